What follows belongs to an exercise in optimizing a design on an open flow for small area; a production flow would make more cautious choices. RTL that was checked went through simulation tests only; none was proved equivalent to the original. Runs are listed by start time; runs that overlapped did not see each other's results, and the first one shown may already differ from the original design. Some runs may be left out. An edit can pass the tests and still lose a function that they never use. For runs 4, 6 and 16, only the layout was checked, not whether the RTL still works. The clock port is modelled as an ideal driver; clocking choices that lean on that would not hold on a real chip. No activity file was given, so power comes from the tool's default toggle rates.

`constraint.sdc`:
```
create_clock -name core_clock -period 20.0 [get_ports {CLK}]
set_input_delay 4.0000 -clock core_clock [delete_from_list [all_inputs] [get_ports {CLK}]]
set_output_delay 4.0000 -clock core_clock [all_outputs]
set_load 0.01 [all_outputs]
```
`design.v`:
```
`timescale 1ns / 1ps
module guanjie(
    input z,
    input bw,
    input lo,
    input lt,
    output pos,
    output neg
    );
assign pos = z & (bw | lo | lt);
assign neg = z & (bw | (lo & ~lt));
endmodule
`timescale 1ns / 1ps
module hexapod(
    input CLK,
    input rst,
    output zu11,
    output zu12,
    output zu13,
    output zu21,
    output zu22,
    output zu23,
    output zu31,
    output zu32,
    output zu33,
    output zu41,
    output zu42,
    output zu43,
    output zu51,
    output zu52,
    output zu53,
    output zu61,
    output zu62,
    output zu63,
    output [2:0] servo_en
    );
reg [7:0]  P;
reg [12:0] Y;
reg [3:0]  qh;
reg        nr;
reg        d;
reg        h;
wire p_end = P[7] & P[6] & P[2] & P[1] & P[0];                  
wire y_end = Y[12] & Y[9] & Y[8] & Y[7] & Y[6] & Y[4];           
wire g_adv = p_end & ~Y[12] & (&Y[11:0]);                        
always @ (posedge CLK or posedge rst)
begin
	if (rst)
	begin
		P  <= 8'd150;
		Y  <= 13'd5072;
		qh <= 4'd0;
		nr <= 1'b0;
		d  <= 1'b1;
		h  <= 1'b1;
	end
	else
	begin
		if (p_end)
		begin
			P <= 8'd0;
			if (y_end)
				Y <= 13'd73;
			else
				Y <= Y + 13'd1;
		end
		else
			P <= P + 8'd1;
		if (g_adv)
		begin
			if (!d)
			begin
				qh <= qh + 4'd1;
				if (qh[3] & qh[1] & qh[0])       
					d <= 1'b1;
			end
			else if (qh == 4'd0)                 
			begin
				d  <= 1'b0;
				h  <= ~h;
				nr <= 1'b1;
			end
			else
				qh <= qh - 4'd1;
		end
	end
end
wire       z  = ~|Y[12:9];                       
wire       bw = ~(Y[8] & Y[7]);                  
wire       lo = ~Y[6];                           
wire [5:0] e  = Y[5:0] ^ {6{~Y[6]}};             
wire [4:0] q = {qh, nr};
wire lt1  = e < {1'b0, q};
wire lt2  = e < {q, 1'b0};
wire lt25 = e < 6'd25;
wire sel  = ~(h ^ d);                            
wire cu = sel ? lt1 : lt25;
wire cv = sel ? lt25 : lt1;
wire a, b, c, dd, ee, f;
guanjie jb(.z(z), .bw(bw), .lo(lo), .lt(cu),  .pos(b),  .neg(c));
guanjie je(.z(z), .bw(bw), .lo(lo), .lt(cv),  .pos(ee), .neg(f));
guanjie ja(.z(z), .bw(bw), .lo(lo), .lt(lt2), .pos(a),  .neg(dd));
wire wa = h ? a : dd;
wire wd = h ? dd : a;
assign zu11 = wa;
assign zu41 = wa;
assign zu31 = wa;
assign zu61 = wa;
assign zu21 = wd;
assign zu51 = wd;
assign zu12 = b;
assign zu32 = b;
assign zu53 = b;
assign zu13 = c;
assign zu33 = c;
assign zu52 = c;
assign zu22 = ee;
assign zu43 = ee;
assign zu63 = ee;
assign zu23 = f;
assign zu42 = f;
assign zu62 = f;
assign servo_en = 3'b111;
endmodule
```
`config.mk`:
```
export PLATFORM = sky130hd
export DESIGN_NAME = hexapod
export DESIGN_NICKNAME = hexapod
export VERILOG_FILES = /design/flow/design.v
export SDC_FILE = /design/flow/constraint.sdc
export NUM_CORES = 4
export LEC_CHECK = 0
export CAP_MARGIN = 20
export CORE_MARGIN = 2
export CORE_UTILIZATION = 40
export SLEW_MARGIN = 20
```
`run.sh`:
```
#!/bin/bash
# synth_recipe.tcl (not shown) runs the flow's synth.tcl, then flattens the netlist and writes it again
# the make line also repeats each setting of config.mk as NAME=value (left out here)
make -C /OpenROAD-flow-scripts/flow DESIGN_CONFIG=/design/flow/config.mk WORK_HOME=/design/flow/orfs CLKGATE_MAP_FILE= SYNTH_SCRIPT=/design/flow/synth_recipe.tcl finish
```
==> impl_summary.log, run 1 <==
[metrics] outcome: complete, no violations
[metrics] largest fanout on the critical path: 16
[metrics] starting utilization of the core area: 41.30%
[metrics] clock tree from TritonCTS: built
[metrics] Synth Instances: 205
[metrics] number of buffers inserted to repair setup after CTS: 0
[metrics] final period utilization: 36.37%
[metrics] Post-synth EDFFs: 0
[metrics] start of the worst register-to-register path: P[2]$_DFF_PP1_
[metrics] Worst setup SP type: flop
[metrics] remaining design rule violation count: 0
[metrics] worst slew margin relative to its limit: 46.50%
[metrics] std cell rows: 25
[metrics] post-DR vias/cell: 5.135
[metrics] worst path required time: 16.00 ns
[metrics] clock-pin slew on the worst setup and hold paths: 0.10 ns
[metrics] adder-cell share of the synthesized area: 9.365%
[metrics] Num CTS Buffers: 3
[metrics] Yosys cell types: 52
[metrics] Tightest Pin Transition: 0.7996 ns
[metrics] vias in the first global route: 1397
[metrics] Layout Area Growth over Synthesis: 10.07%
[metrics] drt pass-1 iters: 4
[metrics] critical path launch point: Y[6]$_DFFE_PP1N_
[metrics] placed wire-length estimate: 2741 um
[metrics] antenna diode count: 0
[metrics] All-Layer GR Usage: 14.77%
[metrics] simple logic cell fraction of the synthesized area: 21.74%
[metrics] final hold slack: 0.4847 ns
[metrics] total standard cell area after synthesis: 1951 um^2
[metrics] CTS sink cnt: 28
[metrics] Die X: 73.83 um
[metrics] Post-layout nets: 224
[metrics] clock period minus worst slack: 7.274 ns
[metrics] # hold bufs at CTS: 0
[metrics] total via count after detailed routing: 1407
[metrics] proportion of synthesized chip area in sequential cells: 36.69%
[metrics] number of warnings printed during yosys synthesis: 1
[metrics] register-to-register path setup slack: 17.61 ns
[metrics] cell count after placement: 270
[metrics] ratio of cells with drive above 1 in the final layout: 14.01%
[metrics] clock latency on the worst-skew pair: 0.28 ns
[metrics] Critical Path AT: 3.27 ns
[metrics] clk_skew: 0.004055 ns
[metrics] cells resized by post-CTS repair: 0
[metrics] post-synthesis compound-gate area fraction: 11.35%
[metrics] crit path kind: reg -> out
[metrics] depth of the most critical reg-to-reg path: 5
[metrics] Chip Height: 73.83 um
[metrics] area taken by multi-input logic gates: 1041 um^2
[metrics] Iteration-0 DRC Markers: 50
[metrics] Finished Cell Area: 2147 um^2
[metrics] count of buffers inserted at the top-level ports: 19
[metrics] instance area at placement: 2076 um^2
[metrics] unrepaired setup endpoints after global routing: false
[metrics] end of the worst register-to-register path: Y[11]$_DFFE_PP0N_
[metrics] filler cell count in the final layout: 429
[metrics] Fmax: 137.5 MHz
[metrics] dominant register cell in the synthesized netlist: dfrtp_1
[metrics] global placement routability congestion: 0.8389
[metrics] FF/Latch Area: 715.7 um^2
[metrics] placeable core area: 4723 um^2
[metrics] maximum level of the CTS H-tree: 1
[metrics] Max Buffers Root-to-Sink: 2
[metrics] number of max-cap violations: 0
[metrics] classification of the worst-slack hold path: reg -> reg
[metrics] final setup fails: 0
[metrics] largest net degree at the start of global routing: 29
[metrics] DR WL/cell: 13.09 um
[metrics] area of the die: 5451 um^2
[metrics] initial antenna violation count: 0
[metrics] synthesized area divided by synthesized cell count: 9.515 um^2
[metrics] async set-reset flop share out of synthesis: 100.0%
[metrics] Ports: 23
[metrics] summed negative setup slack over all endpoints: 0 ns
[metrics] largest family of logic cells by synthesized area: simple AND/OR/NAND/NOR gates
[metrics] parity-gate share of the synthesized area counting xor and xnor cells: 7.633%
[metrics] capture point of the worst path: zu43
[metrics] overflow left after global routing: 0
[metrics] multiplexer share of the synthesized area: 2.694%
[metrics] cell at the root of the clock tree: clkbuf_8
[metrics] wire length of the first global-routing pass: 6313 um
[metrics] hold violation total from the final report: 0
[metrics] count of antenna-violating nets left after detailed routing: 0
[metrics] final-report max-slew violation count: 0
[metrics] total wirelength of the detailed-routed design: 3587 um
[metrics] Seq cells post-synth: 28
[metrics] final non-filler cell total: 274
[metrics] crit path capture type: output pin
## final cells by class
class,count,share of cell area (%)
Clock inverter,1,1.399
Multi-Input combinational cell,145,48.48
Timing Repair Buffer,20,9.207
Tap cell,67,3.904
Sequential cell,28,33.33
Clock buffer,3,1.923
Inverter,10,1.748
## synth_stat cells, types with 4 or more instances
| cell type | count | area share, % |
|---|---|---|
| nor2_1 | 15 | 2.9 |
| a31oi_1 | 5 | 1.6 |
| xnor2_1 | 9 | 4.0 |
| nand4_1 | 4 | 1.3 |
| a21oi_1 | 6 | 1.5 |
| o21ai_0 | 8 | 2.1 |
| nand2_1 | 14 | 2.7 |
| dfrtp_1 | 16 | 21 |
| nand3_1 | 8 | 2.1 |
| dfstp_2 | 12 | 16 |
| xor2_1 | 8 | 3.6 |
| buf_4 | 17 | 6.5 |
| clkbuf_1 | 4 | 0.77 |
| ha_1 | 13 | 8.3 |
| inv_1 | 10 | 1.9 |
| nor3_1 | 4 | 1.0 |
## sequential cells by signal (all words and copies together), names as in the netlist
register and cells:
nr 1, P 8, qh 4, d 1, h 1, Y 13
## logic make-up after synthesis
logic type | Yosys count
xor+xnor | 17
other cells | 1
buf+inv | 34
compound gates | 33
mux | 5
flops | 28
fa+ha+maj | 14
simple gates | 73
## worst max-delay path: stages (launching register included)
cell,delay (ns)
dfstp_2,0.75
xnor2_1,0.20
ha_1,0.27
nor2_1,0.11
a311oi_1,0.06
or4_1,0.48
mux2_2,0.29
a31oi_1,0.24
clkdlybuf4s50_1,0.59
## per-stage QoR
step | utilization [%] | setup slack, ns
floorplan | - | 13.17
global placement | 43.95 | 13.05
detailed placement | 43.95 | 13.02
CTS | 45.46 | 12.70
global route | 45.46 | 12.53
finish | 45.46 | 12.73
## layer usage
metal / GRT usage, % / share of wire, % / vias to the layer above
li1: - / - / 712
met1: 19.15 / 48 / 671
met2: 25.30 / 49 / 20
met3: 3.292 / 2.7 / 4
met4: 2.828 / 0.61 / 0
met5: 0 / 0 / -
## how the worst min path moves through the flow
stage,start,to,depth (start not counted)
after floorplan,P[0]$_DFF_PP0_,P[0]$_DFF_PP0_,1
after global placement,P[0]$_DFF_PP0_,P[0]$_DFF_PP0_,1
after detailed placement,P[0]$_DFF_PP0_,P[0]$_DFF_PP0_,1
after CTS,P[0]$_DFF_PP0_,P[0]$_DFF_PP0_,1
after global routing,P[0]$_DFF_PP0_,P[0]$_DFF_PP0_,1
final,P[0]$_DFF_PP0_,P[0]$_DFF_PP0_,1
## cells in the final DEF (no fill, tap or decap), drive strengths merged, types with 2 or more instances in the layout
cell type | Yosys | layout
o21ai | 8 | 8
clkbuf | 5 | 3
or3 | 3 | 3
or4 | 3 | 3
nor3 | 4 | 4
inv | 10 | 10
nand2 | 15 | 15
xnor2 | 9 | 9
ha | 13 | 13
dfstp | 12 | 12
a21o | 3 | 3
o2bb2ai | 2 | 2
conb | 1 | 3
dfrtp | 16 | 16
clkdlybuf4s50 | 0 | 19
xor2 | 8 | 8
nor4 | 2 | 2
and3 | 4 | 4
and2 | 2 | 2
mux2i | 3 | 3
mux2 | 2 | 2
nor2 | 16 | 16
nor2b | 3 | 3
a31oi | 5 | 5
nand4 | 4 | 4
a21oi | 6 | 6
nand3 | 10 | 10
Power of run 1 is not shown: the default activity estimate is doubtful for this run.
==> run 2, diff against run 1 <==
==> design.v (replaced) <==
`timescale 1ns / 1ps
module guanjie(
    input z,
    input bw,
    input lo,
    input lt,
    output pos,
    output neg
    );
assign pos = z & (bw | lo | lt);
assign neg = z & (bw | (lo & ~lt));
endmodule
`timescale 1ns / 1ps
module hexapod(
    input CLK,
    input rst,
    output zu11,
    output zu12,
    output zu13,
    output zu21,
    output zu22,
    output zu23,
    output zu31,
    output zu32,
    output zu33,
    output zu41,
    output zu42,
    output zu43,
    output zu51,
    output zu52,
    output zu53,
    output zu61,
    output zu62,
    output zu63,
    output [2:0] servo_en
    );
reg [7:0]  P;
reg [6:0]  L;
reg [5:0]  H;
reg [3:0]  c;
reg        nr;
reg        d;
reg        h;
wire p_end = ~P[6] & P[5] & P[4] & ~P[3] & ~P[2] & P[1] & P[0];
wire l_end = L[6] & L[5] & L[4] & L[3] & L[2];                   
wire h_end = H[5] & H[2] & H[1] & H[0];                          
wire b_end = p_end & l_end;
wire g_adv = b_end & h_end;
wire c_top = ~d & c[3] & c[1] & c[0];                             
always @ (posedge CLK or posedge rst)
begin
	if (rst)
	begin
		P  <= 8'd206;
		L  <= 7'd63;
		H  <= 6'd0;
		c  <= 4'd15;
		nr <= 1'b0;
		d  <= 1'b1;
		h  <= 1'b1;
	end
	else
	begin
		P <= {P[6:0], P[7] ^ P[2] ^ p_end};
		if (p_end)
		begin
			if (l_end)
				L <= 7'd0;
			else
				L <= L + 7'd1;
		end
		if (b_end)
		begin
			if (h_end)
				H <= 6'd0;
			else
				H <= H + 6'd1;
		end
		if (g_adv)
		begin
			if (c_top)
			begin
				c[3] <= 1'b0;                    
				d    <= 1'b1;
			end
			else
			begin
				c <= c + 4'd1;
				if (d & (&c))                    
				begin
					d  <= 1'b0;
					h  <= ~h;
					nr <= 1'b1;
				end
			end
		end
	end
end
wire       grp = ~|H[5:2];
wire       blk = H[1] & H[0];
wire       z  = grp & (blk | H[1] | H[0] | L[6]);
wire       bw = ~blk;
wire       lo = ~L[6];
wire [5:0] e  = L[5:0] ^ {6{~L[6]}};             
wire [3:0] qh = c ^ {4{d}};
wire [4:0] q = {qh, nr};
wire lt1  = e < {1'b0, q};
wire lt2  = e < {q, 1'b0};
wire lt25 = e < 6'd25;
wire sel  = ~(h ^ d);                            
wire cu = sel ? lt1 : lt25;
wire cv = sel ? lt25 : lt1;
wire pa, pd, wb, wc, we, wf;
guanjie jb(.z(z), .bw(bw), .lo(lo), .lt(cu),  .pos(wb), .neg(wc));
guanjie je(.z(z), .bw(bw), .lo(lo), .lt(cv),  .pos(we), .neg(wf));
guanjie ja(.z(z), .bw(bw), .lo(lo), .lt(lt2), .pos(pa), .neg(pd));
wire wa = h ? pa : pd;
wire wd = h ? pd : pa;
assign zu11 = wa;
assign zu41 = wa;
assign zu31 = wa;
assign zu61 = wa;
assign zu21 = wd;
assign zu51 = wd;
assign zu12 = wb;
assign zu32 = wb;
assign zu53 = wb;
assign zu13 = wc;
assign zu33 = wc;
assign zu52 = wc;
assign zu22 = we;
assign zu43 = we;
assign zu63 = we;
assign zu23 = wf;
assign zu42 = wf;
assign zu62 = wf;
assign servo_en = 3'b111;
endmodule
==> run 2 against run 1 <==
Effect of this change:
- count of clock-buffer cells in the layout stayed put
- critical path depth down 1
- sequential share of layout area rose by 3.1 points
- maximum frequency rose by 1.1%
- core utilization increased by 0.089 points
- non-clock buffer count shrank 1
==> impl_summary.log, run 2 <==
[metrics] end of the worst register-to-register path: h$_DFFE_PP1P_
[metrics] Critical Path AT: 3.19 ns
[metrics] most frequent cells in the layout: clkdlybuf4s50_1, dfstp_2, nand2_1, o21ai_0, xnor2_1
[metrics] final-report max-slew violation count: 0
[metrics] All-Layer GR Usage: 13.92%
[metrics] vias in the first global route: 1250
[metrics] final setup fails: 0
[metrics] initial antenna violation count: 0
[metrics] final period utilization: 35.96%
[metrics] clock-pin slew on the worst setup and hold paths: 0.09 ns
[metrics] Layout Area Growth over Synthesis: 9.461%
[metrics] remaining design rule violation count: 0
[metrics] final hold slack: 0.3703 ns
[metrics] met1 Use GR: 17.64%
[metrics] dominant register cell in the synthesized netlist: dfstp_2
[metrics] largest fanout on the critical path: 13
[metrics] Seq cells post-synth: 28
[metrics] overflow left after global routing: 0
[metrics] # hold bufs at CTS: 0
[metrics] number of buffers inserted to repair setup after CTS: 0
[metrics] Largest register FFs: 8
[metrics] number of warnings printed during yosys synthesis: 1
[metrics] Chip Height: 71.30 um
[metrics] post-DR vias/cell: 5.440
[metrics] wire length of the first global-routing pass: 5740 um
[metrics] Die X: 71.30 um
[metrics] Worst setup SP type: flop
[metrics] ratio of cells with drive above 1 in the final layout: 15.71%
[metrics] Fmax: 139.1 MHz
[metrics] crit path capture type: output pin
[metrics] busiest metal layer after global routing: met2
[metrics] summed negative setup slack over all endpoints: 0 ns
[metrics] classification of the worst-slack hold path: reg -> reg
[metrics] start of the worst register-to-register path: L[6]$_DFFE_PP0N_
[metrics] clock period minus worst slack: 7.192 ns
[metrics] final non-filler cell total: 243
[metrics] hold violation total from the final report: 0
[metrics] starting utilization of the core area: 41.61%
[metrics] largest registers ranked by flip-flop count: P x8, L x7, H x6
[metrics] depth of the most critical reg-to-reg path: 6
[metrics] Yosys cell types: 45
[metrics] cells taking the most area after synthesis: dfstp_2, dfrtp_1, ha_1
[metrics] Max Buffers Root-to-Sink: 2
[metrics] critical path launch point: L[6]$_DFFE_PP0N_
[metrics] std cell rows: 24
[metrics] most frequently used cell type in the post-synthesis netlist: dfstp_2
[metrics] unrepaired setup endpoints after global routing: false
[metrics] cell at the root of the clock tree: clkbuf_8
[metrics] clock latency on the worst-skew pair: 0.27 ns
[metrics] capture point of the worst path: zu41
[metrics] clock tree from TritonCTS: built
[metrics] M2 GR Usage: 24.38%
[metrics] filler cell count in the final layout: 379
[metrics] Iteration-0 DRC Markers: 97
[metrics] total via count after detailed routing: 1322
[metrics] Tightest Pin Transition: 0.9625 ns
[metrics] Post-layout nets: 204
[metrics] count of buffers inserted at the top-level ports: 19
[metrics] register-to-register path setup slack: 17.17 ns
[metrics] DR WL/cell: 13.63 um
[metrics] cell count after placement: 239
[metrics] clk_skew: 0.002958 ns
[metrics] number of max-cap violations: 0
[metrics] leading post-synthesis cells by instance count: dfstp_2, buf_4, nand2_1, o21ai_0, xnor2_1
[metrics] proportion of synthesized chip area in sequential cells: 39.85%
[metrics] area of the die: 5084 um^2
[metrics] count of antenna-violating nets left after detailed routing: 0
[metrics] critical hold path startpoint: P[1]$_DFF_PP1_
[metrics] met3 GRT Util: 2.532%
[metrics] synthesized area divided by synthesized cell count: 9.688 um^2
[metrics] cell accounting for the most synthesized area: dfstp_2
[metrics] maximum level of the CTS H-tree: 1
[metrics] placeable core area: 4354 um^2
[metrics] Synth Instances: 187
[metrics] Ports: 23
[metrics] cells resized by post-CTS repair: 0
[metrics] global placement routability congestion: 0.9314
[metrics] register with the most flip-flops: P
[metrics] drt pass-1 iters: 4
[metrics] async set-reset flop share out of synthesis: 100.0%
[metrics] CTS sink cnt: 28
[metrics] Post-synth EDFFs: 0
[metrics] placed wire-length estimate: 2459 um
[metrics] largest net degree at the start of global routing: 29
[metrics] leading cell type in the layout, fill and taps excluded: clkdlybuf4s50_1
[metrics] total standard cell area after synthesis: 1812 um^2
[metrics] Num CTS Buffers: 3
[metrics] outcome: complete, no violations
[metrics] crit path kind: reg -> out
[metrics] antenna diode count: 0
[metrics] worst slew margin relative to its limit: 35.44%
[metrics] total wirelength of the detailed-routed design: 3311 um
[metrics] worst path required time: 16.00 ns
[metrics] share of the synthesized area in the top cell type: 24.65%
[metrics] Post-Route Utilization: 45.55%
==> run 2: cell type report <==
type,instances,area [um^2],share of cell area [%]
Multi-Input combinational cell,131,900.9,45.43
Sequential cell,28,721.9,36.40
Tap cell,52,65.06,3.281
Timing Repair Buffer,19,190.2,9.590
Clock inverter,1,30.03,1.514
Clock buffer,3,41.29,2.082
Inverter,9,33.78,1.703
==> run 2: worst min path at each step <==
stage | depth (start not counted) | endpoint
2_1_floorplan | 0 | P[7]$_DFF_PP1_
3_3_place_gp | 0 | P[7]$_DFF_PP1_
3_5_place_dp | 0 | P[7]$_DFF_PP1_
4_1_cts | 0 | P[7]$_DFF_PP1_
5_1_grt | 0 | P[2]$_DFF_PP1_
6_report | 0 | P[2]$_DFF_PP1_
==> run 2: through the flow <==
stage	cell area (um^2)	setup slack (ns)
floorplan	1819	13.57
detailed placement	1912	13.17
global placement	1912	13.35
global route	1983	12.52
CTS	1983	12.86
finish	1983	12.81
==> run 2: cells by family (layout without fill, tap and decap cells) <==
group	after synthesis	after routing	synth area share (%)
xor gates and xnor gates	20	20	9.669
DFF	28	28	39.85
other	1	3	0.2070
and+or+nand+nor	61	61	19.34
AOI/OAI and AO/OA	35	35	12.02
buffers and inverters	30	32	10.84
adders and majority gates	10	10	6.906
muxes	2	2	1.174
==> run 2: per-layer routing <==
metal,vias up,part of all wire (%)
li1,646,-
met1,641,44
met3,2,4.1
met5,-,0
met2,33,51
met4,0,0.51
==> run 2: worst max-delay path, cell delays in order, from the launching register on <==
cell	delay, ns
dfrtp_1	0.63
xnor2_1	0.20
ha_1	0.25
a2111oi_0	0.41
o21ai_0	0.24
and3b_1	0.24
nor3_1	0.34
clkdlybuf4s50_1	0.61
Power of run 2 is not shown: the default activity estimate is doubtful for this run.
==> run 3, diff against run 2 <==
==> flow/run.sh (new file) <==
#!/bin/bash
# The standard layout (standard.sh, ORFS) with three changes aimed at
# cell area: 1x port buffers, a clock tree without dummy loads built from one
# buffer type, and a pass before CTS that moves logic cells to their smallest
# drive strength. Each tool's output is in flow.log and orfs/logs/.
export BUFFER_PORTS_ARGS="-buffer_cell sky130_fd_sc_hd__buf_1"
export CTS_ARGS="-sink_clustering_enable -repair_clock_nets -dont_use_dummy_load -root_buf sky130_fd_sc_hd__clkbuf_8 -buf_list sky130_fd_sc_hd__clkbuf_8 -sink_clustering_size 40 -sink_clustering_max_diameter 300"
export PRE_CTS_TCL=$PWD/flow/pre_cts.tcl
bash standard.sh > flow.log 2>&1
==> flow/downsize.tcl (new file) <==
# Swap every logic cell to the smallest-area cell of the same family
# (same function and pins, other drive strength), then repair slew/cap.
proc area_downsize {} {
  set db [ord::get_db]
  set block [ord::get_db_block]
  set n 0
  foreach inst [$block getInsts] {
    set m [$inst getMaster]
    set name [$m getName]
    if {![regexp {^(sky130_fd_sc_hd__[a-z0-9]+)_([0-9]+)$} $name -> base drv]} { continue }
    if {[regexp {tap|fill|decap|conb|clkbuf|clkdly|dly|df|dl|sdf|edf|lpflow|probe} $base]} { continue }
    set best $m
    set barea [expr {[$m getWidth] * [$m getHeight]}]
    foreach d {0 1 2 4 6 8 12 16} {
      set c [$db findMaster ${base}_$d]
      if {$c == "NULL" || $c == ""} { continue }
      set a [expr {[$c getWidth] * [$c getHeight]}]
      if {$a < $barea} { set best $c; set barea $a }
    }
    if {$best != $m} {
      replace_cell [$inst getName] [$best getName]
      incr n
    }
  }
  puts "area_downsize: swapped $n cells"
}
area_downsize
==> flow/pre_cts.tcl (new file) <==
source [file join [file dirname [info script]] downsize.tcl]
estimate_parasitics -placement
repair_design
==> standard.sh (new file) <==
#!/bin/bash
# synth_recipe.tcl (not shown) runs the flow's synth.tcl, then flattens the netlist and writes it again
# the make line also repeats each setting of config.mk as NAME=value (left out here)
make -C /OpenROAD-flow-scripts/flow DESIGN_CONFIG=/design/flow/config.mk WORK_HOME=/design/flow/orfs CLKGATE_MAP_FILE= SYNTH_SCRIPT=/design/flow/synth_recipe.tcl "${@:-finish}"
removed: run.sh
==> run 3 against run 2 <==
Effect of this change:
- still clean
- non-clock buffer count is 2 higher
- global-route usage is 0.72 points lower
- register-to-register slack worse by 0.40 ns
- worst setup slack better by 0.49 ns
- die area stayed put
- critical path type unchanged
==> impl_summary.log, run 3 <==
[metrics] Fmax: 149.2 MHz
[metrics] Num CTS Buffers: 3
[metrics] remaining design rule violation count: 0
[metrics] clock tree from TritonCTS: built
[metrics] Critical Path AT: 2.70 ns
[metrics] worst hold stages: 0
[metrics] Worst path max stage delay: 0.64 ns
[metrics] Synth Instances: 187
[metrics] crit path capture type: output pin
[metrics] Chip Height: 71.30 um
[metrics] global placement routability congestion: 0.8434
[metrics] CTS sink cnt: 28
[metrics] starting utilization of the core area: 41.61%
[metrics] async set-reset flop share out of synthesis: 100.0%
[metrics] cells taking the most area after synthesis: dfstp_2, dfrtp_1, ha_1
[metrics] post-DR vias/cell: 5.291
[metrics] number of max-cap violations: 0
[metrics] number of warnings printed during yosys synthesis: 1
[metrics] Setup Slack @ Placement: 13.64 ns
[metrics] final setup fails: 0
[metrics] proportion of synthesized chip area in sequential cells: 39.85%
[metrics] Worst setup SP type: flop
[metrics] ratio of cells with drive above 1 in the final layout: 12.50%
[metrics] cell accounting for the most synthesized area: dfstp_2
[metrics] std cell rows: 24
[metrics] total wirelength of the detailed-routed design: 3083 um
[metrics] Critical-path top delay cell: dfrtp_1
[metrics] clk_skew: 0.01574 ns
[metrics] total via count after detailed routing: 1291
[metrics] Iteration-0 DRC Markers: 65
[metrics] largest fanout on the critical path: 13
[metrics] clock latency on the worst-skew pair: 0.27 ns
[metrics] count of antenna-violating nets left after detailed routing: 0
[metrics] Layout Area Growth over Synthesis: -0.5524%
[metrics] All-Layer GR Usage: 13.20%
[metrics] register with the most flip-flops: P
[metrics] synthesized area divided by synthesized cell count: 9.688 um^2
[metrics] initial antenna violation count: 0
[metrics] DR WL/cell: 12.64 um
[metrics] post-layout worst setup margin: 13.30 ns
[metrics] overflow left after global routing: 0
[metrics] total standard cell area after synthesis: 1812 um^2
[metrics] crit path kind: reg -> out
[metrics] area of the die: 5084 um^2
[metrics] Seq cells post-synth: 28
[metrics] Yosys cell types: 45
[metrics] classification of the worst-slack hold path: reg -> reg
[metrics] final-report max-slew violation count: 0
[metrics] antenna diode count: 0
[metrics] dominant register cell in the synthesized netlist: dfstp_2
[metrics] unrepaired setup endpoints after global routing: false
[metrics] Tightest Pin Transition: 0.9485 ns
[metrics] wire length of the first global-routing pass: 5485 um
[metrics] share of the synthesized area in the top cell type: 24.65%
[metrics] depth of the most critical reg-to-reg path: 7
[metrics] clock period minus worst slack: 6.701 ns
[metrics] hold violation total from the final report: 0
[metrics] worst slew margin relative to its limit: 36.28%
[metrics] # hold bufs at CTS: 0
[metrics] cells resized by post-CTS repair: 0
[metrics] count of buffers inserted at the top-level ports: 19
[metrics] outcome: complete, no violations
[metrics] Post-layout nets: 206
[metrics] final period utilization: 33.51%
[metrics] placed wire-length estimate: 2330 um
[metrics] Ports: 23
[metrics] number of buffers inserted to repair setup after CTS: 0
[metrics] most frequent cells in the layout: buf_1, dfstp_2, nand2_1, o21ai_0, xnor2_1
[metrics] series of cell instances along the critical path: xnor2_1 -> ha_1 -> a2111oi_0 -> o21ai_0 -> and3b_1 -> nor3_1 -> buf_1
[metrics] Die X: 71.30 um
[metrics] leading post-synthesis cells by instance count: dfstp_2, buf_4, nand2_1, o21ai_0, xnor2_1
[metrics] Largest register FFs: 8
[metrics] placeable core area: 4354 um^2
[metrics] largest registers ranked by flip-flop count: P x8, L x7, H x6
[metrics] drt pass-1 iters: 4
[metrics] clock-pin slew on the worst setup and hold paths: 0.09 ns
[metrics] Post-synth EDFFs: 0
[metrics] summed negative setup slack over all endpoints: 0 ns
[metrics] most frequently used cell type in the post-synthesis netlist: dfstp_2
[metrics] worst path required time: 16.00 ns
[metrics] vias in the first global route: 1197
[metrics] largest net degree at the start of global routing: 29
[metrics] leading cell type in the layout, fill and taps excluded: buf_1
run 3: cell counts after synthesis:
No cell type changed its count.
run 3: cells by family after synthesis:
family | after synthesis | share of synthesized area [%]
DFF | 28 | 39.85
AOI/OAI and AO/OA | 35 | 12.02
muxes | 2 | 1.174
buffers and inverters | 30 | 10.84
and+or+nand+nor | 61 | 19.34
adders and majority gates | 10 | 6.906
xor gates and xnor gates | 20 | 9.669
other | 1 | 0.2070
run 3: final cells by class:
| class | count | area (um^2) |
|---|---|---|
| Clock buffer | 3 | 41.29 |
| Sequential cell | 28 | 721.9 |
| Timing Repair Buffer | 21 | 81.33 |
| Tap cell | 52 | 65.06 |
| Multi-Input combinational cell | 131 | 858.3 |
| Inverter | 9 | 33.78 |
| Fill cell | 456 | 2552 |
run 3: per-layer routing:
layer,up-vias,share of wire [%],track usage [%]
met3,2,3.7,1.688
met4,0,0.62,3.774
li1,652,-,-
met5,-,0,0
met1,609,52,19.38
met2,28,44,20.47
run 3: final timing paths:
kind | slack [ns] | end | start
setup / recovery | 13.30 | zu41 | L[6]$_DFFE_PP0N_
hold / removal | 0.37 | P[7]$_DFF_PP1_ | P[6]$_DFF_PP1_
setup reg to reg | 16.77 | h$_DFFE_PP1P_ | L[6]$_DFFE_PP0N_
hold reg to reg | 0.37 | P[7]$_DFF_PP1_ | P[6]$_DFF_PP1_
max in group asynchronous | 15.72 | nr$_DFFE_PP0P_ | rst
min in group asynchronous | 3.85 | P[5]$_DFF_PP0_ | rst
run 3: through the flow:
step / util, % / hold WS, ns / instance area, um^2 / cells
3_5_place_dp: 41.35 / 0.3565 / 1800 / 240
6_report: 41.38 / 0.3677 / 1802 / 244
2_1_floorplan: - / 0.3506 / 1819 / 189
3_3_place_gp: 41.35 / 0.3549 / 1800 / 240
5_1_grt: 41.38 / 0.3731 / 1802 / 244
4_1_cts: 41.38 / 0.3691 / 1802 / 244
run 3: critical path: cells and delay by family, from the launching register on:
family / cells / cell delay, ns
fa+ha+maj: 1 / 0.25
flops: 1 / 0.64
simple gates: 2 / 0.56
xor+xnor: 1 / 0.21
compound gates: 2 / 0.57
buf+inv: 1 / 0.19
Power of run 3 is not shown: the default activity estimate is doubtful for this run.
==> run 4, diff against run 3 <==
--- a/design.v
+++ b/design.v
@@ -38,15 +38,15 @@
 reg [6:0]  L;
 reg [5:0]  H;
 reg [3:0]  c;
-reg        nr;
 reg        d;
 reg        h;
+wire       nr = d | ~(c[3] & c[2]);
 wire p_end = ~P[6] & P[5] & P[4] & ~P[3] & ~P[2] & P[1] & P[0];
 wire l_end = L[6] & L[5] & L[4] & L[3] & L[2];                   
 wire h_end = H[5] & H[2] & H[1] & H[0];                          
 wire b_end = p_end & l_end;
 wire g_adv = b_end & h_end;
-wire c_top = ~d & c[3] & c[1] & c[0];                             
+wire c_top = ~d & c[3] & ~c[2] & c[1] & c[0];                    
 always @ (posedge CLK or posedge rst)
 begin
 	if (rst)
@@ -55,9 +55,8 @@
 		L  <= 7'd63;
 		H  <= 6'd0;
 		c  <= 4'd15;
-		nr <= 1'b0;
-		d  <= 1'b1;
-		h  <= 1'b1;
+		d  <= 1'b0;
+		h  <= 1'b0;
 	end
 	else
 	begin
@@ -90,7 +89,6 @@
 				begin
 					d  <= 1'b0;
 					h  <= ~h;
-					nr <= 1'b1;
 				end
 			end
 		end
@@ -104,8 +102,8 @@
 wire [5:0] e  = L[5:0] ^ {6{~L[6]}};             
 wire [3:0] qh = c ^ {4{d}};
 wire [4:0] q = {qh, nr};
-wire lt1  = e < {1'b0, q};
-wire lt2  = e < {q, 1'b0};
+wire lt1  = nr & (e < {1'b0, q});
+wire lt2  = nr & (e < {q, 1'b0});
 wire lt25 = e < 6'd25;
 wire sel  = ~(h ^ d);                            
 wire cu = sel ? lt1 : lt25;
==> flow/run.sh (replaced) <==
#!/bin/bash
# The standard layout (standard.sh, ORFS) with changes aimed at cell
# area: 1x port buffers; before CTS, logic cells moved to their smallest
# drive strength and the clock sinks split over three buffers fed by the
# clock port (TritonCTS then skips those nets). Each tool's output is in
# flow.log and orfs/logs/.
export BUFFER_PORTS_ARGS="-buffer_cell sky130_fd_sc_hd__buf_1"
export CTS_ARGS="-sink_clustering_enable -dont_use_dummy_load"
export PRE_CTS_TCL=$PWD/flow/pre_cts.tcl
bash standard.sh > flow.log 2>&1
==> flow/clkbuf.tcl (new file) <==
# Drive the clock sinks from k clock buffers fed directly by the clock port,
# each buffer placed at the centroid of its group of sinks (groups are
# contiguous in x).
proc split_clock_buffers {cell k} {
  set db [ord::get_db]
  set block [ord::get_db_block]
  set clk [$block findNet CLK]
  set master [$db findMaster $cell]
  set sinks {}
  foreach it [$clk getITerms] {
    set loc [[$it getInst] getLocation]
    lappend sinks [list [lindex $loc 0] [lindex $loc 1] $it]
  }
  set sinks [lsort -integer -index 0 $sinks]
  set n [llength $sinks]
  for {set g 0} {$g < $k} {incr g} {
    set lo [expr {$g * $n / $k}]
    set hi [expr {($g + 1) * $n / $k - 1}]
    set inst [odb::dbInst_create $block $master clkbuf_root_$g]
    set net [odb::dbNet_create $block clknet_root_$g]
    $net setSigType CLOCK
    set sx 0; set sy 0; set m 0
    foreach s [lrange $sinks $lo $hi] {
      set it [lindex $s 2]
      set sx [expr {$sx + [lindex $s 0]}]; set sy [expr {$sy + [lindex $s 1]}]; incr m
      $it disconnect
      $it connect $net
    }
    [$inst findITerm A] connect $clk
    [$inst findITerm X] connect $net
    $inst setLocation [expr {$sx / $m}] [expr {$sy / $m}]
    $inst setPlacementStatus PLACED
    set_cts_config -skip_nets [get_nets clknet_root_$g]
    puts "split_clock_buffers: $cell $g drives $m sinks"
  }
}
==> flow/pre_cts.tcl (replaced) <==
set dir [file dirname [info script]]
source [file join $dir downsize.tcl]
source [file join $dir clkbuf.tcl]
split_clock_buffers sky130_fd_sc_hd__buf_4 3
estimate_parasitics -placement
repair_design
--- a/config.mk
+++ b/config.mk
@@ -7,5 +7,5 @@
 export LEC_CHECK = 0
 export CAP_MARGIN = 20
 export CORE_MARGIN = 2
-export CORE_UTILIZATION = 40
+export CORE_UTILIZATION = 65
 export SLEW_MARGIN = 20
==> run 4 against run 3 <==
Effect of this change:
- routed wire length grew 4.2%
- synthesized area grew 4.0%
- core utilization grew 24 points
- via count rose by 1.2%
- flip-flop and latch count is 1 lower
- synthesized cell count increased by 3.2%
- sequential share of layout area fell by 1.5 points
- clock skew grew 0.0029 ns
- global-route usage grew 9.8 points
- worst setup slack lost 0.19 ns
- critical path type unchanged
- largest cell class unchanged
==> impl_summary.log, run 4 <==
[metrics] Fmax: 145.0 MHz
[metrics] Yosys cell types: 54
[metrics] proportion of synthesized chip area in sequential cells: 36.85%
[metrics] async set-reset flop share out of synthesis: 100.0%
[metrics] total standard cell area after synthesis: 1884 um^2
[metrics] Ports: 23
[metrics] total via count after detailed routing: 1306
[metrics] number of buffers inserted to repair setup after CTS: 0
[metrics] largest fanout on the critical path: 11
[metrics] ratio of cells with drive above 1 in the final layout: 13.40%
[metrics] global placement routability congestion: 0.8950
[metrics] worst path required time: 16.00 ns
[metrics] antenna diode count: 0
[metrics] simple logic cell fraction of the synthesized area: 19.26%
[metrics] clock-pin slew on the worst setup and hold paths: 0.10 ns
[metrics] initial antenna violation count: 0
[metrics] placed wire-length estimate: 2391 um
[metrics] synthesized area divided by synthesized cell count: 9.763 um^2
[metrics] share of the synthesized area in the top cell type: 20.92%
[metrics] summed negative setup slack over all endpoints: 0 ns
[metrics] number of max-cap violations: 0
[metrics] Iteration-0 DRC Markers: 67
[metrics] clock tree from TritonCTS: built
[metrics] Die X: 57.84 um
[metrics] wire length of the first global-routing pass: 5968 um
[metrics] final period utilization: 34.48%
[metrics] # hold bufs at CTS: 0
[metrics] most frequently used cell type in the post-synthesis netlist: nor2_1
[metrics] count of antenna-violating nets left after detailed routing: 0
[metrics] multiplexer share of the synthesized area: 2.523%
[metrics] worst slew margin relative to its limit: 37.10%
[metrics] cells taking the most area after synthesis: dfstp_2, dfrtp_1, ha_1
[metrics] Post-layout nets: 208
[metrics] unrepaired setup endpoints after global routing: false
[metrics] clock latency on the worst-skew pair: 0.40 ns
[metrics] area of the die: 3345 um^2
[metrics] filler cell count in the final layout: 237
[metrics] cell accounting for the most synthesized area: dfstp_2
[metrics] final-report max-slew violation count: 0
[metrics] drt pass-1 iters: 6
[metrics] register with the most flip-flops: P
[metrics] Seq cells post-synth: 27
[metrics] crit path capture type: output pin
[metrics] Largest register FFs: 8
[metrics] busiest metal layer after global routing: met2
[metrics] largest registers ranked by flip-flop count: P x8, L x7, H x6
[metrics] starting utilization of the core area: 68.33%
[metrics] placeable core area: 2758 um^2
[metrics] vias in the first global route: 1311
[metrics] number of warnings printed during yosys synthesis: 1
[metrics] largest net degree at the start of global routing: 28
[metrics] clk_skew: 0.01861 ns
[metrics] most frequent cells in the layout: nor2_1, buf_1, dfstp_2
[metrics] Tightest Pin Transition: 0.9357 ns
[metrics] DR WL/cell: 14.28 um
[metrics] FF/Latch Area: 694.4 um^2
[metrics] All-Layer GR Usage: 22.99%
[metrics] area taken by multi-input logic gates: 914.6 um^2
[metrics] count of buffers inserted at the top-level ports: 19
[metrics] dominant register cell in the synthesized netlist: dfstp_2
[metrics] largest family of logic cells by synthesized area: simple AND/OR/NAND/NOR gates
[metrics] met1 Use GR: 30.76%
[metrics] Chip Height: 57.84 um
[metrics] overflow left after global routing: 0
[metrics] parity-gate share of the synthesized area counting xor and xnor cells: 10.23%
[metrics] Layout Area Growth over Synthesis: -4.382%
[metrics] final setup fails: 0
[metrics] hold violation total from the final report: 0
[metrics] met3 GRT Util: 5.134%
[metrics] post-DR vias/cell: 5.804
[metrics] post-synthesis compound-gate area fraction: 12.62%
[metrics] Synth Instances: 193
[metrics] adder-cell share of the synthesized area: 6.640%
[metrics] remaining design rule violation count: 0
[metrics] classification of the worst-slack hold path: reg -> reg
[metrics] crit path kind: reg -> out
[metrics] Worst setup SP type: flop
[metrics] Critical Path AT: 2.90 ns
[metrics] Post-synth EDFFs: 0
[metrics] std cell rows: 19
[metrics] Num CTS Buffers: 3
[metrics] total wirelength of the detailed-routed design: 3212 um
[metrics] M2 GR Usage: 37.82%
[metrics] outcome: complete, no violations
[metrics] clock period minus worst slack: 6.895 ns
[metrics] cells resized by post-CTS repair: 0
[metrics] leading post-synthesis cells by instance count: nor2_1, buf_4, dfstp_2
==> run 4: cells by family after synthesis <==
logic type | after synthesis
other | 1
XOR/XNOR | 22
adder cells (fa/ha/maj) | 10
buffers and inverters | 36
AND/OR/NAND/NOR | 59
multiplexers | 4
AO/OA/AOI/OAI | 34
flip-flops | 27
==> run 4: final cells by class, without the clock buffers <==
type / count / share of cell area, %
flip-flops and latches: 27 / 38.54
plain buffers: 3 / 1.250
repair buffers: 19 / 3.958
inverters: 10 / 2.083
multi-input cells: 132 / 50.76
well taps: 31 / 2.153
==> run 4: per-stage QoR <==
stage	cells	utilization (%)	hold WS (ns)	cell area [um^2]	worst slack, ns
floorplan	195	-	0.3541	1892	13.68
global placement	219	65.97	0.3670	1819	13.60
detailed placement	219	65.97	0.3639	1819	13.54
CTS	225	65.34	0.3756	1802	13.09
global route	225	65.34	0.3836	1802	12.79
finish	225	65.34	0.3727	1802	13.10
==> run 4: layer usage <==
layer  up-vias  wire length, um
li1        657                -
met1       617             1478
met2        28             1546
met3         4              141
met4         0               45
met5         -                0
==> run 4: final timing paths <==
path | from | to | slack [ns] | cells past startpoint
setup / recovery | d$_DFFE_PP0P_ | zu33 | 13.10 | 9
hold / removal | P[4]$_DFF_PP0_ | P[5]$_DFF_PP0_ | 0.37 | 0
setup reg to reg | L[6]$_DFFE_PP0N_ | c[2]$_DFFE_PP1P_ | 16.79 | 7
hold reg to reg | P[4]$_DFF_PP0_ | P[5]$_DFF_PP0_ | 0.37 | 0
max in group asynchronous | rst | H[5]$_DFFE_PP0N_ | 15.89 | 2
min in group asynchronous | rst | P[0]$_DFF_PP0_ | 3.66 | 2
==> run 4: worst max-delay path, stage by stage, from the launching register on <==
cell and delay [ns]:
dfrtp_1 0.62, inv_1 0.09, ha_1 0.32, ha_1 0.31
o221ai_1 0.10, o21ai_0 0.26, nor2_1 0.09, or3_1 0.31
a21oi_1 0.23, buf_1 0.19
Power of run 4 is not shown: the default activity estimate is doubtful for this run.
==> run 5, diff against run 4 <==
--- a/design.v
+++ b/design.v
@@ -38,15 +38,15 @@
 reg [6:0]  L;
 reg [5:0]  H;
 reg [3:0]  c;
+reg        nr;
 reg        d;
 reg        h;
-wire       nr = d | ~(c[3] & c[2]);
 wire p_end = ~P[6] & P[5] & P[4] & ~P[3] & ~P[2] & P[1] & P[0];
 wire l_end = L[6] & L[5] & L[4] & L[3] & L[2];                   
 wire h_end = H[5] & H[2] & H[1] & H[0];                          
 wire b_end = p_end & l_end;
 wire g_adv = b_end & h_end;
-wire c_top = ~d & c[3] & ~c[2] & c[1] & c[0];                    
+wire c_top = ~d & c[3] & c[1] & c[0];                             
 always @ (posedge CLK or posedge rst)
 begin
 	if (rst)
@@ -55,8 +55,9 @@
 		L  <= 7'd63;
 		H  <= 6'd0;
 		c  <= 4'd15;
-		d  <= 1'b0;
-		h  <= 1'b0;
+		nr <= 1'b0;
+		d  <= 1'b1;
+		h  <= 1'b1;
 	end
 	else
 	begin
@@ -89,6 +90,7 @@
 				begin
 					d  <= 1'b0;
 					h  <= ~h;
+					nr <= 1'b1;
 				end
 			end
 		end
@@ -102,8 +104,8 @@
 wire [5:0] e  = L[5:0] ^ {6{~L[6]}};             
 wire [3:0] qh = c ^ {4{d}};
 wire [4:0] q = {qh, nr};
-wire lt1  = nr & (e < {1'b0, q});
-wire lt2  = nr & (e < {q, 1'b0});
+wire lt1  = e < {1'b0, q};
+wire lt2  = e < {q, 1'b0};
 wire lt25 = e < 6'd25;
 wire sel  = ~(h ^ d);                            
 wire cu = sel ? lt1 : lt25;
==> run 5 against run 4 <==
Effect of this change:
- still clean
- critical path type unchanged
- routed wire length up 4.3%
- register-to-register slack worse by 0.15 ns
- worst hold slack better by 0.0013 ns
- critical endpoint is now zu61
- global-route usage up 0.55 points
- critical path depth down 2
- synthesized cell count down 3.1%
- maximum frequency up 1.1%
- largest cell class unchanged
- core utilization up 0.68 points
- highest routed layer unchanged
- via count up 3.6%
- worst setup slack better by 0.074 ns
==> impl_summary.log, run 5 <==
[metrics] Die X: 56.80 um
[metrics] remaining design rule violation count: 0
[metrics] final period utilization: 34.10%
[metrics] ratio of cells with drive above 1 in the final layout: 13.85%
[metrics] # hold bufs at CTS: 0
[metrics] register-to-register path setup slack: 16.64 ns
[metrics] count of antenna-violating nets left after detailed routing: 0
[metrics] largest fanout on the critical path: 13
[metrics] overflow left after global routing: 0
[metrics] initial antenna violation count: 0
[metrics] clock-pin slew on the worst setup and hold paths: 0.11 ns
[metrics] wire length of the first global-routing pass: 5961 um
[metrics] clk_skew: 0.01250 ns
[metrics] antenna diode count: 0
[metrics] Worst setup SP type: flop
[metrics] series of cell instances along the critical path: xnor2_1 -> ha_1 -> a2111oi_0 -> o21ai_0 -> and3b_1 -> nor3_1 -> buf_1
[metrics] Critical-path top delay cell: dfrtp_1
[metrics] cells taking the most area after synthesis: dfstp_2, dfrtp_1, ha_1
[metrics] most frequent cells in the layout: buf_1, dfstp_2, nand2_1, o21ai_0, xnor2_1
[metrics] number of buffers inserted to repair setup after CTS: 0
[metrics] starting utilization of the core area: 66.85%
[metrics] hold violation total from the final report: 0
[metrics] clock latency on the worst-skew pair: 0.40 ns
[metrics] worst path required time: 16.00 ns
[metrics] Yosys cell types: 45
[metrics] register with the most flip-flops: P
[metrics] DR WL/cell: 14.82 um
[metrics] number of warnings printed during yosys synthesis: 1
[metrics] summed negative setup slack over all endpoints: 0 ns
[metrics] count of buffers inserted at the top-level ports: 19
[metrics] Ports: 23
[metrics] async set-reset flop share out of synthesis: 100.0%
[metrics] All-Layer GR Usage: 23.54%
[metrics] destination of the worst hold path: P[7]$_DFF_PP1_
[metrics] crit path capture type: output pin
[metrics] total via count after detailed routing: 1353
[metrics] Chip Height: 56.80 um
[metrics] final-report max-slew violation count: 0
[metrics] start of the worst register-to-register path: L[6]$_DFFE_PP0N_
[metrics] crit path kind: reg -> out
[metrics] Synth Instances: 187
[metrics] unrepaired setup endpoints after global routing: false
[metrics] std cell rows: 19
[metrics] most frequently used cell type in the post-synthesis netlist: dfstp_2
[metrics] cells resized by post-CTS repair: 0
[metrics] leading post-synthesis cells by instance count: dfstp_2, buf_4, nand2_1, o21ai_0, xnor2_1
[metrics] share of the synthesized area in the top cell type: 24.65%
[metrics] leading cell type in the layout, fill and taps excluded: buf_1
[metrics] worst slew margin relative to its limit: 33.52%
[metrics] total buffers and inverters traversed by the critical path: 1
[metrics] number of max-cap violations: 0
[metrics] post-DR vias/cell: 5.987
[metrics] cell accounting for the most synthesized area: dfstp_2
[metrics] Stages on worst setup path: 7
[metrics] global placement routability congestion: 0.8913
[metrics] outcome: complete, no violations
[metrics] proportion of synthesized chip area in sequential cells: 39.85%
[metrics] placeable core area: 2710 um^2
[metrics] drt pass-1 iters: 4
[metrics] Largest register FFs: 8
[metrics] critical hold path startpoint: P[6]$_DFF_PP1_
[metrics] end of the worst register-to-register path: h$_DFFE_PP1P_
[metrics] total standard cell area after synthesis: 1812 um^2
[metrics] dominant register cell in the synthesized netlist: dfstp_2
[metrics] Post-layout nets: 209
[metrics] synthesized area divided by synthesized cell count: 9.688 um^2
[metrics] vias in the first global route: 1374
[metrics] clock period minus worst slack: 6.821 ns
[metrics] clock tree from TritonCTS: built
[metrics] Num CTS Buffers: 3
[metrics] largest net degree at the start of global routing: 29
[metrics] Tightest Pin Transition: 0.9896 ns
[metrics] Post-synth EDFFs: 0
[metrics] final setup fails: 0
[metrics] placed wire-length estimate: 2452 um
[metrics] total wirelength of the detailed-routed design: 3350 um
[metrics] Worst path max stage delay: 0.64 ns
[metrics] worst hold stages: 0
[metrics] family with the most delay on the worst path: flip-flops
[metrics] Seq cells post-synth: 28
[metrics] area of the die: 3226 um^2
[metrics] Iteration-0 DRC Markers: 48
[metrics] Fmax: 146.6 MHz
[metrics] depth of the most critical reg-to-reg path: 7
[metrics] classification of the worst-slack hold path: reg -> reg
[metrics] Layout Area Growth over Synthesis: -1.243%
[metrics] Critical Path AT: 2.82 ns
[metrics] largest registers ranked by flip-flop count: P x8, L x7, H x6
-- run 5: worst max-delay path by stage --
stage                startpoint   end  slack, ns
3_3_place_gp   L[6]$_DFFE_PP0N_  zu41      13.77
2_1_floorplan  L[6]$_DFFE_PP0N_  zu31      13.57
6_report       L[6]$_DFFE_PP0N_  zu61      13.18
4_1_cts        L[6]$_DFFE_PP0N_  zu61      13.19
3_5_place_dp   L[6]$_DFFE_PP0N_  zu61      13.64
5_1_grt        L[6]$_DFFE_PP0N_  zu61      12.77
-- run 5: through the flow --
step / hold slack (ns) / util [%] / instances / setup slack (ns) / cell area (um^2)
final: 0.3740 / 66.02 / 226 / 13.18 / 1789
after CTS: 0.3750 / 65.47 / 225 / 13.19 / 1774
after detailed placement: 0.3632 / 65.19 / 218 / 13.64 / 1767
after global routing: 0.3802 / 66.02 / 226 / 12.77 / 1789
after global placement: 0.3547 / 65.19 / 218 / 13.77 / 1767
after floorplan: 0.3506 / - / 189 / 13.57 / 1819
-- run 5: final cells by class, without the clock buffers --
type	count	area [um^2]
buffer	3	22.52
fill	232	920.9
inverter	9	33.78
multi-input combinational	131	858.3
sequential	28	721.9
tap	31	38.79
timing repair buffer	21	91.34
-- run 5: worst reg2reg max path: cells and delay by family (launching register included) --
| kind | cells | cell delay, ns |
|---|---|---|
| AND/OR/NAND/NOR | 4 | 1.87 |
| flip-flops | 1 | 0.64 |
| buffers and inverters | 1 | 0.30 |
| XOR/XNOR | 1 | 0.16 |
| adder cells (fa/ha/maj) | 1 | 0.32 |
-- run 5: logic make-up (layout without fill, tap and decap cells) --
family | Yosys count | after routing | synth area share (%)
AO/OA/AOI/OAI | 35 | 35 | 12.02
XOR/XNOR | 20 | 20 | 9.669
adder cells (fa/ha/maj) | 10 | 10 | 6.906
buffers and inverters | 30 | 36 | 10.84
flip-flops | 28 | 28 | 39.85
multiplexers | 2 | 2 | 1.174
other | 1 | 3 | 0.2070
AND/OR/NAND/NOR | 61 | 61 | 19.34
-- run 5: layer usage --
layer / share of wire, % / wire length (um) / track usage (%) / vias to the layer above
met3: 4.8 / 161 / 5.530 / 9
met1: 44 / 1467 / 28.85 / 646
met4: 2.3 / 77 / 11.63 / 0
li1: - / - / - / 659
met5: 0 / 0 / 0 / -
met2: 49 / 1643 / 38.70 / 39
Power of run 5 is not shown: the default activity estimate is doubtful for this run.
==> run 6, diff against run 5 <==
--- a/design.v
+++ b/design.v
@@ -38,15 +38,15 @@
 reg [6:0]  L;
 reg [5:0]  H;
 reg [3:0]  c;
-reg        nr;
 reg        d;
 reg        h;
+wire       nr = d | ~(c[3] & c[2]);
 wire p_end = ~P[6] & P[5] & P[4] & ~P[3] & ~P[2] & P[1] & P[0];
 wire l_end = L[6] & L[5] & L[4] & L[3] & L[2];                   
 wire h_end = H[5] & H[2] & H[1] & H[0];                          
 wire b_end = p_end & l_end;
 wire g_adv = b_end & h_end;
-wire c_top = ~d & c[3] & c[1] & c[0];                             
+wire c_top = ~d & c[3] & ~c[2] & c[1] & c[0];                    
 always @ (posedge CLK or posedge rst)
 begin
 	if (rst)
@@ -55,9 +55,8 @@
 		L  <= 7'd63;
 		H  <= 6'd0;
 		c  <= 4'd15;
-		nr <= 1'b0;
-		d  <= 1'b1;
-		h  <= 1'b1;
+		d  <= 1'b0;
+		h  <= 1'b0;
 	end
 	else
 	begin
@@ -90,7 +89,6 @@
 				begin
 					d  <= 1'b0;
 					h  <= ~h;
-					nr <= 1'b1;
 				end
 			end
 		end
@@ -104,8 +102,8 @@
 wire [5:0] e  = L[5:0] ^ {6{~L[6]}};             
 wire [3:0] qh = c ^ {4{d}};
 wire [4:0] q = {qh, nr};
-wire lt1  = e < {1'b0, q};
-wire lt2  = e < {q, 1'b0};
+wire lt1  = nr & (e < {1'b0, q});
+wire lt2  = nr & (e < {q, 1'b0});
 wire lt25 = e < 6'd25;
 wire sel  = ~(h ^ d);                            
 wire cu = sel ? lt1 : lt25;
--- a/flow/clkbuf.tcl
+++ b/flow/clkbuf.tcl
@@ -12,6 +12,7 @@
     lappend sinks [list [lindex $loc 0] [lindex $loc 1] $it]
   }
   set sinks [lsort -integer -index 0 $sinks]
+  set skip [list CLK]
   set n [llength $sinks]
   for {set g 0} {$g < $k} {incr g} {
     set lo [expr {$g * $n / $k}]
@@ -30,7 +31,9 @@
     [$inst findITerm X] connect $net
     $inst setLocation [expr {$sx / $m}] [expr {$sy / $m}]
     $inst setPlacementStatus PLACED
-    set_cts_config -skip_nets [get_nets clknet_root_$g]
+    lappend skip clknet_root_$g
     puts "split_clock_buffers: $cell $g drives $m sinks"
   }
+  # TritonCTS leaves these nets as they are
+  set_cts_config -skip_nets $skip
 }
--- a/flow/downsize.tcl
+++ b/flow/downsize.tcl
@@ -9,6 +9,12 @@
     set name [$m getName]
     if {![regexp {^(sky130_fd_sc_hd__[a-z0-9]+)_([0-9]+)$} $name -> base drv]} { continue }
     if {[regexp {tap|fill|decap|conb|clkbuf|clkdly|dly|df|dl|sdf|edf|lpflow|probe} $base]} { continue }
+    # leave drivers of large fanout as sized
+    set fo 0
+    foreach it [$inst getITerms] {
+      if {[$it isOutputSignal] && [$it getNet] != "NULL"} { set fo [llength [[$it getNet] getITerms]] }
+    }
+    if {$fo > 8} { continue }
     set best $m
     set barea [expr {[$m getWidth] * [$m getHeight]}]
     foreach d {0 1 2 4 6 8 12 16} {
==> flow/pre_cts.tcl (replaced) <==
set dir [file dirname [info script]]
source [file join $dir downsize.tcl]
source [file join $dir clkbuf.tcl]
split_clock_buffers sky130_fd_sc_hd__buf_4 3
estimate_parasitics -placement

==> run 6 against run 5 <==
Effect of this change:
- first-iteration DRC count rose by 17%
- final area barely moved
- final cell count fell by 1.8%
- maximum frequency rose by 2.5%
- die area rose by 3.7%
==> impl_summary.log, run 6 <==
[metrics] placeable core area: 2758 um^2
[metrics] outcome: complete, no violations
[metrics] most frequent cells in the layout: nor2_1, buf_1, dfstp_2
[metrics] worst path required time: 16.00 ns
[metrics] Synth Instances: 193
[metrics] Chip Height: 57.84 um
[metrics] Worst setup SP type: flop
[metrics] cells resized by post-CTS repair: 0
[metrics] All-Layer GR Usage: 21.62%
[metrics] antenna diode count: 0
[metrics] Die X: 57.84 um
[metrics] DR WL/cell: 14.21 um
[metrics] std cell rows: 19
[metrics] crit path kind: reg -> out
[metrics] synthesized area divided by synthesized cell count: 9.763 um^2
[metrics] starting utilization of the core area: 68.33%
[metrics] start of the worst register-to-register path: L[6]$_DFFE_PP0N_
[metrics] cell accounting for the most synthesized area: dfstp_2
[metrics] count of buffers inserted at the top-level ports: 19
[metrics] Post-layout nets: 205
[metrics] classification of the worst-slack hold path: reg -> reg
[metrics] met1 Use GR: 30.47%
[metrics] total wirelength of the detailed-routed design: 3155 um
[metrics] worst hold stages: 0
[metrics] initial antenna violation count: 0
[metrics] clock latency on the worst-skew pair: 0.14 ns
[metrics] Layout Area Growth over Synthesis: -5.113%
[metrics] Critical Path AT: 2.66 ns
[metrics] critical path launch point: d$_DFFE_PP0P_
[metrics] most frequently used cell type in the post-synthesis netlist: nor2_1
[metrics] placed wire-length estimate: 2391 um
[metrics] Setup Slack @ Placement: 13.54 ns
[metrics] busiest metal layer after global routing: met2
[metrics] Tightest Pin Transition: 0.9112 ns
[metrics] worst slew margin relative to its limit: 38.88%
[metrics] summed negative setup slack over all endpoints: 0 ns
[metrics] remaining design rule violation count: 0
[metrics] Seq cells post-synth: 27
[metrics] cells taking the most area after synthesis: dfstp_2, dfrtp_1, ha_1
[metrics] # hold bufs at CTS: 0
[metrics] number of warnings printed during yosys synthesis: 1
[metrics] depth of the most critical reg-to-reg path: 7
[metrics] post-DR vias/cell: 5.856
[metrics] dominant register cell in the synthesized netlist: dfstp_2
[metrics] final period utilization: 33.28%
[metrics] total via count after detailed routing: 1300
[metrics] Iteration-0 DRC Markers: 56
[metrics] largest net degree at the start of global routing: 28
[metrics] area taken by multi-input logic gates: 923.4 um^2
[metrics] final setup fails: 0
[metrics] drt pass-1 iters: 5
[metrics] final-report max-slew violation count: 0
[metrics] total standard cell area after synthesis: 1884 um^2
[metrics] Post-synth EDFFs: 0
[metrics] area of the die: 3345 um^2
[metrics] crit path capture type: output pin
[metrics] proportion of synthesized chip area in sequential cells: 36.85%
[metrics] met3 GRT Util: 1.563%
[metrics] clock period minus worst slack: 6.656 ns
[metrics] count of antenna-violating nets left after detailed routing: 0
[metrics] vias in the first global route: 1291
[metrics] Ports: 23
[metrics] ratio of cells with drive above 1 in the final layout: 12.04%
[metrics] hold violation total from the final report: 0
[metrics] number of buffers inserted to repair setup after CTS: 0
[metrics] global placement routability congestion: 0.8950
[metrics] Largest register FFs: 8
[metrics] wire length of the first global-routing pass: 5871 um
[metrics] post-layout worst setup margin: 13.34 ns
[metrics] unrepaired setup endpoints after global routing: false
[metrics] clk_skew: 0.02361 ns
[metrics] FF/Latch Area: 694.4 um^2
[metrics] async set-reset flop share out of synthesis: 100.0%
[metrics] share of the synthesized area in the top cell type: 20.92%
[metrics] Fmax: 150.2 MHz
[metrics] register with the most flip-flops: P
[metrics] clock-pin slew on the worst setup and hold paths: 0.10 ns
[metrics] largest fanout on the critical path: 11
[metrics] number of max-cap violations: 0
[metrics] largest registers ranked by flip-flop count: P x8, L x7, H x6
[metrics] Yosys cell types: 54
[metrics] critical hold path startpoint: P[4]$_DFF_PP0_
[metrics] filler cell count in the final layout: 235
[metrics] overflow left after global routing: 0
[metrics] leading post-synthesis cells by instance count: nor2_1, buf_4, dfstp_2
[metrics] M2 GR Usage: 37.50%
==> run 6: layout make-up <==
type	count	area share (%)
repair buffers	19	3.989
multi-input cells	132	51.64
well taps	31	2.169
plain buffers	3	1.260
flip-flops and latches	27	38.84
inverters	10	2.099
==> run 6: worst max-delay path, cell delays in order (launching register included) <==
cell and delay [ns]:
dfrtp_1 0.61, inv_1 0.09, ha_1 0.33, ha_1 0.31, o221ai_1 0.10, o21ai_0 0.26
nor2_1 0.09, or3_1 0.31, a21oi_1 0.23, buf_1 0.19
==> run 6: metrics by stage <==
step           util [%]  instances  hold slack (ns)  cell area (um^2)
2_1_floorplan         -        195           0.3541              1892
3_3_place_gp      65.97        219           0.3670              1819
3_5_place_dp      65.97        219           0.3639              1819
4_1_cts           64.84        222           0.3623              1788
5_1_grt           64.84        222           0.3836              1788
6_report          64.84        222           0.3731              1788
==> run 6: worst paths after layout <==
check,end,slack [ns]
worst max register to register,c[2]$_DFFE_PP1P_,16.98
worst min-delay path,P[5]$_DFF_PP0_,0.37
worst min register to register,P[5]$_DFF_PP0_,0.37
min in group asynchronous,h$_DFFE_PP0P_,3.91
max in group asynchronous,H[5]$_DFFE_PP0N_,15.65
worst max-delay path,zu33,13.34
==> run 6: kinds of logic (layout without fill, tap and decap cells) <==
| kind of cell | after synthesis | count (layout) | synth area share (%) |
|---|---|---|---|
| simple gates | 59 | 59 | 19.26 |
| buf+inv | 36 | 32 | 11.69 |
| compound gates | 34 | 34 | 12.62 |
| flops | 27 | 27 | 36.85 |
| xor+xnor | 22 | 22 | 10.23 |
| fa+ha+maj | 10 | 10 | 6.640 |
| mux | 4 | 4 | 2.523 |
| other cells | 1 | 3 | 0.1990 |
==> run 6: routing by layer <==
metal	part of all wire (%)	up-vias
li1	-	651
met1	47	607
met2	47	35
met3	4.3	7
met4	1.6	0
met5	0	-
Power of run 6 is not shown: the default activity estimate is doubtful for this run.
==> run 7, diff against run 6 <==
--- a/design.v
+++ b/design.v
@@ -38,15 +38,15 @@
 reg [6:0]  L;
 reg [5:0]  H;
 reg [3:0]  c;
+reg        nr;
 reg        d;
 reg        h;
-wire       nr = d | ~(c[3] & c[2]);
 wire p_end = ~P[6] & P[5] & P[4] & ~P[3] & ~P[2] & P[1] & P[0];
 wire l_end = L[6] & L[5] & L[4] & L[3] & L[2];                   
 wire h_end = H[5] & H[2] & H[1] & H[0];                          
 wire b_end = p_end & l_end;
 wire g_adv = b_end & h_end;
-wire c_top = ~d & c[3] & ~c[2] & c[1] & c[0];                    
+wire c_top = ~d & c[3] & c[1] & c[0];                             
 always @ (posedge CLK or posedge rst)
 begin
 	if (rst)
@@ -55,8 +55,9 @@
 		L  <= 7'd63;
 		H  <= 6'd0;
 		c  <= 4'd15;
-		d  <= 1'b0;
-		h  <= 1'b0;
+		nr <= 1'b0;
+		d  <= 1'b1;
+		h  <= 1'b1;
 	end
 	else
 	begin
@@ -89,6 +90,7 @@
 				begin
 					d  <= 1'b0;
 					h  <= ~h;
+					nr <= 1'b1;
 				end
 			end
 		end
@@ -102,8 +104,8 @@
 wire [5:0] e  = L[5:0] ^ {6{~L[6]}};             
 wire [3:0] qh = c ^ {4{d}};
 wire [4:0] q = {qh, nr};
-wire lt1  = nr & (e < {1'b0, q});
-wire lt2  = nr & (e < {q, 1'b0});
+wire lt1  = e < {1'b0, q};
+wire lt2  = e < {q, 1'b0};
 wire lt25 = e < 6'd25;
 wire sel  = ~(h ^ d);                            
 wire cu = sel ? lt1 : lt25;
==> run 7 against run 6 <==
Effect of this change:
- still clean on timing, DRC and antenna
- flip-flop and latch count grew 1
- die area is 3.6% lower
- final cell count unchanged
- sequential share of layout area rose by 1.7 points
- global-route usage rose by 0.23 points
- worst hold slack is essentially flat
- maximum frequency increased by 1.5%
- synthesized area shrank 3.9%
- synthesized cell count down 3.1%
- final area shrank 0.35%
- worst setup slack better by 0.10 ns
- core utilization up 0.91 points
==> impl_summary.log, run 7 <==
[metrics] share of the synthesized area in the top cell type: 24.65%
[metrics] total wirelength of the detailed-routed design: 3233 um
[metrics] family with the most delay on the worst path: flip-flops
[metrics] Critical-path top delay cell: dfrtp_1
[metrics] synthesized area divided by synthesized cell count: 9.688 um^2
[metrics] end of the worst register-to-register path: h$_DFFE_PP1P_
[metrics] leading cell type in the layout, fill and taps excluded: buf_1
[metrics] overflow left after global routing: 0
[metrics] Tightest Pin Transition: 1.023 ns
[metrics] antenna diode count: 0
[metrics] summed negative setup slack over all endpoints: 0 ns
[metrics] register-to-register path setup slack: 16.97 ns
[metrics] hold violation total from the final report: 0
[metrics] total buffers and inverters traversed by the critical path: 1
[metrics] most frequent cells in the layout: buf_1, dfstp_2, nand2_1, o21ai_0, xnor2_1
[metrics] final setup fails: 0
[metrics] clock latency on the worst-skew pair: 0.15 ns
[metrics] Ports: 23
[metrics] area of the die: 3226 um^2
[metrics] Worst path max stage delay: 0.64 ns
[metrics] Die X: 56.80 um
[metrics] drt pass-1 iters: 4
[metrics] cells taking the most area after synthesis: dfstp_2, dfrtp_1, ha_1
[metrics] proportion of synthesized chip area in sequential cells: 39.85%
[metrics] count of antenna-violating nets left after detailed routing: 0
[metrics] wire length of the first global-routing pass: 5837 um
[metrics] Seq cells post-synth: 28
[metrics] dominant register cell in the synthesized netlist: dfstp_2
[metrics] crit path capture type: output pin
[metrics] series of cell instances along the critical path: xnor2_1 -> ha_1 -> a2111oi_0 -> o21ai_0 -> and3b_1 -> nor3_1 -> buf_1
[metrics] Chip Height: 56.80 um
[metrics] DR WL/cell: 14.56 um
[metrics] async set-reset flop share out of synthesis: 100.0%
[metrics] post-DR vias/cell: 5.964
[metrics] capture point of the worst path: zu61
[metrics] Largest register FFs: 8
[metrics] cells resized by post-CTS repair: 0
[metrics] largest net degree at the start of global routing: 29
[metrics] All-Layer GR Usage: 21.85%
[metrics] classification of the worst-slack hold path: reg -> reg
[metrics] depth of the most critical reg-to-reg path: 6
[metrics] final period utilization: 32.78%
[metrics] Fmax: 152.5 MHz
[metrics] initial antenna violation count: 0
[metrics] final-report max-slew violation count: 0
[metrics] Worst setup SP type: flop
[metrics] critical path launch point: L[6]$_DFFE_PP0N_
[metrics] Post-synth EDFFs: 0
[metrics] remaining design rule violation count: 0
[metrics] worst hold stages: 0
[metrics] unrepaired setup endpoints after global routing: false
[metrics] vias in the first global route: 1334
[metrics] total standard cell area after synthesis: 1812 um^2
[metrics] register with the most flip-flops: P
[metrics] clock period minus worst slack: 6.555 ns
[metrics] outcome: complete, no violations
[metrics] starting utilization of the core area: 66.85%
[metrics] Critical Path AT: 2.56 ns
[metrics] # hold bufs at CTS: 0
[metrics] Yosys cell types: 45
[metrics] clock-pin slew on the worst setup and hold paths: 0.11 ns
[metrics] std cell rows: 19
[metrics] number of warnings printed during yosys synthesis: 1
[metrics] most frequently used cell type in the post-synthesis netlist: dfstp_2
[metrics] worst slew margin relative to its limit: 31.27%
[metrics] Post-layout nets: 205
[metrics] largest fanout on the critical path: 13
[metrics] Layout Area Growth over Synthesis: -1.657%
[metrics] largest registers ranked by flip-flop count: P x8, L x7, H x6
[metrics] placeable core area: 2710 um^2
[metrics] leading post-synthesis cells by instance count: dfstp_2, buf_4, nand2_1, o21ai_0, xnor2_1
[metrics] Stages on worst setup path: 7
[metrics] Synth Instances: 187
[metrics] worst path required time: 16.00 ns
[metrics] count of buffers inserted at the top-level ports: 19
[metrics] crit path kind: reg -> out
[metrics] clk_skew: 0.02877 ns
[metrics] start of the worst register-to-register path: L[6]$_DFFE_PP0N_
[metrics] total via count after detailed routing: 1324
[metrics] ratio of cells with drive above 1 in the final layout: 13.09%
[metrics] placed wire-length estimate: 2452 um
[metrics] global placement routability congestion: 0.8913
[metrics] Iteration-0 DRC Markers: 51
[metrics] number of max-cap violations: 0
[metrics] number of buffers inserted to repair setup after CTS: 0
[metrics] cell accounting for the most synthesized area: dfstp_2
run 7: kinds of logic after synthesis:
logic type | after synthesis | share of synthesized area (%)
compound gates | 35 | 12.02
buf+inv | 30 | 10.84
flops | 28 | 39.85
xor+xnor | 20 | 9.669
simple gates | 61 | 19.34
mux | 2 | 1.174
fa+ha+maj | 10 | 6.906
other cells | 1 | 0.2070
run 7: stage by stage:
stage	cell area, um^2	hold slack [ns]	worst slack (ns)	std cells	util, %
2_1_floorplan	1819	0.3506	13.57	189	-
3_3_place_gp	1767	0.3547	13.77	218	65.19
3_5_place_dp	1767	0.3632	13.64	218	65.19
4_1_cts	1767	0.3623	13.64	221	65.19
5_1_grt	1782	0.3801	13.04	222	65.74
6_report	1782	0.3731	13.44	222	65.74
run 7: layout make-up:
class,count,area (um^2)
sequential,28,721.9
inverter,9,33.78
fill,228,928.4
multi-input combinational,131,878.3
timing repair buffer,20,86.33
tap,31,38.79
buffer,3,22.52
run 7: worst min path at each step:
stage | from | slack (ns) | endpoint
finish | P[6]$_DFF_PP1_ | 0.37 | P[7]$_DFF_PP1_
global route | P[1]$_DFF_PP1_ | 0.38 | P[2]$_DFF_PP1_
CTS | P[1]$_DFF_PP1_ | 0.36 | P[2]$_DFF_PP1_
detailed placement | P[1]$_DFF_PP1_ | 0.36 | P[2]$_DFF_PP1_
global placement | P[6]$_DFF_PP1_ | 0.35 | P[7]$_DFF_PP1_
floorplan | P[6]$_DFF_PP1_ | 0.35 | P[7]$_DFF_PP1_
run 7: routing by layer:
metal  share of wire (%)  track usage (%)
met2                  49            37.87
met5                   0                0
met3                 4.2            2.074
met1                  45            29.14
met4                 1.9            5.980
Power of run 7 is not shown: the default activity estimate is doubtful for this run.
==> run 8, diff against run 7 <==
--- a/design.v
+++ b/design.v
@@ -38,65 +38,62 @@
 reg [6:0]  L;
 reg [5:0]  H;
 reg [3:0]  c;
-reg        nr;
 reg        d;
 reg        h;
+wire       nr = d | ~(c[3] & c[2]);
 wire p_end = ~P[6] & P[5] & P[4] & ~P[3] & ~P[2] & P[1] & P[0];
-wire l_end = L[6] & L[5] & L[4] & L[3] & L[2];                   
-wire h_end = H[5] & H[2] & H[1] & H[0];                          
-wire b_end = p_end & l_end;
-wire g_adv = b_end & h_end;
-wire c_top = ~d & c[3] & c[1] & c[0];                             
+wire [7:0] lc;                                   
+assign lc[0] = p_end;
+genvar i;
+generate
+	for (i = 0; i < 7; i = i + 1) begin : lcar
+		assign lc[i+1] = lc[i] & L[i];
+	end
+endgenerate
+wire       l_wrap = lc[7];
+wire [6:0] lt = {lc[6:2], lc[1:0] & {2{~l_wrap}}};
+wire [6:0] hc;
+assign hc[0] = l_wrap;
+generate
+	for (i = 0; i < 6; i = i + 1) begin : hcar
+		assign hc[i+1] = hc[i] & H[i];
+	end
+endgenerate
+wire       g_adv = hc[6];
+wire [5:0] ht = {hc[5], hc[4:3] & {2{~g_adv}}, hc[2:0]};
+wire       c_top = ~d & c[3] & ~c[2] & c[1] & c[0];
+wire [4:0] cc;
+assign cc[0] = g_adv;
+generate
+	for (i = 0; i < 4; i = i + 1) begin : ccar
+		assign cc[i+1] = cc[i] & c[i];
+	end
+endgenerate
+wire [3:0] ct = {cc[3] | (g_adv & c_top), cc[2:0] & {3{~c_top}}};
+wire       dt = (g_adv & c_top) | (cc[4] & d);
+wire       ht_ = cc[4] & d;
 always @ (posedge CLK or posedge rst)
 begin
 	if (rst)
 	begin
-		P  <= 8'd206;
-		L  <= 7'd63;
-		H  <= 6'd0;
-		c  <= 4'd15;
-		nr <= 1'b0;
-		d  <= 1'b1;
-		h  <= 1'b1;
+		P <= 8'd206;
+		L <= 7'd63;
+		H <= 6'd60;
+		c <= 4'd15;
+		d <= 1'b0;
+		h <= 1'b0;
 	end
 	else
 	begin
 		P <= {P[6:0], P[7] ^ P[2] ^ p_end};
-		if (p_end)
-		begin
-			if (l_end)
-				L <= 7'd0;
-			else
-				L <= L + 7'd1;
-		end
-		if (b_end)
-		begin
-			if (h_end)
-				H <= 6'd0;
-			else
-				H <= H + 6'd1;
-		end
-		if (g_adv)
-		begin
-			if (c_top)
-			begin
-				c[3] <= 1'b0;                    
-				d    <= 1'b1;
-			end
-			else
-			begin
-				c <= c + 4'd1;
-				if (d & (&c))                    
-				begin
-					d  <= 1'b0;
-					h  <= ~h;
-					nr <= 1'b1;
-				end
-			end
-		end
+		L <= L ^ lt;
+		H <= H ^ ht;
+		c <= c ^ ct;
+		d <= d ^ dt;
+		h <= h ^ ht_;
 	end
 end
-wire       grp = ~|H[5:2];
+wire       grp = H[5] & H[4] & H[3] & H[2];
 wire       blk = H[1] & H[0];
 wire       z  = grp & (blk | H[1] | H[0] | L[6]);
 wire       bw = ~blk;
@@ -104,8 +101,8 @@
 wire [5:0] e  = L[5:0] ^ {6{~L[6]}};             
 wire [3:0] qh = c ^ {4{d}};
 wire [4:0] q = {qh, nr};
-wire lt1  = e < {1'b0, q};
-wire lt2  = e < {q, 1'b0};
+wire lt1  = nr & (e < {1'b0, q});
+wire lt2  = nr & (e < {q, 1'b0});
 wire lt25 = e < 6'd25;
 wire sel  = ~(h ^ d);                            
 wire cu = sel ? lt1 : lt25;
==> flow/run.sh (replaced) <==
#!/bin/bash
# The standard layout (standard.sh, ORFS) with changes aimed at cell
# area:
#  1. after the standard synthesis, its combinational logic is mapped again
#     by ABC with an area script (resyn.tcl, area.abc); flip-flops and tie
#     cells keep their instances, names and types;
#  2. 1x port buffers;
#  3. before CTS, logic cells moved to their smallest drive strength and the
#     clock sinks split over three buffers fed by the clock port (TritonCTS
#     then skips those nets).
# Each tool's output is in flow.log, resyn.log and orfs/logs/.
set -euo pipefail
export BUFFER_PORTS_ARGS="-buffer_cell sky130_fd_sc_hd__buf_1"
export CTS_ARGS="-sink_clustering_enable -dont_use_dummy_load"
export PRE_CTS_TCL=$PWD/flow/pre_cts.tcl
bash standard.sh synth > flow_synth.log 2>&1
R=$PWD/orfs/results/$FLOW_PLATFORM/hexapod/base
P=$FLOW_HOME/platforms/$FLOW_PLATFORM
cp $R/1_2_yosys.v $R/1_2_yosys_standard.v
export RESYN_LIB=$P/lib/sky130_fd_sc_hd__tt_025C_1v80.lib
export RESYN_IN=$R/1_2_yosys_standard.v
export RESYN_OUT=$R/1_2_yosys_resyn.v
export RESYN_SCRIPT=$PWD/flow/area.abc
export RESYN_KEEP="$(grep -o 'sky130_fd_sc_hd__df[a-z0-9_]*\|sky130_fd_sc_hd__conb_1' $RESYN_IN | sort -u | tr '\n' ' ')"
export RESYN_DONT_USE="$(sed -n '/DONT_USE_CELLS += /,/^$/p' $P/config.mk | grep -o 'sky130_fd_sc_hd__[a-z0-9_]*' | tr '\n' ' ')"
YOSYS=$(dirname $FLOW_HOME)/tools/install/yosys/bin/yosys
$YOSYS -c flow/resyn.tcl > resyn.log 2>&1
# keep the top module only
awk '/^module hexapod\(/{p=1} p{print} p&&/^endmodule/{p=0}' $RESYN_OUT > $R/1_2_yosys.v
touch $R/1_2_yosys.v
bash standard.sh finish > flow.log 2>&1
==> flow/area.abc (new file) <==
strash
&get -n
&deepsyn -T 30
&put
dch -f
amap
&get -n
&st
&dch
&nf -R 1000
&put
--- a/flow/downsize.tcl
+++ b/flow/downsize.tcl
@@ -1,5 +1,5 @@
 # Swap every logic cell to the smallest-area cell of the same family
-# (same function and pins, other drive strength), then repair slew/cap.
+# (same function and pins, other drive strength).
 proc area_downsize {} {
   set db [ord::get_db]
   set block [ord::get_db_block]
@@ -14,14 +14,17 @@
     foreach it [$inst getITerms] {
       if {[$it isOutputSignal] && [$it getNet] != "NULL"} { set fo [llength [[$it getNet] getITerms]] }
     }
-    if {$fo > 8} { continue }
     set best $m
     set barea [expr {[$m getWidth] * [$m getHeight]}]
     foreach d {0 1 2 4 6 8 12 16} {
       set c [$db findMaster ${base}_$d]
       if {$c == "NULL" || $c == ""} { continue }
       set a [expr {[$c getWidth] * [$c getHeight]}]
-      if {$a < $barea} { set best $c; set barea $a }
+      # smallest area; among equal areas the strongest; large-fanout
+      # drivers only move to a stronger cell of the same area
+      if {$fo > 8 && $a > $barea} { continue }
+      if {$fo > 8 && $a < $barea} { continue }
+      if {$a <= $barea} { set best $c; set barea $a }
     }
     if {$best != $m} {
       replace_cell [$inst getName] [$best getName]
==> flow/resyn.tcl (new file) <==
# Re-map the combinational logic of the standard synthesis netlist for
# area. Flip-flops and tie cells keep their instances, names and types.
yosys -import
set lib $::env(RESYN_LIB)
set in $::env(RESYN_IN)
set out $::env(RESYN_OUT)
set script $::env(RESYN_SCRIPT)
read_liberty -ignore_miss_func $lib
read_verilog -defer $in
hierarchy -top hexapod
# cells to keep as they are
foreach m [list {*}[split $::env(RESYN_KEEP) " "]] { setattr -mod -set keep_hierarchy 1 $m }
flatten
# the inlined cells leave wires named cell.pin: give them internal names
yosys rename -hide w:*.*
opt_clean -purge
set dont_use {}
foreach c [split $::env(RESYN_DONT_USE) " "] { if {$c ne ""} { lappend dont_use -dont_use $c } }
abc -liberty $lib {*}$dont_use -script $script
opt_clean -purge
hilomap -singleton -hicell sky130_fd_sc_hd__conb_1 HI -locell sky130_fd_sc_hd__conb_1 LO
insbuf -buf sky130_fd_sc_hd__buf_4 A X
opt_clean -purge
stat -liberty $lib
write_verilog -noattr -noexpr -nohex -nodec -selected $out
--- a/config.mk
+++ b/config.mk
@@ -6,6 +6,6 @@
 export NUM_CORES = 4
 export LEC_CHECK = 0
 export CAP_MARGIN = 20
-export CORE_MARGIN = 2
-export CORE_UTILIZATION = 65
+export CORE_AREA = 2 2 60 60
+export DIE_AREA = 0 0 62 62
 export SLEW_MARGIN = 20
==> run 8 against run 7 <==
Effect of this change:
- core utilization is 20 points lower
- register-to-register slack worse by 0.02 ns
- synthesized area is 19% lower
- sequential share of layout area is 5.8 points higher
- worst hold slack hardly changed
- global-route usage is 9.1 points lower
==> impl_summary.log, run 8 <==
[metrics] Die X: 62 um
[metrics] std cell rows: 21
[metrics] leakage power total: 0.6006 nW
[metrics] Synth Instances: 153
[metrics] final hold slack: 0.3728 ns
[metrics] final setup fails: 0
[metrics] starting utilization of the core area: 44.42%
[metrics] worst supply voltage drop on vdd: 0.06672 mV
[metrics] worst path required time: 16.00 ns
[metrics] final non-filler cell total: 209
[metrics] classification of the worst-slack hold path: reg -> reg
[metrics] count of buffers inserted at the top-level ports: 19
[metrics] leading cell type in the layout, fill and taps excluded: nor2_1
[metrics] final-report max-slew violation count: 0
[metrics] remaining design rule violation count: 0
[metrics] global placement routability congestion: 0.8626
[metrics] total standard cell area after synthesis: 1459 um^2
[metrics] placeable core area: 3284 um^2
[metrics] area of the die: 3844 um^2
[metrics] largest registers ranked by flip-flop count: P x8, L x7, H x6
[metrics] number of max-cap violations: 0
[metrics] post-DR vias/cell: 4.967
[metrics] All-Layer GR Usage: 12.77%
[metrics] cells resized by post-CTS repair: 0
[metrics] number of warnings printed during yosys synthesis: 1
[metrics] register with the most flip-flops: P
[metrics] most frequent cells in the layout: nor2_1, buf_1, dfstp_2
[metrics] Worst setup SP type: flop
[metrics] clock period minus worst slack: 6.536 ns
[metrics] DR WL/cell: 11.65 um
[metrics] Tightest Pin Transition: 0.9437 ns
[metrics] vias in the first global route: 886
[metrics] drt pass-1 iters: 4
[metrics] # hold bufs at CTS: 0
[metrics] Chip Height: 62 um
[metrics] final period utilization: 32.68%
[metrics] synthesized area divided by synthesized cell count: 9.535 um^2
[metrics] wire length of the first global-routing pass: 3843 um
[metrics] Finished Cell Area: 1509 um^2
[metrics] Post-layout nets: 167
[metrics] largest fanout on the critical path: 7
[metrics] clock-pin slew on the worst setup and hold paths: 0.10 ns
[metrics] total via count after detailed routing: 1038
[metrics] cell count after placement: 206
[metrics] placed wire-length estimate: 1837 um
[metrics] ratio of cells with drive above 1 in the final layout: 15.34%
[metrics] number of buffers inserted to repair setup after CTS: 0
[metrics] crit path capture type: output pin
[metrics] hold violation total from the final report: 0
[metrics] power density over the cells: 51.47 nW/um^2
[metrics] Layout Area Growth over Synthesis: 3.431%
[metrics] total wirelength of the detailed-routed design: 2435 um
[metrics] Fmax: 153.0 MHz
[metrics] Post-Route Utilization: 45.94%
[metrics] overflow left after global routing: 0
[metrics] initial antenna violation count: 0
[metrics] clock latency on the worst-skew pair: 0.14 ns
[metrics] summed negative setup slack over all endpoints: 0 ns
[metrics] Critical Path AT: 2.54 ns
[metrics] unrepaired setup endpoints after global routing: false
[metrics] count of antenna-violating nets left after detailed routing: 0
[metrics] Largest register FFs: 8
[metrics] instance area at placement: 1490 um^2
[metrics] antenna diode count: 0
[metrics] largest net degree at the start of global routing: 28
[metrics] crit path kind: reg -> out
[metrics] clk_skew: 0.01851 ns
[metrics] Iteration-0 DRC Markers: 36
[metrics] outcome: complete, no violations
[metrics] worst slew margin relative to its limit: 36.70%
[metrics] Ports: 23
run 8: final timing paths:
kind / start / endpoint / slack (ns) / cells after the start
max: L[1]$_DFF_PP1_ / zu63 / 13.46 / 10
min: P[6]$_DFF_PP1_ / P[7]$_DFF_PP1_ / 0.37 / 0
max reg2reg: P[1]$_DFF_PP1_ / h$_DFF_PP0_ / 16.95 / 9
min reg2reg: P[6]$_DFF_PP1_ / P[7]$_DFF_PP1_ / 0.37 / 0
max in group asynchronous: rst / P[5]$_DFF_PP0_ / 15.63 / 2
min in group asynchronous: rst / h$_DFF_PP0_ / 3.93 / 2
run 8: cell type report:
type                            instances  area, um^2
Buffer                                  3       22.52
Multi-Input combinational cell        110       643.1
Tap cell                               46       57.56
Fill cell                             330        1775
Timing Repair Buffer                   20       75.07
Sequential cell                        27       699.4
Inverter                                3       11.26
run 8: worst max-delay path, stage by stage (launching register included):
cell     delay [ns]
dfstp_2        0.61
xor2_1         0.26
nor2_1         0.08
a21oi_1        0.16
mux2i_1        0.20
o21ai_1        0.08
maj3_1         0.37
mux2i_1        0.14
nand2_1        0.08
a21oi_1        0.23
buf_1          0.18
run 8: power breakdown:
| group | switching, mW | internal, mW |
|---|---|---|
| clock network | 0.0137 | 0.00787 |
| registers | 0 | 0.0548 |
| logic | 0.00129 | 0.0000597 |
| total | 0.0150 | 0.0627 |
run 8: per-stage QoR:
step	setup slack [ns]	power, mW
final	13.46	0.07767
after detailed placement	13.65	0.05708
after CTS	13.65	0.07306
after global routing	13.21	0.08083
after global placement	13.69	0.05704
after floorplan	13.68	0.05713
run 8: metal layers:
metal	part of all wire, %	up-vias	GRT usage [%]	wire [um]
li1	-	527	-	-
met1	48	500	18.46	1179
met2	49	9	22.02	1201
met3	1.8	2	1.035	44
met4	0.41	0	0.6079	10
met5	0	-	0	0
==> run 9, diff against run 8 <==
--- a/design.v
+++ b/design.v
@@ -35,13 +35,16 @@
     output [2:0] servo_en
     );
 reg [7:0]  P;
-reg [6:0]  L;
-reg [5:0]  H;
-reg [3:0]  c;
+reg [6:0]  Lr;
+reg [5:0]  Hr;
+wire [6:0] L = Lr ^ 7'd63;
+wire [5:0] H = Hr ^ 6'd60;
+reg [3:0]  cr;
+wire [3:0] c = ~cr;
 reg        d;
 reg        h;
 wire       nr = d | ~(c[3] & c[2]);
-wire p_end = ~P[6] & P[5] & P[4] & ~P[3] & ~P[2] & P[1] & P[0];
+wire p_end = ~P[6] & ~P[5] & P[4] & P[3] & ~P[2] & ~P[1] & P[0];
 wire [7:0] lc;                                   
 assign lc[0] = p_end;
 genvar i;
@@ -76,19 +79,19 @@
 begin
 	if (rst)
 	begin
-		P <= 8'd206;
-		L <= 7'd63;
-		H <= 6'd60;
-		c <= 4'd15;
+		P <= 8'd132;
+		Lr <= 7'd0;
+		Hr <= 6'd0;
+		cr <= 4'd0;
 		d <= 1'b0;
 		h <= 1'b0;
 	end
 	else
 	begin
-		P <= {P[6:0], P[7] ^ P[2] ^ p_end};
-		L <= L ^ lt;
-		H <= H ^ ht;
-		c <= c ^ ct;
+		P <= {P[6:0], ~(P[7] ^ P[4]) ^ p_end};
+		Lr <= Lr ^ lt;
+		Hr <= Hr ^ ht;
+		cr <= cr ^ ct;
 		d <= d ^ dt;
 		h <= h ^ ht_;
 	end
==> flow/pre_cts.tcl (replaced) <==
set dir [file dirname [info script]]
source [file join $dir downsize.tcl]
source [file join $dir tie.tcl]
source [file join $dir clkbuf.tcl]
split_clock_buffers sky130_fd_sc_hd__buf_4 3
estimate_parasitics -placement
==> flow/tie.tcl (new file) <==
# Drive all constant-1 ports from one tie cell (floorplan gives each port a
# tie cell of its own).
proc merge_tie_cells {} {
  set block [ord::get_db_block]
  set keep ""
  set n 0
  foreach inst [$block getInsts] {
    if {[[$inst getMaster] getName] ne "sky130_fd_sc_hd__conb_1"} { continue }
    set hi [[$inst findITerm HI] getNet]
    set lo [[$inst findITerm LO] getNet]
    if {$lo ne "NULL" || $hi eq "NULL"} { continue }
    if {[llength [$hi getITerms]] != 1} { continue }
    if {$keep eq ""} { set keep $hi; continue }
    foreach bt [$hi getBTerms] { $bt connect $keep }
    odb::dbInst_destroy $inst
    odb::dbNet_destroy $hi
    incr n
  }
  puts "merge_tie_cells: removed $n"
}
merge_tie_cells
==> run 9 against run 8 <==
Effect of this change:
- sequential power about the same
- flip-flop and latch count did not move
- synthesized cell count is 1.3% lower
- power shrank 1.2%
- critical path type unchanged
- critical endpoint is now zu41
==> impl_summary.log, run 9 <==
[metrics] unrepaired setup endpoints after global routing: false
[metrics] classification of the worst-slack hold path: reg -> reg
[metrics] area taken by multi-input logic gates: 641.9 um^2
[metrics] placeable core area: 3284 um^2
[metrics] total standard cell area after synthesis: 1436 um^2
[metrics] hold violation total from the final report: 0
[metrics] number of max-cap violations: 0
[metrics] starting utilization of the core area: 43.73%
[metrics] area of the die: 3844 um^2
[metrics] overflow left after global routing: 0
[metrics] wire length of the first global-routing pass: 3891 um
[metrics] initial antenna violation count: 0
[metrics] Ports: 23
[metrics] worst slew margin relative to its limit: 37.25%
[metrics] synthesized area divided by synthesized cell count: 9.512 um^2
[metrics] final period utilization: 30.94%
[metrics] instance area at placement: 1460 um^2
[metrics] DR WL/cell: 11.50 um
[metrics] Largest register FFs: 8
[metrics] number of warnings printed during yosys synthesis: 1
[metrics] total via count after detailed routing: 1015
[metrics] final non-filler cell total: 204
[metrics] Critical Path AT: 2.19 ns
[metrics] post-DR vias/cell: 4.975
[metrics] Layout Area Growth over Synthesis: 2.700%
[metrics] cells resized by post-CTS repair: 0
[metrics] worst supply voltage drop on vdd: 0.04480 mV
[metrics] crit path capture type: output pin
[metrics] Die X: 62 um
[metrics] remaining design rule violation count: 0
[metrics] worst path required time: 16.00 ns
[metrics] count of buffers inserted at the top-level ports: 19
[metrics] clock period minus worst slack: 6.189 ns
[metrics] Finished Cell Area: 1475 um^2
[metrics] cell count after placement: 203
[metrics] register-to-register path setup slack: 16.57 ns
[metrics] Chip Height: 62 um
[metrics] largest fanout on the critical path: 12
[metrics] global placement routability congestion: 0.7350
[metrics] register with the most flip-flops: P
[metrics] post-layout power: 0.07677 mW
[metrics] ratio of cells with drive above 1 in the final layout: 4.430%
[metrics] largest net degree at the start of global routing: 28
[metrics] power density over the cells: 52.04 nW/um^2
[metrics] antenna diode count: 0
[metrics] clk_skew: 0.01245 ns
[metrics] total wirelength of the detailed-routed design: 2346 um
[metrics] largest registers ranked by flip-flop count: P x8, Lr x7, Hr x6
[metrics] summed negative setup slack over all endpoints: 0 ns
[metrics] most frequent cells in the layout: dfrtp_1, buf_1, nand2_1
[metrics] final-report max-slew violation count: 0
[metrics] # hold bufs at CTS: 0
[metrics] placed wire-length estimate: 1726 um
[metrics] vias in the first global route: 891
[metrics] All-Layer GR Usage: 12.89%
[metrics] filler cell count in the final layout: 348
[metrics] clock-pin slew on the worst setup and hold paths: 0.08 ns
[metrics] number of buffers inserted to repair setup after CTS: 0
[metrics] Iteration-0 DRC Markers: 44
[metrics] FF/Latch Area: 678.2 um^2
[metrics] leading cell type in the layout, fill and taps excluded: dfrtp_1
[metrics] Worst setup SP type: flop
[metrics] clock latency on the worst-skew pair: 0.13 ns
[metrics] crit path kind: reg -> out
[metrics] drt pass-1 iters: 4
[metrics] outcome: complete, no violations
[metrics] Synth Instances: 151
[metrics] leakage power total: 0.6863 nW
[metrics] count of antenna-violating nets left after detailed routing: 0
[metrics] Fmax: 161.6 MHz
[metrics] final setup fails: 0
[metrics] Post-layout nets: 162
[metrics] std cell rows: 21
[metrics] Tightest Pin Transition: 0.9354 ns
## run 9: layout make-up
| cell class | count | area share, % |
|---|---|---|
| Timing Repair Buffer | 19 | 4.835 |
| Tap cell | 46 | 3.902 |
| Sequential cell | 27 | 45.97 |
| Multi-Input combinational cell | 108 | 43.51 |
| Buffer | 3 | 1.527 |
| Inverter | 1 | 0.2545 |
## run 9: per-layer routing
| metal | vias up | track usage [%] | routed length, um |
|---|---|---|---|
| met5 | - | 0 | 0 |
| met4 | 0 | 1.216 | 24 |
| met3 | 2 | 1.242 | 90 |
| met2 | 23 | 23.51 | 1123 |
| met1 | 473 | 17.10 | 1109 |
| li1 | 517 | - | - |
## run 9: worst paths after layout
path,start,endpoint,depth (start not counted)
max reg2reg,P[5]$_DFF_PP0_,h$_DFF_PP0_,11
min reg2reg,P[5]$_DFF_PP0_,P[6]$_DFF_PP0_,0
max in group asynchronous,rst,Lr[4]$_DFF_PP0_,2
min in group asynchronous,rst,Hr[5]$_DFF_PP0_,2
max,Lr[6]$_DFF_PP0_,zu41,10
min,P[5]$_DFF_PP0_,P[6]$_DFF_PP0_,0
## run 9: stage by stage
| stage | worst slack, ns | hold WS (ns) | util [%] |
|---|---|---|---|
| after floorplan | 14.02 | 0.3454 | - |
| after global placement | 14.04 | 0.3630 | 44.46 |
| after detailed placement | 13.93 | 0.3583 | 44.46 |
| after CTS | 13.94 | 0.3631 | 44.91 |
| after global routing | 13.44 | 0.3937 | 44.91 |
| final | 13.81 | 0.3784 | 44.91 |
## run 9: where the power goes
part	switching, mW	internal (mW)
registers	0	0.0546
logic	0.00131	0.0000597
clock network	0.0129	0.00786
## run 9: worst max-delay path, cell delays in order, from the launching register on
cell and delay [ns]:
dfrtp_1 0.61, xor2_1 0.22, nand2_1 0.09, a221oi_1 0.24
nor2_1 0.08, a221oi_1 0.23, nor2_1 0.12, nand3_1 0.09
nor2_1 0.04, nor2_1 0.17, buf_1 0.17
==> run 10, diff against run 9 <==
==> flow/run.sh (replaced) <==
#!/bin/bash
# The standard layout (standard.sh, ORFS) with changes aimed at cell
# area:
#  1. after the standard synthesis, its combinational logic is mapped again
#     by ABC with an area script (resyn.tcl, area.abc; three seeds, the
#     smallest kept); flip-flops and tie cells keep their instances, names
#     and types;
#  2. 1x port buffers;
#  3. before CTS, logic cells moved to their smallest drive strength and the
#     clock sinks split over three buffers fed by the clock port (TritonCTS
#     then skips those nets).
# Each tool's output is in flow_synth.log, flow.log, resyn_*.log and
# orfs/logs/.
set -euo pipefail
export BUFFER_PORTS_ARGS="-buffer_cell sky130_fd_sc_hd__buf_1"
export CTS_ARGS="-sink_clustering_enable -dont_use_dummy_load"
export PRE_CTS_TCL=$PWD/flow/pre_cts.tcl
bash standard.sh synth > flow_synth.log 2>&1
R=$PWD/orfs/results/$FLOW_PLATFORM/hexapod/base
P=$FLOW_HOME/platforms/$FLOW_PLATFORM
cp $R/1_2_yosys.v $R/1_2_yosys_standard.v
export RESYN_LIB=$P/lib/sky130_fd_sc_hd__tt_025C_1v80.lib
export RESYN_IN=$R/1_2_yosys_standard.v
export RESYN_KEEP="$(grep -o 'sky130_fd_sc_hd__df[a-z0-9_]*\|sky130_fd_sc_hd__conb_1' $RESYN_IN | sort -u | tr '\n' ' ')"
export RESYN_DONT_USE="$(sed -n '/DONT_USE_CELLS += /,/^$/p' $P/config.mk | grep -o 'sky130_fd_sc_hd__[a-z0-9_]*' | tr '\n' ' ')"
YOSYS=$(dirname $FLOW_HOME)/tools/install/yosys/bin/yosys
# three ABC runs with different seeds; the smallest result is used
for k in 1 2 3; do
  sed "s/&deepsyn -T 30/\&deepsyn -T 40 -S $k/" flow/area.abc > area_$k.abc
  RESYN_SCRIPT=$PWD/area_$k.abc RESYN_OUT=$R/1_2_yosys_resyn_$k.v $YOSYS -c flow/resyn.tcl > resyn_$k.log 2>&1 &
done
wait
best=""; barea=""
for k in 1 2 3; do
  a=$(grep "Chip area for top module" resyn_$k.log | grep -o "[0-9.]*$" || true)
  echo "resyn $k: $a" >> resyn_pick.log
  [[ -n "$a" ]] || continue
  if [[ -z "$best" ]] || awk -v a="$a" -v b="$barea" 'BEGIN { exit !(a < b) }'; then best=$k; barea=$a; fi
done
echo "picked $best" >> resyn_pick.log
# keep the top module only
awk '/^module hexapod\(/{p=1} p{print} p&&/^endmodule/{p=0}' $R/1_2_yosys_resyn_$best.v > $R/1_2_yosys.v
touch $R/1_2_yosys.v
bash standard.sh finish > flow.log 2>&1
==> run 10 against run 9 <==
Effect of this change:
- sequential power about the same
- critical path depth fell by 1
- highest routed layer unchanged
- via count grew 5.5%
- critical endpoint unchanged
- routed wire length grew 8.8%
- still clean
- clock skew increased by 0.0024 ns
- clock power barely moved
- first-iteration DRC count increased by 6.8%
- flip-flop and latch count stayed put
- maximum frequency fell by 0.89%
- global-route usage up 0.38 points
- worst setup slack worse by 0.056 ns
- register-to-register slack improved by 0.21 ns
==> impl_summary.log, run 10 <==
[metrics] instance area at placement: 1453 um^2
[metrics] post-layout worst setup margin: 13.76 ns
[metrics] Critical Path Most Common Cell: a21oi_1
[metrics] worst supply voltage drop on vdd: 0.04396 mV
[metrics] hold violation total from the final report: 0
[metrics] crit path kind: reg -> out
[metrics] family with the most delay on the worst path: compound AO/OA/AOI/OAI gates
[metrics] Post-layout nets: 164
[metrics] leading cell type in the layout, fill and taps excluded: dfrtp_1
[metrics] crit path capture type: output pin
[metrics] leakage power total: 0.6931 nW
[metrics] Synth Instances: 153
[metrics] Layout Area Growth over Synthesis: 2.715%
[metrics] Tightest Pin Transition: 0.9431 ns
[metrics] initial antenna violation count: 0
[metrics] register with the most flip-flops: P
[metrics] register-to-register path setup slack: 16.78 ns
[metrics] final hold slack: 0.3836 ns
[metrics] final setup fails: 0
[metrics] DR WL/cell: 12.39 um
[metrics] clk_skew: 0.01489 ns
[metrics] largest registers ranked by flip-flop count: P x8, Lr x7, Hr x6
[metrics] series of cell instances along the critical path: clkinv_1 -> a21oi_1 -> a21oi_1 -> a21oi_1 -> o21ai_1 -> o21ai_1 -> nand2_1 -> a211oi_1 -> buf_1
[metrics] Critical-path top delay cell: dfrtp_1
[metrics] clock period minus worst slack: 6.245 ns
[metrics] Largest register FFs: 8
[metrics] Finished Cell Area: 1468 um^2
[metrics] final non-filler cell total: 206
[metrics] drt pass-1 iters: 4
[metrics] number of max-cap violations: 0
[metrics] total via count after detailed routing: 1071
[metrics] largest net degree at the start of global routing: 28
[metrics] global placement routability congestion: 0.7555
[metrics] post-DR vias/cell: 5.199
[metrics] total standard cell area after synthesis: 1429 um^2
[metrics] Worst setup SP type: flop
[metrics] Critical Path AT: 2.24 ns
[metrics] wire length of the first global-routing pass: 3919 um
[metrics] placed wire-length estimate: 1914 um
[metrics] worst slew margin relative to its limit: 36.74%
[metrics] unrepaired setup endpoints after global routing: false
[metrics] total buffers and inverters traversed by the critical path: 2
[metrics] number of buffers inserted to repair setup after CTS: 0
[metrics] Fmax: 160.1 MHz
[metrics] clock latency on the worst-skew pair: 0.13 ns
[metrics] cell count after placement: 205
[metrics] worst path required time: 16.00 ns
[metrics] largest fanout on the critical path: 9
[metrics] final-report max-slew violation count: 0
[metrics] std cell rows: 21
[metrics] summed negative setup slack over all endpoints: 0 ns
[metrics] Iteration-0 DRC Markers: 47
[metrics] Die X: 62 um
[metrics] Ports: 23
[metrics] total wirelength of the detailed-routed design: 2553 um
[metrics] All-Layer GR Usage: 13.26%
[metrics] most frequent cells in the layout: dfrtp_1, buf_1, nor2_1
[metrics] area of the die: 3844 um^2
[metrics] count of antenna-violating nets left after detailed routing: 0
[metrics] placeable core area: 3284 um^2
[metrics] overflow left after global routing: 0
[metrics] power density over the cells: 52.46 nW/um^2
[metrics] count of buffers inserted at the top-level ports: 19
[metrics] final period utilization: 31.22%
[metrics] antenna diode count: 0
[metrics] starting utilization of the core area: 43.50%
[metrics] number of warnings printed during yosys synthesis: 1
[metrics] clock-pin slew on the worst setup and hold paths: 0.09 ns
[metrics] Setup Slack @ Placement: 13.91 ns
[metrics] remaining design rule violation count: 0
[metrics] synthesized area divided by synthesized cell count: 9.339 um^2
[metrics] ratio of cells with drive above 1 in the final layout: 5.000%
[metrics] # hold bufs at CTS: 0
[metrics] filler cell count in the final layout: 325
[metrics] area taken by multi-input logic gates: 623.1 um^2
[metrics] vias in the first global route: 860
[metrics] outcome: complete, no violations
[metrics] FF/Latch Area: 678.2 um^2
[metrics] cells resized by post-CTS repair: 0
[metrics] Chip Height: 62 um
[metrics] Worst path max stage delay: 0.56 ns
[metrics] classification of the worst-slack hold path: reg -> reg
run 10: report_power, final:
part / switching, mW / leakage (nW) / internal, mW / total [mW]
Sequential: 0 / 0.356 / 0.0546 / 0.0546
Combinational: 0.00132 / 0.322 / 0.0000597 / 0.00138
Clock: 0.0131 / 0.0144 / 0.00786 / 0.0210
Total: 0.0145 / 0.693 / 0.0625 / 0.0770
run 10: final cells by class:
class | count | share of cell area (%)
flip-flops and latches | 27 | 46.21
well taps | 46 | 3.922
repair buffers | 19 | 4.859
inverters | 4 | 1.023
multi-input cells | 107 | 42.46
plain buffers | 3 | 1.535
run 10: worst paths after layout:
path,start,to,cells after the start
max,Lr[6]$_DFF_PP0_,zu41,9
min,P[1]$_DFF_PP0_,P[2]$_DFF_PP1_,0
max reg2reg,P[5]$_DFF_PP0_,h$_DFF_PP0_,8
min reg2reg,P[1]$_DFF_PP0_,P[2]$_DFF_PP1_,0
max in group asynchronous,rst,P[0]$_DFF_PP0_,2
min in group asynchronous,rst,Hr[2]$_DFF_PP0_,2
run 10: stage by stage:
stage | total power, mW | util, %
5_1_grt | 0.08119 | 44.69
6_report | 0.07699 | 44.69
4_1_cts | 0.07304 | 44.69
3_5_place_dp | 0.05708 | 44.23
2_1_floorplan | 0.05712 | -
3_3_place_gp | 0.05702 | 44.23
run 10: worst reg2reg max path: stages (launching register included):
cell and delay [ns]:
dfrtp_1 0.39, nand4b_1 0.15, or4_1 0.54, or4_1 0.63
nor2_1 0.17, nand3_1 0.21, or4_1 0.50, a21oi_1 0.20
mux2_2 0.35
run 10: routing by layer:
metal | up-vias | GRT usage (%) | part of all wire, % | routed length [um]
li1 | 542 | - | - | -
met2 | 29 | 24.11 | 49 | 1249
met1 | 498 | 17.71 | 46 | 1173
met4 | 0 | 1.216 | 0.94 | 24
met3 | 2 | 1.242 | 4.1 | 105
met5 | - | 0 | 0 | 0
==> run 11, diff against run 10 <==
--- a/flow/run.sh
+++ b/flow/run.sh
@@ -2,7 +2,7 @@
 # The standard layout (standard.sh, ORFS) with changes aimed at cell
 # area:
 #  1. after the standard synthesis, its combinational logic is mapped again
-#     by ABC with an area script (resyn.tcl, area.abc; three seeds, the
+#     by ABC with an area script (resyn.tcl, area.abc; four seeds, the
 #     smallest kept); flip-flops and tie cells keep their instances, names
 #     and types;
 #  2. 1x port buffers;
@@ -24,14 +24,14 @@
 export RESYN_KEEP="$(grep -o 'sky130_fd_sc_hd__df[a-z0-9_]*\|sky130_fd_sc_hd__conb_1' $RESYN_IN | sort -u | tr '\n' ' ')"
 export RESYN_DONT_USE="$(sed -n '/DONT_USE_CELLS += /,/^$/p' $P/config.mk | grep -o 'sky130_fd_sc_hd__[a-z0-9_]*' | tr '\n' ' ')"
 YOSYS=$(dirname $FLOW_HOME)/tools/install/yosys/bin/yosys
-# three ABC runs with different seeds; the smallest result is used
-for k in 1 2 3; do
+# four ABC runs with different seeds; the smallest result is used
+for k in 1 2 3 4; do
   sed "s/&deepsyn -T 30/\&deepsyn -T 40 -S $k/" flow/area.abc > area_$k.abc
   RESYN_SCRIPT=$PWD/area_$k.abc RESYN_OUT=$R/1_2_yosys_resyn_$k.v $YOSYS -c flow/resyn.tcl > resyn_$k.log 2>&1 &
 done
 wait
 best=""; barea=""
-for k in 1 2 3; do
+for k in 1 2 3 4; do
   a=$(grep "Chip area for top module" resyn_$k.log | grep -o "[0-9.]*$" || true)
   echo "resyn $k: $a" >> resyn_pick.log
   [[ -n "$a" ]] || continue
==> run 11 against run 10 <==
Effect of this change:
- still clean
- global-route usage stayed put
- synthesized cell count unchanged
- clock skew stayed put
- first-iteration DRC count did not move
- sequential share of layout area stayed put
- critical path depth did not move
- sequential power about the same
- routed wire length unchanged
- power unchanged
- synthesized area is the same
- critical path type unchanged
==> impl_summary.log, run 11 <==
[metrics] outcome: complete, no violations
[metrics] worst path required time: 16.00 ns
[metrics] cell internal power dissipation: 0.06252 mW
[metrics] placed wire-length estimate: 1914 um
[metrics] combinational group share of total power: 1.8%
[metrics] total wirelength of the detailed-routed design: 2553 um
[metrics] remaining design rule violation count: 0
[metrics] wire length of the first global-routing pass: 3919 um
[metrics] vias in the first global route: 860
[metrics] cells resized by post-CTS repair: 0
[metrics] crit path kind: reg -> out
[metrics] antenna diode count: 0
[metrics] Seq pwr share: 70.9%
[metrics] drt pass-1 iters: 4
[metrics] hold violation total from the final report: 0
[metrics] Tightest Pin Transition: 0.9431 ns
[metrics] power density over the cells: 52.46 nW/um^2
[metrics] Synth Instances: 153
[metrics] clock period minus worst slack: 6.245 ns
[metrics] placeable core area: 3284 um^2
[metrics] All-Layer GR Usage: 13.26%
[metrics] largest registers ranked by flip-flop count: P x8, Lr x7, Hr x6
[metrics] Largest register FFs: 8
[metrics] summed negative setup slack over all endpoints: 0 ns
[metrics] filler cell count in the final layout: 325
[metrics] Worst setup SP type: flop
[metrics] clock-pin slew on the worst setup and hold paths: 0.09 ns
[metrics] Post-Route Utilization: 44.69%
[metrics] final hold slack: 0.3836 ns
[metrics] post-layout power: 0.07699 mW
[metrics] classification of the worst-slack hold path: reg -> reg
[metrics] area of the die: 3844 um^2
[metrics] share of power burned in the clock network: 27.3%
[metrics] global placement routability congestion: 0.7555
[metrics] ratio of cells with drive above 1 in the final layout: 5.000%
[metrics] final period utilization: 31.22%
[metrics] area taken by multi-input logic gates: 623.1 um^2
[metrics] register with the most flip-flops: P
[metrics] largest fanout on the critical path: 9
[metrics] post-DR vias/cell: 5.199
[metrics] most frequent cells in the layout: dfrtp_1, buf_1, nor2_1
[metrics] starting utilization of the core area: 43.50%
[metrics] leading cell type in the layout, fill and taps excluded: dfrtp_1
[metrics] net switching power: 0.01447 mW
[metrics] Layout Area Growth over Synthesis: 2.715%
[metrics] Iteration-0 DRC Markers: 47
[metrics] Critical Path AT: 2.24 ns
[metrics] clk_skew: 0.01489 ns
[metrics] overflow left after global routing: 0
[metrics] synthesized area divided by synthesized cell count: 9.339 um^2
[metrics] final-report max-slew violation count: 0
[metrics] initial antenna violation count: 0
[metrics] std cell rows: 21
[metrics] final setup fails: 0
[metrics] count of buffers inserted at the top-level ports: 19
[metrics] leakage power total: 0.6931 nW
[metrics] Ports: 23
[metrics] worst slew margin relative to its limit: 36.74%
[metrics] worst supply voltage drop on vdd: 0.04396 mV
[metrics] Chip Height: 62 um
[metrics] crit path capture type: output pin
[metrics] largest net degree at the start of global routing: 28
[metrics] count of antenna-violating nets left after detailed routing: 0
[metrics] total via count after detailed routing: 1071
[metrics] number of buffers inserted to repair setup after CTS: 0
[metrics] number of warnings printed during yosys synthesis: 1
[metrics] Fmax: 160.1 MHz
[metrics] clock latency on the worst-skew pair: 0.13 ns
[metrics] unrepaired setup endpoints after global routing: false
[metrics] DR WL/cell: 12.39 um
[metrics] # hold bufs at CTS: 0
[metrics] Die X: 62 um
[metrics] number of max-cap violations: 0
[metrics] FF/Latch Area: 678.2 um^2
[metrics] total standard cell area after synthesis: 1429 um^2
[metrics] switch share: 18.79%
[metrics] Post-layout nets: 164
## run 11: path summary, 6_finish.rpt
kind                       cells after the start  slack [ns]               to       startpoint
max in group asynchronous                      2       15.63   P[0]$_DFF_PP0_              rst
min in group asynchronous                      2        3.92  Hr[2]$_DFF_PP0_              rst
setup reg to reg                               8       16.78      h$_DFF_PP0_   P[5]$_DFF_PP0_
setup / recovery                               9       13.76             zu41  Lr[6]$_DFF_PP0_
hold reg to reg                                0        0.38   P[2]$_DFF_PP1_   P[1]$_DFF_PP0_
hold / removal                                 0        0.38   P[2]$_DFF_PP1_   P[1]$_DFF_PP0_
## run 11: cell type report
class                           instances  share of cell area, %
Multi-Input combinational cell        107                  42.46
Timing Repair Buffer                   19                  4.859
Inverter                                4                  1.023
Buffer                                  3                  1.535
Tap cell                               46                  3.922
Sequential cell                        27                  46.21
## run 11: per-stage QoR
| stage | std cells | cell area [um^2] | setup slack [ns] |
|---|---|---|---|
| 4_1_cts | 206 | 1468 | 13.92 |
| 5_1_grt | 206 | 1468 | 13.47 |
| 3_5_place_dp | 205 | 1453 | 13.91 |
| 3_3_place_gp | 205 | 1453 | 13.97 |
| 6_report | 206 | 1468 | 13.76 |
| 2_1_floorplan | 155 | 1436 | 13.93 |
## run 11: routing by layer
| layer | GRT usage (%) | vias up | part of all wire, % |
|---|---|---|---|
| met2 | 24.11 | 29 | 49 |
| met5 | 0 | - | 0 |
| met4 | 1.216 | 0 | 0.94 |
| met1 | 17.71 | 498 | 46 |
| met3 | 1.242 | 2 | 4.1 |
| li1 | - | 542 | - |
## run 11: power by group through the flow
stage               clock [mW]  combinational [mW]  sequential (mW)
floorplan                    0             0.00149           0.0556
global placement             0             0.00139           0.0556
detailed placement           0             0.00145           0.0556
CTS                     0.0160             0.00144           0.0556
global route            0.0249             0.00169           0.0546
finish                  0.0210             0.00138           0.0546
## run 11: critical path, stage by stage, from the launching register on
cell,delay (ns)
dfrtp_1,0.56
clkinv_1,0.25
a21oi_1,0.23
a21oi_1,0.10
a21oi_1,0.12
o21ai_1,0.07
o21ai_1,0.07
nand2_1,0.11
a211oi_1,0.41
buf_1,0.20
==> run 12, diff against run 11 <==
--- a/config.mk
+++ b/config.mk
@@ -8,4 +8,5 @@
 export CAP_MARGIN = 20
 export CORE_AREA = 2 2 60 60
 export DIE_AREA = 0 0 62 62
+export PLACE_DENSITY = 0.85
 export SLEW_MARGIN = 20
==> run 12 against run 11 <==
Effect of this change:
- worst hold slack worse by 0.022 ns
- flip-flop and latch count stayed put
- first-iteration DRC count is 30% higher
- worst setup slack better by 0.067 ns
- clock power is 2% higher
- final area stayed put
- global-route usage is 0.46 points lower
- final cell count stayed put
- still clean
- sequential power hardly changed
- routed wire length is 3.0% lower
- critical path depth stayed put
==> impl_summary.log, run 12 <==
[metrics] total via count after detailed routing: 1079
[metrics] Layout Area Growth over Synthesis: 2.715%
[metrics] DR WL/cell: 12.02 um
[metrics] number of max-cap violations: 0
[metrics] destination of the worst hold path: P[6]$_DFF_PP0_
[metrics] worst hold stages: 0
[metrics] leading cell type in the layout, fill and taps excluded: dfrtp_1
[metrics] most frequent cells in the layout: dfrtp_1, buf_1, nor2_1
[metrics] total buffers and inverters traversed by the critical path: 2
[metrics] remaining design rule violation count: 0
[metrics] Tightest Pin Transition: 0.9440 ns
[metrics] worst supply voltage drop on vdd: 0.01848 mV
[metrics] placed wire-length estimate: 1785 um
[metrics] worst slew margin relative to its limit: 36.68%
[metrics] filler cell count in the final layout: 315
[metrics] final period utilization: 30.89%
[metrics] Worst path max stage delay: 0.55 ns
[metrics] Finished Cell Area: 1468 um^2
[metrics] std cell rows: 21
[metrics] largest fanout on the critical path: 9
[metrics] Chip Height: 62 um
[metrics] Critical-path top delay cell: dfrtp_1
[metrics] clock period minus worst slack: 6.178 ns
[metrics] crit path kind: reg -> out
[metrics] Critical Path Most Common Cell: a21oi_1
[metrics] overflow left after global routing: 0
[metrics] total wirelength of the detailed-routed design: 2477 um
[metrics] initial antenna violation count: 0
[metrics] crit path capture type: output pin
[metrics] count of antenna-violating nets left after detailed routing: 0
[metrics] power density over the cells: 52.83 nW/um^2
[metrics] clock-pin slew on the worst setup and hold paths: 0.09 ns
[metrics] Iteration-0 DRC Markers: 61
[metrics] series of cell instances along the critical path: clkinv_1 -> a21oi_1 -> a21oi_1 -> a21oi_1 -> o21ai_1 -> o21ai_1 -> nand2_1 -> a211oi_1 -> buf_1
[metrics] synthesized area divided by synthesized cell count: 9.339 um^2
[metrics] hold violation total from the final report: 0
[metrics] critical hold path startpoint: P[5]$_DFF_PP0_
[metrics] final-report max-slew violation count: 0
[metrics] Ports: 23
[metrics] area taken by multi-input logic gates: 623.1 um^2
[metrics] # hold bufs at CTS: 0
[metrics] worst path required time: 16.00 ns
[metrics] Critical Path AT: 2.18 ns
[metrics] Worst setup SP type: flop
[metrics] starting utilization of the core area: 43.50%
[metrics] number of warnings printed during yosys synthesis: 1
[metrics] global placement routability congestion: 0.8041
[metrics] family with the most delay on the worst path: compound AO/OA/AOI/OAI gates
[metrics] area of the die: 3844 um^2
[metrics] largest registers ranked by flip-flop count: P x8, Lr x7, Hr x6
[metrics] register-to-register path setup slack: 16.74 ns
[metrics] outcome: complete, no violations
[metrics] count of buffers inserted at the top-level ports: 19
[metrics] FF/Latch Area: 678.2 um^2
[metrics] placeable core area: 3284 um^2
[metrics] Die X: 62 um
[metrics] drt pass-1 iters: 4
[metrics] total standard cell area after synthesis: 1429 um^2
[metrics] summed negative setup slack over all endpoints: 0 ns
[metrics] Fmax: 161.9 MHz
[metrics] antenna diode count: 0
[metrics] unrepaired setup endpoints after global routing: false
[metrics] All-Layer GR Usage: 12.81%
[metrics] depth of the most critical reg-to-reg path: 8
[metrics] Post-layout nets: 164
[metrics] final setup fails: 0
[metrics] vias in the first global route: 897
[metrics] post-DR vias/cell: 5.238
[metrics] leakage power total: 0.6931 nW
[metrics] wire length of the first global-routing pass: 3801 um
[metrics] Largest register FFs: 8
[metrics] Synth Instances: 153
[metrics] classification of the worst-slack hold path: reg -> reg
[metrics] largest net degree at the start of global routing: 28
[metrics] start of the worst register-to-register path: P[5]$_DFF_PP0_
[metrics] clk_skew: 0.01700 ns
[metrics] cells resized by post-CTS repair: 0
[metrics] end of the worst register-to-register path: h$_DFF_PP0_
[metrics] ratio of cells with drive above 1 in the final layout: 5.000%
[metrics] instance area at placement: 1453 um^2
[metrics] register with the most flip-flops: P
[metrics] clock latency on the worst-skew pair: 0.14 ns
[metrics] number of buffers inserted to repair setup after CTS: 0
==> run 12: cell type report <==
cell class	count	share of cell area (%)
inverter	4	1.023
sequential	27	46.21
buffer	3	1.535
timing repair buffer	19	4.859
multi-input combinational	107	42.46
tap	46	3.922
==> run 12: power breakdown <==
group | switching, mW | internal, mW | leakage, nW
logic | 0.00138 | 0.0000597 | 0.322
clock network | 0.0136 | 0.00787 | 0.0144
registers | 0 | 0.0546 | 0.356
total | 0.0150 | 0.0625 | 0.693
==> run 12: worst max path at each step <==
stage / start / endpoint / slack (ns) / depth (start not counted)
6_report: Lr[6]$_DFF_PP0_ / zu11 / 13.82 / 9
4_1_cts: Lr[6]$_DFF_PP0_ / zu11 / 13.99 / 9
3_3_place_gp: d$_DFF_PP0_ / zu11 / 13.97 / 11
2_1_floorplan: d$_DFF_PP0_ / zu31 / 13.93 / 11
5_1_grt: Lr[6]$_DFF_PP0_ / zu11 / 13.48 / 9
3_5_place_dp: d$_DFF_PP0_ / zu11 / 13.98 / 11
==> run 12: layer usage <==
metal | up-vias | routed length [um] | GRT usage, %
met4 | 0 | 53 | 2.736
li1 | 543 | - | -
met1 | 500 | 1066 | 15.16
met2 | 31 | 1209 | 23.81
met5 | - | 0 | 0
met3 | 5 | 148 | 2.484
==> run 12: per-stage QoR <==
step | setup WS, ns | instances | util [%] | hold WS [ns] | total power [mW]
final | 13.82 | 206 | 44.69 | 0.3619 | 0.07754
after global routing | 13.48 | 206 | 44.69 | 0.3861 | 0.08042
after CTS | 13.99 | 206 | 44.69 | 0.3610 | 0.07299
after detailed placement | 13.98 | 205 | 44.23 | 0.3617 | 0.05702
after global placement | 13.97 | 205 | 44.23 | 0.3517 | 0.05704
after floorplan | 13.93 | 155 | - | 0.3454 | 0.05712
==> run 13, diff against run 12 <==
==> flow/run.sh (replaced) <==
#!/bin/bash
# The standard layout (standard.sh, ORFS) with changes aimed at cell
# area:
#  1. after the standard synthesis, its combinational logic is mapped again
#     by ABC with an area script (resyn.tcl, area.abc; two rounds of four
#     seeds, the smallest kept); flip-flops and tie cells keep their
#     instances, names and types;
#  2. 1x port buffers;
#  3. before CTS, logic cells moved to their smallest drive strength and the
#     clock sinks split over three buffers fed by the clock port (TritonCTS
#     then skips those nets).
# Each tool's output is in flow_synth.log, flow.log, resyn_*.log and
# orfs/logs/.
set -euo pipefail
export BUFFER_PORTS_ARGS="-buffer_cell sky130_fd_sc_hd__buf_1"
export CTS_ARGS="-sink_clustering_enable -dont_use_dummy_load"
export PRE_CTS_TCL=$PWD/flow/pre_cts.tcl
bash standard.sh synth > flow_synth.log 2>&1
R=$PWD/orfs/results/$FLOW_PLATFORM/hexapod/base
P=$FLOW_HOME/platforms/$FLOW_PLATFORM
cp $R/1_2_yosys.v $R/1_2_yosys_standard.v
export RESYN_LIB=$P/lib/sky130_fd_sc_hd__tt_025C_1v80.lib
export RESYN_KEEP="$(grep -o 'sky130_fd_sc_hd__df[a-z0-9_]*\|sky130_fd_sc_hd__conb_1' $R/1_2_yosys_standard.v | sort -u | tr '\n' ' ')"
export RESYN_DONT_USE="$(sed -n '/DONT_USE_CELLS += /,/^$/p' $P/config.mk | grep -o 'sky130_fd_sc_hd__[a-z0-9_]*' | tr '\n' ' ')"
YOSYS=$(dirname $FLOW_HOME)/tools/install/yosys/bin/yosys
# Two rounds of four ABC runs with different seeds; the second round
# starts from the first round's smallest result. The smallest result of all
# is used.
resyn_round() {  # $1: input netlist, $2: first seed, $3: round name
  for k in 0 1 2 3; do
    local seed=$(($2 + k))
    sed "s/&deepsyn -T 30/\&deepsyn -T 40 -S $seed/" flow/area.abc > area_$3_$seed.abc
    RESYN_IN=$1 RESYN_SCRIPT=$PWD/area_$3_$seed.abc RESYN_OUT=$R/1_2_yosys_$3_$seed.v \
      $YOSYS -c flow/resyn.tcl > resyn_$3_$seed.log 2>&1 &
  done
  wait
  for k in 0 1 2 3; do
    local seed=$(($2 + k))
    local a=$(grep "Chip area for top module" resyn_$3_$seed.log | grep -o "[0-9.]*$" || true)
    echo "$3 seed $seed: $a" >> resyn_pick.log
    [[ -n "$a" ]] || continue
    if [[ -z "$best" ]] || awk -v a="$a" -v b="$barea" 'BEGIN { exit !(a < b) }'; then
      best=$R/1_2_yosys_$3_$seed.v; barea=$a
    fi
  done
  # keep the top module only
  awk '/^module hexapod\(/{p=1} p{print} p&&/^endmodule/{p=0}' $best > $R/1_2_yosys_best.v
  echo "best so far: $best $barea" >> resyn_pick.log
}
best=""; barea=""
resyn_round $R/1_2_yosys_standard.v 1 r1
cp $R/1_2_yosys_best.v $R/1_2_yosys_r1best.v
resyn_round $R/1_2_yosys_r1best.v 5 r2
cp $R/1_2_yosys_best.v $R/1_2_yosys.v
touch $R/1_2_yosys.v
bash standard.sh finish > flow.log 2>&1
--- a/config.mk
+++ b/config.mk
@@ -8,5 +8,4 @@
 export CAP_MARGIN = 20
 export CORE_AREA = 2 2 60 60
 export DIE_AREA = 0 0 62 62
-export PLACE_DENSITY = 0.85
 export SLEW_MARGIN = 20
==> run 13 against run 12 <==
Effect of this change:
- register-to-register slack better by 0.03 ns
- core utilization up 0.53 points
- sequential power about the same
- synthesized cell count up 0.65%
- via count down 5.4%
- clock skew down 0.0042 ns
- maximum frequency up 0.16%
- combinational power up 41%
- still clean on timing, DRC and antenna
- sequential share of layout area down 0.54 points
==> impl_summary.log, run 13 <==
[metrics] Tightest Pin Transition: 0.5933 ns
[metrics] largest registers ranked by flip-flop count: P x8, Lr x7, Hr x6
[metrics] filler cell count in the final layout: 332
[metrics] worst path required time: 16.00 ns
[metrics] count of antenna-violating nets left after detailed routing: 0
[metrics] clock period minus worst slack: 6.168 ns
[metrics] initial antenna violation count: 0
[metrics] Post-layout nets: 166
[metrics] placed wire-length estimate: 1755 um
[metrics] # hold bufs at CTS: 0
[metrics] clk_skew: 0.01277 ns
[metrics] remaining design rule violation count: 0
[metrics] overflow left after global routing: 0
[metrics] classification of the worst-slack hold path: reg -> reg
[metrics] Critical Path AT: 2.17 ns
[metrics] global placement routability congestion: 0.7604
[metrics] total buffers and inverters traversed by the critical path: 1
[metrics] placeable core area: 3284 um^2
[metrics] starting utilization of the core area: 43.20%
[metrics] Synth Instances: 154
[metrics] clock-pin slew on the worst setup and hold paths: 0.09 ns
[metrics] Worst path max stage delay: 0.53 ns
[metrics] series of cell instances along the critical path: and3_1 -> a211oi_1 -> maj3_1 -> a21oi_1 -> o21ai_1 -> o22a_1 -> nor2_1 -> nor2_1 -> buf_1
[metrics] Worst setup SP type: flop
[metrics] final-report max-slew violation count: 0
[metrics] synthesized area divided by synthesized cell count: 9.213 um^2
[metrics] area taken by multi-input logic gates: 616.8 um^2
[metrics] vias in the first global route: 908
[metrics] total standard cell area after synthesis: 1419 um^2
[metrics] family with the most delay on the worst path: compound AO/OA/AOI/OAI gates
[metrics] largest net degree at the start of global routing: 28
[metrics] number of warnings printed during yosys synthesis: 1
[metrics] area of the die: 3844 um^2
[metrics] detailed-routing wirelength on met1: 1101 um
[metrics] All-Layer GR Usage: 13.33%
[metrics] Critical Path Most Common Cell: nor2_1
[metrics] Chip Height: 62 um
[metrics] largest fanout on the critical path: 11
[metrics] drt pass-1 iters: 4
[metrics] met2 wirelength from detailed routing: 1076 um
[metrics] post-layout power: 0.07797 mW
[metrics] final setup fails: 0
[metrics] leading cell type in the layout, fill and taps excluded: dfrtp_1
[metrics] std cell rows: 21
[metrics] Largest register FFs: 8
[metrics] start of the worst register-to-register path: P[4]$_DFF_PP0_
[metrics] total wirelength of the detailed-routed design: 2343 um
[metrics] worst slew margin relative to its limit: 60.11%
[metrics] post-DR vias/cell: 4.909
[metrics] number of max-cap violations: 0
[metrics] depth of the most critical reg-to-reg path: 15
[metrics] register-to-register path setup slack: 16.77 ns
[metrics] number of buffers inserted to repair setup after CTS: 0
[metrics] count of buffers inserted at the top-level ports: 19
[metrics] capture point of the worst path: zu23
[metrics] DR WL/cell: 11.26 um
[metrics] Ports: 23
[metrics] hold violation total from the final report: 0
[metrics] Die X: 62 um
[metrics] critical path launch point: Lr[6]$_DFF_PP0_
[metrics] most frequent cells in the layout: dfrtp_1, nand2_1, nor2_1, buf_1, o21ai_1
[metrics] end of the worst register-to-register path: h$_DFF_PP0_
[metrics] register with the most flip-flops: P
[metrics] final period utilization: 30.84%
[metrics] unrepaired setup endpoints after global routing: false
[metrics] antenna diode count: 0
[metrics] Fmax: 162.1 MHz
[metrics] Highest Signal Layer: met4
[metrics] FF/Latch Area: 678.2 um^2
[metrics] Layout Area Growth over Synthesis: 4.673%
[metrics] leakage power total: 0.7262 nW
[metrics] cells resized by post-CTS repair: 0
[metrics] summed negative setup slack over all endpoints: 0 ns
[metrics] crit path capture type: output pin
[metrics] Stages on worst setup path: 9
[metrics] ratio of cells with drive above 1 in the final layout: 5.556%
[metrics] outcome: complete, no violations
[metrics] crit path kind: reg -> out
[metrics] met3 routed wirelength: 142 um
[metrics] Iteration-0 DRC Markers: 40
[metrics] total via count after detailed routing: 1021
[metrics] clock latency on the worst-skew pair: 0.13 ns
[metrics] Critical-path top delay cell: dfrtp_1
[metrics] worst supply voltage drop on vdd: 0.04127 mV
[metrics] wire length of the first global-routing pass: 3981 um
[metrics] worst hold stages: 0
[metrics] power density over the cells: 52.50 nW/um^2
==> run 13: through the flow <==
step	hold slack, ns	instance area (um^2)	util (%)	setup slack, ns	std cells
after floorplan	0.3533	1426	-	13.88	156
after global placement	0.3602	1443	43.92	13.92	206
after detailed placement	0.3627	1443	43.92	13.86	206
after CTS	0.3623	1458	44.38	13.97	207
after global routing	0.3951	1485	45.22	13.57	208
final	0.3778	1485	45.22	13.83	208
==> run 13: cell type report <==
cell class,instances,share of cell area (%)
tap,46,3.875
buffer,3,1.516
sequential,27,45.66
timing repair buffer,20,6.655
inverter,3,0.7582
multi-input combinational,109,41.53
==> run 13: metal layers <==
layer  global-route usage [%]  vias up
met4                   0.9119        0
li1                         -      527
met5                        0        -
met1                    18.06      465
met3                    2.484        4
met2                    23.21       25
==> run 13: power by group <==
group          total (mW)  switching, mW  internal, mW  leakage, nW
Clock              0.0214         0.0135       0.00786       0.0144
Sequential         0.0546              0        0.0546        0.356
Combinational     0.00203        0.00143      0.000600        0.356
==> run 13: how the worst min path moves through the flow <==
stage | start | end | slack, ns
after floorplan | P[0]$_DFF_PP0_ | P[1]$_DFF_PP0_ | 0.35
after CTS | P[3]$_DFF_PP0_ | P[4]$_DFF_PP0_ | 0.36
after global routing | P[6]$_DFF_PP0_ | P[7]$_DFF_PP1_ | 0.40
after global placement | P[3]$_DFF_PP0_ | P[4]$_DFF_PP0_ | 0.36
final | P[3]$_DFF_PP0_ | P[4]$_DFF_PP0_ | 0.38
after detailed placement | P[1]$_DFF_PP0_ | P[2]$_DFF_PP1_ | 0.36
==> run 14, diff against run 13 <==
==> flow/downsize.tcl (replaced) <==
# Swap every logic cell to the smallest-area cell of the same family (same
# function and pins, other drive strength; inv and clkinv count as one
# family). Among cells of equal area the strongest is taken. Drivers of large
# fanout only move to a stronger cell of the same area.
proc area_downsize {} {
  set db [ord::get_db]
  set block [ord::get_db_block]
  set n 0
  foreach inst [$block getInsts] {
    set m [$inst getMaster]
    set name [$m getName]
    if {![regexp {^sky130_fd_sc_hd__([a-z0-9]+)_([0-9]+)$} $name -> base drv]} { continue }
    if {[regexp {tap|fill|decap|conb|clkbuf|clkdly|dly|df|dl|sdf|edf|lpflow|probe} $base]} { continue }
    set fo 0
    foreach it [$inst getITerms] {
      if {[$it isOutputSignal] && [$it getNet] != "NULL"} { set fo [llength [[$it getNet] getITerms]] }
    }
    set bases [list $base]
    if {$base eq "inv"} { lappend bases clkinv }
    if {$base eq "clkinv"} { lappend bases inv }
    set best $m
    set bdrv $drv
    set barea [expr {[$m getWidth] * [$m getHeight]}]
    set area0 $barea
    foreach b $bases {
      foreach d {0 1 2 4 6 8 12 16} {
        set c [$db findMaster sky130_fd_sc_hd__${b}_$d]
        if {$c == "NULL" || $c == ""} { continue }
        set a [expr {[$c getWidth] * [$c getHeight]}]
        if {$fo > 8 && $a != $area0} { continue }
        if {$a < $barea || ($a == $barea && $d > $bdrv)} { set best $c; set barea $a; set bdrv $d }
      }
    }
    if {$best != $m} {
      replace_cell [$inst getName] [$best getName]
      incr n
    }
  }
  puts "area_downsize: swapped $n cells"
}
area_downsize
==> run 14 against run 13 <==
Effect of this change:
- largest power group unchanged
- synthesized cell count did not move
- routed wire length shrank 0.85%
- clock skew grew 0.0012 ns
- synthesized area unchanged
- first-iteration DRC count down 7.5%
- sequential power barely moved
- still clean
==> impl_summary.log, run 14 <==
[metrics] # hold bufs at CTS: 0
[metrics] worst slew margin relative to its limit: 60.11%
[metrics] most frequent cells in the layout: dfrtp_1, nand2_1, nor2_1, buf_1, o21ai_1
[metrics] largest net degree at the start of global routing: 28
[metrics] Layout Area Growth over Synthesis: 2.734%
[metrics] ratio of cells with drive above 1 in the final layout: 6.832%
[metrics] clock-pin slew on the worst setup and hold paths: 0.09 ns
[metrics] Fmax: 162.1 MHz
[metrics] register-to-register path setup slack: 16.77 ns
[metrics] All-Layer GR Usage: 13.33%
[metrics] crit path kind: reg -> out
[metrics] number of warnings printed during yosys synthesis: 1
[metrics] remaining design rule violation count: 0
[metrics] placed wire-length estimate: 1755 um
[metrics] cells resized by post-CTS repair: 0
[metrics] clk_skew: 0.01397 ns
[metrics] global placement routability congestion: 0.7604
[metrics] overflow left after global routing: 0
[metrics] DR WL/cell: 11.22 um
[metrics] drt pass-1 iters: 4
[metrics] classification of the worst-slack hold path: reg -> reg
[metrics] met1 Use GR: 18.06%
[metrics] worst path required time: 16.00 ns
[metrics] clock period minus worst slack: 6.167 ns
[metrics] Synth Instances: 154
[metrics] post-DR vias/cell: 4.913
[metrics] final setup fails: 0
[metrics] initial antenna violation count: 0
[metrics] met3 GRT Util: 2.484%
[metrics] Iteration-0 DRC Markers: 37
[metrics] Ports: 23
[metrics] largest registers ranked by flip-flop count: P x8, Lr x7, Hr x6
[metrics] Worst setup SP type: flop
[metrics] filler cell count in the final layout: 334
[metrics] leakage power total: 0.7168 nW
[metrics] start of the worst register-to-register path: P[4]$_DFF_PP0_
[metrics] clock latency on the worst-skew pair: 0.13 ns
[metrics] total via count after detailed routing: 1017
[metrics] busiest metal layer after global routing: met2
[metrics] worst supply voltage drop on vdd: 0.04127 mV
[metrics] number of buffers inserted to repair setup after CTS: 0
[metrics] Chip Height: 62 um
[metrics] number of max-cap violations: 0
[metrics] M2 GR Usage: 23.21%
[metrics] power density over the cells: 53.12 nW/um^2
[metrics] vias in the first global route: 908
[metrics] critical path launch point: Lr[6]$_DFF_PP0_
[metrics] std cell rows: 21
[metrics] Critical Path AT: 2.17 ns
[metrics] starting utilization of the core area: 43.20%
[metrics] post-layout worst setup margin: 13.83 ns
[metrics] final period utilization: 30.84%
[metrics] destination of the worst hold path: P[4]$_DFF_PP0_
[metrics] count of buffers inserted at the top-level ports: 19
[metrics] summed negative setup slack over all endpoints: 0 ns
[metrics] unrepaired setup endpoints after global routing: false
[metrics] leading cell type in the layout, fill and taps excluded: dfrtp_1
[metrics] depth of the most critical reg-to-reg path: 15
[metrics] synthesized area divided by synthesized cell count: 9.213 um^2
[metrics] area of the die: 3844 um^2
[metrics] wire length of the first global-routing pass: 3981 um
[metrics] crit path capture type: output pin
[metrics] count of antenna-violating nets left after detailed routing: 0
[metrics] Largest register FFs: 8
[metrics] antenna diode count: 0
[metrics] outcome: complete, no violations
[metrics] final-report max-slew violation count: 0
[metrics] hold violation total from the final report: 0
[metrics] Tightest Pin Transition: 0.5933 ns
[metrics] Setup Slack @ Placement: 13.86 ns
[metrics] Post-layout nets: 165
[metrics] placeable core area: 3284 um^2
[metrics] largest fanout on the critical path: 11
[metrics] register with the most flip-flops: P
[metrics] critical hold path startpoint: P[3]$_DFF_PP0_
[metrics] end of the worst register-to-register path: h$_DFF_PP0_
[metrics] total wirelength of the detailed-routed design: 2323 um
[metrics] worst hold stages: 0
[metrics] Die X: 62 um
[metrics] total standard cell area after synthesis: 1419 um^2
[run 14: layout make-up]
cell class	instances	area, um^2	share of cell area (%)
plain buffers	3	22.52	1.545
inverters	3	11.26	0.7725
multi-input cells	109	616.8	42.32
flip-flops and latches	27	678.2	46.52
well taps	46	57.56	3.948
repair buffers	19	71.32	4.893
[run 14: stage by stage]
| stage | area [um^2] | hold slack (ns) | total power [mW] | cells | util (%) |
|---|---|---|---|---|---|
| 6_report | 1458 | 0.3776 | 0.07743 | 207 | 44.38 |
| 5_1_grt | 1458 | 0.3951 | 0.08049 | 207 | 44.38 |
| 4_1_cts | 1458 | 0.3623 | 0.07306 | 207 | 44.38 |
| 3_5_place_dp | 1443 | 0.3627 | 0.05709 | 206 | 43.92 |
| 3_3_place_gp | 1443 | 0.3602 | 0.05703 | 206 | 43.92 |
| 2_1_floorplan | 1426 | 0.3533 | 0.05712 | 156 | - |
[run 14: worst max path at each step]
| stage | to | slack (ns) |
|---|---|---|
| after floorplan | zu43 | 13.88 |
| after global placement | zu22 | 13.92 |
| after detailed placement | zu43 | 13.86 |
| after CTS | zu23 | 13.97 |
| after global routing | zu33 | 13.57 |
| final | zu23 | 13.83 |
[run 14: where the power goes]
part	internal [mW]	leakage, nW	total (mW)	switching (mW)
Clock	0.00787	0.0144	0.0215	0.0136
Sequential	0.0546	0.356	0.0546	0
Combinational	0.0000643	0.346	0.00138	0.00131
Total	0.0625	0.717	0.0774	0.0149
[run 14: layer usage]
| layer | wire length [um] | up-vias |
|---|---|---|
| li1 | - | 523 |
| met1 | 1105 | 465 |
| met2 | 1052 | 25 |
| met3 | 142 | 4 |
| met4 | 23 | 0 |
| met5 | 0 | - |
[run 14: critical path, cell delays in order (launching register included)]
cell and delay (ns):
dfrtp_1 0.53, and3_1 0.27, a211oi_1 0.24, maj3_1 0.21, a21oi_1 0.04, o21ai_1 0.20, o22a_1 0.18, nor2_1 0.04
nor2_1 0.15, buf_1 0.18
==> run 15, diff against run 14 <==
--- a/flow/run.sh
+++ b/flow/run.sh
@@ -2,7 +2,7 @@
 # The standard layout (standard.sh, ORFS) with changes aimed at cell
 # area:
 #  1. after the standard synthesis, its combinational logic is mapped again
-#     by ABC with an area script (resyn.tcl, area.abc; two rounds of four
+#     by ABC with an area script (resyn.tcl, area.abc; three rounds of four
 #     seeds, the smallest kept); flip-flops and tie cells keep their
 #     instances, names and types;
 #  2. 1x port buffers;
@@ -23,8 +23,8 @@
 export RESYN_KEEP="$(grep -o 'sky130_fd_sc_hd__df[a-z0-9_]*\|sky130_fd_sc_hd__conb_1' $R/1_2_yosys_standard.v | sort -u | tr '\n' ' ')"
 export RESYN_DONT_USE="$(sed -n '/DONT_USE_CELLS += /,/^$/p' $P/config.mk | grep -o 'sky130_fd_sc_hd__[a-z0-9_]*' | tr '\n' ' ')"
 YOSYS=$(dirname $FLOW_HOME)/tools/install/yosys/bin/yosys
-# Two rounds of four ABC runs with different seeds; the second round
-# starts from the first round's smallest result. The smallest result of all
+# Three rounds of four ABC runs with different seeds; each round starts
+# from the smallest result so far. The smallest result of all
 # is used.
 resyn_round() {  # $1: input netlist, $2: first seed, $3: round name
   for k in 0 1 2 3; do
@@ -51,6 +51,8 @@
 resyn_round $R/1_2_yosys_standard.v 1 r1
 cp $R/1_2_yosys_best.v $R/1_2_yosys_r1best.v
 resyn_round $R/1_2_yosys_r1best.v 5 r2
+cp $R/1_2_yosys_best.v $R/1_2_yosys_r2best.v
+resyn_round $R/1_2_yosys_r2best.v 9 r3
 cp $R/1_2_yosys_best.v $R/1_2_yosys.v
 touch $R/1_2_yosys.v
 bash standard.sh finish > flow.log 2>&1
==> run 15 against run 14 <==
Effect of this change:
- critical path depth unchanged
- clock power shrank 3%
- core utilization decreased by 0.11 points
- final area is 0.26% lower
- worst hold slack got worse by 0.0091 ns
- synthesized cell count shrank 4.5%
- flip-flop and latch count unchanged
- sequential share of layout area increased by 0.12 points
- critical path type unchanged
- critical endpoint is now zu61
- largest cell class unchanged
==> impl_summary.log, run 15 <==
[metrics] outcome: complete, no violations
[metrics] remaining design rule violation count: 0
[metrics] unrepaired setup endpoints after global routing: false
[metrics] count of antenna-violating nets left after detailed routing: 0
[metrics] Critical-path top delay cell: dfrtp_1
[metrics] initial antenna violation count: 0
[metrics] total wirelength of the detailed-routed design: 2390 um
[metrics] Synth Instances: 147
[metrics] leakage power total: 0.6595 nW
[metrics] crit path capture type: output pin
[metrics] count of buffers inserted at the top-level ports: 19
[metrics] Finished Cell Area: 1454 um^2
[metrics] number of buffers inserted to repair setup after CTS: 0
[metrics] hold violation total from the final report: 0
[metrics] ratio of cells with drive above 1 in the final layout: 5.195%
[metrics] total buffers and inverters traversed by the critical path: 1
[metrics] final-report max-slew violation count: 0
[metrics] Iteration-0 DRC Markers: 47
[metrics] total standard cell area after synthesis: 1415 um^2
[metrics] worst path required time: 16.00 ns
[metrics] crit path kind: reg -> out
[metrics] # hold bufs at CTS: 0
[metrics] starting utilization of the core area: 43.09%
[metrics] series of cell instances along the critical path: xnor2_1 -> o22ai_1 -> o21ai_1 -> maj3_1 -> a21oi_1 -> nor3_1 -> nor2_1 -> nor3_1 -> buf_1
[metrics] final period utilization: 32.99%
[metrics] vias in the first global route: 876
[metrics] Critical Path AT: 2.60 ns
[metrics] overflow left after global routing: 0
[metrics] drt pass-1 iters: 4
[metrics] family with the most delay on the worst path: simple AND/OR/NAND/NOR gates
[metrics] Worst path max stage delay: 0.52 ns
[metrics] register with the most flip-flops: P
[metrics] post-DR vias/cell: 4.920
[metrics] worst supply voltage drop on vdd: 0.05021 mV
[metrics] Post-layout nets: 158
[metrics] Ports: 23
[metrics] number of max-cap violations: 0
[metrics] clock-pin slew on the worst setup and hold paths: 0.09 ns
[metrics] area of the die: 3844 um^2
[metrics] Layout Area Growth over Synthesis: 2.741%
[metrics] largest net degree at the start of global routing: 28
[metrics] antenna diode count: 0
[metrics] Chip Height: 62 um
[metrics] worst slew margin relative to its limit: 59.95%
[metrics] Largest register FFs: 8
[metrics] classification of the worst-slack hold path: reg -> reg
[metrics] placed wire-length estimate: 1732 um
[metrics] clk_skew: 0.01003 ns
[metrics] final setup fails: 0
[metrics] number of warnings printed during yosys synthesis: 1
[metrics] DR WL/cell: 11.95 um
[metrics] most frequent cells in the layout: dfrtp_1, nor2_1, buf_1
[metrics] clock period minus worst slack: 6.598 ns
[metrics] leading cell type in the layout, fill and taps excluded: dfrtp_1
[metrics] placeable core area: 3284 um^2
[metrics] Critical Path Most Common Cell: nor3_1
[metrics] wire length of the first global-routing pass: 3843 um
[metrics] global placement routability congestion: 0.7808
[metrics] clock latency on the worst-skew pair: 0.13 ns
[metrics] synthesized area divided by synthesized cell count: 9.627 um^2
[metrics] std cell rows: 21
[metrics] total via count after detailed routing: 984
[metrics] summed negative setup slack over all endpoints: 0 ns
[metrics] power density over the cells: 52.91 nW/um^2
[metrics] instance area at placement: 1439 um^2
[metrics] Fmax: 151.6 MHz
[metrics] Die X: 62 um
[metrics] All-Layer GR Usage: 12.76%
[metrics] Worst setup SP type: flop
[metrics] Tightest Pin Transition: 0.5957 ns
[metrics] largest registers ranked by flip-flop count: P x8, Lr x7, Hr x6
[metrics] cells resized by post-CTS repair: 0
[metrics] largest fanout on the critical path: 10
[run 15: cell types whose count changed in the layout (fill, tap and decap cells not counted), sizes merged, moves of 2 or more]
cell / before / now
o22ai: 1 / 3
a21oi: 5 / 8
nand3: 3 / 1
xnor2: 6 / 11
xor2: 12 / 9
and2: 0 / 2
nand2: 21 / 13
o22a: 2 / 0
or3: 1 / 3
inv: 3 / 1
or4: 0 / 2
o21ai: 14 / 9
[run 15: report_power, final]
group          switching [mW]  internal (mW)
combinational         0.00136      0.0000639
clock                  0.0130        0.00786
sequential                  0         0.0546
[run 15: per-layer routing]
layer  up-vias  global-route usage [%]  routed length (um)
met2         7                   21.28                1155
met4         0                  0.9119                  14
met3         3                   2.484                 105
met1       470                   18.04                1113
met5         -                       0                   0
li1        504                       -                   -
[run 15: through the flow]
step	power (mW)	setup WS (ns)	hold WS, ns	cells	utilization (%)
after floorplan	0.05712	13.66	0.3464	149	-
after global placement	0.05699	13.72	0.3545	199	43.81
after detailed placement	0.05705	13.52	0.3544	199	43.81
after CTS	0.07303	13.56	0.3556	200	44.27
after global routing	0.08024	13.11	0.3813	200	44.27
final	0.07692	13.40	0.3685	200	44.27
[run 15: worst paths after layout]
path	endpoint	slack (ns)	cells past startpoint	start
hold / removal	P[6]$_DFF_PP0_	0.37	0	P[5]$_DFF_PP0_
setup reg to reg	h$_DFF_PP0_	16.69	9	P[1]$_DFF_PP0_
setup / recovery	zu61	13.40	9	Lr[6]$_DFF_PP0_
min in group asynchronous	Hr[5]$_DFF_PP0_	3.89	2	rst
max in group asynchronous	P[2]$_DFF_PP1_	15.73	2	rst
hold reg to reg	P[6]$_DFF_PP0_	0.37	0	P[5]$_DFF_PP0_
[run 15: cell type report]
class,instances,area [um^2]
timing repair buffer,19,71.32
buffer,3,22.52
sequential,27,678.2
inverter,1,3.754
fill,319,1831
multi-input combinational,104,620.6
tap,46,57.56
==> run 16, diff against run 15 <==
--- a/design.v
+++ b/design.v
@@ -39,11 +39,11 @@
 reg [5:0]  Hr;
 wire [6:0] L = Lr ^ 7'd63;
 wire [5:0] H = Hr ^ 6'd60;
-reg [3:0]  cr;
-wire [3:0] c = ~cr;
+reg [3:0]  qr;                                   
+wire [3:0] qh = ~qr;
 reg        d;
 reg        h;
-wire       nr = d | ~(c[3] & c[2]);
+wire       nr = d | ~(qh[3] & qh[2]);
 wire p_end = ~P[6] & ~P[5] & P[4] & P[3] & ~P[2] & ~P[1] & P[0];
 wire [7:0] lc;                                   
 assign lc[0] = p_end;
@@ -64,17 +64,18 @@
 endgenerate
 wire       g_adv = hc[6];
 wire [5:0] ht = {hc[5], hc[4:3] & {2{~g_adv}}, hc[2:0]};
-wire       c_top = ~d & c[3] & ~c[2] & c[1] & c[0];
-wire [4:0] cc;
-assign cc[0] = g_adv;
+wire       q_top = ~d & qh[3] & ~qh[2] & qh[1] & qh[0];    
+wire       q_bot = d & ~|qh;                              
+wire [4:0] qc;
+assign qc[0] = g_adv & ~q_bot;
 generate
-	for (i = 0; i < 4; i = i + 1) begin : ccar
-		assign cc[i+1] = cc[i] & c[i];
+	for (i = 0; i < 4; i = i + 1) begin : qcar
+		assign qc[i+1] = qc[i] & (qh[i] ^ d);
 	end
 endgenerate
-wire [3:0] ct = {cc[3] | (g_adv & c_top), cc[2:0] & {3{~c_top}}};
-wire       dt = (g_adv & c_top) | (cc[4] & d);
-wire       ht_ = cc[4] & d;
+wire [3:0] qt = qc[3:0];
+wire       dt = g_adv & (q_top | q_bot);
+wire       ht_ = g_adv & q_bot;
 always @ (posedge CLK or posedge rst)
 begin
 	if (rst)
@@ -82,7 +83,7 @@
 		P <= 8'd132;
 		Lr <= 7'd0;
 		Hr <= 6'd0;
-		cr <= 4'd0;
+		qr <= 4'd0;
 		d <= 1'b0;
 		h <= 1'b0;
 	end
@@ -91,7 +92,7 @@
 		P <= {P[6:0], ~(P[7] ^ P[4]) ^ p_end};
 		Lr <= Lr ^ lt;
 		Hr <= Hr ^ ht;
-		cr <= cr ^ ct;
+		qr <= qr ^ qt;
 		d <= d ^ dt;
 		h <= h ^ ht_;
 	end
@@ -102,7 +103,6 @@
 wire       bw = ~blk;
 wire       lo = ~L[6];
 wire [5:0] e  = L[5:0] ^ {6{~L[6]}};             
-wire [3:0] qh = c ^ {4{d}};
 wire [4:0] q = {qh, nr};
 wire lt1  = nr & (e < {1'b0, q});
 wire lt2  = nr & (e < {q, 1'b0});
==> run 16 against run 15 <==
Effect of this change:
- critical path depth fell by 2
- critical endpoint is now zu22
- highest routed layer unchanged
- flip-flop and latch count did not move
- clock skew rose by 0.011 ns
- sequential share of layout area fell by 0.32 points
==> impl_summary.log, run 16 <==
[metrics] leading cell type in the layout, fill and taps excluded: dfrtp_1
[metrics] unrepaired setup endpoints after global routing: false
[metrics] antenna diode count: 0
[metrics] total standard cell area after synthesis: 1425 um^2
[metrics] destination of the worst hold path: P[2]$_DFF_PP1_
[metrics] met1 Use GR: 18.96%
[metrics] Post-Route Utilization: 44.57%
[metrics] overflow left after global routing: 0
[metrics] Fmax: 157.4 MHz
[metrics] vias in the first global route: 941
[metrics] count of buffers inserted at the top-level ports: 19
[metrics] summed negative setup slack over all endpoints: 0 ns
[metrics] clock period minus worst slack: 6.353 ns
[metrics] Worst setup SP type: flop
[metrics] classification of the worst-slack hold path: reg -> reg
[metrics] Post-layout nets: 160
[metrics] worst supply voltage drop on vdd: 0.04091 mV
[metrics] number of buffers inserted to repair setup after CTS: 0
[metrics] Largest register FFs: 8
[metrics] Iteration-0 DRC Markers: 65
[metrics] Chip Height: 62 um
[metrics] cells resized by post-CTS repair: 0
[metrics] met3 GRT Util: 2.484%
[metrics] final hold slack: 0.3695 ns
[metrics] number of max-cap violations: 0
[metrics] std cell rows: 21
[metrics] Critical Path AT: 2.35 ns
[metrics] outcome: complete, no violations
[metrics] total via count after detailed routing: 1065
[metrics] most frequent cells in the layout: dfrtp_1, buf_1, o21ai_1
[metrics] final setup fails: 0
[metrics] drt pass-1 iters: 4
[metrics] initial antenna violation count: 0
[metrics] worst path required time: 16.00 ns
[metrics] hold violation total from the final report: 0
[metrics] total wirelength of the detailed-routed design: 2683 um
[metrics] critical hold path startpoint: P[1]$_DFF_PP0_
[metrics] final-report max-slew violation count: 0
[metrics] number of warnings printed during yosys synthesis: 1
[metrics] power density over the cells: 53.39 nW/um^2
[metrics] worst slew margin relative to its limit: 60.11%
[metrics] crit path capture type: output pin
[metrics] clk_skew: 0.02076 ns
[metrics] area of the die: 3844 um^2
[metrics] ratio of cells with drive above 1 in the final layout: 4.487%
[metrics] placeable core area: 3284 um^2
[metrics] count of antenna-violating nets left after detailed routing: 0
[metrics] global placement routability congestion: 0.7376
[metrics] M2 GR Usage: 26.79%
[metrics] worst hold stages: 0
[metrics] remaining design rule violation count: 0
[metrics] largest fanout on the critical path: 11
[metrics] post-layout power: 0.07816 mW
[metrics] DR WL/cell: 13.28 um
[metrics] register-to-register path setup slack: 16.88 ns
[metrics] Synth Instances: 149
[metrics] end of the worst register-to-register path: qr[3]$_DFF_PP0_
[metrics] start of the worst register-to-register path: P[6]$_DFF_PP0_
[metrics] synthesized area divided by synthesized cell count: 9.565 um^2
[metrics] crit path kind: reg -> out
[metrics] placed wire-length estimate: 1931 um
[metrics] largest net degree at the start of global routing: 28
[metrics] busiest metal layer after global routing: met2
[metrics] clock latency on the worst-skew pair: 0.14 ns
[metrics] All-Layer GR Usage: 14.67%
[metrics] # hold bufs at CTS: 0
[metrics] wire length of the first global-routing pass: 4326 um
[metrics] clock-pin slew on the worst setup and hold paths: 0.09 ns
[metrics] Ports: 23
[metrics] post-DR vias/cell: 5.272
[metrics] depth of the most critical reg-to-reg path: 11
[metrics] final period utilization: 31.77%
[metrics] Layout Area Growth over Synthesis: 2.721%
[metrics] leakage power total: 0.6794 nW
[metrics] Die X: 62 um
[metrics] largest registers ranked by flip-flop count: P x8, Lr x7, Hr x6
[metrics] Tightest Pin Transition: 0.5832 ns
[metrics] starting utilization of the core area: 43.39%
[metrics] register with the most flip-flops: P
run 16: cell types whose count changed in the layout (fill, tap and decap cells not counted), moves of 3 or more:
cell | previous run | this run
xnor2_1 | 11 | 3
nor2_1 | 19 | 12
o21ai_1 | 9 | 14
a21oi_1 | 8 | 11
mux2i_1 | 0 | 3
o21a_1 | 0 | 3
run 16: routing by layer:
layer / routed length [um] / vias to the layer above
met5: 0 / -
met4: 17 / 0
met3: 107 / 2
met2: 1444 / 24
met1: 1113 / 508
li1: - / 531
run 16: worst max path at each step:
| stage | startpoint | to | cells after the start |
|---|---|---|---|
| floorplan | Lr[6]$_DFF_PP0_ | zu32 | 7 |
| global placement | Lr[6]$_DFF_PP0_ | zu12 | 7 |
| detailed placement | Lr[6]$_DFF_PP0_ | zu22 | 7 |
| CTS | Lr[6]$_DFF_PP0_ | zu22 | 7 |
| global route | Lr[6]$_DFF_PP0_ | zu32 | 7 |
| finish | Lr[6]$_DFF_PP0_ | zu22 | 7 |
run 16: worst max-delay path, cell delays in order, from the launching register on:
cell and delay (ns):
dfrtp_1 0.52, xor2_1 0.26, a22oi_1 0.24, a21oi_1 0.09
a2111oi_0 0.48, mux2i_1 0.17, a21oi_1 0.27, buf_1 0.19
run 16: per-stage QoR:
stage	setup WS [ns]	std cells	instance area (um^2)
finish	13.65	202	1464
global route	13.34	202	1464
CTS	13.82	202	1464
detailed placement	13.81	201	1449
global placement	13.97	201	1449
floorplan	14.02	151	1433
run 16: report_power, final:
| group | total, mW | leakage (nW) | internal (mW) | switching, mW |
|---|---|---|---|---|
| clock | 0.0221 | 0.0144 | 0.00788 | 0.0142 |
| combinational | 0.00145 | 0.309 | 0.0000640 | 0.00139 |
| sequential | 0.0546 | 0.356 | 0.0546 | 0 |
run 16: final cells by class:
type | count | area, um^2
inverter | 2 | 7.507
sequential | 27 | 678.2
tap | 46 | 57.56
buffer | 3 | 22.52
timing repair buffer | 19 | 71.32
multi-input combinational | 105 | 626.9
fill | 329 | 1821

static timing again, ports no longer ideal:
No port has a modelled driver above. Below, the same layouts with a new extraction and two added sets of constraints. Step 1 sets driving cells, clkbuf_16 on the clock port and buf_2 on the other inputs (assumed; they add their load-dependent delay and slew). Step 2, shift: input delay + t, output delay - t, t = (earliest + latest rising clock arrival at the registers) / 2. This alone moves slack from input paths to output paths. a / b / c = ideal / step 1 / step 2; a / b = the first two.
| run | shift t [ns] | slack for setup (ns) | hold WS [ns] |
|---|---|---|---|
| run 1 | 0.303 | 12.726 / 12.701 / 13.004 | 0.485 / 0.485 / 0.485 |
| run 2 | 0.292 | 12.808 / 12.783 / 13.076 | 0.370 / 0.370 / 0.370 |
| run 3 | 0.288 | 13.299 / 13.274 / 13.562 | 0.368 / 0.368 / 0.368 |
| run 4 | 0.408 | 13.105 / 13.085 / 13.494 | 0.373 / 0.373 / 0.373 |
| run 5 | 0.417 | 13.179 / 13.159 / 13.576 | 0.374 / 0.374 / 0.374 |
| run 6 | 0.163 | 13.344 / 13.310 / 13.473 | 0.373 / 0.373 / 0.373 |
| run 7 | 0.168 | 13.445 / 13.411 / 13.579 | 0.373 / 0.373 / 0.373 |
| run 8 | 0.158 | 13.464 / 13.434 / 13.592 | 0.373 / 0.373 / 0.373 |
| run 9 | 0.160 | 13.811 / 13.778 / 13.938 | 0.378 / 0.378 / 0.378 |
| run 10 | 0.161 | 13.756 / 13.721 / 13.882 | 0.384 / 0.384 / 0.384 |
| run 11 | 0.161 | 13.756 / 13.721 / 13.882 | 0.384 / 0.384 / 0.384 |
| run 12 | 0.165 | 13.822 / 13.784 / 13.949 | 0.362 / 0.362 / 0.362 |
| run 13 | 0.161 | 13.832 / 13.799 / 13.959 | 0.378 / 0.378 / 0.378 |
| run 14 | 0.161 | 13.833 / 13.799 / 13.960 | 0.378 / 0.378 / 0.378 |
| run 15 | 0.158 | 13.402 / 13.368 / 13.526 | 0.369 / 0.369 / 0.369 |
| run 16 | 0.164 | 13.647 / 13.613 / 13.777 | 0.369 / 0.370 / 0.370 |
After both steps every run listed still meets setup and hold.
